Source: an optimization exercise on an open RTL-to-GDS flow (aim: small area). Production flows keep margins and buffers that such runs may drop.
Only simulation tests tie the RTL to the original design; equivalence was not proved.
Runs are listed by start time; runs that overlapped did not see each other's results, and the first one shown may already differ from the original design.
Some runs may be left out. An edit can pass the tests and still lose a function that they never use.
Power and IR drop assume default switching activity. The flow treats the clock pin as an ideal source, which a real chip does not have.

==> design/flow/config.mk <==
export PLATFORM = sky130hd
export DESIGN_NAME = neuron_multi_level_output
export DESIGN_NICKNAME = neuron_multi_level_output
export VERILOG_FILES = /design/flow/design.v
export SDC_FILE = /design/flow/constraint.sdc
export NUM_CORES = 8
export LEC_CHECK = 0
export CAP_MARGIN = 20
export CORE_MARGIN = 2
export CORE_UTILIZATION = 40
export PLACE_DENSITY = 0.6
export SLEW_MARGIN = 20
==> design/flow/constraint.sdc <==
create_clock -name core_clock -period 10.0 [get_ports {clk}]
set_input_delay 2.0000 -clock core_clock [delete_from_list [all_inputs] [get_ports {clk}]]
set_output_delay 2.0000 -clock core_clock [all_outputs]
set_load 0.01 [all_outputs]
==> design/flow/design.v <==
`timescale 1ns / 1ps
module neuron_multi_level_output #(parameter length = 128, total_cores = 3, total_length = length * total_cores)
	(
	input wire clk,
	input wire rst,
	input wire output_trigger,
	input wire y_addr_trigger,
	input wire single_core,
	input wire [2:0] num_core,
	output reg idle,
	input wire [31:0] in_fifo_dout,
	input wire in_fifo_valid,
	output reg in_fifo_rd_en,
	output reg [255:0] out_fifo_din,
	output reg out_fifo_wr_en,
	input wire neuron_idle,
	input wire spi_valid,
	input wire [total_length-1:0] spi_input_row,
	input wire [255:0] spi_input_single_core,
	output reg spi_read_trigger,
	output reg neuron_reset_trigger,
	output reg turn_off_inference,
	output reg ext_inference_enable,
	output reg reg_reset
	);
reg [255:0] next_out_fifo_din;
parameter options_per_core = length * 8 / 256;
reg [3:0] state, next_state;
reg [3:0] clk_counter, next_clk_counter;
reg [4:0] pip_counter, next_pip_counter;
reg [total_length-1:0] init_value, next_init_value;
reg [total_length-1:0] y_addr, next_y_addr;
reg [total_length-1:0] fnd_idx, next_fnd_idx;
reg [total_length-1:0] step_found, next_step_found;
reg [6:0] iter_number, next_iter_number;
reg [7*total_length-1:0] num_step, next_num_step;
wire [total_length-1:0] spi_input;
wire [255:0] out_fifo_din_options [options_per_core*total_cores-1:0];
wire [255:0] out_fifo_din_single_core [7:0];
assign spi_input = single_core? spi_input_single_core : spi_input_row;
genvar k, i, j;
for (k=0; k<options_per_core*total_cores; k=k+1) begin: options
	for (i=0; i<8; i=i+1) begin: words
		for (j=0; j<4; j=j+1) begin: bytes
			assign out_fifo_din_options[(total_cores-1-k/options_per_core)*options_per_core + k%options_per_core][(7-i)*32 + j*8 +: 7] = num_step[(k*32 + i*4 + j)*7 +: 7];
			assign out_fifo_din_options[(total_cores-1-k/options_per_core)*options_per_core + k%options_per_core][(7-i)*32 + j*8 + 7] = init_value[k*32 + i*4 + j];
		end
	end
end
for (k=0; k<8; k=k+1) begin: options_sc
	for (i=0; i<8; i=i+1) begin: words_sc
		for (j=0; j<4; j=j+1) begin: bytes_sc
			assign out_fifo_din_single_core[k][(7-i)*32 + j*8 +: 7] = num_step[(k*32 + i*4 + j)*7 +: 7];
			assign out_fifo_din_single_core[k][(7-i)*32 + j*8 + 7] = init_value[k*32 + i*4 + j];
		end
	end
end
parameter [3:0] STATE_IDLE = 4'd0;
parameter [3:0] STATE_PIPE_IN = 4'd1;
parameter [3:0] STATE_EXT_INF_ON_0 = 4'd2;
parameter [3:0] STATE_INF_MODE_OFF = 4'd3;
parameter [3:0] STATE_EXT_INF_OFF_0 = 4'd4;
parameter [3:0] STATE_NEURON_TRIG = 4'd5;
parameter [3:0] STATE_NEURON_WAIT = 4'd6;
parameter [3:0] STATE_SPI_TRIG = 4'd7;
parameter [3:0] STATE_SPI_WAIT = 4'd8;
parameter [3:0] STATE_UPDATE_FND_IDX = 4'd9;
parameter [3:0] STATE_UPDATE_NUM_STEP = 4'd10;
parameter [3:0] STATE_CHECK_FOUND = 4'd11;
parameter [3:0] STATE_PIPE_OUT = 4'd12;
parameter [3:0] STATE_EXT_INF_ON_1 = 4'd13;
parameter [3:0] STATE_INF_MODE_ON = 4'd14;
parameter [3:0] STATE_EXT_INF_OFF_1 = 4'd15;
always @(posedge clk) begin
	if (rst) begin
		state <= STATE_IDLE;
		idle <= 0;
		spi_read_trigger <= 0;
		neuron_reset_trigger <= 0;
		in_fifo_rd_en <= 0;
		out_fifo_wr_en <= 0;
		turn_off_inference <= 0;
		ext_inference_enable <= 0;
		reg_reset <= 0;
		clk_counter <= 0;
		pip_counter <= 0;
		init_value <= 0;
		y_addr <= 0;
		fnd_idx <= 0;
		step_found <= 0;
		iter_number <= 0;
		out_fifo_din <= 0;
		num_step <= 0;
	end else begin
		state <= next_state;
		clk_counter <= next_clk_counter;
		pip_counter <= next_pip_counter;
		init_value <= next_init_value;
		y_addr <= next_y_addr;
		fnd_idx <= next_fnd_idx;
		step_found <= next_step_found;
		iter_number <= next_iter_number;
		out_fifo_din <= next_out_fifo_din;
		num_step <= next_num_step;
		case (state)
			STATE_IDLE: begin
				idle <= 1;
				spi_read_trigger <= 0;
				neuron_reset_trigger <= 0;
				in_fifo_rd_en <= 0;
				out_fifo_wr_en <= 0;
				turn_off_inference <= 0;
				ext_inference_enable <= 0;
				reg_reset <= 0;
			end
			STATE_PIPE_IN: begin
				idle <= 0;
				spi_read_trigger <= 0;
				neuron_reset_trigger <= 0;
				in_fifo_rd_en <= 1;
				out_fifo_wr_en <= 0;
				turn_off_inference <= 0;
				ext_inference_enable <= 0;
				reg_reset <= 0;
			end
			STATE_EXT_INF_ON_0: begin
				idle <= 0;
				spi_read_trigger <= 0;
				neuron_reset_trigger <= 0;
				in_fifo_rd_en <= 0;
				out_fifo_wr_en <= 0;
				turn_off_inference <= 0;
				ext_inference_enable <= 1;
				reg_reset <= 0;
			end
			STATE_INF_MODE_OFF: begin
				idle <= 0;
				spi_read_trigger <= 0;
				neuron_reset_trigger <= 0;
				in_fifo_rd_en <= 0;
				out_fifo_wr_en <= 0;
				turn_off_inference <= 1;
				ext_inference_enable <= 1;
				reg_reset <= 0;
			end
			STATE_EXT_INF_OFF_0: begin
				idle <= 0;
				spi_read_trigger <= 0;
				neuron_reset_trigger <= 0;
				in_fifo_rd_en <= 0;
				out_fifo_wr_en <= 0;
				turn_off_inference <= 1;
				ext_inference_enable <= 0;
				reg_reset <= 0;
			end
			STATE_NEURON_TRIG: begin
				idle <= 0;
				spi_read_trigger <= 0;
				neuron_reset_trigger <= 1;
				in_fifo_rd_en <= 0;
				out_fifo_wr_en <= 0;
				turn_off_inference <= 1;
				ext_inference_enable <= 0;
				reg_reset <= 0;
			end
			STATE_NEURON_WAIT: begin
				idle <= 0;
				spi_read_trigger <= 0;
				neuron_reset_trigger <= 0;
				in_fifo_rd_en <= 0;
				out_fifo_wr_en <= 0;
				turn_off_inference <= 1;
				ext_inference_enable <= 0;
				reg_reset <= 0;
			end
			STATE_SPI_TRIG: begin
				idle <= 0;
				spi_read_trigger <= 1;
				neuron_reset_trigger <= 0;
				in_fifo_rd_en <= 0;
				out_fifo_wr_en <= 0;
				turn_off_inference <= 1;
				ext_inference_enable <= 0;
				reg_reset <= 0;
			end
			STATE_SPI_WAIT: begin
				idle <= 0;
				spi_read_trigger <= 0;
				neuron_reset_trigger <= 0;
				in_fifo_rd_en <= 0;
				out_fifo_wr_en <= 0;
				turn_off_inference <= 1;
				ext_inference_enable <= 0;
				reg_reset <= 0;
			end
			STATE_UPDATE_FND_IDX: begin
				idle <= 0;
				spi_read_trigger <= 0;
				neuron_reset_trigger <= 0;
				in_fifo_rd_en <= 0;
				out_fifo_wr_en <= 0;
				turn_off_inference <= 1;
				ext_inference_enable <= 0;
				reg_reset <= 1;
			end
			STATE_UPDATE_NUM_STEP: begin
				idle <= 0;
				spi_read_trigger <= 0;
				neuron_reset_trigger <= 0;
				in_fifo_rd_en <= 0;
				out_fifo_wr_en <= 0;
				turn_off_inference <= 1;
				ext_inference_enable <= 0;
				reg_reset <= 0;
			end
			STATE_CHECK_FOUND: begin
				idle <= 0;
				spi_read_trigger <= 0;
				neuron_reset_trigger <= 0;
				in_fifo_rd_en <= 0;
				out_fifo_wr_en <= 0;
				turn_off_inference <= 1;
				ext_inference_enable <= 0;
				reg_reset <= 0;
			end
			STATE_PIPE_OUT: begin
				idle <= 0;
				spi_read_trigger <= 0;
				neuron_reset_trigger <= 0;
				in_fifo_rd_en <= 0;
				out_fifo_wr_en <= 1;
				turn_off_inference <= 1;
				ext_inference_enable <= 0;
				reg_reset <= 0;
			end
			STATE_EXT_INF_ON_1: begin
				idle <= 0;
				spi_read_trigger <= 0;
				neuron_reset_trigger <= 0;
				in_fifo_rd_en <= 0;
				out_fifo_wr_en <= 0;
				turn_off_inference <= 1;
				ext_inference_enable <= 1;
				reg_reset <= 0;
			end
			STATE_INF_MODE_ON: begin
				idle <= 0;
				spi_read_trigger <= 0;
				neuron_reset_trigger <= 0;
				in_fifo_rd_en <= 0;
				out_fifo_wr_en <= 0;
				turn_off_inference <= 0;
				ext_inference_enable <= 1;
				reg_reset <= 0;
			end
			STATE_EXT_INF_OFF_1: begin
				idle <= 0;
				spi_read_trigger <= 0;
				neuron_reset_trigger <= 0;
				in_fifo_rd_en <= 0;
				out_fifo_wr_en <= 0;
				turn_off_inference <= 0;
				ext_inference_enable <= 0;
				reg_reset <= 0;
			end
			default: begin
				idle <= 0;
				spi_read_trigger <= 0;
				neuron_reset_trigger <= 0;
				in_fifo_rd_en <= 0;
				out_fifo_wr_en <= 0;
				turn_off_inference <= 0;
				ext_inference_enable <= 0;
				reg_reset <= 0;
			end
		endcase
	end
end
integer index;
always @(*) begin
	case (state)
		STATE_IDLE: begin
			next_clk_counter = 0;
			next_pip_counter = 0;
			next_init_value = init_value;
			next_y_addr = y_addr;
			next_fnd_idx = 0;
			next_step_found = 0;
			next_iter_number = 0;
			next_out_fifo_din = 0;
			next_num_step = num_step;
			if (y_addr_trigger) next_state = STATE_PIPE_IN;
			else if (output_trigger) next_state = STATE_EXT_INF_ON_0;
			else next_state = STATE_IDLE;
		end
		STATE_PIPE_IN: begin
			next_clk_counter = 0;
			next_init_value = init_value;
			next_y_addr = y_addr;
			next_fnd_idx = 0;
			next_step_found = 0;
			next_iter_number = 0;
			next_out_fifo_din = 0;
			next_num_step = 0;
			if (in_fifo_valid) begin
				next_pip_counter = pip_counter + 1;
				next_y_addr[pip_counter*32 +: 32] = in_fifo_dout;
				if (pip_counter == total_length / 32 - 1) begin 
					next_state = STATE_IDLE;
				end else begin
					next_state = STATE_PIPE_IN;
				end
			end else begin
				next_state = STATE_PIPE_IN;
				next_pip_counter = pip_counter;
			end
		end
		STATE_EXT_INF_ON_0: begin
			next_clk_counter = 0;
			next_pip_counter = 0;
			next_init_value = init_value;
			next_y_addr = y_addr;
			next_fnd_idx = fnd_idx;
			next_step_found = step_found;
			next_iter_number = iter_number;
			next_out_fifo_din = 0;
			next_num_step = num_step;
			next_state = STATE_INF_MODE_OFF;
		end
		STATE_INF_MODE_OFF: begin
			next_clk_counter = 0;
			next_pip_counter = 0;
			next_init_value = init_value;
			next_y_addr = y_addr;
			next_fnd_idx = fnd_idx;
			next_step_found = step_found;
			next_iter_number = iter_number;
			next_out_fifo_din = 0;
			next_num_step = num_step;
			next_state = STATE_EXT_INF_OFF_0;
		end
		STATE_EXT_INF_OFF_0: begin
			next_clk_counter = 0;
			next_pip_counter = 0;
			next_init_value = init_value;
			next_y_addr = y_addr;
			next_fnd_idx = fnd_idx;
			next_step_found = step_found;
			next_iter_number = iter_number;
			next_out_fifo_din = 0;
			next_num_step = num_step;
			next_state = STATE_NEURON_TRIG;
		end
		STATE_NEURON_TRIG: begin
			next_clk_counter = clk_counter + 1;
			next_pip_counter = 0;
			next_init_value = init_value;
			next_y_addr = y_addr;
			next_fnd_idx = fnd_idx;
			next_step_found = step_found;
			next_iter_number = iter_number;
			next_out_fifo_din = 0;
			next_num_step = num_step;
			if (clk_counter == 3) next_state = STATE_NEURON_WAIT;
			else next_state = STATE_NEURON_TRIG;
		end
		STATE_NEURON_WAIT: begin
			next_clk_counter = 0;
			next_pip_counter = 0;
			next_init_value = init_value;
			next_y_addr = y_addr;
			next_fnd_idx = fnd_idx;
			next_step_found = step_found;
			next_iter_number = iter_number;
			next_out_fifo_din = 0;
			next_num_step = num_step;
			if (neuron_idle) next_state = STATE_SPI_TRIG;
			else next_state = STATE_NEURON_WAIT;
		end
		STATE_SPI_TRIG: begin
			next_clk_counter = clk_counter + 1;
			next_pip_counter = 0;
			next_init_value = init_value;
			next_y_addr = y_addr;
			next_fnd_idx = fnd_idx;
			next_step_found = step_found;
			next_iter_number = iter_number;
			next_out_fifo_din = 0;
			next_num_step = num_step;
			if (clk_counter == 3) next_state = STATE_SPI_WAIT;
			else next_state = STATE_SPI_TRIG;
		end
		STATE_SPI_WAIT: begin
			next_clk_counter = 0;
			next_pip_counter = 0;
			next_init_value = init_value;
			next_y_addr = y_addr;
			next_fnd_idx = fnd_idx;
			next_step_found = step_found;
			next_iter_number = iter_number;
			next_out_fifo_din = 0;
			next_num_step = num_step;
			if (spi_valid) next_state = STATE_UPDATE_FND_IDX;
			else next_state = STATE_SPI_WAIT;
		end
		STATE_UPDATE_FND_IDX: begin
			next_clk_counter = 0;
			next_pip_counter = 0;
			next_init_value = (iter_number == 0) ? spi_input : init_value;
			next_y_addr = y_addr;
			next_fnd_idx = (iter_number == 0) ? 0 : ((spi_input ^ init_value) & (~step_found));
			next_step_found = (iter_number == 0)? (~y_addr) : step_found;
			next_iter_number = iter_number;
			next_out_fifo_din = 0;
			next_num_step = num_step;
			next_state = STATE_UPDATE_NUM_STEP;
		end
		STATE_UPDATE_NUM_STEP: begin
			next_clk_counter = 0;
			next_pip_counter = 0;
			next_init_value = init_value;
			next_y_addr = y_addr;
			next_fnd_idx = fnd_idx;
			next_step_found = step_found | fnd_idx;
			next_iter_number = iter_number;
			next_out_fifo_din = 0;
			for (index=0; index<total_length; index=index+1) begin
				if (fnd_idx[index] == 1) next_num_step[index*7 +: 7] = iter_number;
				else next_num_step[index*7 +: 7] = num_step[index*7 +: 7];
			end
			next_state = STATE_CHECK_FOUND;
		end
		STATE_CHECK_FOUND: begin
			next_clk_counter = 0;
			next_pip_counter = 0;
			next_init_value = init_value;
			next_y_addr = y_addr;
			next_fnd_idx = fnd_idx;
			next_step_found = step_found;
			next_iter_number = iter_number + 1;
			next_out_fifo_din = 0;
			next_num_step = num_step;
			if ((& step_found) || (iter_number == 100)) next_state = STATE_PIPE_OUT;
			else next_state = STATE_NEURON_TRIG;
		end
		STATE_PIPE_OUT: begin
			next_clk_counter = 0;
			next_pip_counter = pip_counter + 1;
			next_init_value = init_value;
			next_y_addr = y_addr;
			next_fnd_idx = fnd_idx;
			next_step_found = step_found;
			next_iter_number = iter_number;
			next_num_step = num_step;
			if (single_core) begin
				next_out_fifo_din = out_fifo_din_single_core[pip_counter];
				if (pip_counter == 7) begin 
					next_state = STATE_EXT_INF_ON_1;
				end else begin
					next_state = STATE_PIPE_OUT;
				end
			end else begin
				next_out_fifo_din = out_fifo_din_options[pip_counter];
				if (pip_counter == options_per_core*num_core-1) begin 
					next_state = STATE_EXT_INF_ON_1;
				end else begin
					next_state = STATE_PIPE_OUT;
				end
			end
		end
		STATE_EXT_INF_ON_1: begin
			next_clk_counter = 0;
			next_pip_counter = 0;
			next_init_value = init_value;
			next_y_addr = y_addr;
			next_fnd_idx = fnd_idx;
			next_step_found = step_found;
			next_iter_number = iter_number;
			next_out_fifo_din = 0;
			next_num_step = num_step;
			next_state = STATE_INF_MODE_ON;
		end
		STATE_INF_MODE_ON: begin
			next_clk_counter = 0;
			next_pip_counter = 0;
			next_init_value = init_value;
			next_y_addr = y_addr;
			next_fnd_idx = fnd_idx;
			next_step_found = step_found;
			next_iter_number = iter_number;
			next_out_fifo_din = 0;
			next_num_step = num_step;
			next_state = STATE_EXT_INF_OFF_1;
		end
		STATE_EXT_INF_OFF_1: begin
			next_clk_counter = 0;
			next_pip_counter = 0;
			next_init_value = init_value;
			next_y_addr = y_addr;
			next_fnd_idx = fnd_idx;
			next_step_found = step_found;
			next_iter_number = iter_number;
			next_out_fifo_din = 0;
			next_num_step = num_step;
			next_state = STATE_IDLE;
		end
		default: begin
			next_clk_counter = 0;
			next_pip_counter = 0;
			next_init_value = 0;
			next_y_addr = 0;
			next_fnd_idx = 0;
			next_step_found = 0;
			next_iter_number = 0;
			next_out_fifo_din = 0;
			next_num_step = 0;
			next_state = STATE_IDLE;
		end
	endcase
end
endmodule
==> design/flow/run.sh <==
#!/bin/bash
# synth_recipe.tcl (not shown) runs the flow's synth.tcl, then flattens the netlist and writes it again
# the make line also repeats each setting of config.mk as NAME=value (left out here)
make -C /OpenROAD-flow-scripts/flow DESIGN_CONFIG=/design/flow/config.mk WORK_HOME=/design/flow/orfs CLKGATE_MAP_FILE= SYNTH_SCRIPT=/design/flow/synth_recipe.tcl finish
==> results of run 1 <==
[cells by family (layout without fill, tap and decap cells)]
kind of cell / Yosys count / after routing
AO/OA/AOI/OAI: 7417 / 7417
XOR/XNOR: 397 / 397
adder cells (fa/ha/maj): 16 / 16
multiplexers: 834 / 834
AND/OR/NAND/NOR: 6981 / 6981
flip-flops: 4508 / 4508
other: 0 / 42
buffers and inverters: 2435 / 2165
[power by group]
group	total, mW	internal, mW	switching [mW]
Sequential	19.0	18.4	0.571
Clock	18.9	11.0	7.92
Combinational	16.1	3.42	12.7
Total	54.1	32.9	21.2
[metrics by stage]
stage          total power, mW  instances  utilization [%]
6_report                  54.1      28800             46.0
5_1_grt                   55.6      28800             46.0
2_1_floorplan             28.9      22600                -
3_3_place_gp              34.9      27900             42.5
4_1_cts                   53.6      28700             46.0
3_5_place_dp              34.9      27900             42.5
[cell usage in the layout, fill, tap and decap left out, types with 127 or more instances in the layout]
cell type / count
dfxtp_1: 4506
nor2_1: 4443
a22oi_1: 3704
a21oi_1: 1107
nand2_1: 1042
clkdlybuf4s50_1: 944
mux2i_1: 819
clkbuf_16: 484
o21ai_1: 407
nor4_1: 402
o22ai_1: 388
o21a_1: 384
o21ai_0: 375
nand4_1: 365
a211oi_1: 309
xor2_1: 264
a222oi_1: 260
or3_1: 257
nand3_1: 256
o211ai_1: 252
buf_4: 245
a211oi_2: 200
xnor2_1: 133
nor2b_1: 131
clkbuf_8: 127
[cell type report]
cell class | count | area [um2]
antenna | 42 | 105
clock buffer | 694 | 14200
clock inverter | 184 | 2380
fill | 46600 | 261000
inverter | 16 | 60.1
multi-input combinational | 15600 | 94300
sequential | 4508 | 90300
tap | 6425 | 8040
timing repair buffer | 1271 | 13000
[state kept, by name, indices dropped and copies added (netlist names)]
name and count:
clk_counter 4, ext_inference_enable 1, fnd_idx 384, idle 1
in_fifo_rd_en 1, init_value 384, iter_number 7, neuron_reset_trigger 1
num_step 2688, out_fifo_din 256, out_fifo_wr_en 1, pip_counter 5
reg_reset 1, spi_read_trigger 1, state 4, step_found 384
turn_off_inference 1, y_addr 384
[worst max-delay path by stage]
stage,slack [ns],end,from
detailed placement,4.18,y_addr[263],in_fifo_valid
global placement,4.20,y_addr[263],in_fifo_valid
global route,4.41,out_fifo_din[73],pip_counter[2]
CTS,4.58,out_fifo_din[73],pip_counter[2]
finish,4.28,out_fifo_din[73],pip_counter[2]
floorplan,6.40,out_fifo_din[225],single_core
[per-layer routing]
metal / up-vias / wire length (um)
met2: 11300 / 362000
met5: - / 288
met1: 90300 / 342000
li1: 81300 / -
met3: 2018 / 96700
met4: 42 / 60400
==> flow_metrics.env, run 1 <==
export IMPL_maxCapViolations=0
export IMPL_synth_fp_nets=23300
export IMPL_hp_class="register to register"
export IMPL_holdPathEnd="clk_counter[0]"
export IMPL_ctsHtreeMaxLevel=5
export IMPL_final_area_um2=222000
export IMPL_vias_per_cell=6.42
export IMPL_path_common_cell="buf_12"
export IMPL_slew_violations=0
export IMPL_final_setup_worst_slack_ns=4.28
export IMPL_drive_above_1_share_pct=6.31
export IMPL_finalCritPeriodShare_pct=57.2
export IMPL_cts_buffer_depth=4
export IMPL_async_flop_share_pct=0
export IMPL_hold_viol=0
export IMPL_min_period_ns=5.72
export IMPL_ir_drop_v=0.000367
export IMPL_worstMarginPinSlew_ns=1.28
export IMPL_r2r_end="out_fifo_din[73]"
export IMPL_rows=255
export IMPL_dieArea_um2=491000
export IMPL_core_area_um2=483000
export IMPL_outcome="finished clean"
export IMPL_initialDrtViolationCount=28500
export IMPL_synthXorXnorAreaFrac_pct=1.79
export IMPL_post_cts_buffers=0
export IMPL_vias=185000
export IMPL_crit_path_end_kind="register"
export IMPL_max_freq_ghz=0.175
export IMPL_syn2layout_area_growth_pct=14.4
export IMPL_placed_cell_area_um2=206000
export IMPL_route_detailed_drc=0
export IMPL_ys_types=66
export IMPL_syn_area_per_cell_um2=8.60
export IMPL_post_synth_top_count_cell="dfxtp_1"
export IMPL_yosysWarnings=1
export IMPL_dp_hpwl_um=555000
export IMPL_yosysTopAreaCell="dfxtp_1"
export IMPL_ant_nets=0
export IMPL_syn_inst=22600
export IMPL_r2r_slack_ns=4.28
export IMPL_drtPass1Iterations=10
export IMPL_min_from="clk_counter[0]"
export IMPL_critical_path_top_delay_family="buffers and inverters"
export IMPL_r2r_cells=8
export IMPL_p_per_area_nw_per_um2=243
export IMPL_crit_buf_inv=3
export IMPL_setup_violations=0
export IMPL_routedWlPerCell_um=29.9
export IMPL_rsz0062_at_grt="false"
export IMPL_yosysTopAreaCellShare_pct=46.4
export IMPL_cts_clk_slew_worst_paths_ns=0.06
export IMPL_yosys_top_cells_count="4,508 x dfxtp_1, 4,451 x nor2_1, 3,705 x a22oi_1"
export IMPL_grt_pass1_vias=169000
export IMPL_cts_hold_buffers=0
export IMPL_grt_max_degree=233
export IMPL_cp_slowest_cell="dfxtp_4"
export IMPL_hold_depth=1
export IMPL_hold_ws_ns=0.452
export IMPL_worst_ep_required_time_ns=10.92
export IMPL_reg2reg_from="pip_counter[2]"
export IMPL_grt_antenna_before_repair=72
export IMPL_wl_um=861000
export IMPL_grt_util_all_layers_pct=33.2
export IMPL_cp_arrival_ns=6.64
export IMPL_grt_use_met3_pct=7.83
export IMPL_start_kind="register"
export IMPL_ys_flop_type="dfxtp_1"
export IMPL_ioPinCount=947
export IMPL_ys_seq_area_share_pct=46.4
export IMPL_layout_nets=22600
export IMPL_crit_type="register to register"
export IMPL_cp_cell_sequence="buf_12 > ha_4 > nor3_1 > nand2_4 > buf_12 > buf_4 > o211ai_1 > a21oi_1"
export IMPL_fin_worst_skew_ns=0.0600
export IMPL_maxSlewHeadroom_pct=12.3
export IMPL_cts_root_buf="clkbuf_16"
export IMPL_cpPeakStageDelay_ns=0.83
export IMPL_clock_sinks=4508
export IMPL_synthTopCellsByArea="dfxtp_1 46%, a22oi_1 14%, nor2_1 8.6%, mux2i_1 4.3%, clkbuf_1 3.1%"
export IMPL_ys_ff_latch=4508
export IMPL_gr_total_overflow=0
export IMPL_initial_core_util_pct=40.2
export IMPL_met2_usage_pct=48.5
export IMPL_crit_cells=8
export IMPL_grt_use_met1_pct=44.0
export IMPL_gp_congestion=0.902
export IMPL_synth_edff_count=0
export IMPL_setup_tns_ns=0
export IMPL_yosys_area_share_simple_pct=15.3
export IMPL_grt_busiest_layer="met2"
export IMPL_cts_tree="built"
export IMPL_numCtsBuffers=480
export IMPL_yosys_area_share_adder_pct=0.103
export IMPL_syn_area_um2=194000
export IMPL_cts_resized=0
export IMPL_die_height_um=701
export IMPL_grt_first_pass_wirelength_um=1220000
export IMPL_io_buffers=946
export IMPL_die_w_um=701
export IMPL_clkLatencyLatePin_ns=1.09
export IMPL_p_leak_nw=72.0
export IMPL_synth_top_family_by_area="compound AO/OA/AOI/OAI gates"
export IMPL_dp_slack_ns=4.18
export IMPL_path_max_fanout=127
export IMPL_synthMuxAreaShare_pct=4.30
export IMPL_synth_compound_gate_area_share_pct=26.9
==> run 2: changes to the inputs <==
==> design/flow/design.v (replaced) <==
`timescale 1ns / 1ps
module neuron_multi_level_output #(parameter length = 128, total_cores = 3, total_length = length * total_cores)
	(
	input wire clk,
	input wire rst,
	input wire output_trigger,
	input wire y_addr_trigger,
	input wire single_core,
	input wire [2:0] num_core,
	output reg idle,
	input wire [31:0] in_fifo_dout,
	input wire in_fifo_valid,
	output reg in_fifo_rd_en,
	output reg [255:0] out_fifo_din,
	output reg out_fifo_wr_en,
	input wire neuron_idle,
	input wire spi_valid,
	input wire [total_length-1:0] spi_input_row,
	input wire [255:0] spi_input_single_core,
	output reg spi_read_trigger,
	output reg neuron_reset_trigger,
	output reg turn_off_inference,
	output reg ext_inference_enable,
	output reg reg_reset
	);
parameter options_per_core = length * 8 / 256;
localparam NG = total_length / 32;           
localparam CW = (NG + 1 > 16) ? 5 : 4;       
parameter [3:0] STATE_IDLE = 4'd0;
parameter [3:0] STATE_PIPE_IN = 4'd1;
parameter [3:0] STATE_EXT_INF_ON_0 = 4'd2;
parameter [3:0] STATE_INF_MODE_OFF = 4'd3;
parameter [3:0] STATE_EXT_INF_OFF_0 = 4'd4;
parameter [3:0] STATE_NEURON_TRIG = 4'd5;
parameter [3:0] STATE_NEURON_WAIT = 4'd6;
parameter [3:0] STATE_SPI_TRIG = 4'd7;
parameter [3:0] STATE_SPI_WAIT = 4'd8;
parameter [3:0] STATE_UPDATE_FND_IDX = 4'd9;
parameter [3:0] STATE_UPDATE_NUM_STEP = 4'd10;
parameter [3:0] STATE_CHECK_FOUND = 4'd11;
parameter [3:0] STATE_PIPE_OUT = 4'd12;
parameter [3:0] STATE_EXT_INF_ON_1 = 4'd13;
parameter [3:0] STATE_INF_MODE_ON = 4'd14;
parameter [3:0] STATE_EXT_INF_OFF_1 = 4'd15;
reg [3:0] state, next_state;
reg [CW-1:0] cnt, next_cnt;         
reg [6:0] iter_number, next_iter_number;
reg [total_length-1:0] init_value;
reg [total_length-1:0] y_addr;
reg [total_length-1:0] step_found;
wire [total_length-1:0] spi_input = single_core ? spi_input_single_core : spi_input_row;
always @(*) begin
	next_cnt = 0;
	next_iter_number = iter_number;
	next_state = state;
	case (state)
		STATE_IDLE: begin
			next_iter_number = 0;
			if (y_addr_trigger) next_state = STATE_PIPE_IN;
			else if (output_trigger) next_state = STATE_EXT_INF_ON_0;
		end
		STATE_PIPE_IN: begin
			next_iter_number = 0;
			if (in_fifo_valid) begin
				next_cnt = cnt + 1;
				if (cnt == NG - 1) next_state = STATE_IDLE;
			end else begin
				next_cnt = cnt;
			end
		end
		STATE_EXT_INF_ON_0: next_state = STATE_INF_MODE_OFF;
		STATE_INF_MODE_OFF: next_state = STATE_EXT_INF_OFF_0;
		STATE_EXT_INF_OFF_0: next_state = STATE_NEURON_TRIG;
		STATE_NEURON_TRIG: begin
			next_cnt = cnt + 1;
			if (cnt[1:0] == 3) next_state = STATE_NEURON_WAIT;
		end
		STATE_NEURON_WAIT: if (neuron_idle) next_state = STATE_SPI_TRIG;
		STATE_SPI_TRIG: begin
			next_cnt = cnt + 1;
			if (cnt[1:0] == 3) next_state = STATE_SPI_WAIT;
		end
		STATE_SPI_WAIT: if (spi_valid) next_state = STATE_UPDATE_FND_IDX;
		STATE_UPDATE_FND_IDX: next_state = STATE_UPDATE_NUM_STEP;
		STATE_UPDATE_NUM_STEP: next_state = STATE_CHECK_FOUND;
		STATE_CHECK_FOUND: begin
			next_iter_number = iter_number + 1;
			if ((& step_found) || (iter_number == 100)) next_state = STATE_PIPE_OUT;
			else next_state = STATE_NEURON_TRIG;
		end
		STATE_PIPE_OUT: begin
			next_cnt = cnt + 1;
			if (single_core) begin
				if (cnt == 7) next_state = STATE_EXT_INF_ON_1;
			end else begin
				if (cnt == options_per_core*num_core-1) next_state = STATE_EXT_INF_ON_1;
			end
		end
		STATE_EXT_INF_ON_1: next_state = STATE_INF_MODE_ON;
		STATE_INF_MODE_ON: next_state = STATE_EXT_INF_OFF_1;
		STATE_EXT_INF_OFF_1: next_state = STATE_IDLE;
	endcase
end
always @(posedge clk) begin
	if (rst) begin
		state <= STATE_IDLE;
		cnt <= 0;
		iter_number <= 0;
		idle <= 0;
		spi_read_trigger <= 0;
		neuron_reset_trigger <= 0;
		in_fifo_rd_en <= 0;
		out_fifo_wr_en <= 0;
		turn_off_inference <= 0;
		ext_inference_enable <= 0;
		reg_reset <= 0;
	end else begin
		state <= next_state;
		cnt <= next_cnt;
		iter_number <= next_iter_number;
		idle <= (state == STATE_IDLE);
		in_fifo_rd_en <= (state == STATE_PIPE_IN);
		ext_inference_enable <= (state == STATE_EXT_INF_ON_0) || (state == STATE_INF_MODE_OFF) ||
		                        (state == STATE_EXT_INF_ON_1) || (state == STATE_INF_MODE_ON);
		turn_off_inference <= (state >= STATE_INF_MODE_OFF) && (state <= STATE_EXT_INF_ON_1);
		neuron_reset_trigger <= (state == STATE_NEURON_TRIG);
		spi_read_trigger <= (state == STATE_SPI_TRIG);
		reg_reset <= (state == STATE_UPDATE_FND_IDX);
		out_fifo_wr_en <= (state == STATE_PIPE_OUT);
	end
end
wire upd = (state == STATE_UPDATE_FND_IDX);
wire first = (iter_number == 0);
wire [31:0] y_d = rst ? 32'd0 : in_fifo_dout;
wire [total_length-1:0] diff = spi_input ^ init_value;
wire ld = upd && first;
wire cmp = upd && !first;
reg [total_length-1:0] not_found;
always @(*) step_found = ~not_found;
always @(posedge clk) begin
	if (ld) init_value <= spi_input;
	not_found <= ({total_length{ld}} & y_addr) | (not_found & {total_length{!ld}} & ~({total_length{cmp}} & diff));
end
genvar g, n;
generate
for (g = 0; g < NG; g = g + 1) begin: ygrp
	wire y_en = rst || ((state == STATE_PIPE_IN) && in_fifo_valid && (cnt == g));
	always @(posedge clk)
		if (y_en) y_addr[g*32 +: 32] <= y_d;
end
endgenerate
reg [NG*256-1:0] ring;
reg [3:0] phase;
reg clearing;        
reg armed;           
reg [6:0] wr_step;   
wire clr = rst || clearing || (state == STATE_PIPE_IN);
always @(posedge clk) begin
	if (rst) begin
		phase <= 0;
		clearing <= 1;
		armed <= 0;
	end else begin
		phase <= (phase == NG - 1) ? 4'd0 : phase + 1'b1;
		if (phase == NG - 1) clearing <= 0;
		if (upd) armed <= !first;
	end
	if (upd) wr_step <= iter_number;
end
reg [31:0] head_found;
integer h;
always @(*) begin
	head_found = 0;
	for (h = 0; h < NG; h = h + 1)
		head_found = head_found | ({32{phase == h}} & step_found[h*32 +: 32]);
end
wire [255:0] head_in = ring[255:0];
wire [255:0] head_out;
wire [6:0] head_step = clr ? 7'd0 : wr_step;
generate
for (n = 0; n < 32; n = n + 1) begin: hd
	wire wr = clr || (armed && head_found[n] && !head_in[n*8 + 7]);
	assign head_out[n*8 +: 7] = wr ? head_step : head_in[n*8 +: 7];
	assign head_out[n*8 + 7] = head_found[n];
end
endgenerate
always @(posedge clk)
	ring <= {head_out, ring[NG*256-1:256]};
wire [NG-1:0] grp_sel;
generate
for (g = 0; g < NG; g = g + 1) begin: ogrp
	localparam integer SM = (total_cores - 1 - g / options_per_core) * options_per_core + g % options_per_core;
	if (g < 8)
		assign grp_sel[g] = single_core ? (cnt == g + 1) : (cnt == SM + 1);
	else
		assign grp_sel[g] = !single_core && (cnt == SM + 1);
end
endgenerate
reg [NG-1:0] stg_sel;
integer a, b;
always @(*) begin
	stg_sel = 0;
	for (a = 0; a < NG; a = a + 1)        
		for (b = 0; b < NG; b = b + 1)    
			stg_sel[a] = stg_sel[a] | (grp_sel[b] && phase == (b - a + NG) % NG);
end
reg [31:0] o_init, o_found;
reg [255:0] o_ring;
integer k;
always @(*) begin
	o_init = 0;
	o_found = 0;
	o_ring = 0;
	for (k = 0; k < NG; k = k + 1) begin
		o_init = o_init | ({32{grp_sel[k]}} & init_value[k*32 +: 32]);
		o_found = o_found | ({32{grp_sel[k]}} & step_found[k*32 +: 32]);
		o_ring = o_ring | ({256{stg_sel[k]}} & ring[k*256 +: 256]);
	end
end
wire [255:0] dout;
genvar i, j;
generate
for (i = 0; i < 8; i = i + 1) begin: w
	for (j = 0; j < 4; j = j + 1) begin: b
		localparam integer L = i*4 + j;
		wire pend = armed && o_found[L] && !o_ring[L*8 + 7];
		assign dout[(7-i)*32 + j*8 +: 7] = pend ? wr_step : o_ring[L*8 +: 7];
		assign dout[(7-i)*32 + j*8 + 7] = o_init[L];
	end
end
endgenerate
always @(*) out_fifo_din = dout;
endmodule
==> flow_metrics.env, run 2 <==
export IMPL_core_area_um2=340000
export IMPL_gr_total_overflow=0
export IMPL_synth_compound_gate_area_share_pct=16.2
export IMPL_final_cell_mix="3,484 x dfxtp_1, 944 x clkdlybuf4s50_1, 775 x edfxtp_1, 667 x a22o_1, 522 x a222oi_1"
export IMPL_cts_root_buf="clkbuf_16"
export IMPL_drive_above_1_share_pct=14.0
export IMPL_yosysWarnings=1
export IMPL_dp_hpwl_um=372000
export IMPL_crit_path_end_kind="primary output"
export IMPL_synth_edff_count=775
export IMPL_ant_nets=0
export IMPL_numCtsBuffers=415
export IMPL_p_leak_nw=60.1
export IMPL_utilization_pct=49.0
export IMPL_maxSlewHeadroom_pct=8.69
export IMPL_largest_reg_flops=3072
export IMPL_grt_util_all_layers_pct=31.0
export IMPL_grt_max_degree=191
export IMPL_cts_tree="built"
export IMPL_async_flop_share_pct=0
export IMPL_routedWlPerCell_um=34.8
export IMPL_grt_antenna_before_repair=77
export IMPL_cp_slowest_cell="buf_4"
export IMPL_rows=214
export IMPL_synthXorXnorAreaFrac_pct=2.55
export IMPL_clkLatencyLatePin_ns=1.01
export IMPL_yosysTopAreaCell="dfxtp_1"
export IMPL_vias=98400
export IMPL_drtPass1Iterations=8
export IMPL_post_place_cells=15200
export IMPL_cp_arrival_ns=7.12
export IMPL_slew_violations=0
export IMPL_ir_drop_v=0.000170
export IMPL_startpoint="single_core"
export IMPL_setup_violations=0
export IMPL_r2r_slack_ns=5.15
export IMPL_vias_per_cell=6.13
export IMPL_cts_clk_slew_worst_paths_ns=0.06
export IMPL_syn2layout_area_growth_pct=21.9
export IMPL_worstMarginPinSlew_ns=1.35
export IMPL_initial_core_util_pct=40.2
export IMPL_final_common_cell="dfxtp_1"
export IMPL_synthMuxAreaShare_pct=5.60
export IMPL_grt_first_pass_wirelength_um=769000
export IMPL_outcome="finished clean"
export IMPL_syn_inst=10200
export IMPL_wl_um=558000
export IMPL_min_from="ring[1887]"
export IMPL_yosys_top_cells_count="3,485 x dfxtp_1, 775 x edfxtp_1, 667 x a22o_1"
export IMPL_setup_tns_ns=0
export IMPL_syn_area_um2=137000
export IMPL_cp_cell_sequence="buf_8 > xnor2_2 > nor3_1 > a22oi_1 > o2111ai_4 > buf_12 > buf_4 > a221oi_1 > nand4_1 > mux2_2 > clkdlybuf4s50_1"
export IMPL_ioPinCount=947
export IMPL_min_period_ns=9.12
export IMPL_hp_class="register to register"
export IMPL_synth_top_family_by_area="compound AO/OA/AOI/OAI gates"
export IMPL_path_max_fanout=123
export IMPL_io_buffers=946
export IMPL_reg2reg_from="phase[3]"
export IMPL_hold_viol=0
export IMPL_fin_worst_skew_ns=0.0902
export IMPL_dieArea_um2=346000
export IMPL_initialDrtViolationCount=13400
export IMPL_worst_ep_required_time_ns=8.00
export IMPL_hold_ws_ns=0.276
export IMPL_r2r_end="ring[2842]"
export IMPL_syn_area_per_cell_um2=13.4
export IMPL_ys_flop_type="dfxtp_1"
export IMPL_cts_resized=0
export IMPL_total_power_mw=36.6
export IMPL_crit_type="input port to primary output"
export IMPL_cpPeakStageDelay_ns=0.80
export IMPL_post_synth_top_count_cell="dfxtp_1"
export IMPL_synth_fp_nets=10900
export IMPL_top_register="ring"
export IMPL_final_setup_worst_slack_ns=0.878
export IMPL_yosys_area_share_adder_pct=0.119
export IMPL_final_area_um2=167000
export IMPL_ys_ff_latch=4260
export IMPL_cts_buffer_depth=4
export IMPL_post_cts_buffers=0
export IMPL_clock_sinks=4260
export IMPL_ys_seq_area_share_pct=68.1
export IMPL_finalCritPeriodShare_pct=91.2
export IMPL_rsz0062_at_grt="false"
export IMPL_gp_congestion=1.02
export IMPL_synthTopCellsByArea="dfxtp_1 51%, edfxtp_1 17%, a22o_1 4.3%, mux2_2 3.9%, a222oi_1 3.8%"
export IMPL_start_kind="input port"
export IMPL_grt_pass1_vias=97700
export IMPL_placed_cell_area_um2=152000
export IMPL_max_freq_ghz=0.110
export IMPL_dp_slack_ns=1.08
export IMPL_ctsHtreeMaxLevel=5
export IMPL_ys_types=75
export IMPL_final_cells=16000
export IMPL_layout_nets=11800
export IMPL_route_detailed_drc=0
export IMPL_maxCapViolations=0
export IMPL_endpoint="out_fifo_din[98]"
export IMPL_yosys_area_share_simple_pct=5.11
export IMPL_cts_hold_buffers=0
export IMPL_p_per_area_nw_per_um2=220
export IMPL_yosysTopAreaCellShare_pct=51.1
export IMPL_die_w_um=588
export IMPL_die_height_um=588
export IMPL_r2r_cells=8
run 2: cell count changes after synthesis, sizes merged, moves of 968 or more:
cell	previous run	this run
clkbuf	1590	622
a22oi	3705	374
dfxtp	4508	3485
a21oi	1108	29
nor2	4452	369
nand2	1047	39
run 2: where the power goes:
part / switching [mW] / internal, mW / leakage [nW] / total [mW]
sequential: 0.562 / 18.1 / 35.5 / 18.7
clock: 6.84 / 9.35 / 7.06 / 16.2
combinational: 1.04 / 0.691 / 17.5 / 1.73
run 2: cell type report:
type / count / area [um2]
clock buffer: 586 / 12100
multi-input combinational: 5129 / 40900
fill: 29100 / 173000
tap: 4536 / 5680
antenna: 33 / 82.6
inverter: 29 / 109
clock inverter: 188 / 2260
sequential: 4260 / 93000
timing repair buffer: 1277 / 12400
run 2: worst min-delay path by stage:
stage	endpoint	slack, ns	depth (start not counted)
6_report	ring[1631]	0.28	0
5_1_grt	ring[382]	0.27	0
4_1_cts	ring[1631]	0.26	0
3_5_place_dp	ring[180]	0.34	0
3_3_place_gp	ring[802]	0.33	0
2_1_floorplan	ring[1025]	0.33	0
run 2: cell families (layout without fill, tap and decap cells):
group | Yosys count | after routing
mux | 703 | 703
fa+ha+maj | 13 | 13
xor+xnor | 397 | 397
buf+inv | 820 | 2080
simple gates | 1245 | 1245
compound gates | 2771 | 2771
other cells | 0 | 33
flops | 4260 | 4260
run 2: layer usage:
layer	share of wire [%]	routed length (um)	GRT usage [%]
met4	6.9	38300	18.1
met5	0.043	241	0.0958
met2	46	254000	49.2
met1	38	212000	37.9
met3	9.6	53400	8.26
run 2: critical path: cells and delay by family:
| kind | cells | cell delay [ns] |
|---|---|---|
| AO/OA/AOI/OAI | 3 | 0.73 |
| XOR/XNOR | 1 | 0.10 |
| buffers and inverters | 4 | 2.14 |
| multiplexers | 1 | 0.42 |
| AND/OR/NAND/NOR | 2 | 1.38 |
==> run 3: changes to the inputs <==
==> design/flow/flow/run.sh (new file) <==
#!/bin/bash
set -euo pipefail
CTS="-sink_clustering_enable -repair_clock_nets -sink_clustering_size 30 -sink_clustering_max_diameter 100 -buf_list {sky130_fd_sc_hd__clkbuf_4 sky130_fd_sc_hd__clkbuf_8 sky130_fd_sc_hd__clkbuf_16} -dont_use_dummy_load"
bash standard.sh "CTS_ARGS=$CTS" "BUFFER_PORTS_ARGS=-buffer_cell sky130_fd_sc_hd__buf_1" finish > standard.log 2>&1
==> design/flow/standard.sh (new file) <==
#!/bin/bash
# synth_recipe.tcl (not shown) runs the flow's synth.tcl, then flattens the netlist and writes it again
# the make line also repeats each setting of config.mk as NAME=value (left out here)
make -C /OpenROAD-flow-scripts/flow DESIGN_CONFIG=/design/flow/config.mk WORK_HOME=/design/flow/orfs CLKGATE_MAP_FILE= SYNTH_SCRIPT=/design/flow/synth_recipe.tcl "${@:-finish}"
--- a/design/flow/config.mk
+++ b/design/flow/config.mk
@@ -9,4 +9,4 @@
 export CORE_MARGIN = 2
-export CORE_UTILIZATION = 40
-export PLACE_DENSITY = 0.6
+export CORE_UTILIZATION = 50
+export PLACE_DENSITY = 0.62
 export SLEW_MARGIN = 20
removed: design/flow/run.sh
==> flow_metrics.env, run 3 <==
export IMPL_grt_first_pass_wirelength_um=717000
export IMPL_dp_hpwl_um=344000
export IMPL_hold_viol=0
export IMPL_largest_reg_flops=3072
export IMPL_setup_tns_ns=0
export IMPL_worst_ep_required_time_ns=8.00
export IMPL_fin_worst_skew_ns=0.115
export IMPL_numCtsBuffers=166
export IMPL_syn_area_per_cell_um2=13.4
export IMPL_p_leak_nw=52.5
export IMPL_crit_path_end_kind="primary output"
export IMPL_final_cell_mix="3,484 x dfxtp_1, 944 x buf_1, 775 x edfxtp_1, 667 x a22o_1, 522 x a222oi_1"
export IMPL_dp_slack_ns=0.827
export IMPL_wl_um=516000
export IMPL_cts_clk_slew_worst_paths_ns=0.11
export IMPL_top_register="ring"
export IMPL_ys_ff_latch=4260
export IMPL_worstMarginPinSlew_ns=1.35
export IMPL_drtPass1Iterations=13
export IMPL_initialDrtViolationCount=13700
export IMPL_ioPinCount=947
export IMPL_die_height_um=527
export IMPL_ys_types=75
export IMPL_initial_core_util_pct=50.4
export IMPL_synth_edff_count=775
export IMPL_ant_nets=0
export IMPL_crit_type="input port to primary output"
export IMPL_internal_power_mw=21.6
export IMPL_syn2layout_area_growth_pct=8.93
export IMPL_hold_ws_ns=0.285
export IMPL_setup_violations=0
export IMPL_maxSlewHeadroom_pct=9.65
export IMPL_cts_root_buf="clkbuf_16"
export IMPL_grt_pass1_vias=93000
export IMPL_grt_antenna_before_repair=51
export IMPL_synth_fp_nets=10900
export IMPL_yosys_top_cells_count="3,485 x dfxtp_1, 775 x edfxtp_1, 667 x a22o_1"
export IMPL_gp_congestion=1.06
export IMPL_layout_nets=11500
export IMPL_grt_max_degree=189
export IMPL_power_switching_mw=6.55
export IMPL_post_synth_top_count_cell="dfxtp_1"
export IMPL_outcome="finished clean"
export IMPL_grt_util_all_layers_pct=35.9
export IMPL_p_seq_share_pct=66.2
export IMPL_cp_arrival_ns=7.34
export IMPL_core_area_um2=271000
export IMPL_slew_violations=0
export IMPL_hp_class="register to register"
export IMPL_die_w_um=527
export IMPL_gr_total_overflow=0
export IMPL_cts_resized=0
export IMPL_start_kind="input port"
export IMPL_clock_sinks=4260
export IMPL_ys_flop_type="dfxtp_1"
export IMPL_syn_area_um2=137000
export IMPL_async_flop_share_pct=0
export IMPL_p_per_area_nw_per_um2=189
export IMPL_pwr_share_comb_pct=5.3
export IMPL_drive_above_1_share_pct=9.79
export IMPL_yosysTopAreaCell="dfxtp_1"
export IMPL_dieArea_um2=278000
export IMPL_route_detailed_drc=0
export IMPL_final_setup_worst_slack_ns=0.664
export IMPL_yosysWarnings=1
export IMPL_vias_per_cell=6.65
export IMPL_ys_seq_area_share_pct=68.1
export IMPL_yosysTopAreaCellShare_pct=51.1
export IMPL_cts_tree="built"
export IMPL_syn_inst=10200
export IMPL_switching_share_pct=23.3
export IMPL_cts_hold_buffers=0
export IMPL_io_buffers=946
export IMPL_rows=191
export IMPL_max_freq_ghz=0.107
export IMPL_final_common_cell="dfxtp_1"
export IMPL_path_max_fanout=32
export IMPL_finalCritPeriodShare_pct=93.4
export IMPL_clkLatencyLatePin_ns=0.90
export IMPL_clockPowerShare_pct=28.4
export IMPL_maxCapViolations=0
export IMPL_post_cts_buffers=0
export IMPL_rsz0062_at_grt="false"
export IMPL_min_period_ns=9.34
export IMPL_ctsHtreeMaxLevel=4
export IMPL_ir_drop_v=0.000155
export IMPL_vias=95900
export IMPL_cts_buffer_depth=3
export IMPL_routedWlPerCell_um=35.8
export IMPL_synthTopCellsByArea="dfxtp_1 51%, edfxtp_1 17%, a22o_1 4.3%, mux2_2 3.9%, a222oi_1 3.8%"
export IMPL_total_power_mw=28.2
run 3: cell counts after synthesis:
No cell type changed its count.
run 3: worst max-delay path: stages:
cell      delay, ns
clkbuf_4       0.59
xor2_1         0.83
nand2_1        0.59
buf_4          0.47
o22a_1         0.28
o21ai_0        0.44
o41ai_1        0.34
buf_4          0.26
a221oi_1       0.19
and4_1         0.69
mux2_2         0.43
buf_1          0.13
run 3: power groups by stage:
stage	combinational (mW)	sequential (mW)	clock, mW
3_3_place_gp	1.41	19.0	0
2_1_floorplan	0.698	18.7	0
6_report	1.50	18.7	8.01
3_5_place_dp	1.42	19.0	0
4_1_cts	1.43	18.6	8.08
5_1_grt	1.53	18.7	8.65
run 3: layer usage:
layer,part of all wire (%),GRT usage [%],vias up
li1,-,-,40500
met1,38,44.7,48400
met2,45,55.4,5734
met3,9.4,8.66,1266
met4,7.9,24.2,30
met5,0.043,0,-
run 3: cells by family (layout without fill, tap and decap cells):
kind of cell	count (synthesis)	count (layout)	synth area share, %
compound gates	2771	2771	16.2
xor+xnor	397	397	2.55
fa+ha+maj	13	13	0.119
buf+inv	820	1448	2.34
flops	4260	4260	68.1
mux	703	703	5.60
other cells	0	19	0
simple gates	1245	1245	5.11
run 3: area by class of cell:
cell class | instances | area, um2
multi-input combinational | 5129 | 40800
sequential | 4260 | 93000
inverter | 29 | 109
fill | 22500 | 122000
antenna | 19 | 47.5
timing repair buffer | 1253 | 6210
tap | 3570 | 4470
clock buffer | 166 | 4150
run 3: path summary, 6_finish.rpt:
kind | endpoint | slack, ns | depth (start not counted) | start
worst min-delay path | ring[2135] | 0.29 | 0 | ring[2391]
worst min register to register | ring[2135] | 0.29 | 0 | ring[2391]
worst max-delay path | out_fifo_din[178] | 0.66 | 12 | single_core
worst max register to register | ring[2845] | 5.17 | 8 | phase[3]
run 3: metrics by stage:
step / area (um2) / cells / utilization, %
after floorplan: 137000 / 10200 / -
after CTS: 149000 / 14400 / 54.8
after global routing: 149000 / 14400 / 54.9
final: 149000 / 14400 / 54.9
after detailed placement: 145000 / 14200 / 53.3
after global placement: 145000 / 14200 / 53.3
==> run 4: changes to the inputs <==
--- a/design/flow/config.mk
+++ b/design/flow/config.mk
@@ -9,4 +9,4 @@
 export CORE_MARGIN = 2
-export CORE_UTILIZATION = 50
-export PLACE_DENSITY = 0.62
+export CORE_UTILIZATION = 58
+export PLACE_DENSITY = 0.68
 export SLEW_MARGIN = 20
==> flow_metrics.env, run 4 <==
export IMPL_met2_usage_pct=62.8
export IMPL_power_switching_mw=6.57
export IMPL_crit_type="input port to primary output"
export IMPL_p_seq_share_pct=66.1
export IMPL_yosysWarnings=1
export IMPL_grt_util_all_layers_pct=41.6
export IMPL_p_leak_nw=52.8
export IMPL_startpoint="single_core"
export IMPL_cp_arrival_ns=6.60
export IMPL_cts_clk_slew_worst_paths_ns=0.11
export IMPL_finalCritPeriodShare_pct=86.0
export IMPL_pwr_share_comb_pct=5.6
export IMPL_ctsHtreeMaxLevel=4
export IMPL_post_cts_buffers=0
export IMPL_fin_worst_skew_ns=0.121
export IMPL_numCtsBuffers=166
export IMPL_post_place_cells=13900
export IMPL_vias_per_cell=6.90
export IMPL_vias=97100
export IMPL_grt_max_degree=189
export IMPL_grt_use_met1_pct=51.2
export IMPL_hold_viol=0
export IMPL_gr_total_overflow=0
export IMPL_crit_buf_inv=5
export IMPL_async_flop_share_pct=0
export IMPL_yosysTopAreaCellShare_pct=51.1
export IMPL_critical_path_top_delay_family="buffers and inverters"
export IMPL_yosys_top_cells_count="3,485 x dfxtp_1, 775 x edfxtp_1, 667 x a22o_1"
export IMPL_synthXorXnorAreaFrac_pct=2.55
export IMPL_cp_slowest_cell="buf_4"
export IMPL_path_max_fanout=60
export IMPL_dp_hpwl_um=339000
export IMPL_grt_use_met3_pct=10.8
export IMPL_max_freq_ghz=0.116
export IMPL_yosys_area_share_adder_pct=0.119
export IMPL_syn_area_um2=137000
export IMPL_synth_edff_count=775
export IMPL_synth_compound_gate_area_share_pct=16.2
export IMPL_path_common_cell="buf_4"
export IMPL_syn2layout_area_growth_pct=8.91
export IMPL_ir_drop_v=0.000164
export IMPL_total_power_mw=28.2
export IMPL_reg2reg_from="phase[0]"
export IMPL_io_buffers=946
export IMPL_clock_sinks=4260
export IMPL_largest_reg_flops=3072
export IMPL_crit_path_end_kind="primary output"
export IMPL_post_synth_top_count_cell="dfxtp_1"
export IMPL_drtPass1Iterations=10
export IMPL_worst_ep_required_time_ns=8.00
export IMPL_die_height_um=489
export IMPL_min_period_ns=8.60
export IMPL_ioPinCount=947
export IMPL_cts_resized=0
export IMPL_yosysTopAreaCell="dfxtp_1"
export IMPL_top_register="ring"
export IMPL_cts_buffer_depth=3
export IMPL_worstMarginPinSlew_ns=1.30
export IMPL_rsz0062_at_grt="false"
export IMPL_ys_seq_area_share_pct=68.1
export IMPL_cp_cell_sequence="clkbuf_4 > or4b_2 > o22ai_1 > nor3_1 > o2111ai_4 > buf_4 > buf_4 > a221oi_1 > nand4_1 > buf_4 > mux2_2 > buf_1"
export IMPL_grt_pass1_vias=93000
export IMPL_hold_ws_ns=0.291
export IMPL_min_from="ring[2753]"
export IMPL_hp_class="register to register"
export IMPL_gp_congestion=1.06
export IMPL_synthMuxAreaShare_pct=5.60
export IMPL_initialDrtViolationCount=15000
export IMPL_slew_violations=0
export IMPL_syn_area_per_cell_um2=13.4
export IMPL_grt_antenna_before_repair=49
export IMPL_clockPowerShare_pct=28.3
export IMPL_syn_inst=10200
export IMPL_die_w_um=489
export IMPL_start_kind="input port"
export IMPL_routedWlPerCell_um=36.4
export IMPL_initial_core_util_pct=58.2
export IMPL_ys_types=75
export IMPL_setup_tns_ns=0
export IMPL_route_detailed_drc=0
export IMPL_final_cell_mix="3,484 x dfxtp_1, 944 x buf_1, 775 x edfxtp_1, 667 x a22o_1, 522 x a222oi_1"
export IMPL_wl_um=512000
export IMPL_maxCapViolations=0
export IMPL_internal_power_mw=21.6
export IMPL_cts_hold_buffers=0
export IMPL_ys_flop_type="dfxtp_1"
export IMPL_final_common_cell="dfxtp_1"
export IMPL_grt_busiest_layer="met2"
export IMPL_p_per_area_nw_per_um2=189
export IMPL_dieArea_um2=240000
export IMPL_clkLatencyLatePin_ns=0.91
export IMPL_switching_share_pct=23.3
export IMPL_layout_nets=11600
export IMPL_cpPeakStageDelay_ns=0.84
export IMPL_cts_tree="built"
export IMPL_ys_ff_latch=4260
export IMPL_outcome="finished clean"
export IMPL_maxSlewHeadroom_pct=12.8
export IMPL_cts_root_buf="clkbuf_16"
export IMPL_synthTopCellsByArea="dfxtp_1 51%, edfxtp_1 17%, a22o_1 4.3%, mux2_2 3.9%, a222oi_1 3.8%"
export IMPL_yosys_area_share_simple_pct=5.11
export IMPL_rows=178
export IMPL_synth_fp_nets=10900
export IMPL_setup_violations=0
export IMPL_grt_first_pass_wirelength_um=709000
export IMPL_ant_nets=0
export IMPL_drive_above_1_share_pct=10.4
export IMPL_core_area_um2=235000
export IMPL_final_cells=14100
export IMPL_synth_top_family_by_area="compound AO/OA/AOI/OAI gates"
==> run 4: cell counts after synthesis <==
Identical to the previous run, type by type.
==> run 4: cell type report <==
class,count,area [um2]
repair buffers,1307,6600
multi-input cells,5129,40900
fillers,18000,85900
flip-flops and latches,4260,93000
clock buffers,166,4150
well taps,3150,3940
inverters,29,109
diodes,33,82.6
==> run 4: cell families (layout without fill, tap and decap cells) <==
group,after synthesis,count (layout)
adders and majority gates,13,13
buffers and inverters,820,1502
and+or+nand+nor,1245,1245
xor gates and xnor gates,397,397
muxes,703,703
DFF,4260,4260
other,0,33
AOI/OAI and AO/OA,2771,2771
==> run 4: power by group through the flow <==
stage	combinational (mW)	clock (mW)	sequential (mW)
after detailed placement	1.46	0	19.0
after global placement	1.45	0	19.0
after floorplan	0.698	0	18.7
final	1.58	7.99	18.6
after global routing	1.59	8.57	18.7
after CTS	1.47	7.99	18.6
==> run 4: path summary, 6_finish.rpt <==
check,end,slack (ns),cells past startpoint
worst max-delay path,out_fifo_din[210],1.40,12
worst min-delay path,ring[2497],0.29,0
worst min register to register,ring[2497],0.29,0
worst max register to register,ring[2867],5.32,10
==> run 4: per-stage QoR <==
stage | area [um2] | setup WS [ns] | util, %
after floorplan | 137000 | 2.67 | -
after global placement | 144000 | 1.30 | 61.5
after detailed placement | 144000 | 1.53 | 61.5
after CTS | 149000 | 1.54 | 63.3
after global routing | 149000 | 1.36 | 63.4
final | 149000 | 1.40 | 63.4
==> run 4: metal layers <==
metal / vias to the layer above / wire length [um]
met5: - / 148
met4: 24 / 47300
met2: 6304 / 226000
met1: 48600 / 187000
li1: 40700 / -
met3: 1535 / 51400
==> run 4: worst register-to-register path, delay by kind of cell, from the launching register on <==
family,cells,cell delay [ns]
AOI/OAI and AO/OA,2,1.08
muxes,1,0.34
and+or+nand+nor,4,1.77
adders and majority gates,1,0.33
buffers and inverters,2,0.70
DFF,1,0.42
==> run 5: changes to the inputs <==
==> design/flow/flow/run.sh (replaced) <==
#!/bin/bash
set -euo pipefail
CTS="-sink_clustering_enable -repair_clock_nets -sink_clustering_size 25 -sink_clustering_max_diameter 100 -dont_use_dummy_load"
bash standard.sh "CTS_ARGS=$CTS" "BUFFER_PORTS_ARGS=-buffer_cell sky130_fd_sc_hd__buf_1" finish > standard.log 2>&1
--- a/design/flow/config.mk
+++ b/design/flow/config.mk
@@ -9,4 +9,4 @@
 export CORE_MARGIN = 2
-export CORE_UTILIZATION = 58
-export PLACE_DENSITY = 0.68
+export CORE_UTILIZATION = 45
+export PLACE_DENSITY = 0.6
 export SLEW_MARGIN = 20
==> flow_metrics.env, run 5 <==
export IMPL_routedWlPerCell_um=36.0
export IMPL_layout_nets=11600
export IMPL_final_common_cell="dfxtp_1"
export IMPL_ys_seq_area_share_pct=68.1
export IMPL_syn_area_per_cell_um2=13.4
export IMPL_worst_ep_required_time_ns=8.00
export IMPL_post_place_cells=14700
export IMPL_vias=96300
export IMPL_syn_inst=10200
export IMPL_route_detailed_drc=0
export IMPL_r2r_slack_ns=5.41
export IMPL_cts_buffer_depth=4
export IMPL_holdPathEnd="ring[2771]"
export IMPL_async_flop_share_pct=0
export IMPL_setup_tns_ns=0
export IMPL_cpPeakStageDelay_ns=0.80
export IMPL_grt_util_all_layers_pct=33.5
export IMPL_grt_max_degree=220
export IMPL_rows=202
export IMPL_hp_class="register to register"
export IMPL_yosysWarnings=1
export IMPL_cp_cell_sequence="clkbuf_4 > xor2_2 > nand2_1 > buf_4 > o22ai_1 > o41ai_1 > buf_4 > a221oi_1 > nand4_2 > mux2_2 > buf_1"
export IMPL_final_cells=14900
export IMPL_core_area_um2=303000
export IMPL_p_per_area_nw_per_um2=193
export IMPL_dp_slack_ns=1.03
export IMPL_yosysTopAreaCellShare_pct=51.1
export IMPL_maxSlewHeadroom_pct=7.54
export IMPL_dieArea_um2=308000
export IMPL_r2r_end="ring[2843]"
export IMPL_top_register="ring"
export IMPL_grt_first_pass_wirelength_um=738000
export IMPL_initial_core_util_pct=45.2
export IMPL_largest_reg_flops=3072
export IMPL_hold_ws_ns=0.223
export IMPL_cts_resized=0
export IMPL_ioPinCount=947
export IMPL_hold_viol=0
export IMPL_cts_hold_buffers=0
export IMPL_crit_type="input port to primary output"
export IMPL_maxCapViolations=0
export IMPL_final_setup_worst_slack_ns=1.08
export IMPL_rsz0062_at_grt="false"
export IMPL_r2r_cells=10
export IMPL_synth_fp_nets=10900
export IMPL_slew_violations=0
export IMPL_dp_hpwl_um=358000
export IMPL_start_kind="input port"
export IMPL_finalCritPeriodShare_pct=89.2
export IMPL_min_from="ring[3027]"
export IMPL_max_freq_ghz=0.112
export IMPL_clkLatencyLatePin_ns=0.96
export IMPL_cts_clk_slew_worst_paths_ns=0.10
export IMPL_hold_depth=0
export IMPL_reg2reg_from="phase[0]"
export IMPL_outcome="finished clean"
export IMPL_crit_path_end_kind="primary output"
export IMPL_setup_violations=0
export IMPL_min_period_ns=8.92
export IMPL_clock_sinks=4260
export IMPL_cts_tree="built"
export IMPL_path_max_fanout=15
export IMPL_gr_total_overflow=0
export IMPL_post_cts_buffers=0
export IMPL_synth_edff_count=775
export IMPL_final_cell_mix="3,484 x dfxtp_1, 944 x buf_1, 775 x edfxtp_1, 667 x a22o_1, 522 x a222oi_1"
export IMPL_p_leak_nw=53.0
export IMPL_cp_slowest_cell="o22ai_1"
export IMPL_ctsHtreeMaxLevel=4
export IMPL_drtPass1Iterations=10
export IMPL_syn_area_um2=137000
export IMPL_path_common_cell="buf_4"
export IMPL_ys_types=75
export IMPL_wl_um=536000
export IMPL_yosysTopAreaCell="dfxtp_1"
export IMPL_numCtsBuffers=201
export IMPL_ys_flop_type="dfxtp_1"
export IMPL_yosys_top_cells_count="3,485 x dfxtp_1, 775 x edfxtp_1, 667 x a22o_1"
export IMPL_initialDrtViolationCount=13900
export IMPL_ir_drop_v=0.000173
export IMPL_ant_nets=0
export IMPL_syn2layout_area_growth_pct=10.1
export IMPL_cp_arrival_ns=6.92
export IMPL_ys_ff_latch=4260
export IMPL_grt_pass1_vias=93000
export IMPL_vias_per_cell=6.47
export IMPL_drive_above_1_share_pct=10.2
export IMPL_cts_root_buf="clkbuf_16"
export IMPL_fin_worst_skew_ns=0.125
export IMPL_gp_congestion=1.06
export IMPL_total_power_mw=29.0
export IMPL_synthTopCellsByArea="dfxtp_1 51%, edfxtp_1 17%, a22o_1 4.3%, mux2_2 3.9%, a222oi_1 3.8%"
export IMPL_die_height_um=555
export IMPL_die_w_um=555
export IMPL_io_buffers=946
export IMPL_worstMarginPinSlew_ns=1.39
export IMPL_grt_antenna_before_repair=55
export IMPL_post_synth_top_count_cell="dfxtp_1"
[run 5: cell counts after synthesis]
No cell type changed its count.
[run 5: cell families after synthesis]
logic type	after synthesis	synth area share [%]
multiplexers	703	5.60
AO/OA/AOI/OAI	2771	16.2
adder cells (fa/ha/maj)	13	0.119
buffers and inverters	820	2.34
XOR/XNOR	397	2.55
flip-flops	4260	68.1
AND/OR/NAND/NOR	1245	5.11
[run 5: worst max-delay path, delay by kind of cell]
| family | cells | cell delay (ns) |
|---|---|---|
| compound gates | 3 | 1.43 |
| xor+xnor | 1 | 0.59 |
| simple gates | 2 | 1.21 |
| buf+inv | 4 | 1.14 |
| mux | 1 | 0.48 |
[run 5: worst max-delay path by stage]
stage / from / to / depth (start not counted)
2_1_floorplan: iter_number[0] / not_found[375] / 9
3_3_place_gp: single_core / out_fifo_din[8] / 11
3_5_place_dp: single_core / out_fifo_din[14] / 11
4_1_cts: single_core / out_fifo_din[8] / 11
5_1_grt: single_core / out_fifo_din[14] / 11
6_report: single_core / out_fifo_din[8] / 11
[run 5: metal layers]
| layer | wire, um | part of all wire [%] | global-route usage [%] | vias up |
|---|---|---|---|---|
| met1 | 205000 | 38 | 42.1 | 48400 |
| met4 | 40000 | 7.5 | 21.1 | 46 |
| li1 | - | - | - | 40600 |
| met5 | 355 | 0.066 | 0 | - |
| met3 | 49900 | 9.3 | 7.46 | 1326 |
| met2 | 241000 | 45 | 52.1 | 5877 |
[run 5: layout make-up]
| cell class | instances | area [um2] |
|---|---|---|
| diodes | 25 | 62.6 |
| clock buffers | 201 | 5030 |
| fillers | 26200 | 152000 |
| inverters | 29 | 109 |
| multi-input cells | 5129 | 40900 |
| flip-flops and latches | 4260 | 93000 |
| well taps | 3978 | 4980 |
| repair buffers | 1264 | 6380 |
[run 5: report_power, final]
part           internal (mW)  switching, mW  leakage (nW)
registers               18.1          0.548          35.5
logic                  0.510           1.03          15.0
clock network           3.59           5.24          2.48
total                   22.2           6.81          53.0
[run 5: per-stage QoR]
| stage | cell area (um2) | util [%] |
|---|---|---|
| finish | 150000 | 49.7 |
| global placement | 145000 | 48.0 |
| floorplan | 137000 | - |
| detailed placement | 145000 | 48.0 |
| CTS | 150000 | 49.7 |
| global route | 150000 | 49.7 |
==> run 6: changes to the inputs <==
--- a/design/flow/config.mk
+++ b/design/flow/config.mk
@@ -7,3 +7,3 @@
 export LEC_CHECK = 0
-export CAP_MARGIN = 20
+export CAP_MARGIN = 5
 export CORE_MARGIN = 2
@@ -11,2 +11,2 @@
 export PLACE_DENSITY = 0.6
-export SLEW_MARGIN = 20
+export SLEW_MARGIN = 5
==> flow_metrics.env, run 6 <==
export IMPL_vias_per_cell=6.49
export IMPL_final_cells=14900
export IMPL_yosysTopAreaCellShare_pct=51.1
export IMPL_grt_first_pass_wirelength_um=740000
export IMPL_dp_hpwl_um=358000
export IMPL_maxSlewHeadroom_pct=-2.22
export IMPL_drive_above_1_share_pct=10.1
export IMPL_cts_resized=0
export IMPL_slew_violations=2
export IMPL_largest_reg_flops=3072
export IMPL_initial_core_util_pct=45.2
export IMPL_cp_arrival_ns=7.40
export IMPL_drtPass1Iterations=10
export IMPL_ant_nets=0
export IMPL_cts_tree="built"
export IMPL_worstMarginPinSlew_ns=1.53
export IMPL_crit_type="input port to primary output"
export IMPL_final_cell_mix="3,484 x dfxtp_1, 944 x buf_1, 775 x edfxtp_1, 667 x a22o_1, 522 x a222oi_1"
export IMPL_post_place_cells=14700
export IMPL_cts_root_buf="clkbuf_16"
export IMPL_grt_antenna_before_repair=64
export IMPL_routedWlPerCell_um=36.1
export IMPL_max_freq_ghz=0.106
export IMPL_dp_slack_ns=1.14
export IMPL_route_detailed_drc=0
export IMPL_maxCapViolations=1
export IMPL_layout_nets=11600
export IMPL_clkLatencyLatePin_ns=0.96
export IMPL_ys_flop_type="dfxtp_1"
export IMPL_synth_fp_nets=10900
export IMPL_numCtsBuffers=201
export IMPL_ys_types=75
export IMPL_synth_edff_count=775
export IMPL_outcome="failed layout checks"
export IMPL_vias=96700
export IMPL_rows=202
export IMPL_die_w_um=555
export IMPL_synthTopCellsByArea="dfxtp_1 51%, edfxtp_1 17%, a22o_1 4.3%, mux2_2 3.9%, a222oi_1 3.8%"
export IMPL_yosysWarnings=1
export IMPL_post_synth_top_count_cell="dfxtp_1"
export IMPL_ys_ff_latch=4260
export IMPL_finalCritPeriodShare_pct=94.0
export IMPL_cts_clk_slew_worst_paths_ns=0.09
export IMPL_ys_seq_area_share_pct=68.1
export IMPL_syn2layout_area_growth_pct=10.0
export IMPL_fin_worst_skew_ns=0.132
export IMPL_grt_pass1_vias=93400
export IMPL_syn_area_per_cell_um2=13.4
export IMPL_cts_hold_buffers=0
export IMPL_dieArea_um2=308000
export IMPL_final_area_um2=150000
export IMPL_core_area_um2=303000
export IMPL_syn_inst=10200
export IMPL_ctsHtreeMaxLevel=4
export IMPL_top_register="ring"
export IMPL_rsz0062_at_grt="false"
export IMPL_cts_buffer_depth=4
export IMPL_fillers=26100
export IMPL_initialDrtViolationCount=13500
export IMPL_hold_viol=0
export IMPL_grt_max_degree=220
export IMPL_syn_area_um2=137000
export IMPL_ioPinCount=947
export IMPL_worst_ep_required_time_ns=8.00
export IMPL_wl_um=537000
export IMPL_total_power_mw=29.0
export IMPL_hp_class="register to register"
export IMPL_path_max_fanout=15
export IMPL_final_common_cell="dfxtp_1"
export IMPL_setup_tns_ns=0
export IMPL_final_setup_worst_slack_ns=0.597
export IMPL_yosys_top_cells_count="3,485 x dfxtp_1, 775 x edfxtp_1, 667 x a22o_1"
export IMPL_yosysTopAreaCell="dfxtp_1"
export IMPL_die_height_um=555
export IMPL_clock_sinks=4260
export IMPL_async_flop_share_pct=0
export IMPL_io_buffers=946
export IMPL_so_violations="capacitance limit, slew limit"
export IMPL_setup_violations=0
export IMPL_crit_path_end_kind="primary output"
export IMPL_p_leak_nw=52.9
export IMPL_min_period_ns=9.40
export IMPL_start_kind="input port"
export IMPL_gr_total_overflow=0
export IMPL_ir_drop_v=0.000145
export IMPL_post_cts_buffers=0
export IMPL_grt_util_all_layers_pct=33.5
export IMPL_p_per_area_nw_per_um2=193
export IMPL_gp_congestion=1.06
export IMPL_placed_cell_area_um2=145000
==> run 6: final cells by class <==
class,count,area [um2],share of cell area [%]
Tap cell,3978,4980,3.31
Sequential cell,4260,93000,61.9
Antenna cell,31,77.6,0.0516
Inverter,29,109,0.0724
Multi-Input combinational cell,5129,40800,27.1
Clock buffer,201,5030,3.35
Timing Repair Buffer,1260,6330,4.21
==> run 6: worst paths after layout <==
check / slack [ns] / to / start / depth (start not counted)
max: 0.60 / out_fifo_din[8] / single_core / 11
min: 0.29 / ring[2490] / ring[2746] / 0
min reg2reg: 0.29 / ring[2490] / ring[2746] / 0
max reg2reg: 5.18 / not_found[90] / state[3] / 7
==> run 6: cell families (layout without fill, tap and decap cells) <==
logic type	after synthesis	after routing	synth area share [%]
AOI/OAI and AO/OA	2771	2771	16.2
muxes	703	703	5.60
DFF	4260	4260	68.1
xor gates and xnor gates	397	397	2.55
adders and majority gates	13	13	0.119
and+or+nand+nor	1245	1245	5.11
other	0	31	0
buffers and inverters	820	1490	2.34
==> run 6: report_power, final <==
group          leakage [nW]  switching (mW)  internal, mW
clock network          2.48            5.22          3.59
registers              35.5           0.551          18.1
logic                  14.9            1.03         0.509
total                  52.9            6.80          22.2
==> run 6: metrics by stage <==
| stage | util [%] | hold slack (ns) |
|---|---|---|
| 2_1_floorplan | - | 0.330 |
| 3_3_place_gp | 48.0 | 0.331 |
| 3_5_place_dp | 48.0 | 0.335 |
| 4_1_cts | 49.7 | 0.269 |
| 5_1_grt | 49.7 | 0.283 |
| 6_report | 49.7 | 0.288 |
==> run 6: routing by layer <==
metal / wire length (um) / vias up / part of all wire (%) / GRT usage, %
met2: 243000 / 5859 / 45 / 52.5
met5: 253 / - / 0.047 / 0.109
li1: - / 40600 / - / -
met3: 48100 / 1290 / 9.0 / 7.16
met1: 206000 / 48900 / 38 / 42.2
met4: 39700 / 32 / 7.4 / 21.2
==> run 6: critical path: stages <==
cell      delay, ns
clkbuf_4       0.27
xor2_1         0.91
nand2_1        0.77
buf_4          0.47
o22ai_1        0.77
o41ai_1        0.30
buf_4          0.26
a221oi_1       0.36
nand4_2        0.58
mux2_2         0.49
buf_1          0.17
==> run 7: changes to the inputs <==
--- a/design/flow/design.v
+++ b/design/flow/design.v
@@ -47,4 +47,4 @@
 reg [6:0] iter_number, next_iter_number;
+wire first = (iter_number == 0);
 reg [total_length-1:0] init_value;
-reg [total_length-1:0] y_addr;
 reg [total_length-1:0] step_found;
@@ -87,3 +87,3 @@
 			next_iter_number = iter_number + 1;
-			if ((& step_found) || (iter_number == 100)) next_state = STATE_PIPE_OUT;
+			if ((first ? y_zero : (& step_found)) || (iter_number == 100)) next_state = STATE_PIPE_OUT;
 			else next_state = STATE_NEURON_TRIG;
@@ -132,27 +132,15 @@
 wire upd = (state == STATE_UPDATE_FND_IDX);
-wire first = (iter_number == 0);
-wire [31:0] y_d = rst ? 32'd0 : in_fifo_dout;
+wire pipe_in = (state == STATE_PIPE_IN);
 wire [total_length-1:0] diff = spi_input ^ init_value;
-wire ld = upd && first;
-wire cmp = upd && !first;
-reg [total_length-1:0] not_found;
-always @(*) step_found = ~not_found;
-always @(posedge clk) begin
-	if (ld) init_value <= spi_input;
-	not_found <= ({total_length{ld}} & y_addr) | (not_found & {total_length{!ld}} & ~({total_length{cmp}} & diff));
-end
-genvar g, n;
-generate
-for (g = 0; g < NG; g = g + 1) begin: ygrp
-	wire y_en = rst || ((state == STATE_PIPE_IN) && in_fifo_valid && (cnt == g));
-	always @(posedge clk)
-		if (y_en) y_addr[g*32 +: 32] <= y_d;
-end
-endgenerate
 reg [NG*256-1:0] ring;
+reg [NG*32-1:0] y_ring;
 reg [3:0] phase;
+wire [3:0] next_phase = (phase == NG - 1) ? 4'd0 : phase + 1'b1;
 reg clearing;        
 reg armed;           
+reg copying;         
+reg restoring;       
+reg y_zero;          
 reg [6:0] wr_step;   
-wire clr = rst || clearing || (state == STATE_PIPE_IN);
+wire clr = rst || clearing || pipe_in;
 always @(posedge clk) begin
@@ -162,6 +150,19 @@
 		armed <= 0;
+		copying <= 0;
+		restoring <= 0;
+		y_zero <= 1;
 	end else begin
-		phase <= (phase == NG - 1) ? 4'd0 : phase + 1'b1;
+		phase <= next_phase;
 		if (phase == NG - 1) clearing <= 0;
-		if (upd) armed <= !first;
+		if (pipe_in) begin
+			copying <= 1;
+			restoring <= 0;
+			armed <= 0;
+		end else if (upd) begin
+			copying <= 0;
+			restoring <= first;
+			armed <= !first;
+		end
+		if (state == STATE_IDLE && y_addr_trigger) y_zero <= 1;
+		else if (pipe_in && in_fifo_valid && in_fifo_dout != 0) y_zero <= 0;
 	end
@@ -169,22 +170,43 @@
 end
-reg [31:0] head_found;
+wire [NG-1:0] at_head;
+reg [31:0] head_nf;
 integer h;
 always @(*) begin
-	head_found = 0;
+	head_nf = 0;
 	for (h = 0; h < NG; h = h + 1)
-		head_found = head_found | ({32{phase == h}} & step_found[h*32 +: 32]);
+		head_nf = head_nf | ({32{at_head[h]}} & not_found[h*32 +: 32]);
 end
 wire [255:0] head_in = ring[255:0];
+wire [31:0] head_y = y_ring[31:0];
 wire [255:0] head_out;
+wire [31:0] head_y_out = (rst || clearing) ? 32'd0 : copying ? head_nf : head_y;
 wire [6:0] head_step = clr ? 7'd0 : wr_step;
+genvar g, n;
 generate
 for (n = 0; n < 32; n = n + 1) begin: hd
-	wire wr = clr || (armed && head_found[n] && !head_in[n*8 + 7]);
+	wire wr = clr || (armed && !head_nf[n] && !head_in[n*8 + 7]);
 	assign head_out[n*8 +: 7] = wr ? head_step : head_in[n*8 +: 7];
-	assign head_out[n*8 + 7] = head_found[n];
-end
-endgenerate
+	assign head_out[n*8 + 7] = restoring ? !head_y[n] : !head_nf[n];
+end
+endgenerate
+always @(posedge clk) begin
+	ring <= {head_out, ring[NG*256-1:256]};
+	y_ring <= {head_y_out, y_ring[NG*32-1:32]};
+end
+wire cmp = upd && !first;
+wire [31:0] nf_bus = pipe_in ? in_fifo_dout : head_y;
+reg [total_length-1:0] not_found;
+always @(*) step_found = ~not_found;
 always @(posedge clk)
-	ring <= {head_out, ring[NG*256-1:256]};
-wire [NG-1:0] grp_sel;
+	if (upd && first) init_value <= spi_input;
+generate
+for (g = 0; g < NG; g = g + 1) begin: grp
+	assign at_head[g] = (phase == g);
+	wire ld = (pipe_in && in_fifo_valid && cnt == g) || (restoring && !upd && at_head[g]);
+	always @(posedge clk)
+		not_found[g*32 +: 32] <= ({32{ld}} & nf_bus) |
+			(not_found[g*32 +: 32] & {32{!ld}} & ~({32{cmp}} & diff[g*32 +: 32]));
+end
+endgenerate
+wire [NG-1:0] grp_sel_d;
 generate
@@ -193,14 +215,19 @@
 	if (g < 8)
-		assign grp_sel[g] = single_core ? (cnt == g + 1) : (cnt == SM + 1);
+		assign grp_sel_d[g] = single_core ? (next_cnt == g + 1) : (next_cnt == SM + 1);
 	else
-		assign grp_sel[g] = !single_core && (cnt == SM + 1);
-end
-endgenerate
-reg [NG-1:0] stg_sel;
+		assign grp_sel_d[g] = !single_core && (next_cnt == SM + 1);
+end
+endgenerate
+reg [NG-1:0] stg_sel_d;
 integer a, b;
 always @(*) begin
-	stg_sel = 0;
+	stg_sel_d = 0;
 	for (a = 0; a < NG; a = a + 1)        
 		for (b = 0; b < NG; b = b + 1)    
-			stg_sel[a] = stg_sel[a] | (grp_sel[b] && phase == (b - a + NG) % NG);
+			stg_sel_d[a] = stg_sel_d[a] | (grp_sel_d[b] && next_phase == (b - a + NG) % NG);
+end
+reg [NG-1:0] grp_sel, stg_sel;
+always @(posedge clk) begin
+	grp_sel <= grp_sel_d;
+	stg_sel <= stg_sel_d;
 end
--- a/design/flow/config.mk
+++ b/design/flow/config.mk
@@ -7,3 +7,3 @@
 export LEC_CHECK = 0
-export CAP_MARGIN = 5
+export CAP_MARGIN = 20
 export CORE_MARGIN = 2
@@ -11,2 +11,2 @@
 export PLACE_DENSITY = 0.6
-export SLEW_MARGIN = 5
+export SLEW_MARGIN = 20
==> flow_metrics.env, run 7 <==
export IMPL_min_period_ns=7.25
export IMPL_synthTopCellsByArea="dfxtp_1 58%, edfxtp_1 8.7%, a22o_1 5.2%, a221oi_1 5.2%, o21ai_0 3.1%"
export IMPL_maxSlewHeadroom_pct=9.63
export IMPL_async_flop_share_pct=0
export IMPL_cpPeakStageDelay_ns=0.95
export IMPL_ctsHtreeMaxLevel=4
export IMPL_dieArea_um2=305000
export IMPL_ys_types=84
export IMPL_cts_buffer_depth=4
export IMPL_final_common_cell="dfxtp_1"
export IMPL_io_buffers=946
export IMPL_dp_slack_ns=3.70
export IMPL_hold_ws_ns=0.251
export IMPL_grt_first_pass_wirelength_um=744000
export IMPL_gp_congestion=1.08
export IMPL_cts_resized=0
export IMPL_initialDrtViolationCount=12000
export IMPL_critical_path_top_delay_family="buffers and inverters"
export IMPL_ioPinCount=947
export IMPL_die_height_um=552
export IMPL_setup_tns_ns=0
export IMPL_top_register="ring"
export IMPL_finalCritPeriodShare_pct=72.5
export IMPL_path_max_fanout=17
export IMPL_cts_tree="built"
export IMPL_synth_edff_count=391
export IMPL_yosys_top_cells_count="3,896 x dfxtp_1, 825 x o21ai_0, 806 x a22o_1"
export IMPL_rsz0062_at_grt="false"
export IMPL_syn2layout_area_growth_pct=9.43
export IMPL_ant_nets=0
export IMPL_clkLatencyLatePin_ns=0.96
export IMPL_ys_ff_latch=4287
export IMPL_yosysTopAreaCellShare_pct=57.6
export IMPL_cts_root_buf="clkbuf_16"
export IMPL_setup_violations=0
export IMPL_syn_inst=11200
export IMPL_vias=98800
export IMPL_gr_total_overflow=0
export IMPL_yosysWarnings=1
export IMPL_syn_area_um2=135000
export IMPL_largest_reg_flops=3072
export IMPL_ys_flop_type="dfxtp_1"
export IMPL_clock_sinks=4287
export IMPL_grt_max_degree=153
export IMPL_cp_arrival_ns=5.25
export IMPL_vias_per_cell=6.32
export IMPL_numCtsBuffers=200
export IMPL_drtPass1Iterations=7
export IMPL_core_area_um2=300000
export IMPL_crit_path_end_kind="primary output"
export IMPL_worstMarginPinSlew_ns=1.36
export IMPL_final_cells=15600
export IMPL_ys_seq_area_share_pct=66.3
export IMPL_worst_ep_required_time_ns=8.00
export IMPL_final_setup_worst_slack_ns=2.75
export IMPL_dp_hpwl_um=364000
export IMPL_final_cell_mix="3,868 x dfxtp_1, 944 x buf_1, 825 x o21ai_0, 806 x a22o_1, 801 x a221oi_1"
export IMPL_syn_area_per_cell_um2=12.1
export IMPL_slew_violations=0
export IMPL_ir_drop_v=0.000154
export IMPL_cts_hold_buffers=0
export IMPL_initial_core_util_pct=45.2
export IMPL_max_freq_ghz=0.138
export IMPL_maxCapViolations=0
export IMPL_post_cts_buffers=0
export IMPL_crit_buf_inv=4
export IMPL_synth_fp_nets=11900
export IMPL_r2r_slack_ns=4.82
export IMPL_start_kind="register"
export IMPL_post_place_cells=15400
export IMPL_grt_antenna_before_repair=36
export IMPL_grt_pass1_vias=94900
export IMPL_cp_slowest_cell="o31ai_4"
export IMPL_routedWlPerCell_um=34.3
export IMPL_fillers=26400
export IMPL_drive_above_1_share_pct=6.58
export IMPL_die_w_um=552
export IMPL_cts_clk_slew_worst_paths_ns=0.10
export IMPL_outcome="finished clean"
export IMPL_crit_type="register to primary output"
export IMPL_hold_viol=0
export IMPL_path_common_cell="buf_4"
export IMPL_p_leak_nw=52.0
export IMPL_layout_nets=12300
export IMPL_yosysTopAreaCell="dfxtp_1"
export IMPL_rows=201
export IMPL_wl_um=537000
export IMPL_post_synth_top_count_cell="dfxtp_1"
export IMPL_p_per_area_nw_per_um2=199
export IMPL_cp_cell_sequence="buf_4 > inv_1 > buf_4 > o22ai_1 > or4_1 > o31ai_4 > a41oi_1 > buf_1"
export IMPL_route_detailed_drc=0
export IMPL_grt_util_all_layers_pct=33.7
export IMPL_fin_worst_skew_ns=0.121
export IMPL_hp_class="register to register"
## run 7: logic make-up (layout without fill, tap and decap cells)
kind of cell	Yosys count	after routing	share of synthesized area (%)
other	0	26	0
buffers and inverters	906	1372	2.54
DFF	4287	4287	66.3
adders and majority gates	12	12	0.111
and+or+nand+nor	1769	1769	6.03
xor gates and xnor gates	397	397	2.57
muxes	536	536	4.20
AOI/OAI and AO/OA	3275	3275	18.2
## run 7: final timing paths
path / start / to / cells after the start
worst max register to register: phase[0] / ring[3001] / 12
worst min register to register: y_ring[121] / y_ring[89] / 0
worst min-delay path: y_ring[121] / y_ring[89] / 0
worst max-delay path: grp_sel[2] / out_fifo_din[141] / 8
## run 7: per-layer routing
layer | global-route usage, % | wire (um) | up-vias
met1 | 44.8 | 220000 | 49500
met2 | 50.8 | 233000 | 5703
met4 | 20.4 | 37400 | 10
met5 | 0 | 64 | -
met3 | 6.71 | 47100 | 1185
li1 | - | - | 42400
## run 7: through the flow
step	total power, mW	cell area, um2	util, %
global placement	21.0	143000	47.6
finish	29.5	148000	49.5
CTS	29.5	148000	49.3
detailed placement	21.0	143000	47.6
global route	30.3	148000	49.4
floorplan	19.7	135000	-
## run 7: final cells by class
type                            instances  area (um2)  share of cell area [%]
Antenna cell                           26        65.1                  0.0439
Sequential cell                      4287       89800                    60.6
Multi-Input combinational cell       5989       42800                    28.9
Clock buffer                          200        5000                    3.38
Inverter                               39         146                  0.0988
Tap cell                             3958        4950                    3.34
Timing Repair Buffer                 1133        5380                    3.63
## run 7: report_power, final
group / switching (mW) / leakage (nW) / internal [mW]
combinational: 1.52 / 14.6 / 0.620
sequential: 0.632 / 35.0 / 17.9
clock: 5.25 / 2.46 / 3.58
==> run 8: changes to the inputs <==
--- a/design/flow/design.v
+++ b/design/flow/design.v
@@ -27,3 +27,3 @@
 localparam NG = total_length / 32;           
-localparam CW = (NG + 1 > 16) ? 5 : 4;       
+localparam CW = 5;                           
 parameter [3:0] STATE_IDLE = 4'd0;
==> design/flow/flow/run.sh (replaced) <==
#!/bin/bash
set -euo pipefail
CTS="-sink_clustering_enable -repair_clock_nets -sink_clustering_size 25 -sink_clustering_max_diameter 100 -sink_clustering_buffer sky130_fd_sc_hd__clkbuf_16 -buf_list {sky130_fd_sc_hd__clkbuf_4 sky130_fd_sc_hd__clkbuf_8} -dont_use_dummy_load"
bash standard.sh "CTS_ARGS=$CTS" "BUFFER_PORTS_ARGS=-buffer_cell sky130_fd_sc_hd__buf_1" finish > standard.log 2>&1
==> flow_metrics.env, run 8 <==
export IMPL_setup_tns_ns=0
export IMPL_internal_power_mw=22.6
export IMPL_ys_seq_area_share_pct=66.2
export IMPL_startpoint="grp_sel[2]"
export IMPL_start_kind="register"
export IMPL_final_common_cell="dfxtp_1"
export IMPL_path_max_fanout=33
export IMPL_final_area_um2=148000
export IMPL_dieArea_um2=305000
export IMPL_yosysTopAreaCell="dfxtp_1"
export IMPL_dp_hpwl_um=354000
export IMPL_holdPathEnd="y_ring[107]"
export IMPL_r2r_end="ring[2980]"
export IMPL_ys_types=74
export IMPL_syn_area_per_cell_um2=12.1
export IMPL_async_flop_share_pct=0
export IMPL_vias=98000
export IMPL_vias_per_cell=6.27
export IMPL_cts_resized=0
export IMPL_drive_above_1_share_pct=6.59
export IMPL_ys_flop_type="dfxtp_1"
export IMPL_syn_area_um2=135000
export IMPL_p_per_area_nw_per_um2=211
export IMPL_ctsHtreeMaxLevel=4
export IMPL_grt_antenna_before_repair=40
export IMPL_r2r_cells=10
export IMPL_reg2reg_from="phase[2]"
export IMPL_die_w_um=553
export IMPL_min_period_ns=7.43
export IMPL_syn_inst=11200
export IMPL_p_seq_share_pct=63.4
export IMPL_core_area_um2=300000
export IMPL_maxSlewHeadroom_pct=16.7
export IMPL_slew_violations=0
export IMPL_yosysWarnings=1
export IMPL_grt_max_degree=166
export IMPL_hp_class="register to register"
export IMPL_finalCritPeriodShare_pct=74.3
export IMPL_final_cell_mix="3,869 x dfxtp_1, 944 x buf_1, 806 x o21ai_0, 790 x a221oi_1, 787 x a22o_1"
export IMPL_syn2layout_area_growth_pct=9.01
export IMPL_power_switching_mw=8.54
export IMPL_hold_ws_ns=0.210
export IMPL_max_freq_ghz=0.135
export IMPL_die_height_um=553
export IMPL_synth_fp_nets=11900
export IMPL_gp_congestion=1.06
export IMPL_fin_worst_skew_ns=0.164
export IMPL_crit_path_end_kind="primary output"
export IMPL_cp_arrival_ns=5.43
export IMPL_gr_total_overflow=0
export IMPL_cts_clk_slew_worst_paths_ns=0.09
export IMPL_initialDrtViolationCount=11300
export IMPL_yosysTopAreaCellShare_pct=57.6
export IMPL_worstMarginPinSlew_ns=1.25
export IMPL_outcome="finished clean"
export IMPL_rsz0062_at_grt="false"
export IMPL_clock_sinks=4288
export IMPL_cp_cell_sequence="buf_4 > inv_1 > buf_4 > o22ai_1 > or4_1 > o31ai_4 > nor2_1 > a41oi_1 > buf_1"
export IMPL_route_detailed_drc=0
export IMPL_total_power_mw=31.1
export IMPL_post_synth_top_count_cell="dfxtp_1"
export IMPL_worst_ep_required_time_ns=8.00
export IMPL_io_buffers=946
export IMPL_rows=201
export IMPL_hold_depth=0
export IMPL_maxCapViolations=0
export IMPL_drtPass1Iterations=9
export IMPL_clkLatencyLatePin_ns=1.21
export IMPL_hold_viol=0
export IMPL_yosys_top_cells_count="3,897 x dfxtp_1, 806 x o21ai_0, 790 x a221oi_1"
export IMPL_switching_share_pct=27.5
export IMPL_initial_core_util_pct=45.2
export IMPL_ioPinCount=947
export IMPL_wl_um=524000
export IMPL_crit_type="register to primary output"
export IMPL_ys_ff_latch=4288
export IMPL_grt_pass1_vias=95600
export IMPL_cts_tree="built"
export IMPL_synthTopCellsByArea="dfxtp_1 58%, edfxtp_1 8.7%, a221oi_1 5.1%, a22o_1 5.1%, o21ai_0 3.0%"
export IMPL_ant_nets=0
export IMPL_path_common_cell="buf_4"
export IMPL_numCtsBuffers=196
export IMPL_cts_root_buf="clkbuf_8"
export IMPL_clockPowerShare_pct=27.2
export IMPL_cp_slowest_cell="o31ai_4"
export IMPL_post_cts_buffers=0
export IMPL_grt_first_pass_wirelength_um=732000
export IMPL_fillers=26600
export IMPL_r2r_slack_ns=5.12
export IMPL_cts_hold_buffers=0
export IMPL_largest_reg_flops=3072
export IMPL_layout_nets=12300
export IMPL_p_leak_nw=51.5
export IMPL_cts_buffer_depth=4
export IMPL_grt_util_all_layers_pct=32.9
export IMPL_setup_violations=0
export IMPL_pwr_share_comb_pct=9.4
export IMPL_min_from="y_ring[139]"
export IMPL_routedWlPerCell_um=33.6
export IMPL_ir_drop_v=0.000159
export IMPL_synth_edff_count=391
export IMPL_cpPeakStageDelay_ns=1.00
export IMPL_top_register="ring"
export IMPL_placed_cell_area_um2=143000
run 8: cell types whose count changed after synthesis, sizes merged, moves of 11 or more:
cell    previous run  this run
a221oi           801       790
a22o             806       787
a22oi            193       245
a32o              12         1
and2              18         7
buf               79       131
clkbuf           788       723
nand3            102       119
nor2             571       548
o21ai            830       818
o221ai            15         1
run 8: layout make-up:
class                      count  area [um2]  share of cell area [%]
sequential                  4288       89800                    60.8
clock buffer                 196        4670                    3.16
multi-input combinational   5988       42900                    29.1
inverter                      35         131                  0.0890
antenna                       20        50.0                  0.0339
tap                         3958        4950                    3.35
timing repair buffer        1131        5160                    3.49
run 8: critical path, delay by kind of cell, from the launching register on:
family	cells	cell delay, ns
compound gates	3	1.35
buf+inv	4	1.94
flops	1	0.32
simple gates	2	0.66
run 8: worst max-delay path by stage:
| stage | endpoint | slack [ns] | depth (start not counted) |
|---|---|---|---|
| after CTS | out_fifo_din[156] | 2.65 | 6 |
| after global placement | out_fifo_din[156] | 3.87 | 6 |
| final | out_fifo_din[19] | 2.57 | 9 |
| after global routing | out_fifo_din[99] | 2.50 | 6 |
| after floorplan | init_value[0] | 2.63 | 4 |
| after detailed placement | out_fifo_din[19] | 3.86 | 9 |
run 8: through the flow:
step,setup slack (ns),cells,util (%)
after floorplan,2.63,11200,-
after global placement,3.87,15400,47.6
after detailed placement,3.86,15400,47.6
after CTS,2.65,15600,49.2
after global routing,2.50,15600,49.3
final,2.57,15600,49.3
run 8: metal layers:
layer  GRT usage (%)  vias up  wire, um
li1                -    42300         -
met1            43.2    49300    214000
met2            51.0     5191    232000
met3            5.89     1142     42200
met4            19.2        6     35400
met5               0        -        41
run 8: logic make-up after synthesis:
group / Yosys count / synth area share, %
flip-flops: 4288 / 66.2
buffers and inverters: 889 / 2.56
XOR/XNOR: 399 / 2.59
AND/OR/NAND/NOR: 1757 / 5.99
multiplexers: 542 / 4.25
adder cells (fa/ha/maj): 12 / 0.111
AO/OA/AOI/OAI: 3278 / 18.3
run 8: power by group through the flow:
stage                     clock [mW]  sequential, mW  combinational (mW)
after floorplan                    0            19.3                1.62
after global placement             0            20.0                2.84
after detailed placement           0            20.0                2.87
after CTS                       8.56            19.6                2.87
after global routing            9.15            19.7                3.05
final                           8.46            19.7                2.93
==> run 9: changes to the inputs <==
--- a/design/flow/design.v
+++ b/design/flow/design.v
@@ -135,3 +135,2 @@
 reg [NG*256-1:0] ring;
-reg [NG*32-1:0] y_ring;
 reg [3:0] phase;
@@ -140,3 +139,2 @@
 reg armed;           
-reg copying;         
 reg restoring;       
@@ -150,3 +148,2 @@
 		armed <= 0;
-		copying <= 0;
 		restoring <= 0;
@@ -157,3 +154,2 @@
 		if (pipe_in) begin
-			copying <= 1;
 			restoring <= 0;
@@ -161,3 +157,2 @@
 		end else if (upd) begin
-			copying <= 0;
 			restoring <= first;
@@ -179,5 +174,4 @@
 wire [255:0] head_in = ring[255:0];
-wire [31:0] head_y = y_ring[31:0];
 wire [255:0] head_out;
-wire [31:0] head_y_out = (rst || clearing) ? 32'd0 : copying ? head_nf : head_y;
+wire [31:0] head_y;    
 wire [6:0] head_step = clr ? 7'd0 : wr_step;
@@ -186,13 +180,12 @@
 for (n = 0; n < 32; n = n + 1) begin: hd
+	assign head_y[n] = !head_in[n*8 + 7] || (head_in[n*8 +: 7] != 0);
 	wire wr = clr || (armed && !head_nf[n] && !head_in[n*8 + 7]);
 	assign head_out[n*8 +: 7] = wr ? head_step : head_in[n*8 +: 7];
-	assign head_out[n*8 + 7] = restoring ? !head_y[n] : !head_nf[n];
-end
-endgenerate
-always @(posedge clk) begin
+	assign head_out[n*8 + 7] = clearing || (restoring ? !head_y[n] : !head_nf[n]);
+end
+endgenerate
+always @(posedge clk)
 	ring <= {head_out, ring[NG*256-1:256]};
-	y_ring <= {head_y_out, y_ring[NG*32-1:32]};
-end
 wire cmp = upd && !first;
-wire [31:0] nf_bus = pipe_in ? in_fifo_dout : head_y;
+wire [31:0] nf_bus = pipe_in ? in_fifo_dout : clearing ? 32'd0 : head_y;
 reg [total_length-1:0] not_found;
@@ -204,3 +197,4 @@
 	assign at_head[g] = (phase == g);
-	wire ld = (pipe_in && in_fifo_valid && cnt == g) || (restoring && !upd && at_head[g]);
+	wire ld = (pipe_in && in_fifo_valid && cnt == g) ||
+	          ((restoring || clearing) && !pipe_in && !upd && at_head[g]);
 	always @(posedge clk)
==> flow_metrics.env, run 9 <==
export IMPL_syn_area_um2=128000
export IMPL_async_flop_share_pct=0
export IMPL_clkLatencyLatePin_ns=1.15
export IMPL_numCtsBuffers=182
export IMPL_cts_root_buf="clkbuf_8"
export IMPL_dieArea_um2=289000
export IMPL_grt_antenna_before_repair=40
export IMPL_die_height_um=538
export IMPL_ys_types=88
export IMPL_min_period_ns=7.69
export IMPL_yosysTopAreaCellShare_pct=54.8
export IMPL_ant_nets=0
export IMPL_path_common_cell="buf_4"
export IMPL_ioPinCount=947
export IMPL_post_synth_top_count_cell="dfxtp_1"
export IMPL_dp_hpwl_um=367000
export IMPL_vias=97400
export IMPL_core_area_um2=284000
export IMPL_setup_violations=0
export IMPL_synthTopCellsByArea="dfxtp_1 55%, edfxtp_1 9.2%, a22o_1 5.6%, a221oi_1 5.4%, xnor2_1 2.7%"
export IMPL_syn_inst=10800
export IMPL_crit_type="register to primary output"
export IMPL_syn2layout_area_growth_pct=9.10
export IMPL_yosysWarnings=1
export IMPL_vias_per_cell=6.49
export IMPL_worstMarginPinSlew_ns=1.31
export IMPL_outcome="finished clean"
export IMPL_grt_max_degree=163
export IMPL_crit_path_end_kind="primary output"
export IMPL_final_common_cell="dfxtp_1"
export IMPL_finalCritPeriodShare_pct=76.9
export IMPL_max_freq_ghz=0.130
export IMPL_synth_fp_nets=11500
export IMPL_gr_total_overflow=0
export IMPL_rows=196
export IMPL_ys_seq_area_share_pct=63.9
export IMPL_rsz0062_at_grt="false"
export IMPL_top_register="ring"
export IMPL_hp_class="register to register"
export IMPL_maxSlewHeadroom_pct=11.6
export IMPL_final_cell_mix="3,484 x dfxtp_1, 944 x buf_1, 818 x a22o_1, 811 x nor2_1, 790 x a221oi_1"
export IMPL_ys_ff_latch=3903
export IMPL_clock_sinks=3903
export IMPL_cts_clk_slew_worst_paths_ns=0.10
export IMPL_cpPeakStageDelay_ns=0.92
export IMPL_total_power_mw=29.7
export IMPL_cts_tree="built"
export IMPL_io_buffers=946
export IMPL_grt_util_all_layers_pct=35.6
export IMPL_cts_buffer_depth=4
export IMPL_p_per_area_nw_per_um2=212
export IMPL_drive_above_1_share_pct=6.97
export IMPL_final_setup_worst_slack_ns=2.31
export IMPL_route_detailed_drc=0
export IMPL_dp_slack_ns=3.59
export IMPL_cp_slowest_cell="o31ai_4"
export IMPL_cts_hold_buffers=0
export IMPL_initialDrtViolationCount=12100
export IMPL_cp_cell_sequence="buf_4 > inv_1 > buf_4 > o22ai_1 > or4_1 > o31ai_4 > nor2_1 > a41oi_1 > buf_1"
export IMPL_yosys_top_cells_count="3,512 x dfxtp_1, 818 x a22o_1, 814 x nor2_1"
export IMPL_ir_drop_v=0.000142
export IMPL_setup_tns_ns=0
export IMPL_worst_ep_required_time_ns=8.00
export IMPL_yosysTopAreaCell="dfxtp_1"
export IMPL_drtPass1Iterations=9
export IMPL_wl_um=538000
export IMPL_layout_nets=11900
export IMPL_slew_violations=0
export IMPL_p_leak_nw=49.2
export IMPL_ctsHtreeMaxLevel=4
export IMPL_start_kind="register"
export IMPL_die_w_um=538
export IMPL_largest_reg_flops=3072
export IMPL_initial_core_util_pct=45.1
export IMPL_synth_edff_count=391
export IMPL_post_cts_buffers=0
export IMPL_fin_worst_skew_ns=0.140
export IMPL_routedWlPerCell_um=35.8
export IMPL_path_max_fanout=33
export IMPL_hold_viol=0
export IMPL_gp_congestion=1.05
export IMPL_cp_arrival_ns=5.69
export IMPL_grt_pass1_vias=93200
export IMPL_syn_area_per_cell_um2=11.9
export IMPL_ys_flop_type="dfxtp_1"
export IMPL_reg_largest_list="ring: 3072 flops, init_value: 384 flops, not_found: 384 flops"
export IMPL_maxCapViolations=0
export IMPL_cts_resized=0
export IMPL_grt_first_pass_wirelength_um=736000
run 9: changes by cell type in the layout (fill, tap and decap cells not counted), sizes merged, moves of 16 or more:
cell    previous run  this run
nand3b            25         9
nand2            607       216
a21oi             35       315
nor2             548       815
o22ai            204       233
nand3            119       139
mux2i            280       243
dfxtp           3897      3512
nor4             107       144
o21ai            818       506
nor4b              2        34
o211ai             5        39
a22o             787       818
run 9: path summary, 6_finish.rpt:
kind,startpoint,end,slack (ns),depth (start not counted)
setup / recovery,grp_sel[2],out_fifo_din[174],2.31,9
setup reg to reg,phase[2],ring[3036],5.25,8
hold / removal,ring[2126],ring[1870],0.23,0
hold reg to reg,ring[2126],ring[1870],0.23,0
run 9: cells by family after synthesis:
kind of cell / count (synthesis) / share of synthesized area (%)
and+or+nand+nor: 1715 / 6.45
xor gates and xnor gates: 399 / 2.74
muxes: 503 / 4.18
DFF: 3903 / 63.9
buffers and inverters: 893 / 2.76
AOI/OAI and AO/OA: 3338 / 19.8
adders and majority gates: 12 / 0.117
run 9: critical path, delay by kind of cell, from the launching register on:
| family | cells | cell delay, ns |
|---|---|---|
| AND/OR/NAND/NOR | 2 | 0.64 |
| flip-flops | 1 | 0.32 |
| buffers and inverters | 4 | 1.69 |
| AO/OA/AOI/OAI | 3 | 1.84 |
run 9: layout make-up:
cell class	instances	area, um2
Antenna cell	16	40.0
Clock buffer	182	4320
Fill cell	25400	144000
Inverter	41	154
Multi-Input combinational cell	5967	43300
Sequential cell	3903	82100
Tap cell	3762	4710
Timing Repair Buffer	1138	5300
run 9: where the power goes:
part	leakage, nW	switching, mW	total (mW)	internal (mW)
sequential	31.9	1.73	18.1	16.4
combinational	15.2	2.56	3.68	1.12
clock	2.14	4.81	7.85	3.04
total	49.2	9.10	29.7	20.6
run 9: metrics by stage:
step / cell area (um2) / std cells / utilization, % / hold WS (ns)
after detailed placement: 135000 / 14800 / 47.6 / 0.336
after global routing: 140000 / 15000 / 49.2 / 0.220
final: 140000 / 15000 / 49.2 / 0.233
after CTS: 140000 / 15000 / 49.1 / 0.206
after global placement: 135000 / 14800 / 47.6 / 0.332
after floorplan: 128000 / 10800 / - / 0.330
run 9: routing by layer:
| layer | vias up | part of all wire [%] | global-route usage (%) |
|---|---|---|---|
| met5 | - | 0.023 | 0 |
| li1 | 41400 | - | - |
| met1 | 49200 | 42 | 48.7 |
| met2 | 5682 | 44 | 54.6 |
| met4 | 20 | 5.8 | 18.1 |
| met3 | 1097 | 8.6 | 5.80 |
==> run 10: changes to the inputs <==
--- a/design/flow/design.v
+++ b/design/flow/design.v
@@ -50,3 +50,7 @@
 reg [total_length-1:0] step_found;
-wire [total_length-1:0] spi_input = single_core ? spi_input_single_core : spi_input_row;
+wire [total_length-1:0] spi_input;
+assign spi_input[255:0] = single_core ? spi_input_single_core : spi_input_row[255:0];
+generate if (total_length > 256) begin: hi
+	assign spi_input[total_length-1:256] = spi_input_row[total_length-1:256];
+end endgenerate
 always @(*) begin
@@ -189,2 +193,3 @@
 wire cmp = upd && !first;
+wire [total_length-1:0] cmp_v = {{(total_length-256){cmp && !single_core}}, {256{cmp}}};
 wire [31:0] nf_bus = pipe_in ? in_fifo_dout : clearing ? 32'd0 : head_y;
@@ -201,3 +206,3 @@
 		not_found[g*32 +: 32] <= ({32{ld}} & nf_bus) |
-			(not_found[g*32 +: 32] & {32{!ld}} & ~({32{cmp}} & diff[g*32 +: 32]));
+			(not_found[g*32 +: 32] & {32{!ld}} & ~(cmp_v[g*32 +: 32] & diff[g*32 +: 32]));
 end
==> flow_metrics.env, run 10 <==
export IMPL_r2r_end="ring[2868]"
export IMPL_core_area_um2=283000
export IMPL_async_flop_share_pct=0
export IMPL_setup_violations=0
export IMPL_syn_inst=10700
export IMPL_vias=97500
export IMPL_crit_path_end_kind="primary output"
export IMPL_initialDrtViolationCount=12700
export IMPL_r2r_slack_ns=5.04
export IMPL_top_register="ring"
export IMPL_setup_tns_ns=0
export IMPL_crit_cells=9
export IMPL_die_height_um=537
export IMPL_post_cts_buffers=0
export IMPL_path_common_cell="buf_4"
export IMPL_fin_worst_skew_ns=0.134
export IMPL_slew_violations=0
export IMPL_ys_ff_latch=3903
export IMPL_finalCritPeriodShare_pct=71.4
export IMPL_max_freq_ghz=0.140
export IMPL_crit_buf_inv=4
export IMPL_post_synth_top_count_cell="dfxtp_1"
export IMPL_wl_um=531000
export IMPL_layout_nets=11900
export IMPL_ioPinCount=947
export IMPL_syn_area_per_cell_um2=12.0
export IMPL_cts_tree="built"
export IMPL_crit_type="register to primary output"
export IMPL_syn_area_um2=128000
export IMPL_dp_hpwl_um=359000
export IMPL_worst_ep_required_time_ns=8.00
export IMPL_clkLatencyLatePin_ns=1.13
export IMPL_cp_arrival_ns=5.14
export IMPL_yosysTopAreaCell="dfxtp_1"
export IMPL_p_per_area_nw_per_um2=214
export IMPL_gr_total_overflow=0
export IMPL_yosysTopAreaCellShare_pct=55.0
export IMPL_cts_root_buf="clkbuf_8"
export IMPL_syn2layout_area_growth_pct=9.17
export IMPL_hold_viol=0
export IMPL_startpoint="grp_sel[1]"
export IMPL_io_buffers=946
export IMPL_final_cell_mix="3,484 x dfxtp_1, 945 x buf_1, 912 x nor2_1, 827 x a22o_1, 788 x a221oi_1"
export IMPL_synth_edff_count=391
export IMPL_yosysWarnings=1
export IMPL_path_max_fanout=33
export IMPL_endpoint="out_fifo_din[38]"
export IMPL_dp_slack_ns=3.91
export IMPL_ir_drop_v=0.000134
export IMPL_cts_hold_buffers=0
export IMPL_cts_clk_slew_worst_paths_ns=0.10
export IMPL_grt_max_degree=124
export IMPL_initial_core_util_pct=45.3
export IMPL_start_kind="register"
export IMPL_route_detailed_drc=0
export IMPL_critical_path_top_delay_family="buffers and inverters"
export IMPL_gp_congestion=1.04
export IMPL_reg2reg_from="phase[2]"
export IMPL_yosys_top_cells_count="3,512 x dfxtp_1, 915 x nor2_1, 827 x a22o_1"
export IMPL_drtPass1Iterations=6
export IMPL_grt_antenna_before_repair=45
export IMPL_reg_largest_list="ring: 3072 flops, init_value: 384 flops, not_found: 384 flops"
export IMPL_p_leak_nw=49.1
export IMPL_final_common_cell="dfxtp_1"
export IMPL_worstMarginPinSlew_ns=1.21
export IMPL_outcome="finished clean"
export IMPL_cp_cell_sequence="buf_4 > inv_1 > buf_4 > o22ai_1 > or4_1 > o31ai_4 > nor2_1 > a41oi_1 > buf_1"
export IMPL_dieArea_um2=288000
export IMPL_vias_per_cell=6.52
export IMPL_routedWlPerCell_um=35.5
export IMPL_cp_slowest_cell="o31ai_4"
export IMPL_hp_class="register to register"
export IMPL_cts_buffer_depth=4
export IMPL_grt_pass1_vias=93300
export IMPL_total_power_mw=29.8
export IMPL_hold_ws_ns=0.271
export IMPL_drive_above_1_share_pct=7.22
export IMPL_min_period_ns=7.14
export IMPL_numCtsBuffers=183
export IMPL_rows=195
export IMPL_r2r_cells=9
export IMPL_ys_flop_type="dfxtp_1"
export IMPL_synthTopCellsByArea="dfxtp_1 55%, edfxtp_1 9.2%, a22o_1 5.7%, a221oi_1 5.4%, xnor2_1 2.7%"
export IMPL_ys_types=90
export IMPL_die_w_um=537
export IMPL_ys_seq_area_share_pct=64.2
export IMPL_ctsHtreeMaxLevel=4
export IMPL_cpPeakStageDelay_ns=0.93
export IMPL_grt_util_all_layers_pct=35.4
export IMPL_clock_sinks=3903
export IMPL_grt_first_pass_wirelength_um=731000
export IMPL_maxSlewHeadroom_pct=18.8
export IMPL_synth_fp_nets=11400
export IMPL_final_setup_worst_slack_ns=2.86
export IMPL_rsz0062_at_grt="false"
export IMPL_largest_reg_flops=3072
export IMPL_ant_nets=0
export IMPL_maxCapViolations=0
export IMPL_cts_resized=0
export IMPL_utilization_pct=49.4
[run 10: worst min path at each step]
stage / startpoint / endpoint / slack (ns) / cells after the start
finish: ring[1135] / ring[879] / 0.27 / 0
detailed placement: ring[2031] / ring[1775] / 0.34 / 0
global placement: ring[2181] / ring[1925] / 0.33 / 0
CTS: ring[1135] / ring[879] / 0.26 / 0
global route: ring[1135] / ring[879] / 0.25 / 0
floorplan: ring[1375] / ring[1119] / 0.33 / 0
[run 10: per-stage QoR]
stage,instances,cell area [um2]
after floorplan,10700,128000
after global placement,14700,135000
after detailed placement,14700,135000
after CTS,14900,139000
after global routing,14900,140000
final,15000,140000
[run 10: cell type report]
cell class | count | area [um2]
sequential | 3903 | 82100
clock buffer | 183 | 4340
multi-input combinational | 5914 | 43000
fill | 25200 | 143000
timing repair buffer | 1137 | 5240
tap | 3743 | 4680
antenna | 35 | 87.6
inverter | 36 | 138
[run 10: worst reg2reg max path, stage by stage (launching register included)]
cell       delay, ns
dfxtp_4         0.57
buf_4           0.81
and3b_1         0.58
buf_4           0.41
a22oi_1         0.23
nand3_1         0.10
a2111oi_2       0.90
nand3b_1        0.78
mux2i_1         0.35
nor2_1          0.06
[run 10: cells by family (layout without fill, tap and decap cells)]
family / after synthesis / count (layout) / share of synthesized area, %
buffers and inverters: 882 / 1356 / 2.74
other: 0 / 35 / 0
AOI/OAI and AO/OA: 3339 / 3339 / 19.9
DFF: 3903 / 3903 / 64.2
and+or+nand+nor: 1649 / 1649 / 6.02
muxes: 516 / 516 / 4.30
xor gates and xnor gates: 398 / 398 / 2.73
adders and majority gates: 12 / 12 / 0.117
[run 10: per-layer routing]
| layer | part of all wire [%] | up-vias | global-route usage [%] |
|---|---|---|---|
| met5 | 0.027 | - | 0 |
| met4 | 6.9 | 20 | 20.9 |
| met3 | 9.5 | 1167 | 7.45 |
| met2 | 43 | 5847 | 52.2 |
| met1 | 41 | 49200 | 47.7 |
| li1 | - | 41300 | - |
[run 10: power breakdown]
group,internal [mW],switching [mW]
Combinational,1.19,2.64
Clock,3.06,4.82
Sequential,16.5,1.68
==> run 11: changes to the inputs <==
--- a/design/flow/design.v
+++ b/design/flow/design.v
@@ -48,2 +48,3 @@
 wire first = (iter_number == 0);
+reg all_found;        
 reg [total_length-1:0] init_value;
@@ -91,3 +92,3 @@
 			next_iter_number = iter_number + 1;
-			if ((first ? y_zero : (& step_found)) || (iter_number == 100)) next_state = STATE_PIPE_OUT;
+			if ((first ? y_zero : all_found) || (iter_number == 100)) next_state = STATE_PIPE_OUT;
 			else next_state = STATE_NEURON_TRIG;
@@ -168,2 +169,3 @@
 	if (upd) wr_step <= iter_number;
+	if (state == STATE_UPDATE_NUM_STEP) all_found <= ~| not_found;
 end
==> flow_metrics.env, run 11 <==
export IMPL_outcome="finished clean"
export IMPL_cts_resized=0
export IMPL_wl_um=515000
export IMPL_clock_sinks=3904
export IMPL_syn_area_um2=127000
export IMPL_reg_largest_list="ring: 3072 flops, init_value: 384 flops, not_found: 384 flops"
export IMPL_yosysWarnings=1
export IMPL_fin_worst_skew_ns=0.137
export IMPL_worst_ep_required_time_ns=8.00
export IMPL_yosys_top_cells_count="3,512 x dfxtp_1, 940 x nor2_1, 814 x a22o_1"
export IMPL_dp_slack_ns=4.00
export IMPL_final_area_um2=139000
export IMPL_ctsHtreeMaxLevel=4
export IMPL_synth_edff_count=392
export IMPL_power_switching_mw=8.25
export IMPL_grt_first_pass_wirelength_um=714000
export IMPL_maxCapViolations=0
export IMPL_yosysTopAreaCellShare_pct=55.3
export IMPL_hp_class="register to register"
export IMPL_path_common_cell="buf_4"
export IMPL_cts_root_buf="clkbuf_8"
export IMPL_setup_violations=0
export IMPL_ys_types=76
export IMPL_slew_violations=0
export IMPL_numCtsBuffers=183
export IMPL_syn2layout_area_growth_pct=9.40
export IMPL_rsz0062_at_grt="false"
export IMPL_syn_area_per_cell_um2=11.9
export IMPL_cts_tree="built"
export IMPL_dieArea_um2=287000
export IMPL_switching_share_pct=28.6
export IMPL_cp_arrival_ns=5.17
export IMPL_vias_per_cell=6.48
export IMPL_initialDrtViolationCount=12000
export IMPL_finalCritPeriodShare_pct=71.7
export IMPL_route_detailed_drc=0
export IMPL_vias=96500
export IMPL_max_freq_ghz=0.140
export IMPL_cp_slowest_cell="o31ai_4"
export IMPL_post_synth_top_count_cell="dfxtp_1"
export IMPL_path_max_fanout=26
export IMPL_layout_nets=11800
export IMPL_min_period_ns=7.17
export IMPL_crit_buf_inv=4
export IMPL_drtPass1Iterations=7
export IMPL_internal_power_mw=20.6
export IMPL_die_height_um=536
export IMPL_synthTopCellsByArea="dfxtp_1 55%, edfxtp_1 9.3%, a22o_1 5.6%, a221oi_1 5.4%, nor2_1 2.8%"
export IMPL_total_power_mw=28.8
export IMPL_hold_viol=0
export IMPL_ys_seq_area_share_pct=64.5
export IMPL_ioPinCount=947
export IMPL_die_w_um=536
export IMPL_drive_above_1_share_pct=6.95
export IMPL_cp_cell_sequence="buf_4 > clkinv_1 > buf_4 > o22ai_1 > or4_1 > o31ai_4 > nor2_1 > a41oi_1 > buf_1"
export IMPL_worstMarginPinSlew_ns=1.30
export IMPL_routedWlPerCell_um=34.6
export IMPL_final_setup_worst_slack_ns=2.83
export IMPL_crit_type="register to primary output"
export IMPL_cts_clk_slew_worst_paths_ns=0.10
export IMPL_grt_max_degree=144
export IMPL_final_cell_mix="3,482 x dfxtp_1, 944 x buf_1, 937 x nor2_1, 814 x a22o_1, 788 x a221oi_1"
export IMPL_ys_ff_latch=3904
export IMPL_post_cts_buffers=0
export IMPL_rows=195
export IMPL_critical_path_top_delay_family="compound AO/OA/AOI/OAI gates"
export IMPL_p_seq_share_pct=61.1
export IMPL_start_kind="register"
export IMPL_async_flop_share_pct=0
export IMPL_cpPeakStageDelay_ns=0.98
export IMPL_grt_pass1_vias=92900
export IMPL_gp_congestion=1.01
export IMPL_ant_nets=0
export IMPL_yosysTopAreaCell="dfxtp_1"
export IMPL_ir_drop_v=0.000116
export IMPL_top_register="ring"
export IMPL_gr_total_overflow=0
export IMPL_clockPowerShare_pct=27.4
export IMPL_placed_cell_area_um2=135000
export IMPL_initial_core_util_pct=45.1
export IMPL_pwr_share_comb_pct=11.5
export IMPL_syn_inst=10700
export IMPL_grt_antenna_before_repair=58
export IMPL_cts_hold_buffers=0
export IMPL_io_buffers=946
export IMPL_ys_flop_type="dfxtp_1"
export IMPL_maxSlewHeadroom_pct=12.9
export IMPL_largest_reg_flops=3072
export IMPL_crit_path_end_kind="primary output"
export IMPL_cts_buffer_depth=4
export IMPL_dp_hpwl_um=345000
export IMPL_core_area_um2=282000
export IMPL_p_leak_nw=49.8
export IMPL_p_per_area_nw_per_um2=207
export IMPL_grt_util_all_layers_pct=34.4
export IMPL_hold_ws_ns=0.229
export IMPL_clkLatencyLatePin_ns=1.08
export IMPL_synth_fp_nets=11400
export IMPL_final_common_cell="dfxtp_1"
==> run 11: cell count changes in the layout (fill, tap and decap cells not counted), sizes merged, moves of 14 or more <==
cell / delta
nor3: +18
nor2: +23
o21ai: +17
nand3: -17
nand2: -28
nor3b: -14
==> run 11: path summary, 6_finish.rpt <==
kind,start,to,slack (ns),depth (start not counted)
worst max register to register,phase[3],ring[2835],5.08,9
worst min register to register,ring[1540],ring[1284],0.23,0
worst max-delay path,grp_sel[5],out_fifo_din[126],2.83,9
worst min-delay path,ring[1540],ring[1284],0.23,0
==> run 11: stage by stage <==
| step | TNS, ns | util [%] | cells |
|---|---|---|---|
| after global placement | 0 | 47.7 | 14700 |
| after global routing | 0 | 49.4 | 14900 |
| after detailed placement | 0 | 47.8 | 14700 |
| after CTS | 0 | 49.3 | 14900 |
| final | 0 | 49.4 | 14900 |
| after floorplan | -115.25 | - | 10700 |
==> run 11: cells by family (layout without fill, tap and decap cells) <==
logic type               Yosys count  count (layout)  synth area share [%]
flip-flops                      3904            3904                  64.5
AO/OA/AOI/OAI                   3303            3303                  19.6
AND/OR/NAND/NOR                 1651            1651                  6.05
buffers and inverters            884            1351                  2.65
multiplexers                     512             512                  4.29
XOR/XNOR                         401             401                  2.76
adder cells (fa/ha/maj)           12              12                 0.118
other                              0              24                     0
==> run 11: layout make-up <==
class                   count  area (um2)
inverters                  37         139
flip-flops and latches   3904       82200
repair buffers           1131        5250
well taps                3743        4680
multi-input cells        5879       42500
fillers                 25200      143000
clock buffers             183        4340
diodes                     24        60.1
==> run 11: metal layers <==
metal / part of all wire (%) / global-route usage [%] / vias to the layer above
met5: 0.040 / 0 / -
met4: 5.8 / 16.7 / 30
met3: 9.9 / 7.62 / 1122
met2: 43 / 52.3 / 5725
met1: 41 / 46.3 / 48500
li1: - / - / 41100
==> run 11: power by group through the flow <==
stage / clock network [mW] / logic [mW] / registers [mW]
floorplan: 0 / 1.93 / 17.2
global placement: 0 / 3.15 / 17.9
detailed placement: 0 / 3.21 / 17.9
CTS: 7.94 / 3.22 / 17.5
global route: 8.48 / 3.50 / 17.6
finish: 7.88 / 3.32 / 17.6
==> run 12: changes to the inputs <==
--- a/design/flow/config.mk
+++ b/design/flow/config.mk
@@ -10,3 +10,3 @@
 export CORE_UTILIZATION = 45
-export PLACE_DENSITY = 0.6
+export PLACE_DENSITY = 0.72
 export SLEW_MARGIN = 20
==> flow_metrics.env, run 12 <==
export IMPL_largest_reg_flops=3072
export IMPL_p_leak_nw=49.8
export IMPL_finalCritPeriodShare_pct=72.2
export IMPL_dp_slack_ns=3.87
export IMPL_synth_edff_count=392
export IMPL_final_setup_worst_slack_ns=2.78
export IMPL_final_cell_mix="3,482 x dfxtp_1, 944 x buf_1, 937 x nor2_1, 814 x a22o_1, 788 x a221oi_1"
export IMPL_syn_area_um2=127000
export IMPL_syn_area_per_cell_um2=11.9
export IMPL_grt_first_pass_wirelength_um=715000
export IMPL_syn2layout_area_growth_pct=9.45
export IMPL_ctsHtreeMaxLevel=4
export IMPL_dieArea_um2=287000
export IMPL_clock_sinks=3904
export IMPL_crit_type="register to primary output"
export IMPL_cts_resized=0
export IMPL_worst_ep_required_time_ns=8.00
export IMPL_grt_util_all_layers_pct=34.5
export IMPL_post_cts_buffers=0
export IMPL_ys_ff_latch=3904
export IMPL_grt_antenna_before_repair=117
export IMPL_ys_flop_type="dfxtp_1"
export IMPL_core_area_um2=282000
export IMPL_final_common_cell="dfxtp_1"
export IMPL_hold_viol=0
export IMPL_numCtsBuffers=186
export IMPL_top_register="ring"
export IMPL_path_max_fanout=33
export IMPL_route_detailed_drc=0
export IMPL_layout_nets=11800
export IMPL_post_synth_top_count_cell="dfxtp_1"
export IMPL_total_power_mw=28.8
export IMPL_die_height_um=536
export IMPL_clkLatencyLatePin_ns=1.13
export IMPL_r2r_slack_ns=5.17
export IMPL_gr_total_overflow=0
export IMPL_ioPinCount=947
export IMPL_cp_arrival_ns=5.22
export IMPL_rows=195
export IMPL_ir_drop_v=0.000166
export IMPL_yosysWarnings=1
export IMPL_drive_above_1_share_pct=6.87
export IMPL_routedWlPerCell_um=34.7
export IMPL_syn_inst=10700
export IMPL_slew_violations=0
export IMPL_hp_class="register to register"
export IMPL_async_flop_share_pct=0
export IMPL_crit_path_end_kind="primary output"
export IMPL_fin_worst_skew_ns=0.192
export IMPL_initialDrtViolationCount=13900
export IMPL_setup_tns_ns=0
export IMPL_wl_um=517000
export IMPL_cts_clk_slew_worst_paths_ns=0.11
export IMPL_initial_core_util_pct=45.1
export IMPL_grt_pass1_vias=93800
export IMPL_vias=98300
export IMPL_cts_hold_buffers=0
export IMPL_yosysTopAreaCell="dfxtp_1"
export IMPL_maxCapViolations=0
export IMPL_yosysTopAreaCellShare_pct=55.3
export IMPL_max_freq_ghz=0.138
export IMPL_gp_congestion=0.991
export IMPL_start_kind="register"
export IMPL_maxSlewHeadroom_pct=14.5
export IMPL_ant_nets=0
export IMPL_p_per_area_nw_per_um2=207
export IMPL_drtPass1Iterations=7
export IMPL_reg_largest_list="ring: 3072 flops, init_value: 384 flops, not_found: 384 flops"
export IMPL_cts_tree="built"
export IMPL_synth_fp_nets=11400
export IMPL_cts_root_buf="clkbuf_8"
export IMPL_rsz0062_at_grt="false"
export IMPL_ys_seq_area_share_pct=64.5
export IMPL_outcome="finished clean"
export IMPL_fillers=24800
export IMPL_io_buffers=946
export IMPL_die_w_um=536
export IMPL_worstMarginPinSlew_ns=1.28
export IMPL_min_period_ns=7.22
export IMPL_yosys_top_cells_count="3,512 x dfxtp_1, 940 x nor2_1, 814 x a22o_1"
export IMPL_cts_buffer_depth=4
export IMPL_dp_hpwl_um=348000
export IMPL_synthTopCellsByArea="dfxtp_1 55%, edfxtp_1 9.3%, a22o_1 5.6%, a221oi_1 5.4%, nor2_1 2.8%"
export IMPL_setup_violations=0
export IMPL_grt_max_degree=144
export IMPL_vias_per_cell=6.59
export IMPL_ys_types=76
==> run 12: metrics by stage <==
stage / hold WS [ns] / std cells / area [um2] / util [%]
after floorplan: 0.330 / 10700 / 127000 / -
after global placement: 0.332 / 14700 / 134000 / 47.7
after detailed placement: 0.336 / 14700 / 135000 / 47.7
after CTS: 0.192 / 14900 / 139000 / 49.3
after global routing: 0.216 / 14900 / 139000 / 49.4
final: 0.204 / 14900 / 139000 / 49.4
==> run 12: cell families (layout without fill, tap and decap cells) <==
group | Yosys count | after routing | synth area share, %
buffers and inverters | 884 | 1343 | 2.65
xor gates and xnor gates | 401 | 401 | 2.76
AOI/OAI and AO/OA | 3303 | 3303 | 19.6
and+or+nand+nor | 1651 | 1651 | 6.05
DFF | 3904 | 3904 | 64.5
adders and majority gates | 12 | 12 | 0.118
muxes | 512 | 512 | 4.29
other | 0 | 43 | 0
==> run 12: worst paths after layout <==
kind / startpoint / endpoint / cells past startpoint
setup reg to reg: phase[0] / ring[2918] / 9
hold reg to reg: ring[320] / ring[64] / 0
hold / removal: ring[320] / ring[64] / 0
setup / recovery: grp_sel[1] / out_fifo_din[102] / 8
==> run 12: power breakdown <==
group	switching, mW	internal [mW]	leakage (nW)
combinational	2.24	1.08	15.6
sequential	1.14	16.4	31.9
clock	4.78	3.11	2.18
==> run 12: layer usage <==
| metal | GRT usage [%] | vias to the layer above | part of all wire, % |
|---|---|---|---|
| met2 | 51.6 | 6942 | 43 |
| met4 | 18.4 | 50 | 6.0 |
| met3 | 9.27 | 1265 | 12 |
| li1 | - | 41100 | - |
| met1 | 45.4 | 48900 | 39 |
| met5 | 0 | - | 0.062 |
==> run 12: worst max-delay path, cell delays in order (launching register included) <==
cell     delay (ns)
dfxtp_2        0.32
buf_4          0.35
inv_2          0.76
o22ai_1        0.18
or4_1          0.65
o31ai_4        0.91
nor2_1         0.07
a41oi_1        0.64
buf_1          0.21
==> run 12: area by class of cell <==
type / count / area [um2] / area share [%]
Sequential cell: 3904 / 82200 / 59.0
Multi-Input combinational cell: 5879 / 42500 / 30.5
Timing Repair Buffer: 1120 / 5210 / 3.74
Tap cell: 3743 / 4680 / 3.36
Clock buffer: 186 / 4420 / 3.17
Inverter: 37 / 139 / 0.0998
Antenna cell: 43 / 108 / 0.0773
==> run 13: changes to the inputs <==
==> design/flow/flow/run.sh (replaced) <==
#!/bin/bash
set -euo pipefail
CTS="-sink_clustering_enable -repair_clock_nets -sink_clustering_size 25 -sink_clustering_max_diameter 100 -sink_clustering_buffer sky130_fd_sc_hd__clkbuf_16 -buf_list {sky130_fd_sc_hd__clkbuf_4 sky130_fd_sc_hd__clkbuf_8} -dont_use_dummy_load"
bash standard.sh "CTS_ARGS=$CTS" "BUFFER_PORTS_ARGS=-buffer_cell sky130_fd_sc_hd__buf_1" "RECOVER_POWER=100" finish > standard.log 2>&1
--- a/design/flow/config.mk
+++ b/design/flow/config.mk
@@ -10,3 +10,3 @@
 export CORE_UTILIZATION = 45
-export PLACE_DENSITY = 0.72
+export PLACE_DENSITY = 0.6
 export SLEW_MARGIN = 20
==> flow_metrics.env, run 13 <==
export IMPL_setup_tns_ns=0
export IMPL_reg_largest_list="ring: 3072 flops, init_value: 384 flops, not_found: 384 flops"
export IMPL_drtPass1Iterations=9
export IMPL_ys_types=76
export IMPL_ys_ff_latch=3904
export IMPL_rows=195
export IMPL_cts_hold_buffers=0
export IMPL_async_flop_share_pct=0
export IMPL_gp_congestion=1.01
export IMPL_startpoint="grp_sel[0]"
export IMPL_hp_class="register to register"
export IMPL_fin_worst_skew_ns=0.138
export IMPL_finalCritPeriodShare_pct=87.6
export IMPL_maxCapViolations=35
export IMPL_route_detailed_drc=0
export IMPL_die_height_um=536
export IMPL_syn_area_um2=127000
export IMPL_cts_clk_slew_worst_paths_ns=0.10
export IMPL_syn_area_per_cell_um2=11.9
export IMPL_cts_resized=0
export IMPL_r2r_end="not_found[183]"
export IMPL_crit_type="register to primary output"
export IMPL_cts_buffer_depth=4
export IMPL_reg2reg_from="phase[3]"
export IMPL_grt_max_degree=144
export IMPL_outcome="failed layout checks"
export IMPL_post_cts_buffers=0
export IMPL_clock_sinks=3904
export IMPL_numCtsBuffers=183
export IMPL_syn2layout_area_growth_pct=9.00
export IMPL_routedWlPerCell_um=34.6
export IMPL_cts_tree="built"
export IMPL_yosysTopAreaCell="dfxtp_1"
export IMPL_p_leak_nw=49.7
export IMPL_ir_drop_v=0.000116
export IMPL_start_kind="register"
export IMPL_final_setup_worst_slack_ns=1.24
export IMPL_synth_fp_nets=11400
export IMPL_die_w_um=536
export IMPL_p_per_area_nw_per_um2=208
export IMPL_final_cell_mix="3,486 x dfxtp_1, 939 x nor2_1, 877 x buf_1, 814 x a22o_1, 788 x a221oi_1"
export IMPL_wl_um=516000
export IMPL_yosysTopAreaCellShare_pct=55.3
export IMPL_cts_root_buf="clkbuf_8"
export IMPL_final_cells=14900
export IMPL_post_place_cells=14700
export IMPL_holdPathEnd="ring[1284]"
export IMPL_gr_total_overflow=0
export IMPL_drive_above_1_share_pct=3.94
export IMPL_vias=96500
export IMPL_dp_slack_ns=4.00
export IMPL_rsz0062_at_grt="false"
export IMPL_min_from="ring[1540]"
export IMPL_hold_viol=0
export IMPL_ioPinCount=947
export IMPL_path_max_fanout=25
export IMPL_cp_arrival_ns=6.76
export IMPL_utilization_pct=49.2
export IMPL_crit_path_end_kind="primary output"
export IMPL_largest_reg_flops=3072
export IMPL_dp_hpwl_um=345000
export IMPL_grt_pass1_vias=92900
export IMPL_hold_depth=0
export IMPL_setup_violations=0
export IMPL_yosys_top_cells_count="3,512 x dfxtp_1, 940 x nor2_1, 814 x a22o_1"
export IMPL_worst_ep_required_time_ns=8.00
export IMPL_r2r_slack_ns=1.33
export IMPL_core_area_um2=282000
export IMPL_so_violations="capacitance limit, slew limit"
export IMPL_total_power_mw=28.8
export IMPL_ys_flop_type="dfxtp_1"
export IMPL_r2r_cells=6
export IMPL_dieArea_um2=287000
export IMPL_ctsHtreeMaxLevel=4
export IMPL_grt_util_all_layers_pct=34.4
export IMPL_grt_first_pass_wirelength_um=714000
export IMPL_post_synth_top_count_cell="dfxtp_1"
export IMPL_clkLatencyLatePin_ns=1.09
export IMPL_vias_per_cell=6.47
export IMPL_yosysWarnings=1
export IMPL_maxSlewHeadroom_pct=-206
export IMPL_syn_inst=10700
export IMPL_grt_antenna_before_repair=70
export IMPL_io_buffers=946
export IMPL_synthTopCellsByArea="dfxtp_1 55%, edfxtp_1 9.3%, a22o_1 5.6%, a221oi_1 5.4%, nor2_1 2.8%"
export IMPL_max_freq_ghz=0.114
export IMPL_synth_edff_count=392
export IMPL_initialDrtViolationCount=11700
export IMPL_slew_violations=1437
export IMPL_layout_nets=11800
export IMPL_worstMarginPinSlew_ns=4.59
export IMPL_final_common_cell="dfxtp_1"
export IMPL_min_period_ns=8.76
export IMPL_top_register="ring"
export IMPL_ant_nets=0
export IMPL_initial_core_util_pct=45.1
export IMPL_ys_seq_area_share_pct=64.5
[run 13: cell types whose count changed in the layout (fill, tap and decap cells not counted), sizes merged]
cell    delta
inv        -1
diode      +4
clkbuf   +104
buf       -96
clkinv     +1
[run 13: power by group]
group	internal (mW)	switching [mW]	total, mW
combinational	1.06	2.22	3.28
clock	3.06	4.82	7.88
sequential	16.4	1.18	17.6
[run 13: cell families (layout without fill, tap and decap cells)]
group                    after synthesis  after routing  share of synthesized area [%]
multiplexers                         512            512                           4.29
AND/OR/NAND/NOR                     1651           1651                           6.05
adder cells (fa/ha/maj)               12             12                          0.118
flip-flops                          3904           3904                           64.5
buffers and inverters                884           1351                           2.65
XOR/XNOR                             401            401                           2.76
other                                  0             47                              0
AO/OA/AOI/OAI                       3303           3303                           19.6
[run 13: cell type report]
cell class / instances / area, um2
Fill cell: 25200 / 143000
Clock buffer: 183 / 4340
Tap cell: 3743 / 4680
Antenna cell: 47 / 118
Inverter: 37 / 139
Timing Repair Buffer: 1131 / 5060
Multi-Input combinational cell: 5879 / 42100
Sequential cell: 3904 / 82100
[run 13: metrics by stage]
step	hold WS [ns]	instance area [um2]
2_1_floorplan	0.330	127000
3_3_place_gp	0.331	135000
3_5_place_dp	0.336	135000
4_1_cts	0.239	139000
5_1_grt	0.241	139000
6_report	0.227	139000
[run 13: how the worst max path moves through the flow]
stage / endpoint / slack (ns) / depth (start not counted)
floorplan: init_value[0] / -0.30 / 4
global placement: out_fifo_din[165] / 4.01 / 6
detailed placement: out_fifo_din[165] / 4.00 / 6
CTS: out_fifo_din[165] / 2.79 / 6
global route: out_fifo_din[137] / 1.41 / 10
finish: out_fifo_din[43] / 1.24 / 9
[run 13: worst max-delay path, stage by stage, from the launching register on]
cell,delay (ns)
dfxtp_1,0.66
inv_1,0.53
clkbuf_1,1.53
o22ai_1,0.24
or4_1,0.58
o31ai_1,1.09
buf_6,0.31
nor2_1,0.06
a41oi_1,0.45
buf_1,0.21
[run 13: metal layers]
layer | wire (um) | global-route usage, % | up-vias
met5 | 197 | 0 | -
li1 | - | - | 41100
met3 | 50900 | 7.62 | 1160
met1 | 211000 | 46.3 | 48400
met4 | 29300 | 16.7 | 30
met2 | 224000 | 52.3 | 5831
==> run 14: changes to the inputs <==
==> design/flow/flow/run.sh (replaced) <==
#!/bin/bash
set -euo pipefail
CTS="-sink_clustering_enable -repair_clock_nets -sink_clustering_size 25 -sink_clustering_max_diameter 100 -sink_clustering_buffer sky130_fd_sc_hd__clkbuf_16 -buf_list {sky130_fd_sc_hd__clkbuf_4 sky130_fd_sc_hd__clkbuf_8} -dont_use_dummy_load"
bash standard.sh "CTS_ARGS=$CTS" "BUFFER_PORTS_ARGS=-buffer_cell sky130_fd_sc_hd__buf_1" finish > standard.log 2>&1
--- a/design/flow/config.mk
+++ b/design/flow/config.mk
@@ -7,3 +7,3 @@
 export LEC_CHECK = 0
-export CAP_MARGIN = 20
+export CAP_MARGIN = 12
 export CORE_MARGIN = 2
@@ -11,2 +11,2 @@
 export PLACE_DENSITY = 0.6
-export SLEW_MARGIN = 20
+export SLEW_MARGIN = 12
==> flow_metrics.env, run 14 <==
export IMPL_outcome="finished clean"
export IMPL_start_kind="register"
export IMPL_initialDrtViolationCount=11600
export IMPL_dp_hpwl_um=345000
export IMPL_post_synth_top_count_cell="dfxtp_1"
export IMPL_setup_tns_ns=0
export IMPL_fin_worst_skew_ns=0.117
export IMPL_cts_clk_slew_worst_paths_ns=0.10
export IMPL_cts_resized=0
export IMPL_maxSlewHeadroom_pct=3.21
export IMPL_grt_antenna_before_repair=49
export IMPL_cp_arrival_ns=5.18
export IMPL_synth_fp_nets=11400
export IMPL_fillers=25100
export IMPL_grt_util_all_layers_pct=34.4
export IMPL_syn_area_per_cell_um2=11.9
export IMPL_finalCritPeriodShare_pct=71.8
export IMPL_ys_ff_latch=3904
export IMPL_core_area_um2=282000
export IMPL_crit_buf_inv=4
export IMPL_cts_hold_buffers=0
export IMPL_synth_edff_count=392
export IMPL_final_cells=14900
export IMPL_max_freq_ghz=0.139
export IMPL_reg_largest_list="ring: 3072 flops, init_value: 384 flops, not_found: 384 flops"
export IMPL_yosysTopAreaCell="dfxtp_1"
export IMPL_crit_path_end_kind="primary output"
export IMPL_numCtsBuffers=182
export IMPL_worstMarginPinSlew_ns=1.45
export IMPL_largest_reg_flops=3072
export IMPL_die_height_um=536
export IMPL_cpPeakStageDelay_ns=0.91
export IMPL_cp_slowest_cell="dfxtp_4"
export IMPL_cp_cell_sequence="buf_4 > buf_4 > a221oi_1 > buf_4 > a41oi_1 > buf_1"
export IMPL_cts_root_buf="clkbuf_8"
export IMPL_yosys_top_cells_count="3,512 x dfxtp_1, 940 x nor2_1, 814 x a22o_1"
export IMPL_ctsHtreeMaxLevel=4
export IMPL_min_period_ns=7.18
export IMPL_p_per_area_nw_per_um2=207
export IMPL_crit_cells=6
export IMPL_rsz0062_at_grt="false"
export IMPL_final_common_cell="dfxtp_1"
export IMPL_drtPass1Iterations=9
export IMPL_hold_depth=0
export IMPL_syn2layout_area_growth_pct=9.28
export IMPL_vias_per_cell=6.46
export IMPL_synthTopCellsByArea="dfxtp_1 55%, edfxtp_1 9.3%, a22o_1 5.6%, a221oi_1 5.4%, nor2_1 2.8%"
export IMPL_syn_area_um2=127000
export IMPL_routedWlPerCell_um=34.5
export IMPL_hold_ws_ns=0.274
export IMPL_top_register="ring"
export IMPL_ys_flop_type="dfxtp_1"
export IMPL_ir_drop_v=0.000131
export IMPL_hold_viol=0
export IMPL_wl_um=514000
export IMPL_yosysWarnings=1
export IMPL_clkLatencyLatePin_ns=1.14
export IMPL_ioPinCount=947
export IMPL_io_buffers=946
export IMPL_path_common_cell="buf_4"
export IMPL_hp_class="register to register"
export IMPL_critical_path_top_delay_family="buffers and inverters"
export IMPL_path_max_fanout=48
export IMPL_utilization_pct=49.3
export IMPL_grt_max_degree=144
export IMPL_rows=195
export IMPL_ys_seq_area_share_pct=64.5
export IMPL_layout_nets=11800
export IMPL_crit_type="register to primary output"
export IMPL_gr_total_overflow=0
export IMPL_placed_cell_area_um2=135000
export IMPL_grt_pass1_vias=92500
export IMPL_post_cts_buffers=0
export IMPL_maxCapViolations=0
export IMPL_dieArea_um2=287000
export IMPL_ys_types=76
export IMPL_cts_buffer_depth=4
export IMPL_grt_first_pass_wirelength_um=713000
export IMPL_gp_congestion=1.01
export IMPL_die_w_um=536
export IMPL_cts_tree="built"
export IMPL_yosysTopAreaCellShare_pct=55.3
export IMPL_drive_above_1_share_pct=6.88
export IMPL_clock_sinks=3904
export IMPL_post_place_cells=14700
export IMPL_syn_inst=10700
export IMPL_slew_violations=0
export IMPL_final_cell_mix="3,482 x dfxtp_1, 944 x buf_1, 937 x nor2_1, 814 x a22o_1, 788 x a221oi_1"
export IMPL_vias=96300
export IMPL_p_leak_nw=49.7
export IMPL_route_detailed_drc=0
export IMPL_worst_ep_required_time_ns=8.00
export IMPL_async_flop_share_pct=0
export IMPL_ant_nets=0
export IMPL_r2r_cells=10
export IMPL_setup_violations=0
export IMPL_final_area_um2=139000
export IMPL_initial_core_util_pct=45.1
==> run 14: report_power, final <==
| group | internal [mW] | switching [mW] | total, mW |
|---|---|---|---|
| sequential | 16.4 | 1.19 | 17.6 |
| combinational | 1.07 | 2.23 | 3.31 |
| clock | 3.04 | 4.81 | 7.85 |
==> run 14: layout make-up <==
class	count	area, um2	area share [%]
repair buffers	1128	5160	3.72
clock buffers	182	4320	3.11
diodes	23	57.6	0.0414
well taps	3743	4680	3.37
flip-flops and latches	3904	82200	59.1
inverters	37	139	0.0999
multi-input cells	5879	42500	30.6
==> run 14: worst paths after layout <==
check	startpoint	to	slack, ns
worst max-delay path	stg_sel[2]	out_fifo_din[163]	2.82
worst min-delay path	ring[1949]	ring[1693]	0.27
worst max register to register	phase[0]	ring[3067]	5.09
worst min register to register	ring[1949]	ring[1693]	0.27
==> run 14: worst register-to-register path: cells and delay by family (launching register included) <==
family	cells	cell delay (ns)
compound gates	1	0.12
fa+ha+maj	1	0.53
buf+inv	2	0.89
flops	1	0.51
mux	1	0.25
simple gates	5	2.47
==> run 14: stage by stage <==
step	total power, mW	setup WS (ns)
6_report	28.8	2.82
5_1_grt	29.6	2.81
4_1_cts	28.6	2.77
3_5_place_dp	21.1	4.01
3_3_place_gp	21.0	4.01
2_1_floorplan	19.2	-0.300
==> run 14: routing by layer <==
| layer | GRT usage [%] | vias up | routed length (um) | part of all wire (%) |
|---|---|---|---|---|
| met5 | 0 | - | 193 | 0.038 |
| li1 | - | 41100 | - | - |
| met2 | 52.3 | 5754 | 225000 | 44 |
| met4 | 16.2 | 28 | 27700 | 5.4 |
| met1 | 46.2 | 48400 | 210000 | 41 |
| met3 | 8.15 | 1020 | 52000 | 10 |
==> run 14: logic make-up (layout without fill, tap and decap cells) <==
kind of cell               count (synthesis)  count (layout)  share of synthesized area [%]
DFF                                     3904            3904                           64.5
AOI/OAI and AO/OA                       3303            3303                           19.6
and+or+nand+nor                         1651            1651                           6.05
buffers and inverters                    884            1347                           2.65
muxes                                    512             512                           4.29
xor gates and xnor gates                 401             401                           2.76
adders and majority gates                 12              12                          0.118
other                                      0              23                              0
==> run 15: changes to the inputs <==
==> design/flow/flow/run.sh (replaced) <==
#!/bin/bash
set -euo pipefail
CTS="-sink_clustering_enable -repair_clock_nets -sink_clustering_size 28 -sink_clustering_max_diameter 100 -sink_clustering_buffer sky130_fd_sc_hd__clkbuf_16 -buf_list {sky130_fd_sc_hd__clkbuf_4 sky130_fd_sc_hd__clkbuf_8} -dont_use_dummy_load"
bash standard.sh "CTS_ARGS=$CTS" "BUFFER_PORTS_ARGS=-buffer_cell sky130_fd_sc_hd__buf_1" finish > standard.log 2>&1
--- a/design/flow/config.mk
+++ b/design/flow/config.mk
@@ -7,3 +7,3 @@
 export LEC_CHECK = 0
-export CAP_MARGIN = 12
+export CAP_MARGIN = 20
 export CORE_MARGIN = 2
@@ -11,2 +11,2 @@
 export PLACE_DENSITY = 0.6
-export SLEW_MARGIN = 12
+export SLEW_MARGIN = 20
==> flow_metrics.env, run 15 <==
export IMPL_ys_ff_latch=3904
export IMPL_worstMarginPinSlew_ns=1.35
export IMPL_p_leak_nw=49.6
export IMPL_total_power_mw=28.5
export IMPL_reg_largest_list="ring: 3072 flops, init_value: 384 flops, not_found: 384 flops"
export IMPL_start_kind="register"
export IMPL_path_max_fanout=26
export IMPL_grt_max_degree=144
export IMPL_cts_hold_buffers=0
export IMPL_core_area_um2=282000
export IMPL_finalCritPeriodShare_pct=71.9
export IMPL_yosysWarnings=1
export IMPL_crit_path_end_kind="primary output"
export IMPL_reg2reg_from="phase[3]"
export IMPL_worst_ep_required_time_ns=8.00
export IMPL_rows=195
export IMPL_utilization_pct=49.2
export IMPL_grt_util_all_layers_pct=34.4
export IMPL_syn_area_per_cell_um2=11.9
export IMPL_layout_nets=11800
export IMPL_ant_nets=0
export IMPL_ioPinCount=947
export IMPL_outcome="finished clean"
export IMPL_min_from="ring[1566]"
export IMPL_drive_above_1_share_pct=6.83
export IMPL_largest_reg_flops=3072
export IMPL_r2r_end="ring[2851]"
export IMPL_synth_edff_count=392
export IMPL_syn_inst=10700
export IMPL_initial_core_util_pct=45.1
export IMPL_cp_cell_sequence="buf_4 > clkinv_1 > buf_4 > o22ai_1 > or4_1 > o31ai_4 > nor2_1 > a41oi_1 > buf_1"
export IMPL_crit_buf_inv=4
export IMPL_fillers=25200
export IMPL_numCtsBuffers=169
export IMPL_top_register="ring"
export IMPL_r2r_slack_ns=5.00
export IMPL_cts_resized=0
export IMPL_wl_um=515000
export IMPL_routedWlPerCell_um=34.6
export IMPL_cts_clk_slew_worst_paths_ns=0.11
export IMPL_yosysTopAreaCell="dfxtp_1"
export IMPL_cp_arrival_ns=5.19
export IMPL_cts_root_buf="clkbuf_8"
export IMPL_clkLatencyLatePin_ns=1.09
export IMPL_crit_type="register to primary output"
export IMPL_vias_per_cell=6.46
export IMPL_p_per_area_nw_per_um2=205
export IMPL_yosysTopAreaCellShare_pct=55.3
export IMPL_ys_types=76
export IMPL_rsz0062_at_grt="false"
export IMPL_hold_depth=0
export IMPL_syn2layout_area_growth_pct=9.13
export IMPL_io_buffers=946
export IMPL_hold_viol=0
export IMPL_ir_drop_v=0.000125
export IMPL_min_period_ns=7.19
export IMPL_grt_first_pass_wirelength_um=713000
export IMPL_route_detailed_drc=0
export IMPL_cp_slowest_cell="o31ai_4"
export IMPL_clock_sinks=3904
export IMPL_max_freq_ghz=0.139
export IMPL_final_cell_mix="3,482 x dfxtp_1, 944 x buf_1, 937 x nor2_1, 814 x a22o_1, 788 x a221oi_1"
export IMPL_hp_class="register to register"
export IMPL_path_common_cell="buf_4"
export IMPL_drtPass1Iterations=9
export IMPL_cpPeakStageDelay_ns=0.86
export IMPL_synth_fp_nets=11400
export IMPL_post_cts_buffers=0
export IMPL_cts_buffer_depth=4
export IMPL_r2r_cells=9
export IMPL_dieArea_um2=287000
export IMPL_dp_hpwl_um=345000
export IMPL_post_synth_top_count_cell="dfxtp_1"
export IMPL_slew_violations=0
export IMPL_die_w_um=536
export IMPL_maxCapViolations=0
export IMPL_grt_antenna_before_repair=48
export IMPL_setup_violations=0
export IMPL_grt_pass1_vias=92700
export IMPL_fin_worst_skew_ns=0.126
export IMPL_critical_path_top_delay_family="compound AO/OA/AOI/OAI gates"
export IMPL_yosys_top_cells_count="3,512 x dfxtp_1, 940 x nor2_1, 814 x a22o_1"
export IMPL_final_common_cell="dfxtp_1"
export IMPL_maxSlewHeadroom_pct=9.59
export IMPL_ctsHtreeMaxLevel=4
export IMPL_async_flop_share_pct=0
export IMPL_gr_total_overflow=0
export IMPL_ys_seq_area_share_pct=64.5
export IMPL_ys_flop_type="dfxtp_1"
export IMPL_holdPathEnd="ring[1310]"
export IMPL_hold_ws_ns=0.267
export IMPL_gp_congestion=1.01
export IMPL_initialDrtViolationCount=12000
export IMPL_synthTopCellsByArea="dfxtp_1 55%, edfxtp_1 9.3%, a22o_1 5.6%, a221oi_1 5.4%, nor2_1 2.8%"
export IMPL_cts_tree="built"
export IMPL_vias=96200
export IMPL_die_height_um=536
export IMPL_syn_area_um2=127000
==> run 15: cell count changes in the layout (fill, tap and decap cells not counted), sizes merged <==
cell,before,now
diode,23,28
buf,1126,1129
clkbuf,184,171
==> run 15: cell type report <==
class                      instances  area (um2)  area share [%]
timing repair buffer            1131        5250            3.78
sequential                      3904       82200            59.2
inverter                          37         139           0.100
tap                             3743        4680            3.37
clock buffer                     169        3990            2.88
multi-input combinational       5879       42500            30.6
antenna                           28        70.1          0.0505
==> run 15: through the flow <==
stage                     cells  setup WS [ns]  instance area (um2)  setup TNS [ns]
after floorplan           10700         -0.300               127000         -115.25
after detailed placement  14700           4.00               135000               0
after global routing      14900           2.79               139000               0
final                     14900           2.81               139000               0
after global placement    14700           4.01               135000               0
after CTS                 14900           2.80               139000               0
==> run 15: worst reg2reg max path: cells and delay by family, from the launching register on <==
family,cells,cell delay (ns)
flip-flops,1,0.69
AO/OA/AOI/OAI,2,1.05
buffers and inverters,2,1.02
multiplexers,1,0.43
AND/OR/NAND/NOR,4,1.61
==> run 15: worst max-delay path by stage <==
stage	start	to	slack (ns)	depth (start not counted)
global placement	stg_sel[2]	out_fifo_din[165]	4.01	6
floorplan	state[2]	init_value[0]	-0.30	4
global route	grp_sel[5]	out_fifo_din[126]	2.79	9
finish	grp_sel[5]	out_fifo_din[173]	2.81	9
CTS	stg_sel[2]	out_fifo_din[165]	2.80	6
detailed placement	stg_sel[2]	out_fifo_din[165]	4.00	6
==> run 15: metal layers <==
layer / vias up / share of wire, % / track usage (%)
met5: - / 0.031 / 0
met4: 24 / 5.7 / 16.9
met3: 1053 / 9.6 / 7.37
met2: 5621 / 44 / 52.0
met1: 48400 / 41 / 46.6
li1: 41100 / - / -
==> run 15: logic make-up after synthesis <==
family,Yosys count,synth area share (%)
flip-flops,3904,64.5
AO/OA/AOI/OAI,3303,19.6
AND/OR/NAND/NOR,1651,6.05
buffers and inverters,884,2.65
multiplexers,512,4.29
XOR/XNOR,401,2.76
adder cells (fa/ha/maj),12,0.118
==> run 15: report_power, final <==
part           switching (mW)  internal [mW]  total, mW
sequential               1.18           16.4       17.6
clock                    4.75           2.83       7.58
combinational            2.25           1.07       3.32

==> port drivers added, routing unchanged <==
No port has a modelled driver above. Below, the same layouts with a new extraction and two added sets of constraints. Step 1, drivers: a clkbuf_16 drives clk and a buf_2 each remaining input, both assumed. Step 2, shift: input delay + t, output delay - t, t = (earliest + latest rising clock arrival at the registers) / 2. This alone moves slack from input paths to output paths. Slacks: no drivers / after step 1 / after step 2; pairs: no drivers / after step 1.
run	t, ns	setup WS [ns]	worst hold slack (ns)	worst setup path at the end	slew at the worst register clock pin (ns)
run 1	1.186	4.278 / 4.278 / 4.063	0.452 / 0.452 / 0.452	input to register	0.07 / 0.07
run 2	1.070	0.878 / 0.813 / 0.813	0.276 / 0.276 / 0.276	input to output	0.07 / 0.07
run 3	0.963	0.664 / 0.640 / 0.640	0.285 / 0.285 / 0.285	input to output	0.12 / 0.12
run 4	0.958	1.396 / 1.369 / 1.369	0.291 / 0.291 / 0.291	input to output	0.12 / 0.12
run 5	1.004	1.083 / 0.866 / 0.866	0.223 / 0.223 / 0.223	input to output	0.11 / 0.11
run 6	0.997	0.597 / 0.379 / 0.379	0.288 / 0.288 / 0.288	input to output	0.10 / 0.10
run 7	1.007	2.751 / 2.640 / 3.648	0.251 / 0.251 / 0.251	register to output	0.11 / 0.11
run 8	1.226	2.573 / 2.466 / 3.692	0.210 / 0.210 / 0.210	register to output	0.11 / 0.11
run 9	1.192	2.313 / 2.197 / 3.389	0.233 / 0.233 / 0.233	register to output	0.11 / 0.11
run 10	1.174	2.855 / 2.738 / 3.912	0.271 / 0.271 / 0.271	register to output	0.11 / 0.11
run 11	1.152	2.834 / 2.721 / 3.873	0.229 / 0.229 / 0.229	register to output	0.11 / 0.11
run 12	1.121	2.776 / 2.680 / 3.801	0.204 / 0.204 / 0.204	register to output	0.11 / 0.11
run 13	1.157	1.237 / 1.124 / 1.334	0.227 / 0.227 / 0.227	register to register	0.11 / 0.11
run 14	1.173	2.818 / 2.721 / 3.894	0.274 / 0.274 / 0.274	register to output	0.11 / 0.11
run 15	1.152	2.810 / 2.696 / 3.849	0.267 / 0.267 / 0.267	register to output	0.12 / 0.12
The setup slack of run 6, which loses most, moves by -0.218 ns with the drivers and by -0.218 ns with both steps.
